What follows belongs to an exercise in optimizing a design on an open flow for small area, a short achievable clock period and few clock cycles per item; a production flow would make more cautious choices.
Where RTL was checked, it was by simulation tests only, not by an equivalence proof against the original.
Order is by start time. A run may have started before the one above it ended, and the first run may already hold edits.
Some runs may be left out. An edit can pass the tests and still lose a function that they never use.
Function not checked in runs 2, 4, 5 and 8: the RTL went through the layout flow alone.
Power and IR drop assume default switching activity.

## config.mk

```make
export PLATFORM = sky130hd
export DESIGN_NAME = mul_div_unit
export DESIGN_NICKNAME = mul_div_unit
export VERILOG_FILES = /design/flow/design.v
export SDC_FILE = /design/flow/constraint.sdc
export NUM_CORES = 4
export LEC_CHECK = 0
export CAP_MARGIN = 20
export CORE_MARGIN = 2
export CORE_UTILIZATION = 40
export SLEW_MARGIN = 20
```

## constraint.sdc

```tcl
create_clock -name core_clock -period 6.0 [get_ports {clk}]
set_input_delay 1.2000 -clock core_clock [delete_from_list [all_inputs] [get_ports {clk}]]
set_output_delay 1.2000 -clock core_clock [all_outputs]
set_load 0.01 [all_outputs]
```

## design.v

```verilog
module mul_unit #(
  parameter XLEN = 64
)(
  input  wire                clk,
  input  wire                reset_n,
  input  wire                start,         
  input  wire  [1:0]         mul_op,        
  input  wire                is_word_op,    
  input  wire  [XLEN-1:0]    operand_a,     
  input  wire  [XLEN-1:0]    operand_b,     
  output reg   [XLEN-1:0]    result,        
  output wire                busy,          
  output reg                 ready          
);
  localparam MUL    = 2'b00;   
  localparam MULH   = 2'b01;   
  localparam MULHSU = 2'b10;   
  localparam MULHU  = 2'b11;   
  localparam IDLE      = 2'b00;
  localparam COMPUTE   = 2'b01;
  localparam DONE      = 2'b10;
  reg [1:0] state, state_next;
  wire [6:0] op_width;
  assign op_width = (XLEN == 64 && is_word_op) ? 7'd32 : XLEN[6:0];
  wire op_a_signed, op_b_signed;
  assign op_a_signed = (mul_op == MULH) || (mul_op == MULHSU);
  assign op_b_signed = (mul_op == MULH);
  wire [XLEN-1:0] abs_a, abs_b;
  wire sign_a, sign_b;
  generate
    if (XLEN == 64) begin : gen_sign_64
      assign sign_a = is_word_op ? operand_a[31] : operand_a[XLEN-1];
      assign sign_b = is_word_op ? operand_b[31] : operand_b[XLEN-1];
    end else begin : gen_sign_32
      assign sign_a = operand_a[XLEN-1];
      assign sign_b = operand_b[XLEN-1];
    end
  endgenerate
  wire negate_a = op_a_signed && sign_a;
  wire negate_b = op_b_signed && sign_b;
  wire [XLEN-1:0] masked_a, masked_b;
  generate
    if (XLEN == 64) begin : gen_mask_64
      assign masked_a = is_word_op ? {{32{operand_a[31]}}, operand_a[31:0]} : operand_a;
      assign masked_b = is_word_op ? {{32{operand_b[31]}}, operand_b[31:0]} : operand_b;
    end else begin : gen_mask_32
      assign masked_a = operand_a;
      assign masked_b = operand_b;
    end
  endgenerate
  assign abs_a = negate_a ? (~masked_a + 1'b1) : masked_a;
  assign abs_b = negate_b ? (~masked_b + 1'b1) : masked_b;
  reg [2*XLEN-1:0] product;
  reg [2*XLEN-1:0] multiplicand;
  reg [XLEN-1:0]   multiplier;
  reg [6:0] cycle_count;
  reg result_negative;
  reg [1:0] op_reg;
  reg       word_op_reg;
  reg [XLEN-1:0] extracted_result;
  always @(posedge clk or negedge reset_n) begin
    if (!reset_n) begin
      state <= IDLE;
    end else begin
      state <= state_next;
    end
  end
  always @(*) begin
    state_next = state;
    case (state)
      IDLE: begin
        if (start) state_next = COMPUTE;
      end
      COMPUTE: begin
        if (cycle_count >= op_width) state_next = DONE;
      end
      DONE: begin
        state_next = IDLE;
      end
      default: state_next = IDLE;
    endcase
  end
  always @(posedge clk or negedge reset_n) begin
    if (!reset_n) begin
      product         <= {(2*XLEN){1'b0}};
      multiplicand    <= {(2*XLEN){1'b0}};
      multiplier      <= {XLEN{1'b0}};
      cycle_count     <= 7'd0;
      ready           <= 1'b0;
      result          <= {XLEN{1'b0}};
      result_negative <= 1'b0;
      op_reg          <= 2'b00;
      word_op_reg     <= 1'b0;
    end else begin
      case (state)
        IDLE: begin
          ready <= 1'b0;
          if (start) begin
            product         <= {(2*XLEN){1'b0}};
            multiplicand    <= {{XLEN{1'b0}}, abs_a};
            multiplier      <= abs_b;
            cycle_count     <= 7'd0;
            result_negative <= negate_a ^ negate_b;   
            op_reg          <= mul_op;
            word_op_reg     <= is_word_op;
          end
        end
        COMPUTE: begin
          if (multiplier[0]) begin
            product <= product + multiplicand;
          end
          multiplicand <= multiplicand << 1;
          multiplier   <= multiplier >> 1;
          cycle_count  <= cycle_count + 1;
        end
        DONE: begin
          ready <= 1'b1;
          case (op_reg)
            MUL: begin
              if (result_negative) begin
                extracted_result = ~product[XLEN-1:0] + 1'b1;
              end else begin
                extracted_result = product[XLEN-1:0];
              end
            end
            MULH, MULHSU, MULHU: begin
              if (result_negative && op_reg != MULHU) begin
                reg [2*XLEN-1:0] neg_product;
                neg_product = ~product + 1'b1;
                extracted_result = neg_product[2*XLEN-1:XLEN];
              end else begin
                extracted_result = product[2*XLEN-1:XLEN];
              end
            end
            default: extracted_result = product[XLEN-1:0];
          endcase
          if (XLEN == 64 && word_op_reg) begin
            result <= {{32{extracted_result[31]}}, extracted_result[31:0]};
          end else begin
            result <= extracted_result;
          end
        end
        default: begin
          ready <= 1'b0;
        end
      endcase
    end
  end
  assign busy = (state != IDLE);
endmodule
module div_unit #(
  parameter XLEN = 64
)(
  input  wire                clk,
  input  wire                reset_n,
  input  wire                start,         
  input  wire  [1:0]         div_op,        
  input  wire                is_word_op,    
  input  wire  [XLEN-1:0]    dividend,      
  input  wire  [XLEN-1:0]    divisor,       
  output reg   [XLEN-1:0]    result,        
  output wire                busy,          
  output reg                 ready          
);
  localparam DIV  = 2'b00;   
  localparam DIVU = 2'b01;   
  localparam REM  = 2'b10;   
  localparam REMU = 2'b11;   
  wire is_signed_op;
  assign is_signed_op = (div_op == DIV) || (div_op == REM);
  wire sign_dividend, sign_divisor;
  generate
    if (XLEN == 64) begin : gen_sign_64
      assign sign_dividend = is_word_op ? dividend[31] : dividend[XLEN-1];
      assign sign_divisor  = is_word_op ? divisor[31] : divisor[XLEN-1];
    end else begin : gen_sign_32
      assign sign_dividend = dividend[XLEN-1];
      assign sign_divisor  = divisor[XLEN-1];
    end
  endgenerate
  wire negate_dividend = is_signed_op && sign_dividend;
  wire negate_divisor  = is_signed_op && sign_divisor;
  wire [XLEN-1:0] masked_dividend, masked_divisor;
  generate
    if (XLEN == 64) begin : gen_mask_64
      assign masked_dividend = is_word_op ?
                              (is_signed_op ? {{32{dividend[31]}}, dividend[31:0]} : {{32{1'b0}}, dividend[31:0]}) :
                              dividend;
      assign masked_divisor  = is_word_op ?
                              (is_signed_op ? {{32{divisor[31]}}, divisor[31:0]} : {{32{1'b0}}, divisor[31:0]}) :
                              divisor;
    end else begin : gen_mask_32
      assign masked_dividend = dividend;
      assign masked_divisor  = divisor;
    end
  endgenerate
  wire [XLEN-1:0] abs_dividend = negate_dividend ? (~masked_dividend + 1'b1) : masked_dividend;
  wire [XLEN-1:0] abs_divisor  = negate_divisor  ? (~masked_divisor + 1'b1)  : masked_divisor;
  reg [XLEN-1:0]     dividend_reg;    
  reg [2*XLEN-2:0]   divisor_reg;     
  reg [XLEN-1:0]     quotient;
  reg [XLEN-1:0]     quotient_msk;    
  reg [1:0] op_reg;
  reg       word_op_reg;
  reg       outsign;                
  reg       running;
  reg [XLEN-1:0] extracted_result;
  assign busy = running;
  always @(posedge clk or negedge reset_n) begin
    if (!reset_n) begin
      dividend_reg  <= {XLEN{1'b0}};
      divisor_reg   <= {(2*XLEN-1){1'b0}};
      quotient      <= {XLEN{1'b0}};
      quotient_msk  <= {XLEN{1'b0}};
      ready         <= 1'b0;
      result        <= {XLEN{1'b0}};
      op_reg        <= 2'b00;
      word_op_reg   <= 1'b0;
      outsign       <= 1'b0;
      running       <= 1'b0;
    end else begin
      ready <= 1'b0;
      if (start && !running) begin
        running      <= 1'b1;
        op_reg       <= div_op;
        word_op_reg  <= is_word_op;
        dividend_reg <= abs_dividend;
        divisor_reg  <= abs_divisor << (XLEN - 1);   
        quotient     <= {XLEN{1'b0}};
        quotient_msk <= {1'b1, {(XLEN-1){1'b0}}};   
        if (div_op == DIV)
          outsign <= (sign_dividend != sign_divisor) && (masked_divisor != {XLEN{1'b0}});
        else if (div_op == REM)
          outsign <= sign_dividend;
        else
          outsign <= 1'b0;   
      end
      else if (quotient_msk != {XLEN{1'b0}} && running) begin
        if (divisor_reg <= dividend_reg) begin
          dividend_reg <= dividend_reg - divisor_reg[XLEN-1:0];
          quotient     <= quotient | quotient_msk;
        end else begin
        end
        divisor_reg  <= divisor_reg >> 1;
        quotient_msk <= quotient_msk >> 1;
      end
      else if (quotient_msk == {XLEN{1'b0}} && running) begin
        running <= 1'b0;
        ready   <= 1'b1;
        case (op_reg)
          DIV, DIVU: begin
            extracted_result = outsign ? (~quotient + 1'b1) : quotient;
          end
          REM, REMU: begin
            extracted_result = outsign ? (~dividend_reg + 1'b1) : dividend_reg;
          end
        endcase
        if (XLEN == 64 && word_op_reg) begin
          result <= {{32{extracted_result[31]}}, extracted_result[31:0]};
        end else begin
          result <= extracted_result;
        end
      end
    end
  end
endmodule
module mul_div_unit #(
  parameter XLEN = 64
)(
  input  wire                clk,
  input  wire                reset_n,
  input  wire                start,         
  input  wire  [3:0]         operation,     
  input  wire                is_word_op,    
  input  wire  [XLEN-1:0]    operand_a,
  input  wire  [XLEN-1:0]    operand_b,
  output wire  [XLEN-1:0]    result,
  output wire                busy,          
  output wire                ready          
);
  localparam OP_MUL    = 4'b0000;   
  localparam OP_MULH   = 4'b0001;   
  localparam OP_MULHSU = 4'b0010;   
  localparam OP_MULHU  = 4'b0011;   
  localparam OP_DIV    = 4'b0100;   
  localparam OP_DIVU   = 4'b0101;   
  localparam OP_REM    = 4'b0110;   
  localparam OP_REMU   = 4'b0111;   
  reg [XLEN-1:0] operand_a_reg;
  reg [XLEN-1:0] operand_b_reg;
  reg [3:0]      operation_reg;
  reg            is_word_op_reg;
  reg start_delayed;
  wire is_mul = (operation_reg[3:2] == 2'b00);   
  wire is_div = (operation_reg[3:2] == 2'b01);   
  always @(posedge clk or negedge reset_n) begin
    if (!reset_n) begin
      operand_a_reg <= {XLEN{1'b0}};
      operand_b_reg <= {XLEN{1'b0}};
      operation_reg <= 4'b0000;
      is_word_op_reg <= 1'b0;
      start_delayed <= 1'b0;
    end else begin
      if (start && !busy) begin
        operand_a_reg <= operand_a;
        operand_b_reg <= operand_b;
        operation_reg <= operation;
        is_word_op_reg <= is_word_op;
        start_delayed <= 1'b1;
      end else begin
        start_delayed <= 1'b0;
      end
    end
  end
  wire start_to_units = start_delayed;
  wire [XLEN-1:0] operand_a_to_unit = operand_a_reg;
  wire [XLEN-1:0] operand_b_to_unit = operand_b_reg;
  wire        mul_start;
  wire [1:0]  mul_op;
  wire [XLEN-1:0] mul_result;
  wire        mul_busy;
  wire        mul_ready;
  assign mul_start = start_to_units && is_mul;
  assign mul_op    = operation_reg[1:0];
  mul_unit #(
    .XLEN(XLEN)
  ) mul_inst (
    .clk(clk),
    .reset_n(reset_n),
    .start(mul_start),
    .mul_op(mul_op),
    .is_word_op(is_word_op_reg),
    .operand_a(operand_a_to_unit),
    .operand_b(operand_b_to_unit),
    .result(mul_result),
    .busy(mul_busy),
    .ready(mul_ready)
  );
  wire        div_start;
  wire [1:0]  div_op;
  wire [XLEN-1:0] div_result;
  wire        div_busy;
  wire        div_ready;
  assign div_start = start_to_units && is_div;
  assign div_op    = operation_reg[1:0];
  div_unit #(
    .XLEN(XLEN)
  ) div_inst (
    .clk(clk),
    .reset_n(reset_n),
    .start(div_start),
    .div_op(div_op),
    .is_word_op(is_word_op_reg),
    .dividend(operand_a_to_unit),
    .divisor(operand_b_to_unit),
    .result(div_result),
    .busy(div_busy),
    .ready(div_ready)
  );
  assign result = is_mul ? mul_result : div_result;
  assign busy   = mul_busy || div_busy;
  assign ready  = mul_ready || div_ready;
endmodule
```

## run.sh

```bash
#!/bin/bash
# synth_recipe.tcl (not shown) runs the flow's synth.tcl, then flattens the netlist and writes it again
# the make line also repeats each setting of config.mk as NAME=value (left out here)
make -C /OpenROAD-flow-scripts/flow DESIGN_CONFIG=/design/flow/config.mk WORK_HOME=/design/flow/orfs CLKGATE_MAP_FILE= SYNTH_SCRIPT=/design/flow/synth_recipe.tcl finish
```

==> impl_metrics.ini, run 1 <==
[floorplan]
core_area_um2 = 157800
pin_count = 202
initial_utilization_pct = 40.15
die_w_um = 402.0
dieArea_um2 = 161600
die_h_um = 402.0
fp-row-count = 146

[sta]
hold_violations = 0
period_minus_slack_ns = 5.053
report.final.slew_viol_count = 0
setup_viol = 0
slew_headroom_pct = 20.32
hold-worst-slack_ns = 0.4697
clock_skew_ns = 0.02601
rsz0062_at_grt = false
worst_pin_slew_ns = 1.187
fmax_mhz = 197.9
layout_setup_ws_ns = 0.9473
finalCritPeriodShare_pct = 84.21
setup_tns_ns = 0

[clock_network]
postCtsSetupBuffers = 0
htreeDepth = 3
cts_buffers = 110
root_buffer = clkbuf_16
clkSinkCount = 920
path_clk_slew_ns = 0.06
cts_tree = yes
clock_latency_ns = 0.78
cts_resized = 0
cts_hold_buf = 0
cts.path.max_buffers = 3

[synth]
synth-seq-cells = 920
synth.area.top_cells = dfrtp_1, nand2_1, o21ai_0
synth_nets = 8232
ys_seq_area_share_pct = 36.33
synth_top_area_share_pct = 36.33
synth.top_cells.by_count = nand2_1, dfrtp_1, o21ai_0
syn_inst = 7828
synth_area_um2 = 63370
avgSynthCellArea_um2 = 8.096
synth-warning-count = 3
yosysMostFrequentCell = nand2_1
synth_edf_count = 0
async_flop_share_pct = 100.0
synth_flop_cell = dfrtp_1
netlist.top_cell.by_area = dfrtp_1
yosys.cell_types.count = 92

[grt]
grt_overflow = 0
grtUsageTotal_pct = 29.63
grt_pass1_wl_mm = 366.9
grt_max_degree = 200
grt_pass1_vias = 56270
antenna_found_initial = 13

[detailed_routing]
via_per_inst = 6.008
wl_per_cell_um = 24.74
drc_errors = 0
drt-total-wl_mm = 245.3
dr.max_layer_used = met5
wl_met1_mm = 105.3
dr_wl_met2_mm = 109.0
drtIter0Drc = 6079
dr.pass1.iters = 6
postRouteAntennaNets = 0
dr_total_vias = 59570
detailroute.wirelength.met3_mm = 19.42

[critical_path]
critPathRequiredTime_ns = 6.64
path_max_fanout = 6
startpoint = operand_a_reg[0]
crit_arrival_ns = 5.69
critPathCaptureType = flop
worstSetupPathType = reg2reg
r2r-end = mul_inst.multiplicand[62]
reg2reg_slack_ns = 0.95
endpoint = mul_inst.multiplicand[62]
worstReg2RegStart = operand_a_reg[0]
start_kind = flop
reg2reg_depth = 13

[placement]
io_buffers = 201
dpl_cell_area_um2 = 67250
finalWeightedCongestion = 0.9884
dp_hpwl_mm = 185.2
preCtsSetupSlack_ns = 1.083

[finish]
drive_gt1_share_pct = 7.616
fill_cells = 15760
num-nets-final = 8147
fin_area_um2 = 71470
area_growth_pct = 12.77

[pwr]
power_density_nw_per_um2 = 560.7
ir_worst_vdd_mv = 0.3107
leakage_nw = 30.50

[job]
max-cap-violations = 0

[hold_path]
hp-class = reg2reg

[outcome]
status = finished clean
==> layout by cell type (no fill, tap or decap), types with 110 or more instances in the layout <==
cell type	n
clkdlybuf4s50_1	200
nor2_1	560
o21ai_0	881
a22oi_1	127
a21o_1	168
a21oi_1	734
clkbuf_16	110
dfrtp_1	916
nor3_1	135
xor2_1	281
mux2_2	190
ha_1	266
inv_1	226
xnor2_1	346
nand2_1	1205
==> worst max-delay path, cell delays in order (launching register included) <==
cell,delay (ns)
dfrtp_1,0.38
inv_1,0.17
ha_1,0.21
or3b_1,0.41
nor3_2,0.43
nand2_1,0.18
or3_1,0.42
or4_1,0.56
nor4_2,0.61
o211ai_1,0.42
nor3_2,0.47
a21oi_1,0.14
xor2_1,0.39
o21ai_0,0.13
==> metal layers <==
layer	vias to the layer above	GRT usage [%]
met5	-	0
met4	10	12.50
met3	461	5.739
met2	2415	45.67
met1	29180	40.53
li1	27510	-
==> stage by stage <==
step	power [mW]	utilization, %	instances
CTS	39.74	45.27	9911
finish	40.07	45.28	9915
floorplan	23.46	-	7828
detailed placement	31.89	42.61	9703
global route	42.25	45.28	9912
global placement	31.75	42.60	9702
==> power by group <==
part           switching, mW  internal [mW]
Clock                   3.06           4.68
Sequential              2.81           8.10
Combinational           13.9           7.48
Total                   19.8           20.3
==> cells by family (layout without fill, tap and decap cells) <==
| family | Yosys count | in the layout | synth area share [%] |
|---|---|---|---|
| AO/OA/AOI/OAI | 2471 | 2471 | 22.94 |
| multiplexers | 236 | 236 | 4.182 |
| XOR/XNOR | 627 | 627 | 8.666 |
| buffers and inverters | 745 | 756 | 4.434 |
| AND/OR/NAND/NOR | 2561 | 2561 | 18.13 |
| other | 0 | 4 | 0 |
| adder cells (fa/ha/maj) | 268 | 268 | 5.315 |
| flip-flops | 920 | 920 | 36.33 |
==> cell type report <==
class	count	area, um^2	share of cell area [%]
clock inverters	62	1028	1.439
clock buffers	146	3168	4.433
well taps	2072	2592	3.628
diodes	4	10.01	0.01401
flip-flops and latches	920	23030	32.23
multi-input cells	6163	37710	52.76
inverters	229	859.6	1.203
repair buffers	319	3065	4.289
==> worst min path at each step <==
stage / cells past startpoint / from / to / slack (ns)
floorplan: 2 / div_inst.result[42] / div_inst.result[42] / 0.43
global placement: 2 / mul_inst.ready / mul_inst.ready / 0.45
detailed placement: 2 / div_inst.result[42] / div_inst.result[42] / 0.46
CTS: 2 / div_inst.result[42] / div_inst.result[42] / 0.47
global route: 2 / mul_inst.result[7] / mul_inst.result[7] / 0.50
finish: 2 / div_inst.result[42] / div_inst.result[42] / 0.47
Testbench counts, summed over its fixed seeds: cycles 204,900, ops 3,200.
==> run 2, diff against run 1 <==
==> design.v (replaced) <==
module mdu_chunks (
  input  wire [63:0] v,
  input  wire        e,
  output wire [2:0]  m
);
  wire f1 = (v[63:15] == {49{e}});
  wire f2 = (v[63:31] == {33{e}});
  wire f3 = (v[63:47] == {17{e}});
  wire f4 = (v[63]    == e);
  assign m = f1 ? 3'd1 : f2 ? 3'd2 : f3 ? 3'd3 : f4 ? 3'd4 : 3'd5;
endmodule
module mdu_lzc64 (
  input  wire [63:0] v,
  output wire [6:0]  lz
);
  wire [31:0] z1;
  wire [31:0] c1;
  genvar g;
  generate
    for (g = 0; g < 32; g = g + 1) begin : l1
      assign z1[g] = ~(v[2*g+1] | v[2*g]);
      assign c1[g] = ~v[2*g+1];
    end
  endgenerate
  wire [15:0] z2;
  wire [31:0] c2;
  generate
    for (g = 0; g < 16; g = g + 1) begin : l2
      assign z2[g] = z1[2*g+1] & z1[2*g];
      assign c2[2*g+1:2*g] = z1[2*g+1] ? {1'b1, c1[2*g]} : {1'b0, c1[2*g+1]};
    end
  endgenerate
  wire [7:0]  z3;
  wire [23:0] c3;
  generate
    for (g = 0; g < 8; g = g + 1) begin : l3
      assign z3[g] = z2[2*g+1] & z2[2*g];
      assign c3[3*g+2:3*g] = z2[2*g+1] ? {1'b1, c2[4*g+1:4*g]} : {1'b0, c2[4*g+3:4*g+2]};
    end
  endgenerate
  wire [3:0]  z4;
  wire [15:0] c4;
  generate
    for (g = 0; g < 4; g = g + 1) begin : l4
      assign z4[g] = z3[2*g+1] & z3[2*g];
      assign c4[4*g+3:4*g] = z3[2*g+1] ? {1'b1, c3[6*g+2:6*g]} : {1'b0, c3[6*g+5:6*g+3]};
    end
  endgenerate
  wire [1:0]  z5;
  wire [9:0]  c5;
  generate
    for (g = 0; g < 2; g = g + 1) begin : l5
      assign z5[g] = z4[2*g+1] & z4[2*g];
      assign c5[5*g+4:5*g] = z4[2*g+1] ? {1'b1, c4[8*g+3:8*g]} : {1'b0, c4[8*g+7:8*g+4]};
    end
  endgenerate
  assign lz = (z5[1] & z5[0]) ? 7'd64 :
              z5[1] ? {2'b01, c5[4:0]} : {2'b00, c5[9:5]};
endmodule
module mul_div_unit #(
  parameter XLEN = 64
)(
  input  wire                clk,
  input  wire                reset_n,
  input  wire                start,
  input  wire  [3:0]         operation,
  input  wire                is_word_op,
  input  wire  [XLEN-1:0]    operand_a,
  input  wire  [XLEN-1:0]    operand_b,
  output wire  [XLEN-1:0]    result,
  output wire                busy,
  output wire                ready
);
  localparam S_IDLE  = 0;
  localparam S_MPREP = 1;
  localparam S_MIT   = 2;
  localparam S_MEXT  = 3;
  localparam S_DPREP = 4;
  localparam S_ABSB  = 5;
  localparam S_NORM  = 6;
  localparam S_DIT   = 7;
  localparam S_FIN   = 8;
  reg [8:0]  st;
  reg        rdy;
  reg        bsy;
  reg [65:0] ra;
  reg [63:0] rx;
  reg [63:0] rl;
  reg        xs;         
  reg        yb;         
  reg        sel1, sel2, bneg;    
  reg [5:0]  cnt;
  reg [1:0]  mc;         
  reg        e5;         
  reg [2:0]  opr;
  reg        wr;
  reg        sn, sd;     
  reg        negq;       
  wire is_div = opr[2];
  wire hi     = ~opr[2] & (opr[1] | opr[0]);
  wire m_sa   = ~(opr[1] & opr[0]);           
  wire m_sb   = ~opr[1];                      
  wire d_sg   = ~opr[0];                      
  wire d_rem  = opr[1];
  wire wsx = ~(operation[2] & operation[0]);
  wire [63:0] a_in = is_word_op ? {{32{wsx & operand_a[31]}}, operand_a[31:0]} : operand_a;
  wire [63:0] b_in = is_word_op ? {{32{wsx & operand_b[31]}}, operand_b[31:0]} : operand_b;
  wire neg_n = d_sg & ra[63];
  wire neg_d = d_sg & rx[63];
  reg  [66:0] add_a;
  always @(*) begin
    add_a = 67'd0;
    if (st[S_MIT] | st[S_MEXT])
      add_a = {ra[65], ra};
    else if (st[S_DIT])
      add_a = {3'b000, ra[63:0]};
    else if (st[S_DPREP])
      add_a = {3'b000, ~ra[63:0]};
    else if (st[S_FIN] & d_rem)
      add_a = {3'b000, ra[63:0] ^ {64{negq}}};
  end
  wire [66:0] x67  = {xs, xs, xs, rx};
  wire [66:0] x267 = {xs, xs, rx, 1'b0};
  wire [66:0] pp   = ((sel1 ? x67 : 67'd0) | (sel2 ? x267 : 67'd0)) ^ {67{bneg}};
  wire [66:0] qterm = (st[S_FIN] & ~d_rem) ? {3'b000, rl ^ {64{negq}}} : 67'd0;
  wire [66:0] add_b = pp | qterm;
  wire        cin   = bneg | (st[S_DPREP] & neg_n) | (st[S_FIN] & negq);
  wire [66:0] sum   = add_a + add_b + {66'd0, cin};
  wire xa = m_sa & ra[63];
  wire xb = m_sb & rx[63];
  wire [2:0] ma, mb;
  mdu_chunks cha (.v(ra[63:0]), .e(xa), .m(ma));
  mdu_chunks chb (.v(rx),       .e(xb), .m(mb));
  wire swap = (ma < mb);
  wire [63:0] mplier = swap ? ra[63:0] : rx;
  wire [63:0] mcand  = swap ? rx : ra[63:0];
  wire        mcx    = swap ? xb : xa;
  wire [2:0]  mm     = swap ? ma : mb;
  function [2:0] booth;    
    input [2:0] y;
    begin
      booth[2] = y[1] ^ y[0];
      booth[1] = (y == 3'b011) | (y == 3'b100);
      booth[0] = y[2] & ~(y[1] & y[0]);
    end
  endfunction
  wire [6:0] lzn, lzd;
  mdu_lzc64 lz_n (.v(ra[63:0]), .lz(lzn));
  mdu_lzc64 lz_d (.v(rx),       .lz(lzd));
  wire [7:0] sdiff = {1'b0, lzd} - {1'b0, lzn};
  wire       dz    = lzd[6];
  wire       qz    = sdiff[7];            
  wire [63:0] dsh  = rx << sdiff[5:0];
  wire [127:0] win = hi ? {{62{ra[65]}}, ra} : {ra[63:0], rl};
  reg  [63:0] mres;
  always @(*) begin
    case (mc)
      2'd0: mres = win[111:48];
      2'd1: mres = win[95:32];
      2'd2: mres = win[79:16];
      default: mres = win[63:0];
    endcase
  end
  wire [63:0] fres  = is_div ? sum[63:0] : mres;
  wire [63:0] fresw = wr ? {{32{fres[31]}}, fres[31:0]} : fres;
  always @(posedge clk or negedge reset_n) begin
    if (!reset_n) begin
      st  <= 9'd1 << S_IDLE;
      rdy <= 1'b0;
      bsy <= 1'b0;
    end else begin
      rdy <= 1'b0;
      st  <= 9'd0;
      case (1'b1)
        st[S_IDLE]: begin
          if (start) begin
            bsy <= 1'b1;
            st[operation[2] ? S_DPREP : S_MPREP] <= 1'b1;
          end else begin
            st[S_IDLE] <= 1'b1;
          end
        end
        st[S_MPREP]: st[S_MIT] <= 1'b1;
        st[S_MIT]:   if (cnt == 6'd0) st[e5 ? S_MEXT : S_FIN] <= 1'b1;
                     else st[S_MIT] <= 1'b1;
        st[S_MEXT]:  st[S_FIN] <= 1'b1;
        st[S_DPREP]: begin
          if (neg_d) st[S_ABSB] <= 1'b1;
          else if (neg_n) st[S_NORM] <= 1'b1;
          else if (dz | qz) st[S_FIN] <= 1'b1;
          else st[S_DIT] <= 1'b1;
        end
        st[S_ABSB]:  st[S_NORM] <= 1'b1;
        st[S_NORM]: begin
          if (dz | qz) st[S_FIN] <= 1'b1;
          else st[S_DIT] <= 1'b1;
        end
        st[S_DIT]:   if (cnt == 6'd0) st[S_FIN] <= 1'b1;
                     else st[S_DIT] <= 1'b1;
        st[S_FIN]: begin
          st[S_IDLE] <= 1'b1;
          rdy <= 1'b1;
          bsy <= 1'b0;
        end
        default: st[S_IDLE] <= 1'b1;
      endcase
    end
  end
  wire do_norm = st[S_NORM] | (st[S_DPREP] & ~neg_n & ~neg_d);
  always @(posedge clk) begin
    case (1'b1)
      st[S_IDLE]: begin
        ra   <= {2'b00, a_in};
        rx   <= b_in;
        opr  <= operation[2:0];
        wr   <= is_word_op;
        sel1 <= 1'b0;
        sel2 <= 1'b0;
        bneg <= 1'b0;
        xs   <= 1'b0;
      end
      st[S_MPREP]: begin
        ra   <= 66'd0;
        rl   <= mplier;
        rx   <= mcand;
        xs   <= mcx;
        yb   <= 1'b0;
        {sel1, sel2, bneg} <= booth({mplier[1:0], 1'b0});
        e5   <= (mm == 3'd5);
        mc   <= (mm == 3'd5) ? 2'd3 : mm[1:0] - 2'd1;
        cnt  <= (mm == 3'd5) ? 6'd31 : {mm[1:0] - 2'd1, 3'b111};
      end
      st[S_MIT]: begin
        ra  <= {sum[66], sum[66:2]};
        rl  <= {sum[1:0], rl[63:2]};
        yb  <= rl[1];
        cnt <= cnt - 6'd1;
        if (cnt == 6'd0)
          {sel1, sel2, bneg} <= 3'b100;       
        else
          {sel1, sel2, bneg} <= booth({rl[3:2], rl[1]});
      end
      st[S_MEXT]: begin
        ra <= sum[65:0];
      end
      st[S_DPREP]: begin
        sn <= neg_n;
        sd <= neg_d;
        if (neg_n)
          ra <= {2'b00, sum[63:0]};
        if (neg_d) begin
          sel1 <= 1'b1;
          bneg <= 1'b1;
        end
      end
      st[S_ABSB]: begin
        rx   <= sum[63:0];
        sel1 <= 1'b0;
        bneg <= 1'b0;
      end
      st[S_DIT]: begin
        if (~sum[66])
          ra <= {2'b00, sum[63:0]};
        rl  <= {rl[62:0], ~sum[66]};
        rx  <= {1'b0, rx[63:1]};
        cnt <= cnt - 6'd1;
        if (cnt == 6'd0) begin
          sel1 <= 1'b0;
          bneg <= 1'b0;
        end
      end
      st[S_FIN]: begin
        rx <= fresw;
      end
      default: ;
    endcase
    if (do_norm) begin
      negq <= d_rem ? (st[S_NORM] ? sn : neg_n)
                    : ((st[S_NORM] ? (sn ^ sd) : (neg_n ^ neg_d)) & ~dz);
      cnt  <= sdiff[5:0];
      if (dz) begin
        rl <= {64{1'b1}};
      end else if (qz) begin
        rl <= 64'd0;
      end else begin
        rl   <= 64'd0;
        rx   <= dsh;
        sel1 <= 1'b1;
        bneg <= 1'b1;
      end
    end
  end
  assign result = rx;
  assign busy   = bsy;
  assign ready  = rdy;
endmodule
==> run 2 against run 1 <==
- area after synthesis down 49%
- first-iteration DRC count up 9.7%
- synthesized cell count is 44% lower
- hold slack better by 0.052 ns
- clock skew rose by 0.018 ns
- critical path type unchanged
==> impl_metrics.ini, run 2 <==
[floorplan]
pin_count = 202
core_area_um2 = 80550
fp-row-count = 104
initial_utilization_pct = 40.45
die_w_um = 289.4
die_h_um = 289.4
dieArea_um2 = 83750

[critical_path]
critPathMaxStageDelay_ns = 0.62
slowest_stage = nor4_4
r2r-end = rx[54]
critPathRequiredTime_ns = 6.43
crit_arrival_ns = 6.28
cpMostUsedCell = buf_4
start_kind = flop
critPathCaptureType = flop
worstSetupPathType = reg2reg
worstReg2RegStart = ra[27]
cp_num_buf_inv = 3
critPathTopFamily = compound AO/OA/AOI/OAI gates
reg2reg_slack_ns = 0.15
path_max_fanout = 4
reg2reg_depth = 20
crit_chain = nor4_4 -> and3_1 -> nand2_1 -> nor2_1 -> nor3_1 -> buf_4 -> a41oi_1 -> ha_1 -> nor2b_1 -> o21ai_0 -> a21boi_0 -> o31a_1 -> o31ai_2 -> buf_4 -> nor2_4 -> buf_4 -> a21oi_1 -> o311ai_0 -> a2111oi_0 -> a31oi_1

[detailed_routing]
postRouteAntennaNets = 0
drtIter0Drc = 6667
wl_per_cell_um = 33.76
via_per_inst = 6.918
drt-total-wl_mm = 192.6
dr_total_vias = 39470
drc_errors = 0
dr.pass1.iters = 9

[synth]
async_flop_share_pct = 4.889
synth_edf_count = 146
avgSynthCellArea_um2 = 7.438
synth_area_um2 = 32580
syn_inst = 4380
ys_seq_area_share_pct = 18.48
synth-seq-cells = 225
synth-warning-count = 1
synth_mux_area_share_pct = 17.39
synth-adder-area-share_pct = 3.257
synth-compound-area-share_pct = 29.87
yosysMostFrequentCell = o21ai_0
synthXorXnorAreaFrac_pct = 7.151
synth_flop_cell = edfxtp_1
netlist.top_cell.by_area = edfxtp_1
synth_top_area_share_pct = 13.46
synth.area.top_cells = edfxtp_1, mux2i_1, o21ai_0
synth.top_cells.by_count = o21ai_0, a21oi_1, nor2_1
synthSimpleGateAreaFrac_pct = 16.72
synth_top_family_by_area = compound AO/OA/AOI/OAI gates
synth_nets = 4599
yosys.cell_types.count = 95

[sta]
setup_viol = 0
fmax_mhz = 170.9
clock_skew_ns = 0.04412
finalCritPeriodShare_pct = 97.54
hold-worst-slack_ns = 0.5220
report.final.slew_viol_count = 0
worst_pin_slew_ns = 1.104
slew_headroom_pct = 24.50
hold_violations = 0
rsz0062_at_grt = false
period_minus_slack_ns = 5.852

[clock_network]
path_clk_slew_ns = 0.06
clock_latency_ns = 0.58
cts_tree = yes
htreeDepth = 2
clkSinkCount = 225
cts_buffers = 34
cts_hold_buf = 0
cts.path.max_buffers = 3
root_buffer = clkbuf_16
postCtsSetupBuffers = 0

[placement]
dp_hpwl_mm = 146.5
finalWeightedCongestion = 1.115
io_buffers = 200

[hold_path]
min_from = bsy
min_to = bsy
hold_depth = 2
hp-class = reg2reg

[finish]
num-nets-final = 4837
largest-register = ra
fill_cells = 8153
area_growth_pct = 20.57
mostFrequentLayoutCell = o21ai_0
multi_input_area_um2 = 24460
drive_gt1_share_pct = 16.63
largest_reg_flops = 66
regArea_um2 = 6040
layout_common_cells = o21ai_0, buf_4, a21oi_1

[grt]
grtUsageTotal_pct = 44.54
grt_pass1_vias = 36380
grt_pass1_wl_mm = 269.3
grt_max_degree = 83
antenna_found_initial = 6
grt_overflow = 0

[job]
max-cap-violations = 0

[outcome]
status = finished clean
## run 2: repair_timing
| action | 4_1_cts | 5_1_grt |
|---|---|---|
| gates resized for setup | 3 | 8 |
| endpoints found under the hold margin | 0 | 0 |
| setup endpoints to repair | 4 | 11 |
## run 2: worst max path at each step
stage,cells after the start,to,start,slack (ns)
final,20,rx[54],ra[27],0.15
after global routing,21,rx[54],ra[14],0.01
after CTS,21,rx[63],ra[59],0.15
after detailed placement,21,rx[63],ra[22],-0.34
after global placement,20,rx[63],ra[27],-0.50
after floorplan,18,ra[0],st[2],0.27
## run 2: metal layers
| metal | global-route usage (%) | routed length (um) | vias to the layer above |
|---|---|---|---|
| met3 | 16.61 | 28180 | 694 |
| met5 | 1.250 | 161 | - |
| met4 | 25.91 | 14070 | 4 |
| li1 | - | - | 16770 |
| met2 | 62.91 | 77070 | 3176 |
| met1 | 57.56 | 73150 | 18820 |
## run 2: worst reg2reg max path, delay by kind of cell (launching register included)
family	cells	cell delay, ns
fa+ha+maj	1	0.31
simple gates	7	1.75
buf+inv	3	0.51
flops	1	0.45
compound gates	9	2.70
## run 2: area by class of cell
class                      count  area share (%)
clock buffer                  44           2.472
multi-input combinational   3569           62.27
timing repair buffer         687           15.14
clock inverter                16          0.3759
tap                         1060           3.376
sequential                   225           15.38
inverter                     101          0.9747
antenna                        3         0.01911
## run 2: cells by family (layout without fill, tap and decap cells)
family | Yosys count | in the layout
other | 0 | 3
DFF | 225 | 225
xor gates and xnor gates | 266 | 266
adders and majority gates | 83 | 83
AOI/OAI and AO/OA | 1564 | 1564
muxes | 459 | 459
buffers and inverters | 586 | 848
and+or+nand+nor | 1197 | 1197
## run 2: per-stage QoR
stage	instance area, um^2	setup slack, ns	cells	utilization [%]	setup TNS [ns]
after global routing	39280	0.01093	5703	48.76	0
after floorplan	32580	0.2707	4380	-	0
after detailed placement	38090	-0.3414	5642	47.29	-0.5499
after CTS	39220	0.1546	5702	48.69	0
after global placement	38080	-0.4959	5642	47.28	-1.882
final	39280	0.1477	5705	48.77	0
Power of run 2 is not shown: default switching activity piles up to over one toggle a cycle in this logic, so the estimate is an artifact.
==> run 3, diff against run 2 <==
==> design.v (replaced) <==
module mdu_chunks (
  input  wire [63:0] v,
  input  wire        e,
  output wire [2:0]  m
);
  wire f1 = (v[63:15] == {49{e}});
  wire f2 = (v[63:31] == {33{e}});
  wire f3 = (v[63:47] == {17{e}});
  wire f4 = (v[63]    == e);
  assign m = f1 ? 3'd1 : f2 ? 3'd2 : f3 ? 3'd3 : f4 ? 3'd4 : 3'd5;
endmodule
module mdu_add69 (
  input  wire [68:0] a,
  input  wire [68:0] b,
  input  wire        cin,
  output wire [68:0] s
);
  localparam N = 70;    
  wire [N-1:0] g0 = {a & b, cin};
  wire [N-1:0] p0 = {a ^ b, 1'b0};
  wire [N-1:0] g [0:7];
  wire [N-1:0] p [0:7];
  assign g[0] = g0;
  assign p[0] = p0;
  genvar l, i;
  generate
    for (l = 0; l < 7; l = l + 1) begin : lv
      for (i = 0; i < N; i = i + 1) begin : bt
        if (i >= (1 << l)) begin : op
          assign g[l+1][i] = g[l][i] | (p[l][i] & g[l][i - (1 << l)]);
          assign p[l+1][i] = p[l][i] & p[l][i - (1 << l)];
        end else begin : pass
          assign g[l+1][i] = g[l][i];
          assign p[l+1][i] = p[l][i];
        end
      end
    end
  endgenerate
  assign s = p0[N-1:1] ^ g[7][N-2:0];
endmodule
module mdu_lzc64 (
  input  wire [63:0] v,
  output wire [6:0]  lz
);
  wire [31:0] z1;
  wire [31:0] c1;
  genvar g;
  generate
    for (g = 0; g < 32; g = g + 1) begin : l1
      assign z1[g] = ~(v[2*g+1] | v[2*g]);
      assign c1[g] = ~v[2*g+1];
    end
  endgenerate
  wire [15:0] z2;
  wire [31:0] c2;
  generate
    for (g = 0; g < 16; g = g + 1) begin : l2
      assign z2[g] = z1[2*g+1] & z1[2*g];
      assign c2[2*g+1:2*g] = z1[2*g+1] ? {1'b1, c1[2*g]} : {1'b0, c1[2*g+1]};
    end
  endgenerate
  wire [7:0]  z3;
  wire [23:0] c3;
  generate
    for (g = 0; g < 8; g = g + 1) begin : l3
      assign z3[g] = z2[2*g+1] & z2[2*g];
      assign c3[3*g+2:3*g] = z2[2*g+1] ? {1'b1, c2[4*g+1:4*g]} : {1'b0, c2[4*g+3:4*g+2]};
    end
  endgenerate
  wire [3:0]  z4;
  wire [15:0] c4;
  generate
    for (g = 0; g < 4; g = g + 1) begin : l4
      assign z4[g] = z3[2*g+1] & z3[2*g];
      assign c4[4*g+3:4*g] = z3[2*g+1] ? {1'b1, c3[6*g+2:6*g]} : {1'b0, c3[6*g+5:6*g+3]};
    end
  endgenerate
  wire [1:0]  z5;
  wire [9:0]  c5;
  generate
    for (g = 0; g < 2; g = g + 1) begin : l5
      assign z5[g] = z4[2*g+1] & z4[2*g];
      assign c5[5*g+4:5*g] = z4[2*g+1] ? {1'b1, c4[8*g+3:8*g]} : {1'b0, c4[8*g+7:8*g+4]};
    end
  endgenerate
  assign lz = (z5[1] & z5[0]) ? 7'd64 :
              z5[1] ? {2'b01, c5[4:0]} : {2'b00, c5[9:5]};
endmodule
module mul_div_unit #(
  parameter XLEN = 64
)(
  input  wire                clk,
  input  wire                reset_n,
  input  wire                start,
  input  wire  [3:0]         operation,
  input  wire                is_word_op,
  input  wire  [XLEN-1:0]    operand_a,
  input  wire  [XLEN-1:0]    operand_b,
  output wire  [XLEN-1:0]    result,
  output wire                busy,
  output wire                ready
);
  localparam S_IDLE  = 0;
  localparam S_MPREP = 1;
  localparam S_MIT   = 2;
  localparam S_MEXT  = 3;
  localparam S_SKIP  = 4;
  localparam S_DPREP = 5;
  localparam S_ABSB  = 6;
  localparam S_LZ    = 7;
  localparam S_SHIFT = 8;
  localparam S_DIT   = 9;
  localparam S_CORR  = 10;
  localparam S_FIN   = 11;
  localparam NS      = 12;
  reg [NS-1:0] st;
  reg          rdy;
  reg          bsy;
  reg [65:0] ra;
  reg [63:0] rx;
  reg [63:0] rl;
  reg [5:0]  cnt;
  reg [1:0]  mc;         
  reg        e5;         
  reg [2:0]  opr;
  reg        wr;
  reg        sn, sd;     
  reg        negq;       
  reg [6:0]  lzn_r, lzd_r;
  reg        osel;       
  reg        a_sx, a_en, a_inv;     
  reg        sel1, sel2, bneg;      
  reg        tsel1, tsel2, tneg;    
  reg        b_q;                   
  reg        cx;                    
  reg        xs;                    
  wire hi     = ~opr[2] & (opr[1] | opr[0]);
  wire m_sa   = ~(opr[1] & opr[0]);           
  wire m_sb   = ~opr[1];                      
  wire d_sg   = ~opr[0];                      
  wire d_rem  = opr[1];
  wire wsx = ~(operation[2] & operation[0]);
  wire [63:0] a_in = is_word_op ? {{32{wsx & operand_a[31]}}, operand_a[31:0]} : operand_a;
  wire [63:0] b_in = is_word_op ? {{32{wsx & operand_b[31]}}, operand_b[31:0]} : operand_b;
  wire [68:0] add_a = {a_sx ? {{3{ra[65]}}, ra[65:64]} : 5'b00000,
                       (ra[63:0] & {64{a_en}}) ^ {64{a_inv}}};
  wire [68:0] x69   = {{5{xs}}, rx};
  wire [68:0] x269  = {{4{xs}}, rx, 1'b0};
  wire [68:0] x469  = {{3{xs}}, rx, 2'b00};
  wire [68:0] x869  = {{2{xs}}, rx, 3'b000};
  wire [68:0] pp0   = ((sel1 ? x69 : 69'd0) | (sel2 ? x269 : 69'd0) |
                       (b_q ? {5'b00000, rl} : 69'd0)) ^ {69{bneg}};
  wire [68:0] pp1   = ((tsel1 ? x469 : 69'd0) | (tsel2 ? x869 : 69'd0)) ^ {69{tneg}};
  wire [68:0] csa_s = add_a ^ pp0 ^ pp1;
  wire [68:0] csa_c = {(add_a[67:0] & pp0[67:0]) | (add_a[67:0] & pp1[67:0]) |
                       (pp0[67:0] & pp1[67:0]), bneg};
  wire [68:0] sum;
  mdu_add69 add (.a(csa_s), .b(csa_c), .cin(tneg | cx), .s(sum));
  wire xa = m_sa & ra[63];
  wire xb = m_sb & rx[63];
  wire [2:0] ma, mb;
  mdu_chunks cha (.v(ra[63:0]), .e(xa), .m(ma));
  mdu_chunks chb (.v(rx),       .e(xb), .m(mb));
  wire swap = (mb < ma);                      
  wire [3:0] y0 = swap ? rx[3:0] : rl[3:0];
  wire [2:0] mm = swap ? mb : ma;
  function [2:0] booth;    
    input [2:0] y;
    begin
      booth[2] = y[1] ^ y[0];
      booth[1] = (y == 3'b011) | (y == 3'b100);
      booth[0] = y[2] & ~(y[1] & y[0]);
    end
  endfunction
  wire [6:0] lzn, lzd;
  mdu_lzc64 lz_n (.v(ra[63:0]), .lz(lzn));
  mdu_lzc64 lz_d (.v(rx),       .lz(lzd));
  wire [7:0] sdiff = {1'b0, lzd_r} - {1'b0, lzn_r};
  wire       dz    = lzd_r[6];
  wire       qz    = sdiff[7];            
  wire       neg_n = d_sg & ra[63];
  wire       neg_d = d_sg & rx[63];
  wire       c_neg = d_rem ? sn : ((sn ^ sd) & ~dz);
  reg [NS-1:0] st_n;
  reg          done;
  reg          osel_n;
  reg          negq_n;
  always @(*) begin
    st_n   = {NS{1'b0}};
    done   = 1'b0;
    osel_n = osel;
    negq_n = negq;
    case (1'b1)
      st[S_IDLE]: begin
        if (start) st_n[operation[2] ? S_DPREP : S_MPREP] = 1'b1;
        else st_n[S_IDLE] = 1'b1;
      end
      st[S_MPREP]: st_n[S_MIT] = 1'b1;
      st[S_MIT]: begin
        osel_n = ~hi;
        if (cnt != 6'd0) st_n[S_MIT] = 1'b1;
        else if (mc != 2'd3) st_n[S_SKIP] = 1'b1;
        else if (e5) st_n[S_MEXT] = 1'b1;
        else done = 1'b1;
      end
      st[S_MEXT]: done = 1'b1;
      st[S_SKIP]: begin
        if (cnt != 6'd0) st_n[S_SKIP] = 1'b1;
        else done = 1'b1;
      end
      st[S_DPREP]: begin
        if (neg_d) st_n[S_ABSB] = 1'b1;
        else if (neg_n) st_n[S_LZ] = 1'b1;
        else st_n[S_SHIFT] = 1'b1;
      end
      st[S_ABSB]:  st_n[S_LZ] = 1'b1;
      st[S_LZ]:    st_n[S_SHIFT] = 1'b1;
      st[S_SHIFT]: begin
        negq_n = c_neg;
        if (dz | qz) begin
          osel_n = ~d_rem;
          if (d_rem & sn) st_n[S_FIN] = 1'b1;
          else done = 1'b1;
        end else st_n[S_DIT] = 1'b1;
      end
      st[S_DIT]: begin
        if (cnt != 6'd0) st_n[S_DIT] = 1'b1;
        else begin
          osel_n = ~d_rem;
          if (d_rem & sum[68]) st_n[S_CORR] = 1'b1;
          else if (negq) st_n[S_FIN] = 1'b1;
          else done = 1'b1;
        end
      end
      st[S_CORR]: begin
        if (negq) st_n[S_FIN] = 1'b1;
        else done = 1'b1;
      end
      st[S_FIN]: begin
        osel_n = 1'b0;
        done = 1'b1;
      end
      default: ;
    endcase
    if (done) st_n[S_IDLE] = 1'b1;
  end
  always @(posedge clk or negedge reset_n) begin
    if (!reset_n) begin
      st  <= {{(NS-1){1'b0}}, 1'b1};
      rdy <= 1'b0;
      bsy <= 1'b0;
    end else begin
      st  <= st_n;
      rdy <= done;
      if (st[S_IDLE]) bsy <= start;
      else if (done) bsy <= 1'b0;
    end
  end
  wire fin_rem  = st_n[S_FIN] & d_rem;
  wire fin_quot = st_n[S_FIN] & ~d_rem;
  reg [2:0] bd0_n, bd1_n;
  always @(*) begin
    bd0_n = 3'b000;
    bd1_n = 3'b000;
    if (st[S_MPREP]) begin
      bd0_n = booth({y0[1:0], 1'b0});
      bd1_n = booth(y0[3:1]);
    end else if (st_n[S_MIT]) begin
      bd0_n = booth(rl[5:3]);
      bd1_n = booth(rl[7:5]);
    end else if (st_n[S_MEXT]) begin
      bd0_n = 3'b100;                         
    end else if (st_n[S_ABSB] | (st[S_SHIFT] & st_n[S_DIT])) begin
      bd0_n = 3'b101;                         
    end else if (st[S_DIT] & (st_n[S_DIT] | st_n[S_CORR])) begin
      bd0_n = {1'b1, 1'b0, ~sum[68]};         
    end else if (fin_quot) begin
      bd0_n = {2'b00, negq_n};
    end
  end
  always @(posedge clk) begin
    a_sx  <= st_n[S_MIT] | st_n[S_MEXT] | st_n[S_DIT] | st_n[S_CORR];
    a_en  <= st_n[S_MIT] | st_n[S_MEXT] | st_n[S_DIT] | st_n[S_CORR] |
             st_n[S_DPREP] | fin_rem;
    a_inv <= st_n[S_DPREP] | (fin_rem & negq_n);
    cx    <= st_n[S_DPREP] | (fin_rem & negq_n);
    b_q   <= fin_quot;
    {sel1, sel2, bneg}    <= bd0_n;
    {tsel1, tsel2, tneg}  <= bd1_n;
    osel  <= osel_n;
    negq  <= negq_n;
    lzn_r <= lzn;
    lzd_r <= lzd;
  end
  always @(posedge clk) begin
    case (1'b1)
      st[S_IDLE]: begin
        ra  <= {2'b00, a_in};
        rl  <= a_in;
        rx  <= b_in;
        opr <= operation[2:0];
        wr  <= is_word_op;
        xs  <= 1'b0;
      end
      st[S_MPREP]: begin
        ra <= 66'd0;
        if (swap) begin
          rl <= rx;
          rx <= ra[63:0];
        end
        xs  <= swap ? xa : xb;
        e5  <= (mm == 3'd5);
        mc  <= (mm == 3'd5) ? 2'd3 : mm[1:0] - 2'd1;
        cnt <= (mm == 3'd5) ? 6'd15 : {2'b00, mm[1:0] - 2'd1, 2'b11};
      end
      st[S_MIT]: begin
        ra  <= {sum[68], sum[68:4]};
        rl  <= {sum[3:0], rl[63:4]};
        cnt <= (cnt == 6'd0) ? {4'd0, 2'd2 - mc} : cnt - 6'd1;
      end
      st[S_MEXT]: begin
        ra <= sum[65:0];
      end
      st[S_SKIP]: begin
        ra  <= {{16{ra[65]}}, ra[65:16]};
        rl  <= {ra[15:0], rl[63:16]};
        cnt <= cnt - 6'd1;
      end
      st[S_DPREP]: begin
        sn <= neg_n;
        sd <= neg_d;
        if (neg_n)
          ra <= {2'b00, sum[63:0]};
      end
      st[S_ABSB]: begin
        rx <= sum[63:0];
      end
      st[S_SHIFT]: begin
        rl <= {64{dz}};
        if (~(dz | qz)) begin
          rx  <= rx << sdiff[5:0];
          cnt <= sdiff[5:0];
        end
      end
      st[S_DIT]: begin
        ra  <= sum[65:0];
        rl  <= {rl[62:0], ~sum[68]};
        if (cnt != 6'd0)
          rx <= {1'b0, rx[63:1]};
        cnt <= cnt - 6'd1;
      end
      st[S_CORR]: begin
        ra <= sum[65:0];
      end
      st[S_FIN]: begin
        ra <= {2'b00, sum[63:0]};
      end
      default: ;
    endcase
  end
  wire [63:0] rv = osel ? rl : ra[63:0];
  assign result = wr ? {{32{rv[31]}}, rv[31:0]} : rv;
  assign busy   = bsy;
  assign ready  = rdy;
endmodule
--- a/config.mk
+++ b/config.mk
@@ -8,4 +8,5 @@
 export CAP_MARGIN = 20
 export CORE_MARGIN = 2
-export CORE_UTILIZATION = 40
+export CORE_UTILIZATION = 35
+export SETUP_SLACK_MARGIN = 1.5
 export SLEW_MARGIN = 20
==> run 3 against run 2 <==
- utilization is 3.0 points lower
- non-clock buffer count is 14 lower
- cell count is essentially flat
- sequential share of layout area grew 2.1 points
- die area increased by 12%
- routed wire length down 4.0%
- register-to-register slack gained 0.93 ns
- flip-flop and latch count increased by 25
- hold slack better by 0.013 ns
- final area rose by 4.9%
- via count down 4.3%
- synthesized cell count fell by 3.9%
- largest cell class unchanged
==> impl_metrics.ini, run 3 <==
[finish]
layout_common_cells = nand2_1, a21oi_1, buf_4
fill_cells = 8907
fin_cells = 5702
num-nets-final = 4788
mostFrequentLayoutCell = nand2_1
post-route-util_pct = 45.73
largest_reg_flops = 66
area_growth_pct = 29.43
drive_gt1_share_pct = 20.92
largest-register = ra

[clock_network]
clkSinkCount = 250
cts_tree = yes
cts_buffers = 34
htreeDepth = 2
path_clk_slew_ns = 0.06
clock_latency_ns = 0.60
root_buffer = clkbuf_16
cts.path.max_buffers = 3
cts_hold_buf = 0

[floorplan]
die_h_um = 305.7
core_area_um2 = 90150
initial_utilization_pct = 35.33
pin_count = 202
fp-row-count = 110
dieArea_um2 = 93430
die_w_um = 305.7

[synth]
synth_nets = 4502
synth_flop_cell = edfxtp_1
synth_top_area_share_pct = 19.61
synth.top_cells.by_count = a21oi_1, nand2_1, nor2_1
synth_edf_count = 208
netlist.top_cell.by_area = edfxtp_1
avgSynthCellArea_um2 = 7.567
ys_seq_area_share_pct = 22.47
yosys.cell_types.count = 95
yosysMostFrequentCell = a21oi_1
synth.area.top_cells = edfxtp_1, a21oi_1, nand2_1
synth-seq-cells = 250
async_flop_share_pct = 5.600
synth-warning-count = 2
syn_inst = 4209
synth_area_um2 = 31850

[sta]
worst_pin_slew_ns = 1.280
period_minus_slack_ns = 4.921
rsz0062_at_grt = true
slew_headroom_pct = 14.54
clock_skew_ns = 0.05385
hold_violations = 0
report.final.slew_viol_count = 0
finalCritPeriodShare_pct = 82.02
setup_tns_ns = 0
hold-worst-slack_ns = 0.5352
setup_viol = 0
fmax_mhz = 203.2

[placement]
io_buffers = 200
finalWeightedCongestion = 1.068
placed_cells = 5406
dp_hpwl_mm = 134.8

[grt]
grtUsageTotal_pct = 37.37
grt_pass1_vias = 34520
grt_overflow = 0
grt_max_degree = 80
antenna_found_initial = 12
grt_pass1_wl_mm = 252.8

[critical_path]
worstSetupPathType = reg2reg
path_max_fanout = 7
critPathMaxStageDelay_ns = 0.62
critPathCaptureType = flop
critPathRequiredTime_ns = 6.47
start_kind = flop
worstReg2RegStart = rl[34]
cpMostUsedCell = nand2_1
slowest_stage = edfxtp_1
startpoint = rl[34]
crit_arrival_ns = 5.39
crit_chain = a222oi_1 -> xor2_1 -> fa_1 -> inv_1 -> ha_1 -> and4_1 -> nand2_1 -> or3_4 -> a2111oi_4 -> a211oi_2 -> buf_6 -> o21ai_4 -> xnor2_2 -> nand2_1 -> a311o_1 -> or3b_1

[detailed_routing]
drc_errors = 0
postRouteAntennaNets = 0
wl_per_cell_um = 32.43
via_per_inst = 6.627
drtIter0Drc = 6702
drt-total-wl_mm = 184.9
dr.pass1.iters = 10
dr_total_vias = 37790

[outcome]
status = finished clean

[hold_path]
hp-class = reg2reg
min_from = negq

[job]
max-cap-violations = 0
run 3: changes by cell type in the layout (fill, tap and decap cells not counted), moves of 49 or more:
cell,change
a222oi_1,+61
buf_4,-78
fa_1,+67
inv_1,+102
nand2_1,+119
xor2_1,+154
edfxtp_1,+62
buf_6,+49
xnor2_1,-187
mux2i_1,-154
a21oi_1,+56
o21ai_0,-216
nor2_1,-79
run 3: area by class of cell:
class | count | area (um^2) | share of cell area (%)
Sequential cell | 250 | 7207 | 17.48
Antenna cell | 5 | 12.51 | 0.03035
Multi-Input combinational cell | 3325 | 24410 | 59.21
Clock buffer | 43 | 915.9 | 2.222
Inverter | 211 | 792.0 | 1.921
Clock inverter | 19 | 171.4 | 0.4158
Timing Repair Buffer | 673 | 6245 | 15.15
Tap cell | 1176 | 1471 | 3.569
run 3: path summary, 6_finish.rpt:
path                       cells after the start  endpoint  slack, ns
hold reg to reg                                2      negq       0.54
max in group asynchronous                      1     st[4]       4.51
setup reg to reg                              16      a_en       1.08
min in group asynchronous                      1     st[8]       1.01
setup / recovery                              16      a_en       1.08
hold / removal                                 2      negq       0.54
run 3: per-stage QoR:
| stage | area (um^2) | setup slack [ns] |
|---|---|---|
| after CTS | 39310 | 1.123 |
| after global routing | 41210 | 0.9797 |
| after floorplan | 31860 | 1.363 |
| final | 41220 | 1.079 |
| after detailed placement | 35780 | 0.5740 |
| after global placement | 35780 | 0.6144 |
run 3: cell families (layout without fill, tap and decap cells):
group | Yosys count | count (layout) | share of synthesized area, %
AOI/OAI and AO/OA | 1397 | 1397 | 27.56
xor gates and xnor gates | 272 | 272 | 7.503
adders and majority gates | 157 | 157 | 7.818
buffers and inverters | 636 | 946 | 7.767
DFF | 250 | 250 | 22.47
muxes | 241 | 241 | 9.259
other | 0 | 5 | 0
and+or+nand+nor | 1256 | 1258 | 17.62
run 3: repair_timing:
item                                   CTS  global route
gates resized for setup                244           236
setup endpoints to repair              283           211
pin swaps                               70           165
cloned                                   7             5
buffers inserted                       134            83
endpoints found under the hold margin    0             0
run 3: worst max-delay path: cells and delay by family (launching register included):
family	cells	cell delay (ns)
adders and majority gates	2	0.98
xor gates and xnor gates	2	0.35
buffers and inverters	2	0.21
and+or+nand+nor	5	1.30
DFF	1	0.62
AOI/OAI and AO/OA	5	1.32
run 3: routing by layer:
metal  vias to the layer above  global-route usage (%)  share of wire, %  wire, um
met2                      3172                   54.32                41     75120
met5                         -                       0             0.017        32
met4                         4                   19.85               7.2     13360
met3                       695                   12.41                15     28350
met1                     18080                   48.86                37     68080
li1                      15840                       -                 -         -
Testbench counts for the RTL of run 3, summed over its fixed seeds: cycles 39,070, ops 3,200.
Power of run 3 is not shown: the default activity estimate is doubtful for this run.
==> run 4, diff against run 3 <==
--- a/design.v
+++ b/design.v
@@ -102,16 +102,15 @@
 );
   localparam S_IDLE  = 0;
-  localparam S_MPREP = 1;
-  localparam S_MIT   = 2;
-  localparam S_MEXT  = 3;
-  localparam S_SKIP  = 4;
-  localparam S_DPREP = 5;
-  localparam S_ABSB  = 6;
-  localparam S_LZ    = 7;
-  localparam S_SHIFT = 8;
-  localparam S_DIT   = 9;
-  localparam S_CORR  = 10;
-  localparam S_FIN   = 11;
-  localparam NS      = 12;
+  localparam S_MIT   = 1;
+  localparam S_MEXT  = 2;
+  localparam S_SKIP  = 3;
+  localparam S_DPREP = 4;
+  localparam S_ABSB  = 5;
+  localparam S_LZ    = 6;
+  localparam S_SHIFT = 7;
+  localparam S_DIT   = 8;
+  localparam S_CORR  = 9;
+  localparam S_FIN   = 10;
+  localparam NS      = 11;
   reg [NS-1:0] st;
   reg          rdy;
@@ -136,6 +135,4 @@
   reg        xs;                    
   wire hi     = ~opr[2] & (opr[1] | opr[0]);
-  wire m_sa   = ~(opr[1] & opr[0]);           
-  wire m_sb   = ~opr[1];                      
   wire d_sg   = ~opr[0];                      
   wire d_rem  = opr[1];
@@ -157,11 +154,13 @@
   wire [68:0] sum;
   mdu_add69 add (.a(csa_s), .b(csa_c), .cin(tneg | cx), .s(sum));
-  wire xa = m_sa & ra[63];
-  wire xb = m_sb & rx[63];
+  wire i_sa = ~(operation[1] & operation[0]);    
+  wire i_sb = ~operation[1];                     
+  wire xa = i_sa & a_in[63];
+  wire xb = i_sb & b_in[63];
   wire [2:0] ma, mb;
-  mdu_chunks cha (.v(ra[63:0]), .e(xa), .m(ma));
-  mdu_chunks chb (.v(rx),       .e(xb), .m(mb));
+  mdu_chunks cha (.v(a_in), .e(xa), .m(ma));
+  mdu_chunks chb (.v(b_in), .e(xb), .m(mb));
   wire swap = (mb < ma);                      
-  wire [3:0] y0 = swap ? rx[3:0] : rl[3:0];
+  wire [3:0] y0 = swap ? b_in[3:0] : a_in[3:0];
   wire [2:0] mm = swap ? mb : ma;
   function [2:0] booth;    
@@ -193,8 +192,7 @@
     case (1'b1)
       st[S_IDLE]: begin
-        if (start) st_n[operation[2] ? S_DPREP : S_MPREP] = 1'b1;
+        if (start) st_n[operation[2] ? S_DPREP : S_MIT] = 1'b1;
         else st_n[S_IDLE] = 1'b1;
       end
-      st[S_MPREP]: st_n[S_MIT] = 1'b1;
       st[S_MIT]: begin
         osel_n = ~hi;
@@ -263,5 +261,5 @@
     bd0_n = 3'b000;
     bd1_n = 3'b000;
-    if (st[S_MPREP]) begin
+    if (st[S_IDLE] & st_n[S_MIT]) begin
       bd0_n = booth({y0[1:0], 1'b0});
       bd1_n = booth(y0[3:1]);
@@ -296,18 +294,16 @@
     case (1'b1)
       st[S_IDLE]: begin
-        ra  <= {2'b00, a_in};
-        rl  <= a_in;
-        rx  <= b_in;
         opr <= operation[2:0];
         wr  <= is_word_op;
-        xs  <= 1'b0;
-      end
-      st[S_MPREP]: begin
-        ra <= 66'd0;
-        if (swap) begin
-          rl <= rx;
-          rx <= ra[63:0];
+        if (operation[2]) begin
+          ra <= {2'b00, a_in};
+          rx <= b_in;
+          xs <= 1'b0;
+        end else begin
+          ra <= 66'd0;
+          rl <= swap ? b_in : a_in;
+          rx <= swap ? a_in : b_in;
+          xs <= swap ? xa : xb;
         end
-        xs  <= swap ? xa : xb;
         e5  <= (mm == 3'd5);
         mc  <= (mm == 3'd5) ? 2'd3 : mm[1:0] - 2'd1;
--- a/config.mk
+++ b/config.mk
@@ -9,4 +9,5 @@
 export CORE_MARGIN = 2
 export CORE_UTILIZATION = 35
+export PLACE_DENSITY = 0.5
 export SETUP_SLACK_MARGIN = 1.5
 export SLEW_MARGIN = 20
==> run 4 against run 3 <==
- still clean on timing, DRC and antenna
- synthesized cell count decreased by 4.3%
- count of clock-buffer cells in the layout increased by 6
- final area increased by 1.1%
- die area increased by 1.0%
- global-route usage about the same
- via count decreased by 4.0%
- sequential share of layout area decreased by 0.19 points
- critical path type unchanged
- highest routed layer unchanged
==> impl_metrics.ini, run 4 <==
[outcome]
status = finished clean

[detailed_routing]
drt-total-wl_mm = 184.0
via_per_inst = 6.594
dr.pass1.iters = 10
wl_per_cell_um = 33.47
dr_total_vias = 36260
drtIter0Drc = 6353
postRouteAntennaNets = 0
drc_errors = 0

[synth]
synth_area_um2 = 32180
avgSynthCellArea_um2 = 7.990
yosys.cell_types.count = 106
async_flop_share_pct = 5.221
synth.top_cells.by_count = nand2_1, a21oi_1, nor2_1
synth_nets = 4320
synth_edf_count = 211
netlist.top_cell.by_area = edfxtp_1
syn_inst = 4027
synth-adder-area-share_pct = 7.738
synthSimpleGateAreaFrac_pct = 15.94
yosysMostFrequentCell = nand2_1
synth-compound-area-share_pct = 26.50
ys_seq_area_share_pct = 22.26
synth-warning-count = 2
synth_mux_area_share_pct = 12.59
synth.area.top_cells = edfxtp_1, a21oi_1, mux2i_1
synth_flop_cell = edfxtp_1
synthXorXnorAreaFrac_pct = 7.455
synth_top_area_share_pct = 19.69
synth-seq-cells = 249
synth_top_family_by_area = compound AO/OA/AOI/OAI gates

[clock_network]
cts_buffers = 36
path_clk_slew_ns = 0.06
clkSinkCount = 249
cts_hold_buf = 0
clock_latency_ns = 0.59
htreeDepth = 2
root_buffer = clkbuf_16
cts.path.max_buffers = 3
cts_tree = yes

[placement]
dp_hpwl_mm = 137.5
finalWeightedCongestion = 1.036
preCtsSetupSlack_ns = 0.2318
io_buffers = 200
dpl_cell_area_um2 = 36040
placed_cells = 5243

[floorplan]
core_area_um2 = 91390
die_w_um = 307.2
initial_utilization_pct = 35.21
fp-row-count = 111
die_h_um = 307.2
dieArea_um2 = 94370
pin_count = 202

[grt]
grt_pass1_vias = 33750
grt_pass1_wl_mm = 253.9
grt_max_degree = 82
grt_overflow = 0
grtUsageTotal_pct = 37.37
antenna_found_initial = 7

[sta]
fmax_mhz = 205.3
slew_headroom_pct = 15.97
clock_skew_ns = 0.01592
setup_viol = 0
worst_pin_slew_ns = 1.249
period_minus_slack_ns = 4.871
finalCritPeriodShare_pct = 81.19
hold-worst-slack_ns = 0.5419
layout_setup_ws_ns = 1.129
setup_tns_ns = 0
rsz0062_at_grt = true
report.final.slew_viol_count = 0
hold_violations = 0

[critical_path]
reg2reg_slack_ns = 1.13
start_kind = flop
r2r-end = rx[62]
worstReg2RegStart = sel2
critPathRequiredTime_ns = 6.33
path_max_fanout = 7
critPathCaptureType = flop
worstSetupPathType = reg2reg
reg2reg_depth = 17
crit_arrival_ns = 5.20

[pwr]
power_density_nw_per_um2 = 260.7
ir_worst_vdd_mv = 0.2337
leakage_nw = 16.76
power_mw = 10.87

[finish]
largest_reg_flops = 66
drive_gt1_share_pct = 22.62
area_growth_pct = 29.57
fin_area_um2 = 41690
largest-register = ra
fill_cells = 9050
post-route-util_pct = 45.62
mostFrequentLayoutCell = nand2_1
layout_common_cells = nand2_1, a21oi_1, buf_4
num-nets-final = 4578
fin_cells = 5499

[hold_path]
hp-class = reg2reg
min_from = negq
min_to = negq
hold_depth = 2

[job]
max-cap-violations = 0
==> run 4: how the worst max path moves through the flow <==
stage          endpoint     startpoint  cells past startpoint
2_1_floorplan    ra[58]           bneg                     17
3_3_place_gp       tneg  operand_a[49]                     18
3_5_place_dp       tneg  operand_a[49]                     17
4_1_cts          ra[58]           sel2                     16
5_1_grt          rx[62]           sel2                     19
6_report         rx[62]           sel2                     17
==> run 4: power by group <==
part | total [mW] | leakage [nW] | internal, mW | switching [mW]
registers | 2.46 | 2.45 | 2.11 | 0.351
logic | 6.24 | 13.8 | 2.46 | 3.78
clock network | 2.16 | 0.534 | 1.18 | 0.979
==> run 4: layout make-up <==
cell class                 count  area, um^2  area share (%)
tap                         1186        1484           3.559
sequential                   249        7211           17.30
clock buffer                  49       970.9           2.329
clock inverter                15       132.6          0.3181
multi-input combinational   3189       25290           60.67
antenna                        2       5.005         0.01200
timing repair buffer         609        5833           13.99
inverter                     200       759.5           1.822
==> run 4: worst max-delay path, stage by stage, from the launching register on <==
cell      delay [ns]
dfxtp_4         0.43
buf_6           0.17
a222oi_1        0.56
xnor2_1         0.22
fa_1            0.49
ha_4            0.30
nand4_1         0.19
nor3_2          0.24
buf_4           0.18
nand2_4         0.05
nand3_4         0.12
a31oi_4         0.14
o41ai_4         0.33
buf_4           0.20
a311oi_4        0.14
o41ai_4         0.30
xor2_2          0.19
a211o_1         0.35
==> run 4: kinds of logic (layout without fill, tap and decap cells) <==
group / after synthesis / count (layout)
AOI/OAI and AO/OA: 1288 / 1288
xor gates and xnor gates: 273 / 274
adders and majority gates: 157 / 157
buffers and inverters: 591 / 873
DFF: 249 / 249
muxes: 317 / 317
other: 0 / 2
and+or+nand+nor: 1152 / 1153
==> run 4: what timing repair did <==
item                                    CTS  global route
setup buffers                           118            61
gates cloned                             10             1
pin swaps                               157           124
gates resized for setup                 347           277
endpoints found under the setup margin  177           169
==> run 4: per-layer routing <==
layer | share of wire, % | up-vias | GRT usage [%]
met3 | 14 | 491 | 10.49
met1 | 38 | 17670 | 50.84
met4 | 5.7 | 2 | 16.47
met2 | 42 | 2697 | 54.98
met5 | 0.0087 | - | 0
li1 | - | 15400 | -
==> run 5, diff against run 4 <==
--- a/design.v
+++ b/design.v
@@ -128,8 +128,9 @@
   reg [6:0]  lzn_r, lzd_r;
   reg        osel;       
+  reg        ohi;        
   reg        a_sx, a_en, a_inv;     
   reg        sel1, sel2, bneg;      
   reg        tsel1, tsel2, tneg;    
-  reg        b_q;                   
+  reg        a_q;                   
   reg        cx;                    
   reg        xs;                    
@@ -141,11 +142,10 @@
   wire [63:0] b_in = is_word_op ? {{32{wsx & operand_b[31]}}, operand_b[31:0]} : operand_b;
   wire [68:0] add_a = {a_sx ? {{3{ra[65]}}, ra[65:64]} : 5'b00000,
-                       (ra[63:0] & {64{a_en}}) ^ {64{a_inv}}};
+                       ((ra[63:0] & {64{a_en}}) | (rl & {64{a_q}})) ^ {64{a_inv}}};
   wire [68:0] x69   = {{5{xs}}, rx};
   wire [68:0] x269  = {{4{xs}}, rx, 1'b0};
   wire [68:0] x469  = {{3{xs}}, rx, 2'b00};
   wire [68:0] x869  = {{2{xs}}, rx, 3'b000};
-  wire [68:0] pp0   = ((sel1 ? x69 : 69'd0) | (sel2 ? x269 : 69'd0) |
-                       (b_q ? {5'b00000, rl} : 69'd0)) ^ {69{bneg}};
+  wire [68:0] pp0   = ((sel1 ? x69 : 69'd0) | (sel2 ? x269 : 69'd0)) ^ {69{bneg}};
   wire [68:0] pp1   = ((tsel1 ? x469 : 69'd0) | (tsel2 ? x869 : 69'd0)) ^ {69{tneg}};
   wire [68:0] csa_s = add_a ^ pp0 ^ pp1;
@@ -198,5 +198,5 @@
         osel_n = ~hi;
         if (cnt != 6'd0) st_n[S_MIT] = 1'b1;
-        else if (mc != 2'd3) st_n[S_SKIP] = 1'b1;
+        else if (mc != (wr ? 2'd1 : 2'd3)) st_n[S_SKIP] = 1'b1;
         else if (e5) st_n[S_MEXT] = 1'b1;
         else done = 1'b1;
@@ -273,6 +273,4 @@
     end else if (st[S_DIT] & (st_n[S_DIT] | st_n[S_CORR])) begin
       bd0_n = {1'b1, 1'b0, ~sum[68]};         
-    end else if (fin_quot) begin
-      bd0_n = {2'b00, negq_n};
     end
   end
@@ -281,10 +279,11 @@
     a_en  <= st_n[S_MIT] | st_n[S_MEXT] | st_n[S_DIT] | st_n[S_CORR] |
              st_n[S_DPREP] | fin_rem;
-    a_inv <= st_n[S_DPREP] | (fin_rem & negq_n);
-    cx    <= st_n[S_DPREP] | (fin_rem & negq_n);
-    b_q   <= fin_quot;
+    a_inv <= st_n[S_DPREP] | (st_n[S_FIN] & negq_n);
+    cx    <= st_n[S_DPREP] | (st_n[S_FIN] & negq_n);
+    a_q   <= fin_quot;
     {sel1, sel2, bneg}    <= bd0_n;
     {tsel1, tsel2, tneg}  <= bd1_n;
     osel  <= osel_n;
+    ohi   <= st[S_IDLE] ? (is_word_op & ~operation[2]) : ohi;
     negq  <= negq_n;
     lzn_r <= lzn;
@@ -313,5 +312,5 @@
         ra  <= {sum[68], sum[68:4]};
         rl  <= {sum[3:0], rl[63:4]};
-        cnt <= (cnt == 6'd0) ? {4'd0, 2'd2 - mc} : cnt - 6'd1;
+        cnt <= (cnt == 6'd0) ? {4'd0, (wr ? 2'd0 : 2'd2) - mc} : cnt - 6'd1;
       end
       st[S_MEXT]: begin
@@ -356,5 +355,6 @@
   end
   wire [63:0] rv = osel ? rl : ra[63:0];
-  assign result = wr ? {{32{rv[31]}}, rv[31:0]} : rv;
+  wire [31:0] rw = ohi ? rl[63:32] : rv[31:0];
+  assign result = wr ? {{32{rw[31]}}, rw} : rv;
   assign busy   = bsy;
   assign ready  = rdy;
--- a/config.mk
+++ b/config.mk
@@ -8,6 +8,6 @@
 export CAP_MARGIN = 20
 export CORE_MARGIN = 2
-export CORE_UTILIZATION = 35
-export PLACE_DENSITY = 0.5
+export CORE_UTILIZATION = 45
 export SETUP_SLACK_MARGIN = 1.5
 export SLEW_MARGIN = 20
+export TNS_END_PERCENT = 10
==> run 5 against run 4 <==
- still clean
- setup slack got worse by 0.13 ns
- synthesized cell count up 6.1%
- routed wire length shrank 1.7%
- sequential share of layout area is 0.53 points higher
- critical path depth rose by 5
- flip-flop and latch count grew 1
- hold slack got worse by 0.012 ns
- non-clock buffer count down 11
- clock skew rose by 0.028 ns
- utilization rose by 12 points
==> impl_metrics.ini, run 5 <==
[critical_path]
critPathRequiredTime_ns = 6.36
worstSetupPathType = reg2reg
critPathCaptureType = flop
crit_arrival_ns = 5.36
start_kind = flop
path_max_fanout = 5

[sta]
finalCritPeriodShare_pct = 83.31
report.final.slew_viol_count = 0
rsz0062_at_grt = true
layout_setup_ws_ns = 1.001
setup_tns_ns = 0
slew_headroom_pct = 11.16
hold_violations = 0
clock_skew_ns = 0.04429
fmax_mhz = 200.1
period_minus_slack_ns = 4.999
hold-worst-slack_ns = 0.5299
worst_pin_slew_ns = 1.316
setup_viol = 0

[synth]
synth_flop_cell = edfxtp_1
synth-warning-count = 2
avgSynthCellArea_um2 = 7.509
ys_seq_area_share_pct = 22.43
yosys.cell_types.count = 83
synth_area_um2 = 32070
synth-seq-cells = 250
netlist.top_cell.by_area = edfxtp_1
yosysMostFrequentCell = nand2_1
synth_nets = 4563
synth_top_area_share_pct = 19.85
async_flop_share_pct = 5.200
synth_edf_count = 212
synth.area.top_cells = edfxtp_1, a21oi_1, mux2i_1
synth.top_cells.by_count = nand2_1, a21oi_1, nor2_1
syn_inst = 4271

[finish]
fin_cells = 5476
num-nets-final = 4798
fill_cells = 6666
multi_input_area_um2 = 24350
area_growth_pct = 26.54
regArea_um2 = 7234
drive_gt1_share_pct = 17.51
layout_common_cells = nand2_1, a21oi_1, buf_4
largest-register = ra
mostFrequentLayoutCell = nand2_1
largest_reg_flops = 66

[outcome]
status = finished clean

[grt]
grt_max_degree = 131
grt_pass1_wl_mm = 251.3
grt_overflow = 0
antenna_found_initial = 10
grt_pass1_vias = 34390
grtUsageTotal_pct = 46.90

[detailed_routing]
dr_total_vias = 37730
via_per_inst = 6.890
postRouteAntennaNets = 0
dr.pass1.iters = 7
drt-total-wl_mm = 180.9
drc_errors = 0
drtIter0Drc = 6319
wl_per_cell_um = 33.04

[hold_path]
hp-class = reg2reg

[clock_network]
cts_tree = yes
cts_buffers = 37
root_buffer = clkbuf_16
clock_latency_ns = 0.61
cts_hold_buf = 0
cts.path.max_buffers = 3
path_clk_slew_ns = 0.06
clkSinkCount = 250
htreeDepth = 2

[floorplan]
dieArea_um2 = 73420
fp-row-count = 97
die_w_um = 271.0
pin_count = 202
core_area_um2 = 70270
die_h_um = 271.0
initial_utilization_pct = 45.64

[job]
max-cap-violations = 0

[placement]
dp_hpwl_mm = 133.1
preCtsSetupSlack_ns = 0.3674
io_buffers = 200
finalWeightedCongestion = 1.102
placed_cells = 5311
-- run 5: cell types whose count changed after synthesis, moves of 26 or more --
cell and change:
o21ai_0 +155, a22oi_1 +115, a222oi_1 -59, mux4_2 -51, clkbuf_1 +46, nor2_1 +43, a21oi_1 +42, mux2i_1 +41
a21o_1 +33, buf_2 -31, xnor2_1 +30, xor2_1 -27, mux2_2 -26
-- run 5: final timing paths --
check / start / end / slack [ns] / cells after the start
min in group asynchronous: reset_n / st[6] / 1.04 / 1
worst min-delay path: bsy / bsy / 0.53 / 1
worst min register to register: bsy / bsy / 0.53 / 1
max in group asynchronous: reset_n / st[3] / 4.39 / 1
worst max register to register: a_en / ra[59] / 1.00 / 22
worst max-delay path: a_en / ra[59] / 1.00 / 22
-- run 5: worst max-delay path, cell delays in order, from the launching register on --
cell	delay, ns
dfxtp_4	0.40
buf_8	0.16
buf_16	0.14
a22oi_2	0.31
xnor2_2	0.13
fa_1	0.59
ha_4	0.23
buf_6	0.11
o21a_1	0.19
o211ai_1	0.20
o21bai_2	0.15
a21oi_2	0.18
buf_4	0.15
a211oi_2	0.07
buf_4	0.16
o21ai_4	0.15
buf_6	0.12
or3b_4	0.41
o221ai_4	0.19
xnor2_1	0.10
buf_4	0.15
buf_6	0.12
a221o_1	0.30
-- run 5: cell type report --
class / count / area share (%)
tap: 940 / 2.898
inverter: 189 / 1.757
sequential: 250 / 17.83
multi-input combinational: 3430 / 60.01
clock inverter: 19 / 0.6228
clock buffer: 48 / 2.432
timing repair buffer: 598 / 14.44
antenna: 2 / 0.01233
-- run 5: kinds of logic after synthesis --
family / share of synthesized area, %
multiplexers: 9.391
buffers and inverters: 7.058
adder cells (fa/ha/maj): 7.725
XOR/XNOR: 7.510
AO/OA/AOI/OAI: 29.40
AND/OR/NAND/NOR: 16.48
flip-flops: 22.43
-- run 5: what timing repair did --
action | in CTS | in global routing
pin swaps | 107 | 79
setup endpoints to repair | 185 | 252
setup buffers | 47 | 32
gates resized for setup | 266 | 177
cloned | 10 | 7
-- run 5: per-layer routing --
| layer | vias up | wire, um | track usage, % |
|---|---|---|---|
| met5 | - | 12 | 0 |
| met4 | 2 | 16780 | 33.00 |
| met3 | 638 | 23500 | 10.40 |
| met2 | 2985 | 73410 | 67.40 |
| met1 | 18120 | 67200 | 62.11 |
| li1 | 15980 | - | - |
-- run 5: through the flow --
stage | utilization [%] | instance area [um^2]
after global routing | 57.75 | 40580
after floorplan | - | 32070
after detailed placement | 51.72 | 36350
after global placement | 51.72 | 36350
final | 57.75 | 40580
after CTS | 56.10 | 39430
Power of run 5 is not shown: default switching activity piles up to over one toggle a cycle in this logic, so the estimate is an artifact.
==> run 6, diff against run 5 <==
--- a/design.v
+++ b/design.v
@@ -210,5 +210,8 @@
         if (neg_d) st_n[S_ABSB] = 1'b1;
         else if (neg_n) st_n[S_LZ] = 1'b1;
-        else st_n[S_SHIFT] = 1'b1;
+        else if (sum[68]) begin
+          osel_n = ~d_rem;
+          done = 1'b1;
+        end else st_n[S_SHIFT] = 1'b1;
       end
       st[S_ABSB]:  st_n[S_LZ] = 1'b1;
@@ -255,4 +258,7 @@
     end
   end
+  wire i_negn   = ~operation[0] & a_in[63];
+  wire dp_neg   = st_n[S_DPREP] & i_negn;
+  wire dp_cmp   = st_n[S_DPREP] & ~i_negn;
   wire fin_rem  = st_n[S_FIN] & d_rem;
   wire fin_quot = st_n[S_FIN] & ~d_rem;
@@ -269,5 +275,5 @@
     end else if (st_n[S_MEXT]) begin
       bd0_n = 3'b100;                         
-    end else if (st_n[S_ABSB] | (st[S_SHIFT] & st_n[S_DIT])) begin
+    end else if (st_n[S_ABSB] | (st[S_SHIFT] & st_n[S_DIT]) | dp_cmp) begin
       bd0_n = 3'b101;                         
     end else if (st[S_DIT] & (st_n[S_DIT] | st_n[S_CORR])) begin
@@ -279,6 +285,6 @@
     a_en  <= st_n[S_MIT] | st_n[S_MEXT] | st_n[S_DIT] | st_n[S_CORR] |
              st_n[S_DPREP] | fin_rem;
-    a_inv <= st_n[S_DPREP] | (st_n[S_FIN] & negq_n);
-    cx    <= st_n[S_DPREP] | (st_n[S_FIN] & negq_n);
+    a_inv <= dp_neg | (st_n[S_FIN] & negq_n);
+    cx    <= dp_neg | (st_n[S_FIN] & negq_n);
     a_q   <= fin_quot;
     {sel1, sel2, bneg}    <= bd0_n;
@@ -325,4 +331,5 @@
         sn <= neg_n;
         sd <= neg_d;
+        rl <= 64'd0;
         if (neg_n)
           ra <= {2'b00, sum[63:0]};
--- a/config.mk
+++ b/config.mk
@@ -8,6 +8,5 @@
 export CAP_MARGIN = 20
 export CORE_MARGIN = 2
-export CORE_UTILIZATION = 45
+export CORE_UTILIZATION = 40
 export SETUP_SLACK_MARGIN = 1.5
 export SLEW_MARGIN = 20
-export TNS_END_PERCENT = 10
==> run 6 against run 5 <==
- still clean on timing, DRC and antenna
- setup slack got worse by 0.041 ns
- final area is 2.6% higher
- critical endpoint is now ra[60]
- count of clock-buffer cells in the layout down 2
- die area increased by 11%
- sequential share of layout area decreased by 0.49 points
- flip-flop and latch count stayed put
- largest cell class unchanged
- utilization shrank 4.9 points
==> impl_metrics.ini, run 6 <==
[floorplan]
core_area_um2 = 78740
dieArea_um2 = 81440
fp-row-count = 103
die_h_um = 285.4
die_w_um = 285.4
initial_utilization_pct = 40.22
pin_count = 202

[sta]
period_minus_slack_ns = 5.040
setup_tns_ns = 0
slew_headroom_pct = 17.65
report.final.slew_viol_count = 0
hold-worst-slack_ns = 0.5244
layout_setup_ws_ns = 0.9602
fmax_mhz = 198.4
setup_viol = 0
worst_pin_slew_ns = 1.226
rsz0062_at_grt = true
hold_violations = 0
clock_skew_ns = 0.04709
finalCritPeriodShare_pct = 84.00

[grt]
grt_pass1_wl_mm = 249.3
antenna_found_initial = 9
grt_max_degree = 74
grtUsageTotal_pct = 42.09
grt_pass1_vias = 33750
grt_overflow = 0

[critical_path]
cp_num_buf_inv = 6
start_kind = flop
worstSetupPathType = reg2reg
path_max_fanout = 12
crit_arrival_ns = 5.36
reg2reg_depth = 20
critPathTopFamily = compound AO/OA/AOI/OAI gates
critPathCaptureType = flop
critPathRequiredTime_ns = 6.32
critPathMaxStageDelay_ns = 0.55
cpMostUsedCell = buf_4
crit_chain = buf_12 -> buf_16 -> a22oi_2 -> xor2_1 -> buf_4 -> fa_1 -> inv_1 -> ha_4 -> a21oi_2 -> o21ai_2 -> a211o_1 -> o211ai_1 -> o31ai_2 -> buf_4 -> a211o_4 -> o22ai_4 -> o31ai_4 -> xnor2_1 -> buf_4 -> a221o_1
crit_cells = 20
slowest_stage = fa_1

[synth]
synth_top_area_share_pct = 20.10
synth_edf_count = 212
avgSynthCellArea_um2 = 7.854
synth_nets = 4324
synth.top_cells.by_count = nand2_1, a21oi_1, o21ai_0
synth_area_um2 = 31670
syn_inst = 4032
yosysMostFrequentCell = nand2_1
synth-seq-cells = 250
ys_seq_area_share_pct = 22.71
async_flop_share_pct = 5.200
netlist.top_cell.by_area = edfxtp_1
synth.area.top_cells = edfxtp_1, mux2i_1, a22oi_1
synth_flop_cell = edfxtp_1
synth-warning-count = 2
yosys.cell_types.count = 98

[detailed_routing]
dr.pass1.iters = 7
via_per_inst = 6.838
drt-total-wl_mm = 179.8
postRouteAntennaNets = 0
drc_errors = 0
dr_total_vias = 36750
drtIter0Drc = 6104
wl_per_cell_um = 33.46

[pwr]
ir_worst_vdd_mv = 0.2210
power_mw = 11.90
pwr-share-comb_pct = 59.3
pwr-share-seq_pct = 21.5
p_switching_mw = 5.685
power_density_nw_per_um2 = 285.6
pwr-share-clk_pct = 19.1
internal_power_mw = 6.211
leakage_nw = 16.70
sw_frac_of_total_pct = 47.79

[placement]
preCtsSetupSlack_ns = 0.2543
finalWeightedCongestion = 1.047
io_buffers = 200
dp_hpwl_mm = 133.7
dpl_cell_area_um2 = 35990

[finish]
fill_cells = 7402
fin_area_um2 = 41650
num-nets-final = 4584
layout_common_cells = nand2_1, buf_4, a21oi_1
largest-register = ra
area_growth_pct = 31.53
mostFrequentLayoutCell = nand2_1
drive_gt1_share_pct = 23.37
largest_reg_flops = 66

[clock_network]
path_clk_slew_ns = 0.06
clkSinkCount = 250
htreeDepth = 2
cts.path.max_buffers = 3
cts_buffers = 36
root_buffer = clkbuf_16
cts_hold_buf = 0
clock_latency_ns = 0.60
cts_tree = yes

[hold_path]
hp-class = reg2reg
hold_depth = 2

[job]
max-cap-violations = 0

[outcome]
status = finished clean
## run 6: cell types whose count changed in the layout (fill, tap and decap cells not counted), sizes merged, moves of 24 or more
| cell | change |
|---|---|
| a211oi | -43 |
| a21oi | -146 |
| a22oi | +45 |
| clkdlybuf4s50 | -37 |
| dlymetal6s2s | +39 |
| nand2 | -52 |
| nor2 | -47 |
| nor3 | +24 |
| o2111ai | +31 |
| o21ai | -37 |
| or2 | +27 |
## run 6: path summary, 6_finish.rpt
path / endpoint / slack (ns) / start
min reg2reg: st[7] / 0.52 / st[6]
max in group asynchronous: st[7] / 4.52 / reset_n
max: ra[60] / 0.96 / a_q
min in group asynchronous: st[5] / 1.02 / reset_n
min: st[7] / 0.52 / st[6]
max reg2reg: ra[60] / 0.96 / a_q
## run 6: layout make-up
| type | count | area [um^2] | share of cell area (%) |
|---|---|---|---|
| Sequential cell | 250 | 7222 | 17.34 |
| Clock buffer | 46 | 1011 | 2.427 |
| Multi-Input combinational cell | 3234 | 25330 | 60.81 |
| Clock inverter | 18 | 177.7 | 0.4266 |
| Antenna cell | 6 | 15.01 | 0.03605 |
| Tap cell | 1050 | 1314 | 3.154 |
| Inverter | 175 | 659.4 | 1.583 |
| Timing Repair Buffer | 595 | 5924 | 14.22 |
## run 6: repair_timing
item	4_1_cts	5_1_grt
gates resized for setup	334	402
pin swaps	104	138
setup endpoints to repair	203	191
cloned	9	3
endpoints found under the hold margin	0	0
setup buffers	49	56
## run 6: cell families after synthesis
family / count (synthesis) / share of synthesized area (%)
adder cells (fa/ha/maj): 156 / 7.823
XOR/XNOR: 271 / 7.495
multiplexers: 304 / 10.92
flip-flops: 250 / 22.71
buffers and inverters: 548 / 6.827
AND/OR/NAND/NOR: 1170 / 16.72
AO/OA/AOI/OAI: 1333 / 27.51
## run 6: power groups by stage
stage	clock (mW)	combinational [mW]	sequential [mW]
5_1_grt	2.32	7.33	2.55
2_1_floorplan	0	3.45	2.34
3_3_place_gp	0	5.79	2.55
6_report	2.28	7.06	2.56
3_5_place_dp	0	5.78	2.55
4_1_cts	2.25	6.30	2.52
## run 6: worst reg2reg max path: stages, from the launching register on
cell and delay (ns):
dfxtp_4 0.39, buf_12 0.14, buf_16 0.16, a22oi_2 0.28, xor2_1 0.14, buf_4 0.17, fa_1 0.55, inv_1 0.08
ha_4 0.22, a21oi_2 0.21, o21ai_2 0.14, a211o_1 0.27, o211ai_1 0.29, o31ai_2 0.12, buf_4 0.17, a211o_4 0.36
o22ai_4 0.34, o31ai_4 0.11, xnor2_1 0.14, buf_4 0.17, a221o_1 0.34
## run 6: per-layer routing
metal	wire, um	GRT usage [%]
met1	68450	56.45
met2	72700	60.03
met3	26770	14.98
met4	11850	19.83
met5	49	0
## run 6: stage by stage
stage | util, % | std cells
after floorplan | - | 4032
after global placement | 45.71 | 5187
after detailed placement | 45.71 | 5187
after CTS | 50.15 | 5309
after global routing | 52.88 | 5368
final | 52.90 | 5374
Testbench counts for the RTL of run 6, summed over its fixed seeds: cycles 36,069, ops 3,200.
==> run 7, diff against run 6 <==
--- a/design.v
+++ b/design.v
@@ -128,5 +128,5 @@
   reg [6:0]  lzn_r, lzd_r;
   reg        osel;       
-  reg        ohi;        
+  reg        o32;        
   reg        a_sx, a_en, a_inv;     
   reg        sel1, sel2, bneg;      
@@ -198,13 +198,10 @@
         osel_n = ~hi;
         if (cnt != 6'd0) st_n[S_MIT] = 1'b1;
-        else if (mc != (wr ? 2'd1 : 2'd3)) st_n[S_SKIP] = 1'b1;
+        else if (~mc[0]) st_n[S_SKIP] = 1'b1;
         else if (e5) st_n[S_MEXT] = 1'b1;
         else done = 1'b1;
       end
       st[S_MEXT]: done = 1'b1;
-      st[S_SKIP]: begin
-        if (cnt != 6'd0) st_n[S_SKIP] = 1'b1;
-        else done = 1'b1;
-      end
+      st[S_SKIP]: done = 1'b1;
       st[S_DPREP]: begin
         if (neg_d) st_n[S_ABSB] = 1'b1;
@@ -291,5 +288,5 @@
     {tsel1, tsel2, tneg}  <= bd1_n;
     osel  <= osel_n;
-    ohi   <= st[S_IDLE] ? (is_word_op & ~operation[2]) : ohi;
+    o32   <= st[S_MIT] ? ~mc[1] : (st[S_IDLE] ? 1'b0 : o32);
     negq  <= negq_n;
     lzn_r <= lzn;
@@ -318,5 +315,5 @@
         ra  <= {sum[68], sum[68:4]};
         rl  <= {sum[3:0], rl[63:4]};
-        cnt <= (cnt == 6'd0) ? {4'd0, (wr ? 2'd0 : 2'd2) - mc} : cnt - 6'd1;
+        cnt <= cnt - 6'd1;
       end
       st[S_MEXT]: begin
@@ -326,5 +323,4 @@
         ra  <= {{16{ra[65]}}, ra[65:16]};
         rl  <= {ra[15:0], rl[63:16]};
-        cnt <= cnt - 6'd1;
       end
       st[S_DPREP]: begin
@@ -361,7 +357,7 @@
     endcase
   end
-  wire [63:0] rv = osel ? rl : ra[63:0];
-  wire [31:0] rw = ohi ? rl[63:32] : rv[31:0];
-  assign result = wr ? {{32{rw[31]}}, rw} : rv;
+  wire [63:0] rv = o32 ? (osel ? {ra[31:0], rl[63:32]} : {{30{ra[65]}}, ra[65:32]})
+                      : (osel ? rl : ra[63:0]);
+  assign result = wr ? {{32{rv[31]}}, rv[31:0]} : rv;
   assign busy   = bsy;
   assign ready  = rdy;
==> run 7 against run 6 <==
- still clean
- routed wire length up 4.0%
- critical path depth fell by 2
- setup slack better by 0.073 ns
- utilization decreased by 1.2 points
- clock skew decreased by 0.022 ns
- die area is 4.4% higher
- first-iteration DRC count rose by 1.9%
- sequential share of layout area is 0.25 points lower
- global-route usage shrank 0.10 points
- non-clock buffer count is 1 lower
- area after synthesis rose by 4.5%
- largest power group unchanged
- highest routed layer unchanged
==> impl_metrics.ini, run 7 <==
[outcome]
status = finished clean

[finish]
num-nets-final = 4644
mostFrequentLayoutCell = a21oi_1
drive_gt1_share_pct = 22.44
largest-register = ra
area_growth_pct = 27.99
layout_common_cells = a21oi_1, nand2_1, buf_4
largest_reg_flops = 66

[floorplan]
die_w_um = 291.7
dieArea_um2 = 85060
pin_count = 202
fp-row-count = 105
initial_utilization_pct = 40.37
core_area_um2 = 81980
die_h_um = 291.7

[pwr]
ir_worst_vdd_mv = 0.2416
power_density_nw_per_um2 = 348.3
leakage_nw = 16.74
power_mw = 14.75

[clock_network]
cts.path.max_buffers = 3
path_clk_slew_ns = 0.06
cts_hold_buf = 0
root_buffer = clkbuf_16
cts_tree = yes
cts_buffers = 36
clock_latency_ns = 0.59
htreeDepth = 2
clkSinkCount = 250

[sta]
worst_pin_slew_ns = 1.213
rsz0062_at_grt = true
hold_violations = 0
setup_viol = 0
slew_headroom_pct = 18.29
period_minus_slack_ns = 4.966
finalCritPeriodShare_pct = 82.77
report.final.slew_viol_count = 0
setup_tns_ns = 0
fmax_mhz = 201.4
clock_skew_ns = 0.02490

[detailed_routing]
drt-total-wl_mm = 187.0
wl_per_cell_um = 34.21
dr.max_layer_used = met5
drtIter0Drc = 6217
dr.pass1.iters = 8
dr_wl_met2_mm = 77.76
via_per_inst = 6.930
postRouteAntennaNets = 0
detailroute.wirelength.met3_mm = 24.84
drc_errors = 0
dr_total_vias = 37870
wl_met1_mm = 68.49

[synth]
netlist.top_cell.by_area = edfxtp_1
ys_seq_area_share_pct = 21.73
synth_flop_cell = edfxtp_1
synth.top_cells.by_count = a21oi_1, nand2_1, clkbuf_1
syn_inst = 4136
synth_area_um2 = 33100
synth.area.top_cells = edfxtp_1, a21oi_1, mux2i_1
synth-seq-cells = 250
yosys.cell_types.count = 93
async_flop_share_pct = 5.200
synth_edf_count = 212
yosysMostFrequentCell = a21oi_1
synth_nets = 4428
avgSynthCellArea_um2 = 8.002
synth-warning-count = 2
synth_top_area_share_pct = 19.23

[critical_path]
worstReg2RegStart = a_en
start_kind = flop
worstSetupPathType = reg2reg
reg2reg_depth = 18
crit_arrival_ns = 5.30
critPathCaptureType = flop
critPathRequiredTime_ns = 6.33
reg2reg_slack_ns = 1.03
path_max_fanout = 7
r2r-end = ra[52]

[hold_path]
min_to = st[3]
hp-class = reg2reg
hold_depth = 1
min_from = mc[0]

[placement]
finalWeightedCongestion = 1.063
io_buffers = 200
dp_hpwl_mm = 138.2

[grt]
antenna_found_initial = 8
grtUsageTotal_pct = 41.99
grt_pass1_vias = 34730
grt_pass1_wl_mm = 258.9
grt_max_degree = 100
grt_overflow = 0

[job]
max-cap-violations = 0
-- run 7: worst max-delay path by stage --
stage,from,to,slack (ns),depth (start not counted)
finish,a_en,ra[52],1.03,18
detailed placement,operand_b[31],rx[62],0.34,14
floorplan,tsel2,rx[49],1.50,17
global route,a_en,ra[50],1.03,19
global placement,operand_b[31],rx[62],0.32,14
CTS,a_en,a_en,1.24,19
-- run 7: power breakdown --
part           total, mW  internal (mW)  switching, mW
registers           2.79           2.29          0.499
clock network       2.39           1.41          0.987
logic               9.57           3.70           5.87
-- run 7: cell type report --
class | count | area, um^2
well taps | 1070 | 1339
fillers | 7861 | 39620
flip-flops and latches | 250 | 7238
clock buffers | 47 | 1035
inverters | 244 | 930.9
diodes | 15 | 37.54
repair buffers | 594 | 5495
clock inverters | 19 | 246.5
multi-input cells | 3226 | 26040
-- run 7: kinds of logic (layout without fill, tap and decap cells) --
family | Yosys count | after routing | share of synthesized area (%)
AOI/OAI and AO/OA | 1459 | 1460 | 29.44
xor gates and xnor gates | 271 | 271 | 7.171
adders and majority gates | 156 | 156 | 7.485
buffers and inverters | 661 | 904 | 7.788
DFF | 250 | 250 | 21.73
muxes | 301 | 301 | 11.74
other | 0 | 15 | 0
and+or+nand+nor | 1038 | 1038 | 14.65
-- run 7: worst max-delay path, stage by stage (launching register included) --
cell and delay [ns]:
dfxtp_4 0.42, buf_6 0.16, buf_4 0.14, a22oi_2 0.24, xor2_1 0.15, fa_1 0.55
inv_1 0.04, ha_1 0.46, nand4_1 0.19, nor4_2 0.19, buf_4 0.20, nand2_2 0.06
a211o_4 0.37, nand3_1 0.32, a31oi_2 0.23, o21bai_1 0.20, xor2_1 0.19, buf_4 0.21
a221o_1 0.35
-- run 7: metrics by stage --
stage          setup WS, ns  instances  util [%]  area [um^2]  hold slack (ns)
4_1_cts               1.236       5388     49.33        40440           0.4669
3_3_place_gp         0.3247       5236     44.99        36890           0.4584
2_1_floorplan         1.502       4136         -        33150           0.4401
6_report              1.034       5465     51.67        42360           0.4682
3_5_place_dp         0.3419       5236     44.99        36890           0.4560
5_1_grt               1.029       5450     51.63        42320           0.4902
-- run 7: what timing repair did --
| action | in CTS | in global routing |
|---|---|---|
| endpoints found under the hold margin | 0 | 0 |
| setup buffers | 80 | 62 |
| gates resized for setup | 400 | 317 |
| pin swaps | 90 | 128 |
| setup endpoints to repair | 183 | 161 |
| cloned | 6 | 0 |
-- run 7: metal layers --
metal	up-vias	track usage [%]
li1	15890	-
met1	18320	53.52
met2	2940	60.96
met3	714	12.55
met4	2	28.66
met5	-	0
Testbench counts for the RTL of run 7, summed over its fixed seeds: cycles 34,161, ops 3,200.
==> run 8, diff against run 7 <==
--- a/design.v
+++ b/design.v
@@ -108,9 +108,8 @@
   localparam S_ABSB  = 5;
   localparam S_LZ    = 6;
-  localparam S_SHIFT = 7;
-  localparam S_DIT   = 8;
-  localparam S_CORR  = 9;
-  localparam S_FIN   = 10;
-  localparam NS      = 11;
+  localparam S_DIT   = 7;
+  localparam S_CORR  = 8;
+  localparam S_FIN   = 9;
+  localparam NS      = 10;
   reg [NS-1:0] st;
   reg          rdy;
@@ -126,5 +125,4 @@
   reg        sn, sd;     
   reg        negq;       
-  reg [6:0]  lzn_r, lzd_r;
   reg        osel;       
   reg        o32;        
@@ -175,10 +173,12 @@
   mdu_lzc64 lz_n (.v(ra[63:0]), .lz(lzn));
   mdu_lzc64 lz_d (.v(rx),       .lz(lzd));
-  wire [7:0] sdiff = {1'b0, lzd_r} - {1'b0, lzn_r};
-  wire       dz    = lzd_r[6];
+  wire [7:0] sdiff = {1'b0, lzd} - {1'b0, lzn};
+  wire       dz    = lzd[6];
   wire       qz    = sdiff[7];            
   wire       neg_n = d_sg & ra[63];
   wire       neg_d = d_sg & rx[63];
-  wire       c_neg = d_rem ? sn : ((sn ^ sd) & ~dz);
+  wire       c_sn  = st[S_LZ] & sn;
+  wire       c_neg = d_rem ? c_sn : ((c_sn ^ (st[S_LZ] & sd)) & ~dz);
+  wire       norm  = st[S_LZ] | (st[S_DPREP] & ~neg_n & ~neg_d);
   reg [NS-1:0] st_n;
   reg          done;
@@ -204,22 +204,20 @@
       st[S_MEXT]: done = 1'b1;
       st[S_SKIP]: done = 1'b1;
-      st[S_DPREP]: begin
-        if (neg_d) st_n[S_ABSB] = 1'b1;
-        else if (neg_n) st_n[S_LZ] = 1'b1;
-        else if (sum[68]) begin
+      st[S_DPREP], st[S_LZ]: begin
+        if (st[S_DPREP] & neg_d) st_n[S_ABSB] = 1'b1;
+        else if (st[S_DPREP] & neg_n) st_n[S_LZ] = 1'b1;
+        else if (st[S_DPREP] & sum[68]) begin
           osel_n = ~d_rem;
           done = 1'b1;
-        end else st_n[S_SHIFT] = 1'b1;
+        end else begin
+          negq_n = c_neg;
+          if (dz | qz) begin
+            osel_n = ~d_rem;
+            if (d_rem & c_sn) st_n[S_FIN] = 1'b1;
+            else done = 1'b1;
+          end else st_n[S_DIT] = 1'b1;
+        end
       end
       st[S_ABSB]:  st_n[S_LZ] = 1'b1;
-      st[S_LZ]:    st_n[S_SHIFT] = 1'b1;
-      st[S_SHIFT]: begin
-        negq_n = c_neg;
-        if (dz | qz) begin
-          osel_n = ~d_rem;
-          if (d_rem & sn) st_n[S_FIN] = 1'b1;
-          else done = 1'b1;
-        end else st_n[S_DIT] = 1'b1;
-      end
       st[S_DIT]: begin
         if (cnt != 6'd0) st_n[S_DIT] = 1'b1;
@@ -272,5 +270,5 @@
     end else if (st_n[S_MEXT]) begin
       bd0_n = 3'b100;                         
-    end else if (st_n[S_ABSB] | (st[S_SHIFT] & st_n[S_DIT]) | dp_cmp) begin
+    end else if (st_n[S_ABSB] | (norm & st_n[S_DIT]) | dp_cmp) begin
       bd0_n = 3'b101;                         
     end else if (st[S_DIT] & (st_n[S_DIT] | st_n[S_CORR])) begin
@@ -290,6 +288,4 @@
     o32   <= st[S_MIT] ? ~mc[1] : (st[S_IDLE] ? 1'b0 : o32);
     negq  <= negq_n;
-    lzn_r <= lzn;
-    lzd_r <= lzd;
   end
   always @(posedge clk) begin
@@ -334,11 +330,4 @@
         rx <= sum[63:0];
       end
-      st[S_SHIFT]: begin
-        rl <= {64{dz}};
-        if (~(dz | qz)) begin
-          rx  <= rx << sdiff[5:0];
-          cnt <= sdiff[5:0];
-        end
-      end
       st[S_DIT]: begin
         ra  <= sum[65:0];
@@ -356,4 +345,11 @@
       default: ;
     endcase
+    if (norm) begin
+      rl <= {64{dz}};
+      if (~(dz | qz)) begin
+        rx  <= rx << sdiff[5:0];
+        cnt <= sdiff[5:0];
+      end
+    end
   end
   wire [63:0] rv = o32 ? (osel ? {ra[31:0], rl[63:32]} : {{30{ra[65]}}, ra[65:32]})
==> run 8 against run 7 <==
- die area fell by 1.5%
- critical path depth rose by 5
- flip-flop and latch count fell by 15
- routed wire length rose by 25%
- hold slack improved by 0.0057 ns
==> impl_metrics.ini, run 8 <==
[outcome]
status = finished clean

[clock_network]
cts.path.max_buffers = 3
cts_tree = yes
cts_hold_buf = 0
htreeDepth = 1
cts_buffers = 28
clkSinkCount = 235
path_clk_slew_ns = 0.07
root_buffer = clkbuf_16
clock_latency_ns = 0.64

[critical_path]
crit_chain = nor4_2 -> buf_4 -> nand4_1 -> nor4_2 -> nor4_1 -> nor3_1 -> o311a_1 -> a21oi_2 -> buf_6 -> fa_2 -> clkinvlp_4 -> buf_12 -> buf_6 -> nor2_1 -> a21oi_2 -> mux2i_1 -> buf_4 -> a211oi_2 -> a311oi_1 -> buf_4 -> nor3_1 -> buf_4 -> or4_1
critPathTopFamily = simple AND/OR/NAND/NOR gates
crit_cells = 23
slowest_stage = fa_2
endpoint = rx[49]
startpoint = ra[54]
critPathCaptureType = flop
r2r-end = rx[49]
cpMostUsedCell = buf_4
worstReg2RegStart = ra[54]
cp_num_buf_inv = 8
reg2reg_slack_ns = 0.75
critPathMaxStageDelay_ns = 0.64
path_max_fanout = 7
reg2reg_depth = 23
crit_arrival_ns = 5.73
critPathRequiredTime_ns = 6.48
worstSetupPathType = reg2reg
start_kind = flop

[synth]
synth_top_area_share_pct = 13.27
avgSynthCellArea_um2 = 7.289
synth_flop_cell = edfxtp_1
netlist.top_cell.by_area = edfxtp_1
ys_seq_area_share_pct = 19.05
yosysMostFrequentCell = nand2_1
synth_nets = 4762
synth-warning-count = 2
synth_area_um2 = 32580
syn_inst = 4470
yosys.cell_types.count = 81
synth_edf_count = 144
async_flop_share_pct = 5.106
synth-seq-cells = 235
synth.top_cells.by_count = nand2_1, a21oi_1, o21ai_0
synth.area.top_cells = edfxtp_1, nand2_1, a21oi_1

[detailed_routing]
drc_errors = 0
drtIter0Drc = 7502
postRouteAntennaNets = 0
via_per_inst = 7.013
dr_total_vias = 44870
dr.pass1.iters = 9
wl_per_cell_um = 36.57
drt-total-wl_mm = 234.0

[sta]
clock_skew_ns = 0.04244
setup_tns_ns = 0
period_minus_slack_ns = 5.247
slew_headroom_pct = 20.77
setup_viol = 0
report.final.slew_viol_count = 0
rsz0062_at_grt = true
finalCritPeriodShare_pct = 87.45
layout_setup_ws_ns = 0.7527
hold_violations = 0
fmax_mhz = 190.6
worst_pin_slew_ns = 1.184

[placement]
dp_hpwl_mm = 169.5
finalWeightedCongestion = 1.126
io_buffers = 200
preCtsSetupSlack_ns = 0.2828

[finish]
drive_gt1_share_pct = 36.99
fill_cells = 7042
layout_common_cells = buf_4, nand2_1, a21oi_1
num-nets-final = 5598
mostFrequentLayoutCell = buf_4
largest_reg_flops = 66
area_growth_pct = 55.57
post-route-util_pct = 62.93
largest-register = ra

[floorplan]
die_h_um = 289.4
initial_utilization_pct = 40.45
die_w_um = 289.4
dieArea_um2 = 83750
fp-row-count = 104
core_area_um2 = 80550
pin_count = 202

[grt]
grt_pass1_vias = 40610
antenna_found_initial = 17
grt_max_degree = 91
grt_overflow = 0
grtUsageTotal_pct = 52.95
grt_pass1_wl_mm = 312.3

[hold_path]
hp-class = reg2reg

[job]
max-cap-violations = 0
==> run 8: cell types whose count changed after synthesis, moves of 35 or more <==
cell      before  now
o21ai_0      231  374
edfxtp_1     212  144
dfxtp_1       25   79
mux2i_1      198  137
nand2_1      341  649
o221ai_1      17   52
a221oi_1      95   15
clkbuf_1     299  355
a22oi_1      215  279
inv_1        241  164
==> run 8: stage by stage <==
stage                     hold slack [ns]  std cells  instance area, um^2
after floorplan                    0.4398       4470                32710
after global routing               0.4989       6390                50660
after CTS                          0.4660       6280                47530
final                              0.4739       6398                50680
after global placement             0.4504       6020                40300
after detailed placement           0.4561       6020                40300
==> run 8: layer usage <==
layer,part of all wire [%],track usage [%]
met3,16,24.71
met1,35,63.55
met2,39,73.65
met4,10,38.34
met5,0.16,1.364
==> run 8: how the worst min path moves through the flow <==
stage | startpoint | to | slack, ns | cells after the start
2_1_floorplan | mc[0] | st[3] | 0.44 | 1
3_3_place_gp | mc[0] | st[3] | 0.45 | 1
3_5_place_dp | mc[0] | st[3] | 0.46 | 1
4_1_cts | mc[0] | st[3] | 0.47 | 1
5_1_grt | mc[0] | st[3] | 0.50 | 1
6_report | mc[0] | st[3] | 0.47 | 1
==> run 8: logic make-up (layout without fill, tap and decap cells) <==
family,count (synthesis),in the layout,synth area share (%)
compound gates,1610,1611,31.81
simple gates,1377,1377,18.86
buf+inv,616,1473,7.231
xor+xnor,276,276,7.420
flops,235,235,19.05
mux,200,200,8.023
fa+ha+maj,156,156,7.604
other cells,0,10,0
==> run 8: layout make-up <==
class                           instances  area (um^2)  area share (%)
Clock inverter                         14        130.1          0.2567
Sequential cell                       235         6265           12.36
Timing Repair Buffer                 1255        12350           24.36
Antenna cell                           10        25.02         0.04937
Tap cell                             1060         1326           2.617
Inverter                              166        634.4           1.252
Clock buffer                           38        873.3           1.723
Multi-Input combinational cell       3620        29090           57.38
==> run 8: repair_timing <==
item / 4_1_cts / 5_1_grt
pin swaps: 292 / 222
cloned: 29 / 11
setup endpoints to repair: 248 / 206
gates resized for setup: 849 / 476
setup buffers: 179 / 97
Power of run 8 is not shown: default switching activity piles up to over one toggle a cycle in this logic, so the estimate is an artifact.
==> run 9, diff against run 8 <==
--- a/design.v
+++ b/design.v
@@ -27,7 +27,7 @@
     for (l = 0; l < 7; l = l + 1) begin : lv
       for (i = 0; i < N; i = i + 1) begin : bt
-        if (i >= (1 << l)) begin : op
-          assign g[l+1][i] = g[l][i] | (p[l][i] & g[l][i - (1 << l)]);
-          assign p[l+1][i] = p[l][i] & p[l][i - (1 << l)];
+        if (((i >> l) & 1) == 1) begin : op
+          assign g[l+1][i] = g[l][i] | (p[l][i] & g[l][((i >> l) << l) - 1]);
+          assign p[l+1][i] = p[l][i] & p[l][((i >> l) << l) - 1];
         end else begin : pass
           assign g[l+1][i] = g[l][i];
--- a/config.mk
+++ b/config.mk
@@ -9,4 +9,4 @@
 export CORE_MARGIN = 2
 export CORE_UTILIZATION = 40
-export SETUP_SLACK_MARGIN = 1.5
+export SETUP_SLACK_MARGIN = 1.0
 export SLEW_MARGIN = 20
==> run 9 against run 8 <==
- critical path depth down 2
- first-iteration DRC count fell by 3.1%
- synthesized cell count decreased by 9.7%
- area after synthesis decreased by 4.0%
- count of clock-buffer cells in the layout up 2
- routed wire length decreased by 13%
- highest routed layer unchanged
==> impl_metrics.ini, run 9 <==
[grt]
antenna_found_initial = 30
grt_overflow = 0
grt_pass1_vias = 34760
grt_max_degree = 90
grt_pass1_wl_mm = 273.0
grtUsageTotal_pct = 47.82

[sta]
setup_tns_ns = 0
slew_headroom_pct = 16.53
finalCritPeriodShare_pct = 88.93
period_minus_slack_ns = 5.336
clock_skew_ns = 0.02627
hold_violations = 0
report.final.slew_viol_count = 0
setup_viol = 0
worst_pin_slew_ns = 1.239
fmax_mhz = 187.4
rsz0062_at_grt = true

[clock_network]
cts_hold_buf = 0
cts_buffers = 31
htreeDepth = 1
cts_tree = yes
clkSinkCount = 235
path_clk_slew_ns = 0.07
cts.path.max_buffers = 3
clock_latency_ns = 0.65
root_buffer = clkbuf_16

[floorplan]
fp-row-count = 102
initial_utilization_pct = 40.36
die_h_um = 283.6
die_w_um = 283.6
dieArea_um2 = 80410
core_area_um2 = 77470
pin_count = 202

[critical_path]
critPathRequiredTime_ns = 6.48
critPathTopFamily = compound AO/OA/AOI/OAI gates
path_max_fanout = 8
start_kind = flop
slowest_stage = dfxtp_4
crit_arrival_ns = 5.82
critPathCaptureType = flop
worstSetupPathType = reg2reg
cp_num_buf_inv = 6
crit_chain = buf_12 -> a22oi_2 -> xnor2_1 -> fa_1 -> inv_2 -> ha_4 -> and2_4 -> o211ai_1 -> a311o_2 -> buf_12 -> a2111oi_4 -> buf_4 -> o31ai_2 -> buf_6 -> a2111oi_4 -> buf_4 -> o21a_1 -> o21ai_2 -> a21o_1 -> a32o_2 -> a211o_1
critPathMaxStageDelay_ns = 0.53

[placement]
dp_hpwl_mm = 156.1
io_buffers = 200
finalWeightedCongestion = 1.212

[synth]
synth_nets = 4333
async_flop_share_pct = 5.106
synth_flop_cell = edfxtp_1
synth.top_cells.by_count = nand2_1, o21ai_0, clkbuf_1
synth_top_family_by_area = compound AO/OA/AOI/OAI gates
synth-warning-count = 2
avgSynthCellArea_um2 = 7.746
syn_inst = 4036
ys_seq_area_share_pct = 19.85
synth_area_um2 = 31260
yosysMostFrequentCell = nand2_1
synth.area.top_cells = edfxtp_1, mux2i_1, a22oi_1
netlist.top_cell.by_area = edfxtp_1
synth-compound-area-share_pct = 29.85
synthSimpleGateAreaFrac_pct = 16.17
synth_top_area_share_pct = 13.83
synth-adder-area-share_pct = 8.268
synth_edf_count = 144
synth-seq-cells = 235
synth_mux_area_share_pct = 11.50
synthXorXnorAreaFrac_pct = 7.508
yosys.cell_types.count = 85

[finish]
largest-register = ra
num-nets-final = 4713
mostFrequentLayoutCell = buf_4
layout_common_cells = buf_4, nand2_1, o21ai_0
largest_reg_flops = 66
drive_gt1_share_pct = 21.84
area_growth_pct = 30.32

[detailed_routing]
drtIter0Drc = 7273
wl_per_cell_um = 37.09
postRouteAntennaNets = 0
via_per_inst = 7.035
drc_errors = 0
dr_total_vias = 38760
dr.pass1.iters = 11
drt-total-wl_mm = 204.3

[job]
max-cap-violations = 0

[hold_path]
hp-class = reg2reg

[outcome]
status = finished clean
## run 9: changes by cell type after synthesis, sizes merged, moves of 17 or more
| cell | before | now |
|---|---|---|
| a211oi | 82 | 101 |
| o211ai | 28 | 52 |
| o22ai | 24 | 41 |
| mux2i | 137 | 222 |
| a21oi | 433 | 289 |
| and3 | 25 | 51 |
| clkbuf | 355 | 318 |
| o21ai | 378 | 326 |
| nand2 | 649 | 414 |
| nand4 | 54 | 33 |
## run 9: path summary, 6_finish.rpt
check                      cells past startpoint  slack (ns)  startpoint  endpoint
max                                           21        0.66        sel1      a_en
min reg2reg                                    1        0.47       mc[0]     st[3]
min in group asynchronous                      1        1.00     reset_n     st[3]
max in group asynchronous                      1        4.45     reset_n     st[1]
min                                            1        0.47       mc[0]     st[3]
max reg2reg                                   21        0.66        sel1      a_en
## run 9: layout make-up
type                            count  area, um^2
Multi-Input combinational cell   3236       24620
Tap cell                         1040        1301
Clock buffer                       40       862.1
Inverter                          165       629.4
Antenna cell                       29       72.57
Sequential cell                   235        6270
Clock inverter                     18       177.7
Timing Repair Buffer              747        6810
Fill cell                        7541       36730
## run 9: what timing repair did
item                       4_1_cts  5_1_grt
cloned                           2        5
setup buffers                   70       58
resized for setup              169      236
setup endpoints to repair      139      158
pin swaps                       28       64
## run 9: metal layers
metal	GRT usage [%]	up-vias	wire, um
li1	-	15790	-
met1	58.92	18600	73040
met2	65.37	3497	78110
met3	25.00	853	35760
met4	28.88	20	17140
met5	0.4762	-	297
## run 9: cells by family after synthesis
family	count (synthesis)
AOI/OAI and AO/OA	1410
xor gates and xnor gates	268
DFF	235
buffers and inverters	565
adders and majority gates	161
muxes	291
and+or+nand+nor	1106
## run 9: through the flow
| stage | std cells | area (um^2) | utilization [%] | hold slack, ns | worst slack [ns] |
|---|---|---|---|---|---|
| after floorplan | 4036 | 31270 | - | 0.4319 | 0.9893 |
| after global placement | 5288 | 36540 | 47.17 | 0.4581 | 0.2237 |
| after detailed placement | 5288 | 36540 | 47.17 | 0.4710 | 0.2289 |
| after CTS | 5418 | 39060 | 50.42 | 0.4661 | 0.8574 |
| after global routing | 5481 | 40670 | 52.50 | 0.5140 | 0.6243 |
| final | 5510 | 40740 | 52.59 | 0.4721 | 0.6643 |
Testbench counts for the RTL of run 9, summed over its fixed seeds: cycles 33,120, ops 3,200.
Power of run 9 is left out for the same reason.
==> run 10, diff against run 9 <==
--- a/config.mk
+++ b/config.mk
@@ -9,4 +9,5 @@
 export CORE_MARGIN = 2
 export CORE_UTILIZATION = 40
+export PLACE_DENSITY = 0.75
 export SETUP_SLACK_MARGIN = 1.0
 export SLEW_MARGIN = 20
==> run 10 against run 9 <==
- count of clock-buffer cells in the layout fell by 1
- still clean
- flip-flop and latch count did not move
- maximum frequency rose by 2.0%
- via count rose by 2.8%
- synthesized cell count did not move
- hold slack improved by 0.027 ns
- critical endpoint unchanged
- routed wire length fell by 2.2%
==> impl_metrics.ini, run 10 <==
[clock_network]
cts_tree = yes
cts_buffers = 30
root_buffer = clkbuf_16
htreeDepth = 1
cts.path.max_buffers = 3
clock_latency_ns = 0.64
path_clk_slew_ns = 0.06
clkSinkCount = 235

[synth]
async_flop_share_pct = 5.106
synth-warning-count = 2
ys_seq_area_share_pct = 19.85
synth_flop_cell = edfxtp_1
synth_nets = 4333
yosysMostFrequentCell = nand2_1
synth_mux_area_share_pct = 11.50
yosys.cell_types.count = 85
synth_area_um2 = 31260
synth.top_cells.by_count = nand2_1, o21ai_0, clkbuf_1
synth.area.top_cells = edfxtp_1, mux2i_1, a22oi_1
synth-compound-area-share_pct = 29.85
synth_top_family_by_area = compound AO/OA/AOI/OAI gates
synth-adder-area-share_pct = 8.268
netlist.top_cell.by_area = edfxtp_1
synth_top_area_share_pct = 13.83
synth_edf_count = 144
synthSimpleGateAreaFrac_pct = 16.17
avgSynthCellArea_um2 = 7.746
syn_inst = 4036
synthXorXnorAreaFrac_pct = 7.508
synth-seq-cells = 235

[finish]
fill_cells = 7348
num-nets-final = 4801
post-route-util_pct = 53.66
largest-register = ra
multi_input_area_um2 = 24720
mostFrequentLayoutCell = buf_4
area_growth_pct = 32.97
layout_common_cells = buf_4, nand2_1, o21ai_0
drive_gt1_share_pct = 24.13
fin_area_um2 = 41570
regArea_um2 = 6266
largest_reg_flops = 66

[placement]
finalWeightedCongestion = 1.142
dpl_cell_area_um2 = 37370
io_buffers = 200
dp_hpwl_mm = 149.8

[critical_path]
critPathTopFamily = compound AO/OA/AOI/OAI gates
critPathMaxStageDelay_ns = 0.51
critPathCaptureType = flop
cpMostUsedCell = buf_4
start_kind = flop
worstSetupPathType = reg2reg
slowest_stage = fa_1
crit_arrival_ns = 5.75
critPathRequiredTime_ns = 6.52
crit_chain = buf_4 -> buf_4 -> a22oi_2 -> xor2_1 -> fa_1 -> inv_1 -> ha_4 -> o21a_1 -> o211ai_1 -> a311o_1 -> buf_12 -> a2111oi_4 -> o31ai_2 -> buf_4 -> a2111oi_4 -> buf_6 -> o21a_1 -> o21ai_2 -> buf_4 -> a21o_1 -> a32o_2 -> a211o_1
cp_num_buf_inv = 7
path_max_fanout = 6

[detailed_routing]
wl_per_cell_um = 35.80
dr.pass1.iters = 14
postRouteAntennaNets = 0
dr_total_vias = 39860
drtIter0Drc = 7403
drc_errors = 0
via_per_inst = 7.144
drt-total-wl_mm = 199.7

[floorplan]
pin_count = 202
dieArea_um2 = 80410
initial_utilization_pct = 40.36
core_area_um2 = 77470
die_w_um = 283.6
fp-row-count = 102
die_h_um = 283.6

[sta]
clock_skew_ns = 0.03202
setup_viol = 0
fmax_mhz = 191.2
period_minus_slack_ns = 5.230
slew_headroom_pct = 18.04
report.final.slew_viol_count = 0
worst_pin_slew_ns = 1.221
rsz0062_at_grt = true
hold_violations = 0
finalCritPeriodShare_pct = 87.17
setup_tns_ns = 0

[grt]
antenna_found_initial = 19
grt_max_degree = 95
grtUsageTotal_pct = 46.61
grt_pass1_vias = 35580
grt_overflow = 0
grt_pass1_wl_mm = 270.1

[outcome]
status = finished clean

[hold_path]
hp-class = reg2reg

[job]
max-cap-violations = 0
## run 10: stage by stage
| step | setup slack, ns | hold WS [ns] | cells |
|---|---|---|---|
| finish | 0.7698 | 0.4990 | 5580 |
| detailed placement | 0.2419 | 0.4838 | 5386 |
| global route | 0.7171 | 0.5349 | 5568 |
| global placement | 0.2142 | 0.4827 | 5386 |
| CTS | 0.9326 | 0.4949 | 5503 |
| floorplan | 0.9893 | 0.4319 | 4036 |
## run 10: worst paths after layout
check	cells past startpoint	endpoint	slack (ns)	start
min in group asynchronous	1	bsy	0.93	reset_n
worst min register to register	2	negq	0.50	negq
max in group asynchronous	1	st[1]	4.62	reset_n
worst min-delay path	2	negq	0.50	negq
worst max register to register	22	a_en	0.77	a_q
worst max-delay path	22	a_en	0.77	a_q
## run 10: final cells by class
class	instances	share of cell area, %
inverters	165	1.514
flip-flops and latches	235	15.07
multi-input cells	3237	59.47
diodes	14	0.08427
clock buffers	39	1.986
repair buffers	835	18.46
well taps	1040	3.130
clock inverters	15	0.2829
## run 10: layer usage
metal / up-vias / global-route usage (%) / share of wire [%]
met5: - / 1.845 / 0.43
met4: 40 / 30.44 / 9.5
met3: 1110 / 24.84 / 18
met2: 3928 / 62.92 / 38
met1: 18830 / 56.78 / 35
li1: 15960 / - / -
## run 10: worst register-to-register path, delay by kind of cell (launching register included)
family | cells | cell delay (ns)
fa+ha+maj | 2 | 0.79
compound gates | 12 | 2.56
xor+xnor | 1 | 0.16
buf+inv | 7 | 1.14
flops | 1 | 0.48
## run 10: logic make-up (layout without fill, tap and decap cells)
kind of cell	count (synthesis)	in the layout
AOI/OAI and AO/OA	1410	1410
xor gates and xnor gates	268	268
adders and majority gates	161	161
buffers and inverters	565	1054
DFF	235	235
muxes	291	291
other	0	14
and+or+nand+nor	1106	1107
## run 10: repair_timing
action,4_1_cts,5_1_grt
cloned,6,8
hold buffers,0,0
pin swaps,29,78
resized for setup,161,277
setup buffers,57,55
endpoints found under the setup margin,128,178
Power of run 10 is left out for the same reason.
==> run 11, diff against run 10 <==
--- a/design.v
+++ b/design.v
@@ -253,34 +253,64 @@
     end
   end
-  wire i_negn   = ~operation[0] & a_in[63];
-  wire dp_neg   = st_n[S_DPREP] & i_negn;
-  wire dp_cmp   = st_n[S_DPREP] & ~i_negn;
-  wire fin_rem  = st_n[S_FIN] & d_rem;
-  wire fin_quot = st_n[S_FIN] & ~d_rem;
+  wire i_negn = ~operation[0] & a_in[63];
+  wire cnt0   = (cnt == 6'd0);
+  wire fixr   = d_rem & sum[68];            
+  reg       a_sx_n, a_en_n, a_inv_n, a_q_n;
   reg [2:0] bd0_n, bd1_n;
   always @(*) begin
-    bd0_n = 3'b000;
-    bd1_n = 3'b000;
-    if (st[S_IDLE] & st_n[S_MIT]) begin
-      bd0_n = booth({y0[1:0], 1'b0});
-      bd1_n = booth(y0[3:1]);
-    end else if (st_n[S_MIT]) begin
-      bd0_n = booth(rl[5:3]);
-      bd1_n = booth(rl[7:5]);
-    end else if (st_n[S_MEXT]) begin
-      bd0_n = 3'b100;                         
-    end else if (st_n[S_ABSB] | (norm & st_n[S_DIT]) | dp_cmp) begin
-      bd0_n = 3'b101;                         
-    end else if (st[S_DIT] & (st_n[S_DIT] | st_n[S_CORR])) begin
-      bd0_n = {1'b1, 1'b0, ~sum[68]};         
-    end
+    a_sx_n  = 1'b1;
+    a_en_n  = 1'b1;
+    a_inv_n = 1'b0;
+    a_q_n   = 1'b0;
+    bd0_n   = 3'b000;
+    bd1_n   = 3'b000;
+    case (1'b1)
+      st[S_IDLE]: begin
+        if (operation[2]) begin
+          a_sx_n  = 1'b0;
+          a_inv_n = i_negn;
+          bd0_n   = i_negn ? 3'b000 : 3'b101;
+        end else begin
+          bd0_n = booth({y0[1:0], 1'b0});
+          bd1_n = booth(y0[3:1]);
+        end
+      end
+      st[S_MIT]: begin
+        if (cnt0) bd0_n = 3'b100;             
+        else begin
+          bd0_n = booth(rl[5:3]);
+          bd1_n = booth(rl[7:5]);
+        end
+      end
+      st[S_DPREP]: begin
+        a_en_n = ~neg_d;
+        bd0_n  = 3'b101;
+      end
+      st[S_LZ]: begin
+        a_inv_n = (dz | qz) & c_neg;
+        bd0_n   = (dz | qz) ? 3'b000 : 3'b101;
+      end
+      st[S_DIT]: begin
+        if (cnt0) begin
+          a_sx_n  = d_rem | ~negq;
+          a_en_n  = d_rem | ~negq;
+          a_q_n   = ~d_rem & negq;
+          a_inv_n = negq & ~fixr;
+          bd0_n   = {fixr, 2'b00};
+        end else
+          bd0_n = {1'b1, 1'b0, ~sum[68]};     
+      end
+      st[S_CORR]: begin
+        a_inv_n = negq;
+      end
+      default: ;
+    endcase
   end
   always @(posedge clk) begin
-    a_sx  <= st_n[S_MIT] | st_n[S_MEXT] | st_n[S_DIT] | st_n[S_CORR];
-    a_en  <= st_n[S_MIT] | st_n[S_MEXT] | st_n[S_DIT] | st_n[S_CORR] |
-             st_n[S_DPREP] | fin_rem;
-    a_inv <= dp_neg | (st_n[S_FIN] & negq_n);
-    cx    <= dp_neg | (st_n[S_FIN] & negq_n);
-    a_q   <= fin_quot;
+    a_sx  <= a_sx_n;
+    a_en  <= a_en_n;
+    a_inv <= a_inv_n;
+    cx    <= a_inv_n;
+    a_q   <= a_q_n;
     {sel1, sel2, bneg}    <= bd0_n;
     {tsel1, tsel2, tneg}  <= bd1_n;
--- a/config.mk
+++ b/config.mk
@@ -9,5 +9,4 @@
 export CORE_MARGIN = 2
 export CORE_UTILIZATION = 40
-export PLACE_DENSITY = 0.75
-export SETUP_SLACK_MARGIN = 1.0
+export SETUP_SLACK_MARGIN = 1.3
 export SLEW_MARGIN = 20
==> run 11 against run 10 <==
- final area up 7.8%
- first-iteration DRC count down 16%
- flip-flop and latch count is the same
- clock skew down 0.0026 ns
- setup slack improved by 0.095 ns
- global-route usage decreased by 2.1 points
- synthesized cell count increased by 2.4%
- via count down 1.5%
- register-to-register slack improved by 0.095 ns
- critical path depth decreased by 2
- maximum frequency up 1.9%
- hold slack got worse by 0.058 ns
- critical endpoint is now rx[48]
==> impl_metrics.ini, run 11 <==
[grt]
grt_overflow = 0
grt_max_degree = 116
grtUsageTotal_pct = 44.50
grt_pass1_wl_mm = 262.4
antenna_found_initial = 8
grt_pass1_vias = 35680

[hold_path]
hp-class = reg2reg

[synth]
synth_area_um2 = 31660
synth.top_cells.by_count = nand2_1, a21oi_1, nor2_1
avgSynthCellArea_um2 = 7.659
synth_flop_cell = edfxtp_1
synth-warning-count = 2
async_flop_share_pct = 5.106
synth-seq-cells = 235
synth_edf_count = 145
synth_top_area_share_pct = 13.75
synth_nets = 4430
ys_seq_area_share_pct = 19.64
synth.area.top_cells = edfxtp_1, mux2i_1, a21oi_1
netlist.top_cell.by_area = edfxtp_1
syn_inst = 4133
yosysMostFrequentCell = nand2_1
yosys.cell_types.count = 90

[detailed_routing]
drtIter0Drc = 6222
wl_per_cell_um = 33.50
dr_total_vias = 39280
drc_errors = 0
via_per_inst = 6.834
postRouteAntennaNets = 0
dr.pass1.iters = 14
drt-total-wl_mm = 192.6

[finish]
largest_reg_flops = 66
multi_input_area_um2 = 26840
fill_cells = 7242
regArea_um2 = 6266
num-nets-final = 4961
mostFrequentLayoutCell = buf_4
largest-register = ra
area_growth_pct = 41.53
drive_gt1_share_pct = 29.98
layout_common_cells = buf_4, nand2_1, a21oi_1

[outcome]
status = finished clean

[critical_path]
critPathRequiredTime_ns = 6.45
crit_arrival_ns = 5.59
path_max_fanout = 8
critPathCaptureType = flop
worstSetupPathType = reg2reg
reg2reg_slack_ns = 0.86
start_kind = flop

[floorplan]
pin_count = 202
core_area_um2 = 78610
die_w_um = 285.3
dieArea_um2 = 81400
die_h_um = 285.3
fp-row-count = 103
initial_utilization_pct = 40.27

[sta]
finalCritPeriodShare_pct = 85.58
fmax_mhz = 194.7
setup_viol = 0
slew_headroom_pct = 18.43
setup_tns_ns = 0
report.final.slew_viol_count = 0
hold_violations = 0
period_minus_slack_ns = 5.135
worst_pin_slew_ns = 1.219
clock_skew_ns = 0.02945
rsz0062_at_grt = true

[clock_network]
path_clk_slew_ns = 0.07
cts_tree = yes
clock_latency_ns = 0.58
cts.path.max_buffers = 3
root_buffer = clkbuf_16
cts_buffers = 34
clkSinkCount = 235
htreeDepth = 2

[placement]
finalWeightedCongestion = 1.072
io_buffers = 200
dp_hpwl_mm = 140.6

[job]
max-cap-violations = 0
==> run 11: cells by family after synthesis <==
logic type | count (synthesis) | synth area share, %
buffers and inverters | 574 | 7.028
muxes | 288 | 11.30
DFF | 235 | 19.64
adders and majority gates | 161 | 8.166
xor gates and xnor gates | 261 | 7.221
AOI/OAI and AO/OA | 1376 | 28.11
and+or+nand+nor | 1238 | 18.53
==> run 11: final timing paths <==
check	from	cells past startpoint	end
max	ra[63]	20	rx[48]
min	mc[0]	1	st[3]
max reg2reg	ra[63]	20	rx[48]
min reg2reg	mc[0]	1	st[3]
max in group asynchronous	reset_n	1	st[1]
min in group asynchronous	reset_n	1	st[7]
==> run 11: what timing repair did <==
action | CTS | global route
hold buffers | 0 | 0
buffers inserted | 131 | 116
gates cloned | 16 | 9
pin swaps | 149 | 200
setup endpoints to repair | 216 | 199
resized for setup | 499 | 457
==> run 11: layer usage <==
metal | up-vias | wire, um | global-route usage [%] | share of wire (%)
met5 | - | 56 | 0 | 0.029
met4 | 8 | 19080 | 34.78 | 9.9
met3 | 784 | 24880 | 11.82 | 13
met2 | 3230 | 78400 | 64.66 | 41
met1 | 18870 | 70150 | 55.87 | 36
li1 | 16390 | - | - | -
==> run 11: worst max-delay path, cell delays in order (launching register included) <==
cell and delay [ns]:
edfxtp_1 0.41, nor4_2 0.67, nand2_1 0.24, nor2_1 0.21
o221ai_1 0.14, o21ai_0 0.12, a32o_2 0.34, ha_4 0.19
inv_2 0.03, fa_2 0.55, buf_12 0.14, buf_12 0.14
mux4_2 0.55, nand2_2 0.09, o21a_1 0.16, nand2_1 0.08
o21ai_2 0.10, nor2_1 0.08, nor2_2 0.22, a211oi_4 0.13
or4_1 0.40
==> run 11: through the flow <==
| step | util, % | worst slack, ns | instance area [um^2] | hold slack, ns | instances |
|---|---|---|---|---|---|
| floorplan | - | 1.291 | 31750 | 0.4143 | 4133 |
| global placement | 47.21 | 0.08251 | 37110 | 0.4260 | 5406 |
| detailed placement | 47.21 | 0.07552 | 37110 | 0.4265 | 5406 |
| CTS | 53.29 | 1.005 | 41900 | 0.4455 | 5615 |
| global route | 56.96 | 0.8045 | 44780 | 0.4680 | 5740 |
| finish | 56.99 | 0.8649 | 44800 | 0.4410 | 5748 |
==> run 11: layout make-up <==
cell class / count / share of cell area (%)
Multi-Input combinational cell: 3325 / 59.91
Timing Repair Buffer: 896 / 19.17
Sequential cell: 235 / 13.99
Tap cell: 1050 / 2.932
Clock buffer: 45 / 2.083
Inverter: 172 / 1.458
Clock inverter: 17 / 0.4189
Antenna cell: 8 / 0.04469
Testbench counts for the RTL of run 11, summed over its fixed seeds: cycles 33,120, ops 3,200.
Power of run 11 is left out for the same reason.
==> run 12, diff against run 11 <==
--- a/config.mk
+++ b/config.mk
@@ -9,4 +9,4 @@
 export CORE_MARGIN = 2
 export CORE_UTILIZATION = 40
-export SETUP_SLACK_MARGIN = 1.3
+export SETUP_SLACK_MARGIN = 1.7
 export SLEW_MARGIN = 20
==> run 12 against run 11 <==
- first-iteration DRC count increased by 6.1%
- final area increased by 0.57%
- hold slack improved by 0.029 ns
- clock skew up 0.0063 ns
- utilization is 0.32 points higher
- non-clock buffer count down 69
- sequential share of layout area is 0.059 points lower
- count of clock-buffer cells in the layout down 10
- critical path depth rose by 1
- die area unchanged
- routed wire length fell by 1.9%
- largest cell class unchanged
==> impl_metrics.ini, run 12 <==
[sta]
period_minus_slack_ns = 5.280
fmax_mhz = 189.4
clock_skew_ns = 0.03576
report.final.slew_viol_count = 0
worst_pin_slew_ns = 1.184
rsz0062_at_grt = true
setup_tns_ns = 0
slew_headroom_pct = 20.79
hold_violations = 0
finalCritPeriodShare_pct = 88.00
setup_viol = 0

[critical_path]
reg2reg_slack_ns = 0.72
cp_num_buf_inv = 5
r2r-end = rx[62]
crit_arrival_ns = 5.74
crit_chain = or4_4 -> or3_4 -> nand2b_4 -> nor2_4 -> and2_4 -> a32o_2 -> ha_4 -> inv_2 -> fa_2 -> buf_12 -> buf_4 -> buf_4 -> a211oi_1 -> a21oi_1 -> nand2_1 -> a31oi_4 -> mux2i_1 -> buf_4 -> o211ai_1 -> a21bo_2 -> a211oi_2
slowest_stage = fa_2
worstReg2RegStart = ra[52]
critPathMaxStageDelay_ns = 0.60
critPathTopFamily = compound AO/OA/AOI/OAI gates
start_kind = flop
critPathRequiredTime_ns = 6.46
critPathCaptureType = flop
startpoint = ra[52]
cpMostUsedCell = buf_4
reg2reg_depth = 21
worstSetupPathType = reg2reg
path_max_fanout = 5

[finish]
layout_common_cells = buf_4, nand2_1, a21oi_1
largest-register = ra
fill_cells = 7182
post-route-util_pct = 57.31
largest_reg_flops = 66
num-nets-final = 4886
area_growth_pct = 42.33
drive_gt1_share_pct = 31.22
mostFrequentLayoutCell = buf_4

[grt]
grt_max_degree = 91
grt_overflow = 0
grt_pass1_vias = 35950
antenna_found_initial = 6
grt_pass1_wl_mm = 262.0
grtUsageTotal_pct = 43.94

[detailed_routing]
wl_per_cell_um = 33.34
via_per_inst = 6.906
drc_errors = 0
drtIter0Drc = 6601
drt-total-wl_mm = 188.9
postRouteAntennaNets = 0
dr.pass1.iters = 6
dr_total_vias = 39120

[synth]
netlist.top_cell.by_area = edfxtp_1
synth-warning-count = 2
avgSynthCellArea_um2 = 7.659
synth.area.top_cells = edfxtp_1, mux2i_1, a21oi_1
yosys.cell_types.count = 90
syn_inst = 4133
ys_seq_area_share_pct = 19.64
yosysMostFrequentCell = nand2_1
synth.top_cells.by_count = nand2_1, a21oi_1, nor2_1
synth_area_um2 = 31660
synth_nets = 4430
synth_edf_count = 145
async_flop_share_pct = 5.106
synth-seq-cells = 235
synth_top_area_share_pct = 13.75
synth_flop_cell = edfxtp_1

[outcome]
status = finished clean

[hold_path]
hp-class = reg2reg
min_from = mc[0]
min_to = st[3]
hold_depth = 1

[clock_network]
cts_tree = yes
root_buffer = clkbuf_16
htreeDepth = 1
path_clk_slew_ns = 0.07
cts_hold_buf = 0
clkSinkCount = 235
cts.path.max_buffers = 3
clock_latency_ns = 0.62
cts_buffers = 29

[floorplan]
dieArea_um2 = 81400
die_w_um = 285.3
fp-row-count = 103
pin_count = 202
die_h_um = 285.3
initial_utilization_pct = 40.27
core_area_um2 = 78610

[placement]
finalWeightedCongestion = 1.079
io_buffers = 200
dp_hpwl_mm = 136.3

[job]
max-cap-violations = 0
[run 12: cell count changes in the layout (fill, tap and decap cells not counted), sizes merged]
cell,previous run,this run
bufbuf,4,8
clkbuf,66,50
buf,686,618
dlymetal6s2s,22,6
clkdlybuf4s50,142,111
diode,8,3
clkdlybuf4s15,2,20
dlygate4sd2,19,48
clkdlybuf4s18,0,1
xor2,128,127
clkinv,9,12
inv,175,174
[run 12: metal layers]
metal  wire, um  track usage, %
met5         82               0
met1      67100           55.43
met2      76350           62.69
met3      26080           12.78
met4      19280           34.38
[run 12: cell families (layout without fill, tap and decap cells)]
logic type | count (synthesis) | in the layout | synth area share, %
AOI/OAI and AO/OA | 1376 | 1376 | 28.11
xor gates and xnor gates | 261 | 261 | 7.221
adders and majority gates | 161 | 161 | 8.166
buffers and inverters | 574 | 1053 | 7.028
DFF | 235 | 235 | 19.64
muxes | 288 | 288 | 11.30
other | 0 | 3 | 0
and+or+nand+nor | 1238 | 1238 | 18.53
[run 12: what timing repair did]
| item | CTS | global route |
|---|---|---|
| gates resized for setup | 843 | 393 |
| gates cloned | 16 | 5 |
| setup endpoints to repair | 272 | 219 |
| pin swaps | 238 | 167 |
| buffers inserted | 193 | 79 |
[run 12: cell type report]
type | instances | area [um^2] | share of cell area, %
clock buffer | 35 | 789.5 | 1.752
multi-input combinational | 3324 | 27470 | 60.97
clock inverter | 19 | 183.9 | 0.4082
timing repair buffer | 827 | 8354 | 18.54
tap | 1050 | 1314 | 2.916
sequential | 235 | 6275 | 13.93
inverter | 172 | 660.6 | 1.466
antenna | 3 | 7.507 | 0.01666
[run 12: how the worst max path moves through the flow]
stage / end / slack [ns] / cells after the start
finish: rx[62] / 0.72 / 21
global placement: rx[62] / 0.13 / 20
CTS: rx[62] / 0.92 / 17
detailed placement: rx[62] / 0.16 / 20
global route: rx[62] / 0.72 / 21
floorplan: rx[57] / 1.47 / 17
[run 12: through the flow]
step / hold WS [ns] / setup WS [ns] / instance area (um^2) / cells
final: 0.4696 / 0.7202 / 45050 / 5665
after global routing: 0.4876 / 0.7162 / 45050 / 5663
after CTS: 0.4658 / 0.9199 / 42740 / 5578
after detailed placement: 0.4502 / 0.1637 / 36480 / 5315
after global placement: 0.4240 / 0.1311 / 36480 / 5315
after floorplan: 0.4143 / 1.465 / 32080 / 4133
Power of run 12 is left out for the same reason.
==> run 13, diff against run 12 <==
--- a/design.v
+++ b/design.v
@@ -108,8 +108,9 @@
   localparam S_ABSB  = 5;
   localparam S_LZ    = 6;
-  localparam S_DIT   = 7;
-  localparam S_CORR  = 8;
-  localparam S_FIN   = 9;
-  localparam NS      = 10;
+  localparam S_SHIFT = 7;
+  localparam S_DIT   = 8;
+  localparam S_CORR  = 9;
+  localparam S_FIN   = 10;
+  localparam NS      = 11;
   reg [NS-1:0] st;
   reg          rdy;
@@ -125,4 +126,5 @@
   reg        sn, sd;     
   reg        negq;       
+  reg [6:0]  lzn_r, lzd_r;
   reg        osel;       
   reg        o32;        
@@ -173,12 +175,10 @@
   mdu_lzc64 lz_n (.v(ra[63:0]), .lz(lzn));
   mdu_lzc64 lz_d (.v(rx),       .lz(lzd));
-  wire [7:0] sdiff = {1'b0, lzd} - {1'b0, lzn};
-  wire       dz    = lzd[6];
+  wire [7:0] sdiff = {1'b0, lzd_r} - {1'b0, lzn_r};
+  wire       dz    = lzd_r[6];
   wire       qz    = sdiff[7];            
   wire       neg_n = d_sg & ra[63];
   wire       neg_d = d_sg & rx[63];
-  wire       c_sn  = st[S_LZ] & sn;
-  wire       c_neg = d_rem ? c_sn : ((c_sn ^ (st[S_LZ] & sd)) & ~dz);
-  wire       norm  = st[S_LZ] | (st[S_DPREP] & ~neg_n & ~neg_d);
+  wire       c_neg = d_rem ? sn : ((sn ^ sd) & ~dz);
   reg [NS-1:0] st_n;
   reg          done;
@@ -204,20 +204,22 @@
       st[S_MEXT]: done = 1'b1;
       st[S_SKIP]: done = 1'b1;
-      st[S_DPREP], st[S_LZ]: begin
-        if (st[S_DPREP] & neg_d) st_n[S_ABSB] = 1'b1;
-        else if (st[S_DPREP] & neg_n) st_n[S_LZ] = 1'b1;
-        else if (st[S_DPREP] & sum[68]) begin
+      st[S_DPREP]: begin
+        if (neg_d) st_n[S_ABSB] = 1'b1;
+        else if (neg_n) st_n[S_LZ] = 1'b1;
+        else if (sum[68]) begin
           osel_n = ~d_rem;
           done = 1'b1;
-        end else begin
-          negq_n = c_neg;
-          if (dz | qz) begin
-            osel_n = ~d_rem;
-            if (d_rem & c_sn) st_n[S_FIN] = 1'b1;
-            else done = 1'b1;
-          end else st_n[S_DIT] = 1'b1;
-        end
+        end else st_n[S_SHIFT] = 1'b1;
       end
       st[S_ABSB]:  st_n[S_LZ] = 1'b1;
+      st[S_LZ]:    st_n[S_SHIFT] = 1'b1;
+      st[S_SHIFT]: begin
+        negq_n = c_neg;
+        if (dz | qz) begin
+          osel_n = ~d_rem;
+          if (d_rem & sn) st_n[S_FIN] = 1'b1;
+          else done = 1'b1;
+        end else st_n[S_DIT] = 1'b1;
+      end
       st[S_DIT]: begin
         if (cnt != 6'd0) st_n[S_DIT] = 1'b1;
@@ -253,64 +255,34 @@
     end
   end
-  wire i_negn = ~operation[0] & a_in[63];
-  wire cnt0   = (cnt == 6'd0);
-  wire fixr   = d_rem & sum[68];            
-  reg       a_sx_n, a_en_n, a_inv_n, a_q_n;
+  wire i_negn   = ~operation[0] & a_in[63];
+  wire dp_neg   = st_n[S_DPREP] & i_negn;
+  wire dp_cmp   = st_n[S_DPREP] & ~i_negn;
+  wire fin_rem  = st_n[S_FIN] & d_rem;
+  wire fin_quot = st_n[S_FIN] & ~d_rem;
   reg [2:0] bd0_n, bd1_n;
   always @(*) begin
-    a_sx_n  = 1'b1;
-    a_en_n  = 1'b1;
-    a_inv_n = 1'b0;
-    a_q_n   = 1'b0;
-    bd0_n   = 3'b000;
-    bd1_n   = 3'b000;
-    case (1'b1)
-      st[S_IDLE]: begin
-        if (operation[2]) begin
-          a_sx_n  = 1'b0;
-          a_inv_n = i_negn;
-          bd0_n   = i_negn ? 3'b000 : 3'b101;
-        end else begin
-          bd0_n = booth({y0[1:0], 1'b0});
-          bd1_n = booth(y0[3:1]);
-        end
-      end
-      st[S_MIT]: begin
-        if (cnt0) bd0_n = 3'b100;             
-        else begin
-          bd0_n = booth(rl[5:3]);
-          bd1_n = booth(rl[7:5]);
-        end
-      end
-      st[S_DPREP]: begin
-        a_en_n = ~neg_d;
-        bd0_n  = 3'b101;
-      end
-      st[S_LZ]: begin
-        a_inv_n = (dz | qz) & c_neg;
-        bd0_n   = (dz | qz) ? 3'b000 : 3'b101;
-      end
-      st[S_DIT]: begin
-        if (cnt0) begin
-          a_sx_n  = d_rem | ~negq;
-          a_en_n  = d_rem | ~negq;
-          a_q_n   = ~d_rem & negq;
-          a_inv_n = negq & ~fixr;
-          bd0_n   = {fixr, 2'b00};
-        end else
-          bd0_n = {1'b1, 1'b0, ~sum[68]};     
-      end
-      st[S_CORR]: begin
-        a_inv_n = negq;
-      end
-      default: ;
-    endcase
+    bd0_n = 3'b000;
+    bd1_n = 3'b000;
+    if (st[S_IDLE] & st_n[S_MIT]) begin
+      bd0_n = booth({y0[1:0], 1'b0});
+      bd1_n = booth(y0[3:1]);
+    end else if (st_n[S_MIT]) begin
+      bd0_n = booth(rl[5:3]);
+      bd1_n = booth(rl[7:5]);
+    end else if (st_n[S_MEXT]) begin
+      bd0_n = 3'b100;                         
+    end else if (st_n[S_ABSB] | (st[S_SHIFT] & st_n[S_DIT]) | dp_cmp) begin
+      bd0_n = 3'b101;                         
+    end else if (st[S_DIT] & (st_n[S_DIT] | st_n[S_CORR])) begin
+      bd0_n = {1'b1, 1'b0, ~sum[68]};         
+    end
   end
   always @(posedge clk) begin
-    a_sx  <= a_sx_n;
-    a_en  <= a_en_n;
-    a_inv <= a_inv_n;
-    cx    <= a_inv_n;
-    a_q   <= a_q_n;
+    a_sx  <= st_n[S_MIT] | st_n[S_MEXT] | st_n[S_DIT] | st_n[S_CORR];
+    a_en  <= st_n[S_MIT] | st_n[S_MEXT] | st_n[S_DIT] | st_n[S_CORR] |
+             st_n[S_DPREP] | fin_rem;
+    a_inv <= dp_neg | (st_n[S_FIN] & negq_n);
+    cx    <= dp_neg | (st_n[S_FIN] & negq_n);
+    a_q   <= fin_quot;
     {sel1, sel2, bneg}    <= bd0_n;
     {tsel1, tsel2, tneg}  <= bd1_n;
@@ -318,4 +290,6 @@
     o32   <= st[S_MIT] ? ~mc[1] : (st[S_IDLE] ? 1'b0 : o32);
     negq  <= negq_n;
+    lzn_r <= lzn;
+    lzd_r <= lzd;
   end
   always @(posedge clk) begin
@@ -360,4 +334,11 @@
         rx <= sum[63:0];
       end
+      st[S_SHIFT]: begin
+        rl <= {64{dz}};
+        if (~(dz | qz)) begin
+          rx  <= rx << sdiff[5:0];
+          cnt <= sdiff[5:0];
+        end
+      end
       st[S_DIT]: begin
         ra  <= sum[65:0];
@@ -375,11 +356,4 @@
       default: ;
     endcase
-    if (norm) begin
-      rl <= {64{dz}};
-      if (~(dz | qz)) begin
-        rx  <= rx << sdiff[5:0];
-        cnt <= sdiff[5:0];
-      end
-    end
   end
   wire [63:0] rv = o32 ? (osel ? {ra[31:0], rl[63:32]} : {{30{ra[65]}}, ra[65:32]})
--- a/config.mk
+++ b/config.mk
@@ -9,4 +9,4 @@
 export CORE_MARGIN = 2
 export CORE_UTILIZATION = 40
-export SETUP_SLACK_MARGIN = 1.7
+export SETUP_SLACK_MARGIN = 1.5
 export SLEW_MARGIN = 20
==> run 13 against run 12 <==
- maximum frequency grew 3.2%
- die area grew 0.64%
- highest routed layer unchanged
- clock skew grew 0.011 ns
- count of clock-buffer cells in the layout grew 10
- sequential share of layout area grew 4.1 points
- flip-flop and latch count grew 15
- non-clock buffer count shrank 313
- setup slack gained 0.17 ns
- area after synthesis grew 0.65%
==> impl_metrics.ini, run 13 <==
[critical_path]
crit_arrival_ns = 5.57
critPathCaptureType = flop
worstSetupPathType = reg2reg
path_max_fanout = 7
critPathRequiredTime_ns = 6.46
start_kind = flop

[sta]
worst_pin_slew_ns = 1.156
layout_setup_ws_ns = 0.8862
rsz0062_at_grt = true
setup_tns_ns = 0
period_minus_slack_ns = 5.114
report.final.slew_viol_count = 0
fmax_mhz = 195.5
hold_violations = 0
slew_headroom_pct = 22.70
finalCritPeriodShare_pct = 85.23
hold-worst-slack_ns = 0.4819
setup_viol = 0
clock_skew_ns = 0.04725

[clock_network]
path_clk_slew_ns = 0.06
cts_buffers = 36
cts_tree = yes
clock_latency_ns = 0.61
cts.path.max_buffers = 3
root_buffer = clkbuf_16
cts_hold_buf = 0
htreeDepth = 2
clkSinkCount = 250

[detailed_routing]
drt-total-wl_mm = 172.0
drc_errors = 0
dr.pass1.iters = 8
drtIter0Drc = 6348
wl_per_cell_um = 33.72
via_per_inst = 6.948
dr_total_vias = 35440
postRouteAntennaNets = 0

[outcome]
status = finished clean

[finish]
largest-register = ra
drive_gt1_share_pct = 20.30
area_growth_pct = 25.86
fin_area_um2 = 40100
layout_common_cells = a21oi_1, nor2_1, nand2_1
num-nets-final = 4310
mostFrequentLayoutCell = a21oi_1
largest_reg_flops = 66

[placement]
io_buffers = 200
dpl_cell_area_um2 = 35360
preCtsSetupSlack_ns = 0.2571
finalWeightedCongestion = 1.075
dp_hpwl_mm = 125.6

[floorplan]
fp-row-count = 103
pin_count = 202
die_h_um = 286.2
initial_utilization_pct = 40.40
dieArea_um2 = 81920
core_area_um2 = 78870
die_w_um = 286.2

[synth]
synth-seq-cells = 250
synth_nets = 4129
synth.top_cells.by_count = a21oi_1, nor2_1, clkbuf_1
yosys.cell_types.count = 102
syn_inst = 3832
netlist.top_cell.by_area = edfxtp_1
synth_edf_count = 212
synth.area.top_cells = edfxtp_1, mux2i_1, a21oi_1
synth-warning-count = 2
yosysMostFrequentCell = a21oi_1
avgSynthCellArea_um2 = 8.314
synth_top_area_share_pct = 19.98
synth_area_um2 = 31860
ys_seq_area_share_pct = 22.58
async_flop_share_pct = 5.200
synth_flop_cell = edfxtp_1

[job]
max-cap-violations = 0

[hold_path]
hp-class = reg2reg

[grt]
grtUsageTotal_pct = 40.06
grt_overflow = 0
grt_pass1_wl_mm = 238.2
grt_pass1_vias = 32610
antenna_found_initial = 16
grt_max_degree = 89
==> run 13: cell types whose count changed after synthesis, moves of 53 or more <==
| cell | change |
|---|---|
| a221oi_1 | +64 |
| inv_1 | +74 |
| edfxtp_1 | +67 |
| nor3b_1 | -58 |
| nand2_1 | -150 |
| o21ai_0 | -119 |
| dfxtp_1 | -53 |
==> run 13: worst max-delay path: stages (launching register included) <==
cell      delay [ns]
dfxtp_4         0.43
buf_12          0.19
a22oi_2         0.39
xor2_2          0.22
fa_1            0.54
inv_2           0.05
ha_4            0.29
nand4_4         0.09
or4_4           0.48
a211oi_2        0.20
buf_4           0.19
o2111a_2        0.32
o211a_4         0.23
buf_6           0.11
o21bai_4        0.07
a31o_4          0.26
mux2i_2         0.21
nand3b_1        0.39
o211a_1         0.27
==> run 13: cell families after synthesis <==
group | synth area share [%]
and+or+nand+nor | 12.85
AOI/OAI and AO/OA | 28.35
buffers and inverters | 7.564
adders and majority gates | 8.113
xor gates and xnor gates | 7.120
muxes | 13.43
DFF | 22.58
==> run 13: layer usage <==
metal / global-route usage [%] / wire, um
met1: 51.49 / 61970
met2: 58.12 / 71350
met5: 0.5233 / 281
met4: 25.01 / 13470
met3: 12.81 / 24920
==> run 13: area by class of cell <==
| type | count | area [um^2] |
|---|---|---|
| fill | 7538 | 38770 |
| multi-input combinational | 2962 | 24460 |
| sequential | 250 | 7234 |
| timing repair buffer | 514 | 4989 |
| tap | 1050 | 1314 |
| clock buffer | 45 | 954.7 |
| inverter | 249 | 940.9 |
| clock inverter | 20 | 182.7 |
| antenna | 10 | 25.02 |
==> run 13: path summary, 6_finish.rpt <==
check	end	startpoint	depth (start not counted)	slack [ns]
setup / recovery	sel1	a_q	18	0.89
hold / removal	st[3]	mc[0]	1	0.48
setup reg to reg	sel1	a_q	18	0.89
hold reg to reg	st[3]	mc[0]	1	0.48
max in group asynchronous	st[7]	reset_n	1	4.45
min in group asynchronous	st[1]	reset_n	1	1.00
==> run 13: per-stage QoR <==
stage / utilization, % / instances
CTS: 49.13 / 5039
global placement: 44.83 / 4894
finish: 50.84 / 5100
global route: 50.82 / 5091
floorplan: - / 3832
detailed placement: 44.83 / 4894
==> run 13: timing repair <==
item,in CTS,in global routing
buffers inserted,77,50
pin swaps,108,140
endpoints found under the setup margin,201,190
resized for setup,320,244
gates cloned,3,1
Testbench counts for the RTL of run 13, summed over its fixed seeds: cycles 34,161, ops 3,200.
Power of run 13 is left out for the same reason.
==> run 14, diff against run 13 <==
--- a/design.v
+++ b/design.v
@@ -255,34 +255,64 @@
     end
   end
-  wire i_negn   = ~operation[0] & a_in[63];
-  wire dp_neg   = st_n[S_DPREP] & i_negn;
-  wire dp_cmp   = st_n[S_DPREP] & ~i_negn;
-  wire fin_rem  = st_n[S_FIN] & d_rem;
-  wire fin_quot = st_n[S_FIN] & ~d_rem;
+  wire i_negn = ~operation[0] & a_in[63];
+  wire cnt0   = (cnt == 6'd0);
+  wire fixr   = d_rem & sum[68];            
+  reg       a_sx_n, a_en_n, a_inv_n, a_q_n;
   reg [2:0] bd0_n, bd1_n;
   always @(*) begin
-    bd0_n = 3'b000;
-    bd1_n = 3'b000;
-    if (st[S_IDLE] & st_n[S_MIT]) begin
-      bd0_n = booth({y0[1:0], 1'b0});
-      bd1_n = booth(y0[3:1]);
-    end else if (st_n[S_MIT]) begin
-      bd0_n = booth(rl[5:3]);
-      bd1_n = booth(rl[7:5]);
-    end else if (st_n[S_MEXT]) begin
-      bd0_n = 3'b100;                         
-    end else if (st_n[S_ABSB] | (st[S_SHIFT] & st_n[S_DIT]) | dp_cmp) begin
-      bd0_n = 3'b101;                         
-    end else if (st[S_DIT] & (st_n[S_DIT] | st_n[S_CORR])) begin
-      bd0_n = {1'b1, 1'b0, ~sum[68]};         
-    end
+    a_sx_n  = 1'b1;
+    a_en_n  = 1'b1;
+    a_inv_n = 1'b0;
+    a_q_n   = 1'b0;
+    bd0_n   = 3'b000;
+    bd1_n   = 3'b000;
+    case (1'b1)
+      st[S_IDLE]: begin
+        if (operation[2]) begin
+          a_sx_n  = 1'b0;
+          a_inv_n = i_negn;
+          bd0_n   = i_negn ? 3'b000 : 3'b101;
+        end else begin
+          bd0_n = booth({y0[1:0], 1'b0});
+          bd1_n = booth(y0[3:1]);
+        end
+      end
+      st[S_MIT]: begin
+        if (cnt0) bd0_n = 3'b100;             
+        else begin
+          bd0_n = booth(rl[5:3]);
+          bd1_n = booth(rl[7:5]);
+        end
+      end
+      st[S_DPREP]: begin
+        a_en_n = ~neg_d;
+        bd0_n  = 3'b101;
+      end
+      st[S_SHIFT]: begin
+        a_inv_n = (dz | qz) & c_neg;
+        bd0_n   = (dz | qz) ? 3'b000 : 3'b101;
+      end
+      st[S_DIT]: begin
+        if (cnt0) begin
+          a_sx_n  = d_rem | ~negq;
+          a_en_n  = d_rem | ~negq;
+          a_q_n   = ~d_rem & negq;
+          a_inv_n = negq & ~fixr;
+          bd0_n   = {fixr, 2'b00};
+        end else
+          bd0_n = {1'b1, 1'b0, ~sum[68]};     
+      end
+      st[S_CORR]: begin
+        a_inv_n = negq;
+      end
+      default: ;
+    endcase
   end
   always @(posedge clk) begin
-    a_sx  <= st_n[S_MIT] | st_n[S_MEXT] | st_n[S_DIT] | st_n[S_CORR];
-    a_en  <= st_n[S_MIT] | st_n[S_MEXT] | st_n[S_DIT] | st_n[S_CORR] |
-             st_n[S_DPREP] | fin_rem;
-    a_inv <= dp_neg | (st_n[S_FIN] & negq_n);
-    cx    <= dp_neg | (st_n[S_FIN] & negq_n);
-    a_q   <= fin_quot;
+    a_sx  <= a_sx_n;
+    a_en  <= a_en_n;
+    a_inv <= a_inv_n;
+    cx    <= a_inv_n;
+    a_q   <= a_q_n;
     {sel1, sel2, bneg}    <= bd0_n;
     {tsel1, tsel2, tneg}  <= bd1_n;
==> run 14 against run 13 <==
- critical path depth is 1 lower
- via count is 1.1% higher
- area after synthesis is 0.40% higher
- highest routed layer unchanged
- flip-flop and latch count stayed put
- die area is 0.39% higher
- still clean on timing, DRC and antenna
- clock skew is 0.019 ns lower
==> impl_metrics.ini, run 14 <==
[outcome]
status = finished clean

[clock_network]
cts.path.max_buffers = 3
path_clk_slew_ns = 0.06
htreeDepth = 2
root_buffer = clkbuf_16
clkSinkCount = 250
cts_tree = yes
cts_buffers = 35
clock_latency_ns = 0.59
cts_hold_buf = 0

[synth]
yosysMostFrequentCell = a21oi_1
synth_nets = 4118
yosys.cell_types.count = 101
async_flop_share_pct = 5.200
synth-seq-cells = 250
synth.area.top_cells = edfxtp_1, mux4_2, mux2i_1
synth_flop_cell = edfxtp_1
syn_inst = 3821
synth.top_cells.by_count = a21oi_1, nand2_1, clkbuf_1
synth_edf_count = 213
avgSynthCellArea_um2 = 8.371
synth_top_area_share_pct = 20.00
synth-warning-count = 2
netlist.top_cell.by_area = edfxtp_1
ys_seq_area_share_pct = 22.52
synth_area_um2 = 31990

[detailed_routing]
postRouteAntennaNets = 0
dr.max_layer_used = met5
wl_met1_mm = 62.77
dr_wl_met2_mm = 72.56
drc_errors = 0
drt-total-wl_mm = 178.9
dr_total_vias = 35840
wl_per_cell_um = 35.31
via_per_inst = 7.074
drtIter0Drc = 6385
dr.pass1.iters = 9
detailroute.wirelength.met3_mm = 27.23

[grt]
grt_pass1_wl_mm = 246.6
antenna_found_initial = 9
grt_max_degree = 85
grt_pass1_vias = 32980
grt_overflow = 0
grtUsageTotal_pct = 41.89

[floorplan]
core_area_um2 = 79130
die_w_um = 286.8
fp-row-count = 103
die_h_um = 286.8
dieArea_um2 = 82250
initial_utilization_pct = 40.42
pin_count = 202

[placement]
io_buffers = 200
dpl_cell_area_um2 = 35330
dp_hpwl_mm = 129.8
finalWeightedCongestion = 1.091

[sta]
clock_skew_ns = 0.02793
hold_violations = 0
rsz0062_at_grt = true
hold-worst-slack_ns = 0.4912
period_minus_slack_ns = 4.917
worst_pin_slew_ns = 1.134
setup_tns_ns = 0
setup_viol = 0
fmax_mhz = 203.4
report.final.slew_viol_count = 0
slew_headroom_pct = 24.20
finalCritPeriodShare_pct = 81.95

[hold_path]
hp-class = reg2reg

[finish]
multi_input_area_um2 = 24300
fin_area_um2 = 39860
fill_cells = 7582
largest_reg_flops = 66
drive_gt1_share_pct = 20.05
area_growth_pct = 24.62
layout_common_cells = a21oi_1, nand2_1, inv_1
regArea_um2 = 7247
num-nets-final = 4282
post-route-util_pct = 50.38
mostFrequentLayoutCell = a21oi_1
largest-register = ra

[critical_path]
start_kind = flop
path_max_fanout = 7
crit_arrival_ns = 5.21
critPathRequiredTime_ns = 6.29
worstSetupPathType = reg2reg
critPathCaptureType = flop

[job]
max-cap-violations = 0
==> run 14: cell types whose count changed after synthesis, moves of 23 or more <==
cell,before,now
mux2i_1,227,184
nor2_1,286,245
nand2_1,253,292
o21ai_0,167,206
o21ai_1,30,7
==> run 14: layout make-up <==
| type | count | area share, % |
|---|---|---|
| tap | 1050 | 3.296 |
| timing repair buffer | 486 | 12.24 |
| antenna | 6 | 0.03767 |
| clock inverter | 21 | 0.5210 |
| sequential | 250 | 18.18 |
| clock buffer | 41 | 2.332 |
| multi-input combinational | 2955 | 60.96 |
| inverter | 257 | 2.426 |
==> run 14: worst paths after layout <==
kind / slack (ns) / to / cells after the start / startpoint
max: 1.08 / rx[32] / 17 / a_q
min: 0.49 / st[3] / 1 / mc[0]
max reg2reg: 1.08 / rx[32] / 17 / a_q
min reg2reg: 0.49 / st[3] / 1 / mc[0]
max in group asynchronous: 4.46 / st[1] / 1 / reset_n
min in group asynchronous: 1.04 / st[9] / 1 / reset_n
==> run 14: cell families after synthesis <==
group           Yosys count  synth area share [%]
mux                     312                 13.23
compound gates         1324                 28.16
buf+inv                 616                 7.655
xor+xnor                256                 7.033
simple gates            902                 13.32
flops                   250                 22.52
fa+ha+maj               161                 8.081
==> run 14: what timing repair did <==
action	CTS	global route
cloned	7	2
pin swaps	64	58
setup endpoints to repair	231	204
gates resized for setup	226	244
buffers inserted	87	38
==> run 14: critical path: stages (launching register included) <==
cell and delay [ns]:
dfxtp_4 0.43, buf_6 0.15, a22oi_2 0.49, xor2_2 0.17
fa_1 0.54, inv_2 0.05, ha_4 0.26, o211ai_1 0.16
nor4b_4 0.32, o211ai_4 0.14, a211oi_2 0.25, buf_6 0.18
nor2_4 0.06, fa_2 0.36, xnor2_2 0.15, buf_4 0.14
a222oi_1 0.58, o211ai_1 0.16
==> run 14: stage by stage <==
| step | instances | setup slack (ns) |
|---|---|---|
| 2_1_floorplan | 3821 | 1.497 |
| 3_3_place_gp | 4864 | 0.3192 |
| 3_5_place_dp | 4864 | 0.2890 |
| 4_1_cts | 5020 | 1.320 |
| 5_1_grt | 5061 | 1.027 |
| 6_report | 5066 | 1.083 |
==> run 14: routing by layer <==
| layer | up-vias | global-route usage, % |
|---|---|---|
| met3 | 735 | 15.37 |
| met2 | 3109 | 59.97 |
| li1 | 14690 | - |
| met1 | 17300 | 52.42 |
| met5 | - | 0.8721 |
| met4 | 10 | 28.28 |
Testbench counts for the RTL of run 14, summed over its fixed seeds: cycles 34,161, ops 3,200.
Power of run 14 is left out for the same reason.
==> run 15, diff against run 14 <==
--- a/config.mk
+++ b/config.mk
@@ -9,4 +9,4 @@
 export CORE_MARGIN = 2
 export CORE_UTILIZATION = 40
-export SETUP_SLACK_MARGIN = 1.5
+export SETUP_SLACK_MARGIN = 1.2
 export SLEW_MARGIN = 20
==> run 15 against run 14 <==
- still clean on timing, DRC and antenna
- area after synthesis is the same
- routed wire length shrank 2.0%
- synthesized cell count is the same
- non-clock buffer count shrank 41
- hold slack lost 0.027 ns
- cell count shrank 0.83%
- via count shrank 1.4%
- flip-flop and latch count is the same
- count of clock-buffer cells in the layout grew 3
- largest cell class unchanged
==> impl_metrics.ini, run 15 <==
[sta]
worst_pin_slew_ns = 1.086
finalCritPeriodShare_pct = 82.96
slew_headroom_pct = 27.59
rsz0062_at_grt = true
fmax_mhz = 200.9
period_minus_slack_ns = 4.978
setup_tns_ns = 0
hold_violations = 0
clock_skew_ns = 0.04488
setup_viol = 0
report.final.slew_viol_count = 0

[critical_path]
cpMostUsedCell = buf_6
path_max_fanout = 7
reg2reg_slack_ns = 1.02
r2r-end = rx[32]
critPathMaxStageDelay_ns = 0.58
critPathRequiredTime_ns = 6.28
crit_chain = buf_8 -> buf_6 -> buf_6 -> a22oi_2 -> xor2_4 -> fa_1 -> inv_2 -> ha_4 -> nand4_1 -> or3_4 -> a211oi_4 -> buf_6 -> nor2_4 -> fa_2 -> xnor2_2 -> buf_4 -> a222oi_1 -> o211ai_1
critPathCaptureType = flop
slowest_stage = fa_1
critPathTopFamily = compound AO/OA/AOI/OAI gates
reg2reg_depth = 18
worstReg2RegStart = a_en
cp_num_buf_inv = 6
worstSetupPathType = reg2reg
start_kind = flop
crit_arrival_ns = 5.26

[clock_network]
root_buffer = clkbuf_16
cts_tree = yes
cts_buffers = 35
path_clk_slew_ns = 0.06
clkSinkCount = 250
clock_latency_ns = 0.59
cts.path.max_buffers = 3
htreeDepth = 2

[hold_path]
min_from = mc[0]
min_to = st[3]
hold_depth = 1
hp-class = reg2reg

[placement]
io_buffers = 200
placed_cells = 4856
finalWeightedCongestion = 1.100
dp_hpwl_mm = 129.3

[grt]
grt_use_met2_pct = 59.12
use_met3_pct = 12.98
grtUsageTotal_pct = 40.64
grt_pass1_wl_mm = 240.0
grt_pass1_vias = 31790
grt_overflow = 0
grt_max_degree = 105
antenna_found_initial = 11
top_usage_layer = met2
use_met1_pct = 51.55

[detailed_routing]
postRouteAntennaNets = 0
drc_errors = 0
drt-total-wl_mm = 175.3
dr.pass1.iters = 7
via_per_inst = 7.033
drtIter0Drc = 6555
dr_total_vias = 35330
wl_per_cell_um = 34.89

[finish]
drive_gt1_share_pct = 16.12
fin_cells = 5024
mostFrequentLayoutCell = a21oi_1
area_growth_pct = 20.22
layout_common_cells = a21oi_1, nand2_1, inv_1
largest-register = ra
num-nets-final = 4242
largest_reg_flops = 66

[floorplan]
dieArea_um2 = 82250
die_w_um = 286.8
initial_utilization_pct = 40.42
fp-row-count = 103
die_h_um = 286.8
core_area_um2 = 79130
pin_count = 202

[synth]
synth-seq-cells = 250
synth.top_cells.by_count = a21oi_1, nand2_1, clkbuf_1
yosys.cell_types.count = 101
synth_area_um2 = 31990
synth-warning-count = 2
netlist.top_cell.by_area = edfxtp_1
synth_top_area_share_pct = 20.00
async_flop_share_pct = 5.200
synth_nets = 4118
ys_seq_area_share_pct = 22.52
yosysMostFrequentCell = a21oi_1
syn_inst = 3821
synth_flop_cell = edfxtp_1
synth.area.top_cells = edfxtp_1, mux4_2, mux2i_1
avgSynthCellArea_um2 = 8.371
synth_edf_count = 213

[outcome]
status = finished clean

[job]
max-cap-violations = 0
[run 15: cell counts after synthesis]
No cell type changed its count.
[run 15: logic make-up (layout without fill, tap and decap cells)]
group	after synthesis	after routing	synth area share, %
buf+inv	616	763	7.655
simple gates	902	902	13.32
fa+ha+maj	161	161	8.081
compound gates	1324	1324	28.16
mux	312	312	13.23
other cells	0	5	0
xor+xnor	256	257	7.033
flops	250	250	22.52
[run 15: per-layer routing]
| layer | vias up | routed length (um) | share of wire, % |
|---|---|---|---|
| met5 | - | 68 | 0.039 |
| met4 | 10 | 15070 | 8.6 |
| met3 | 681 | 24650 | 14 |
| met2 | 2879 | 72320 | 41 |
| met1 | 17160 | 63170 | 36 |
| li1 | 14600 | - | - |
[run 15: final cells by class]
type                    count  area (um^2)
repair buffers            445         4278
clock inverters            17        212.7
inverters                 257        964.7
well taps                1050         1314
diodes                      5        12.51
flip-flops and latches    250         7242
fillers                  7755        40670
clock buffers              44        940.9
multi-input cells        2956        23490
[run 15: how the worst max path moves through the flow]
stage             startpoint     end  slack (ns)  cells past startpoint
2_1_floorplan           tneg  ra[60]        1.30                     17
3_3_place_gp   operand_b[24]  rx[58]        0.30                     13
3_5_place_dp   operand_b[24]  rx[58]        0.26                     13
4_1_cts                 a_en  ra[60]        1.13                     18
5_1_grt                 a_en  rx[32]        1.02                     18
6_report                a_en  rx[32]        1.02                     18
[run 15: metrics by stage]
| step | area (um^2) | hold slack (ns) | worst slack [ns] | util, % |
|---|---|---|---|---|
| after global placement | 35250 | 0.4583 | 0.3031 | 44.55 |
| after global routing | 38440 | 0.4894 | 1.023 | 48.58 |
| after CTS | 37400 | 0.4628 | 1.130 | 47.26 |
| after detailed placement | 35250 | 0.4529 | 0.2554 | 44.55 |
| after floorplan | 32010 | 0.4319 | 1.301 | - |
| final | 38460 | 0.4637 | 1.022 | 48.60 |
[run 15: what timing repair did]
item | CTS | global route
pin swaps | 19 | 61
endpoints found under the setup margin | 167 | 172
hold buffers | 0 | 0
endpoints found under the hold margin | 0 | 0
gates resized for setup | 85 | 139
cloned | 1 | 6
setup buffers | 58 | 37
Power of run 15 is left out for the same reason.
==> run 16, diff against run 15 <==
--- a/design.v
+++ b/design.v
@@ -128,4 +128,5 @@
   reg [6:0]  lzn_r, lzd_r;
   reg        osel;       
+  reg        o16;        
   reg        o32;        
   reg        a_sx, a_en, a_inv;     
@@ -198,5 +199,5 @@
         osel_n = ~hi;
         if (cnt != 6'd0) st_n[S_MIT] = 1'b1;
-        else if (~mc[0]) st_n[S_SKIP] = 1'b1;
+        else if (mc == 2'd2) st_n[S_SKIP] = 1'b1;
         else if (e5) st_n[S_MEXT] = 1'b1;
         else done = 1'b1;
@@ -318,5 +319,6 @@
     {tsel1, tsel2, tneg}  <= bd1_n;
     osel  <= osel_n;
-    o32   <= st[S_MIT] ? ~mc[1] : (st[S_IDLE] ? 1'b0 : o32);
+    o16   <= st[S_MIT] ? (mc == 2'd0) : (st[S_IDLE] ? 1'b0 : o16);
+    o32   <= st[S_MIT] ? (mc == 2'd1) : (st[S_IDLE] ? 1'b0 : o32);
     negq  <= negq_n;
     lzn_r <= lzn;
@@ -387,5 +389,6 @@
     endcase
   end
-  wire [63:0] rv = o32 ? (osel ? {ra[31:0], rl[63:32]} : {{30{ra[65]}}, ra[65:32]})
+  wire [63:0] rv = o16 ? (osel ? {ra[47:0], rl[63:48]} : {{46{ra[65]}}, ra[65:48]}) :
+                   o32 ? (osel ? {ra[31:0], rl[63:32]} : {{30{ra[65]}}, ra[65:32]})
                       : (osel ? rl : ra[63:0]);
   assign result = wr ? {{32{rv[31]}}, rv[31:0]} : rv;
--- a/config.mk
+++ b/config.mk
@@ -9,4 +9,4 @@
 export CORE_MARGIN = 2
 export CORE_UTILIZATION = 40
-export SETUP_SLACK_MARGIN = 1.2
+export SETUP_SLACK_MARGIN = 1.5
 export SLEW_MARGIN = 20
==> run 16 against run 15 <==
- cell count up 5.0%
- critical path depth is 1 higher
- maximum frequency shrank 2.7%
- utilization grew 2.8 points
- sequential share of layout area is 1.3 points lower
- global-route usage rose by 2.2 points
==> impl_metrics.ini, run 16 <==
[sta]
hold_violations = 0
clock_skew_ns = 0.04028
worst_pin_slew_ns = 1.303
rsz0062_at_grt = true
period_minus_slack_ns = 5.113
fmax_mhz = 195.6
finalCritPeriodShare_pct = 85.22
slew_headroom_pct = 12.79
setup_viol = 0
report.final.slew_viol_count = 0
setup_tns_ns = 0
hold-worst-slack_ns = 0.5633

[critical_path]
reg2reg_slack_ns = 0.89
critPathRequiredTime_ns = 6.35
r2r-end = ra[63]
reg2reg_depth = 19
worstReg2RegStart = a_en
crit_arrival_ns = 5.46
worstSetupPathType = reg2reg
path_max_fanout = 6
critPathCaptureType = flop
start_kind = flop

[placement]
placed_cells = 5048
dpl_cell_area_um2 = 36460
io_buffers = 200
dp_hpwl_mm = 137.9
finalWeightedCongestion = 1.106

[finish]
multi_input_area_um2 = 25250
drive_gt1_share_pct = 20.80
fin_area_um2 = 41560
largest-register = ra
num-nets-final = 4477
regArea_um2 = 7276
layout_common_cells = a21oi_1, nor2_1, nand2_1
fin_cells = 5277
fill_cells = 7640
mostFrequentLayoutCell = a21oi_1
area_growth_pct = 26.76
largest_reg_flops = 66

[clock_network]
root_buffer = clkbuf_16
cts_tree = yes
cts_buffers = 38
cts.path.max_buffers = 3
cts_hold_buf = 0
clock_latency_ns = 0.62
path_clk_slew_ns = 0.06
htreeDepth = 2
clkSinkCount = 251

[detailed_routing]
wl_per_cell_um = 36.38
dr_total_vias = 37460
postRouteAntennaNets = 0
drt-total-wl_mm = 192.0
drtIter0Drc = 5988
drc_errors = 0
via_per_inst = 7.099
dr.pass1.iters = 7

[synth]
synth-warning-count = 2
avgSynthCellArea_um2 = 8.246
synth.area.top_cells = edfxtp_1, mux2i_1, a21oi_1
synth.top_cells.by_count = a21oi_1, clkbuf_1, nor2_1
yosysMostFrequentCell = a21oi_1
synth-adder-area-share_pct = 7.884
synth_area_um2 = 32790
synthXorXnorAreaFrac_pct = 6.705
netlist.top_cell.by_area = edfxtp_1
synth_top_area_share_pct = 19.60
syn_inst = 3976
async_flop_share_pct = 5.179
synth_nets = 4273
synth-seq-cells = 251
synth_top_family_by_area = compound AO/OA/AOI/OAI gates
synth_edf_count = 214
synthSimpleGateAreaFrac_pct = 13.01
synth-compound-area-share_pct = 28.27
synth_flop_cell = edfxtp_1
ys_seq_area_share_pct = 22.06
yosys.cell_types.count = 93
synth_mux_area_share_pct = 14.52

[grt]
top_usage_layer = met2
grt_use_met2_pct = 61.27
grt_max_degree = 81
grtUsageTotal_pct = 42.84
grt_pass1_vias = 33890
grt_overflow = 0
use_met3_pct = 13.91
use_met1_pct = 56.15
grt_pass1_wl_mm = 260.5
antenna_found_initial = 16

[outcome]
status = finished clean

[floorplan]
core_area_um2 = 80810
fp-row-count = 104
initial_utilization_pct = 40.57
dieArea_um2 = 84270
die_w_um = 290.3
pin_count = 202
die_h_um = 290.3

[hold_path]
hp-class = reg2reg
min_from = e5
min_to = st[2]
hold_depth = 2

[job]
max-cap-violations = 0
[run 16: cell types whose count changed after synthesis, moves of 25 or more]
cell | previous run | this run
nor2b_1 | 44 | 19
o31ai_1 | 43 | 11
clkbuf_1 | 262 | 306
o21a_1 | 18 | 46
mux2i_1 | 184 | 227
a211oi_1 | 62 | 29
o21ai_0 | 206 | 253
nor2_1 | 245 | 297
a21oi_1 | 344 | 410
[run 16: timing repair]
item	4_1_cts	5_1_grt
resized for setup	238	238
cloned	6	7
setup endpoints to repair	241	233
setup buffers	78	60
pin swaps	73	137
[run 16: layout make-up]
cell class              count  share of cell area, %
diodes                     10                0.06021
clock buffers              49                  2.613
clock inverters            18                 0.5088
inverters                 252                  2.282
multi-input cells        3086                  60.76
flip-flops and latches    251                  17.51
well taps                1060                  3.191
repair buffers            551                  13.08
[run 16: metrics by stage]
stage,util (%),setup WS (ns)
after global routing,51.40,0.7928
after CTS,49.11,0.9965
after global placement,45.12,-0.00006661
final,51.43,0.8866
after detailed placement,45.12,-0.02614
after floorplan,-,1.502
[run 16: worst max path at each step]
stage,startpoint,endpoint,slack (ns),cells after the start
3_5_place_dp,operand_a[30],rx[34],-0.03,10
4_1_cts,a_en,ra[63],1.0,19
5_1_grt,a_en,ra[63],0.79,20
6_report,a_en,ra[63],0.89,19
3_3_place_gp,operand_a[30],rx[32],-0.00007,10
2_1_floorplan,sel1,ra[63],1.50,19
[run 16: cells by family (layout without fill, tap and decap cells)]
logic type / count (synthesis) / after routing
flops: 251 / 251
simple gates: 922 / 922
xor+xnor: 251 / 251
fa+ha+maj: 161 / 161
buf+inv: 641 / 870
compound gates: 1388 / 1389
other cells: 0 / 10
mux: 362 / 363
[run 16: worst max-delay path, stage by stage (launching register included)]
cell	delay [ns]
dfxtp_4	0.36
buf_12	0.14
buf_12	0.13
clkbuf_16	0.16
a22oi_2	0.44
xor2_1	0.17
fa_1	0.52
inv_1	0.05
ha_1	0.38
and2_1	0.23
and3_1	0.28
and3_1	0.26
nand2_1	0.19
a21o_1	0.26
nand2_2	0.08
a21o_1	0.19
fa_2	0.53
mux2i_1	0.16
o21ai_1	0.08
a31o_2	0.23
[run 16: layer usage]
layer | up-vias | part of all wire, %
met1 | 18210 | 36
li1 | 15290 | -
met3 | 756 | 15
met2 | 3182 | 41
met4 | 14 | 8.1
met5 | - | 0.050
Testbench counts for the RTL of run 16, summed over its fixed seeds: cycles 33,380, ops 3,200.
Power of run 16 is left out for the same reason.

re-timing with driven ports:
No port has a modelled driver above. Below, the same layouts with a new extraction and two added sets of constraints.
Step 1: set_driving_cell puts a clkbuf_16 on clk and a buf_2 on each other input, an assumption about the parent block.
Step 2 also shifts input and output timing later by t, the mid clock arrival at the registers, as if the neighbouring blocks saw the same clock.
Three values: ideal ports, drivers, drivers and shift; two values: the first two.
run | t (ns) | setup slack, ns | worst setup path at the end | worst slew at a driven data input, ns | pins driven straight from the clock port
run 1 | 0.856 | 0.947 / 0.947 / 0.947 | register to register | 0.14 | 1
run 2 | 0.634 | 0.148 / 0.148 / 0.148 | register to register | 0.10 | 1
run 3 | 0.641 | 1.079 / 1.079 / 1.079 | register to register | 0.06 | 1
run 4 | 0.658 | 1.129 / 1.129 / 0.885 | input to register | 0.06 | 1
run 5 | 0.670 | 1.001 / 1.001 / 0.812 | input to register | 0.06 | 1
run 6 | 0.641 | 0.960 / 0.960 / 0.790 | input to register | 0.09 | 1
run 7 | 0.653 | 1.034 / 1.034 / 0.823 | input to register | 0.06 | 1
run 8 | 0.682 | 0.753 / 0.753 / 0.631 | input to register | 0.05 | 1
run 9 | 0.700 | 0.664 / 0.664 / 0.486 | input to register | 0.25 | 1
run 10 | 0.690 | 0.770 / 0.770 / 0.218 | input to register | 0.11 | 1
run 11 | 0.637 | 0.865 / 0.865 / 0.724 | input to register | 0.05 | 1
run 12 | 0.682 | 0.720 / 0.720 / 0.720 | register to register | 0.06 | 1
run 13 | 0.655 | 0.886 / 0.886 / 0.886 | register to register | 0.06 | 1
run 14 | 0.647 | 1.083 / 1.083 / 0.942 | input to register | 0.08 | 1
run 15 | 0.639 | 1.022 / 1.022 / 0.603 | input to register | 0.07 | 1
run 16 | 0.668 | 0.887 / 0.887 / 0.644 | input to register | 0.15 | 1
After both steps setup and hold are still met in every run listed. For run 10, which loses most, drivers alone change the setup slack by 0.000 ns; drivers and shift together by -0.552 ns.
